Source: an optimization exercise on an open RTL-to-GDS flow (aim: small area). Production flows keep margins and buffers that such runs may drop.
RTL that was checked went through simulation tests only; none was proved equivalent to the original.
Order is by start time. A run may have started before the one above it ended, and the first run may already hold edits.
Some runs may be left out. An edit can pass the tests and still lose a function that they never use.
For runs 3 to 6, only the layout was checked, not whether the RTL still works.
Power is estimated from default activity; no workload was simulated. No driver is modelled on the clock port, so clocking that relies on it looks cheaper here than on a real chip.

==> flow/design.v <==
`timescale 1ns / 1ps
`default_nettype none
module cic_filter# (
parameter INPUT_DATA_WIDTH = 16,
parameter DECIMATION_RATIO_R = 2048,
parameter NUMBER_OF_STAGES_N = 5,
parameter OUTPUT_DATA_WIDTH = 32
)(
    input wire i_clk,
    input wire i_resetn,
    input wire signed [INPUT_DATA_WIDTH - 1 : 0] i_data,
    output wire o_clk,
    output reg signed [OUTPUT_DATA_WIDTH - 1 : 0] o_data
);
localparam DATA_WIDTH = INPUT_DATA_WIDTH + NUMBER_OF_STAGES_N * $clog2(DECIMATION_RATIO_R);
localparam COUNTER_WIDTH = $clog2(DECIMATION_RATIO_R);
reg signed [DATA_WIDTH - 1 : 0] r_integratorData [NUMBER_OF_STAGES_N : 0];
reg signed [DATA_WIDTH - 1: 0] r_combData [NUMBER_OF_STAGES_N : 0];
reg signed [DATA_WIDTH - 1: 0] r_oldCombData [NUMBER_OF_STAGES_N - 1 : 0];
always @(posedge i_clk or negedge i_resetn) begin
    if(~i_resetn) begin
        r_integratorData[0] <= 0;
    end else begin
        r_integratorData[0] <= i_data;
    end
end
genvar i;
generate
    for(i = 0; i < NUMBER_OF_STAGES_N; i = i + 1) begin
        always @(posedge i_clk or negedge i_resetn) begin
            if(~i_resetn) begin
                r_integratorData[i+1] <= 0;
            end else begin
                r_integratorData[i+1] <= r_integratorData[i+1] + r_integratorData[i];
            end
        end
    end
endgenerate
reg [COUNTER_WIDTH - 1 : 0] r_clockCounter;
wire w_slowClock;
assign w_slowClock = r_clockCounter[COUNTER_WIDTH - 1];
always @(posedge i_clk or negedge i_resetn) begin
    if(~i_resetn) begin
        r_clockCounter <= 0;
    end else begin
        r_clockCounter <= r_clockCounter + 1;
    end
end
wire w_slowRise = (r_clockCounter == {1'b0, {(COUNTER_WIDTH - 1){1'b1}}});
wire w_slowFall = (r_clockCounter == {COUNTER_WIDTH{1'b1}});
always @(posedge i_clk or negedge i_resetn) begin
    if(~i_resetn) begin 
        r_combData[0] <= 0;
    end else if (w_slowRise) begin
        r_combData[0] <= r_integratorData[NUMBER_OF_STAGES_N];
    end
end
genvar j;
generate
    for(j = 0; j < NUMBER_OF_STAGES_N; j = j + 1) begin
        always @(posedge i_clk or negedge i_resetn) begin
            if (~i_resetn) begin
                r_combData[j+1] <= 0;
                r_oldCombData[j] <= 0;
            end else if (w_slowRise) begin
                r_combData[j+1] <= r_combData[j] - r_oldCombData[j];
                r_oldCombData[j] <= r_combData[j];
            end
        end
    end
endgenerate
always @(posedge i_clk or negedge i_resetn) begin
    if(~i_resetn) begin
        o_data <= 0;
    end else if (w_slowFall) begin
        o_data <= r_combData[NUMBER_OF_STAGES_N][(DATA_WIDTH - 1) -: OUTPUT_DATA_WIDTH];
    end
end
assign o_clk = w_slowClock;
endmodule
==> flow/run.sh <==
#!/bin/bash
# synth_recipe.tcl (not shown) runs the flow's synth.tcl, then flattens the netlist and writes it again
# the make line also repeats each setting of config.mk as NAME=value (left out here)
make -C /OpenROAD-flow-scripts/flow DESIGN_CONFIG=/design/flow/config.mk WORK_HOME=/design/flow/orfs CLKGATE_MAP_FILE= SYNTH_SCRIPT=/design/flow/synth_recipe.tcl finish
==> flow/config.mk <==
export PLATFORM = sky130hd
export DESIGN_NAME = cic_filter
export DESIGN_NICKNAME = cic_filter
export VERILOG_FILES = /design/flow/design.v
export SDC_FILE = /design/flow/constraint.sdc
export NUM_CORES = 4
export LEC_CHECK = 0
export CAP_MARGIN = 20
export CORE_MARGIN = 2
export CORE_UTILIZATION = 40
export SLEW_MARGIN = 20
==> flow/constraint.sdc <==
create_clock -name core_clock -period 6.0 [get_ports {i_clk}]
set_input_delay 1.2000 -clock core_clock [delete_from_list [all_inputs] [get_ports {i_clk}]]
set_output_delay 1.2000 -clock core_clock [all_outputs]
set_load 0.01 [all_outputs]
==> impl_metrics.sql, run 1 <==
INSERT INTO impl_metrics (metric_group, metric, value, unit) VALUES
('place', 'placement.io_buffers', '50', ''),
('worst_hold_path', 'worstHoldPathType', 'reg2reg', ''),
('clock_tree', 'clock_tree.root_cell', 'sky130_fd_sc_hd__clkbuf_16', ''),
('timing', 'min_period', '4309', 'ps'),
('global_routing', 'grt.total_usage', '18.31', '%'),
('synth', 'synth_top_cells_by_area', 'sky130_fd_sc_hd__dfrtp_1 37%, sky130_fd_sc_hd__ha_1 11%, sky130_fd_sc_hd__nand2_1 6.8%, sky130_fd_sc_hd__o21ai_0 6.5%, sky130_fd_sc_hd__a21oi_1 5.2%', ''),
('layout', 'post_route_cells_drive_above_1_share', '4.134', '%'),
('clock_tree', 'tritoncts', 'done', ''),
('pwr', 'power.leakage', '40.82', 'nW'),
('timing', 'fin_worst_skew', '24.88', 'ps'),
('clock_tree', 'cts.hold.buffers_added', '0', ''),
('clock_tree', 'max-clock-path-buffers', '3', ''),
('timing', 'worstMarginPinSlew', '1053', 'ps'),
('outcome', 'outcome', 'finished clean', ''),
('clock_tree', 'cts.repair.resized', '0', ''),
('route', 'finalWirelength', '182100', 'microns'),
('synth', 'netlist-cell-type-count', '97', ''),
('critical_path', 'regToRegStartpoint', 'r_integratorData[0][15]', ''),
('global_routing', 'grt_residual_overflow', '0', ''),
('pwr', 'peakVddDrop', '0.0002748', 'V'),
('synth', 'async_flop_share', '100.0', '%'),
('worst_hold_path', 'hp-start', 'r_clockCounter[9]', ''),
('die', 'std_cell_rows', '161', ''),
('critical_path', 'worst-path-max-fanout', '24', ''),
('layout', 'fin_area', '0.08492', 'sq mm'),
('layout', 'commonest_non_fill_non_tap_cell_in_the_layout', 'sky130_fd_sc_hd__nand2_1', ''),
('critical_path', 'crit_slowest_cell', 'sky130_fd_sc_hd__dfrtp_2', ''),
('pwr', 'powerDensity', '476.0', 'mW/mm^2'),
('route', 'avgViaCountPerCell', '5.359', ''),
('die', 'core', '0.1930', 'sq mm'),
('place', 'placer_congestion', '0.9132', ''),
('die', 'die_y', '445.0', 'microns'),
('critical_path', 'critical_path.endpoint', 'r_integratorData[1][64]', ''),
('route', 'dr.first_iter.drc_count', '3146', ''),
('synth', 'synth.cell_area', '0.07780', 'sq mm'),
('synth', 'synth_enable_flop_cells', '0', ''),
('timing', 'timing_max_transition_violations_final', '0', ''),
('synth', 'synth-warning-count', '4', ''),
('die', 'chipWidth', '445.0', 'microns'),
('clock_tree', 'cts-buffers-inserted', '136', ''),
('place', 'dpl-instance-area', '0.08034', 'sq mm'),
('critical_path', 'reg2reg_depth', '12', ''),
('clock_tree', 'cts.reportedPaths.clkPinSlew', '60', 'ps'),
('timing', 'grt_setup_unrepaired', 'false', ''),
('timing', 'finalHoldViolations', '0', ''),
('critical_path', 'worst_path_most_repeated_cell', 'sky130_fd_sc_hd__a21oi_1', ''),
('route', 'first_pass_iteration_count_of_the_detailed_router', '5', ''),
('place', 'dp.final_hpwl', '137600', 'microns'),
('layout', 'insertedDiodeCount', '0', ''),
('critical_path', 'critPathLaunch', 'r_integratorData[0][15]', ''),
('critical_path', 'critical_path.max_stage_delay', '670', 'ps'),
('route', 'ant_nets', '0', ''),
('route', 'dr_total_vias', '62140', ''),
('synth', 'synthFlopType', 'sky130_fd_sc_hd__dfrtp_1', ''),
('critical_path', 'reg2reg_end', 'r_integratorData[1][64]', ''),
('timing', 'maxClockFrequency', '232.1', 'MHz'),
('timing', 'final.period_utilization', '71.82', '%'),
('timing', 'setup_viol', '0', ''),
('synth', 'postSynthRegisterBits', '1156', ''),
('die', 'top_level_ports', '51', ''),
('timing', 'relSlewSlack', '28.91', '%'),
('synth', 'synth_area_leader_cell', 'sky130_fd_sc_hd__dfrtp_1', ''),
('layout', 'area.growth.synth_to_final', '9.157', '%'),
('die', 'initial_core_utilization', '40.31', '%'),
('global_routing', 'antenna_violations_before_repair', '0', ''),
('clock_tree', 'cts_num_sinks', '1156', ''),
('critical_path', 'crit_path_start_kind', 'flop', ''),
('flow_run', 'drv_cap', '0', ''),
('timing', 'final.setup.tns', '0', 'ps'),
('global_routing', 'wire_length_of_the_first_global_routing_pass', '307300', 'microns'),
('critical_path', 'cp_data_required_time', '6680', 'ps');
==> cell usage after synthesis (14+ instances only) <==
cell type / count
sky130_fd_sc_hd__xnor2_1: 384
sky130_fd_sc_hd__a31o_2: 15
sky130_fd_sc_hd__a211oi_1: 59
sky130_fd_sc_hd__a2111oi_0: 16
sky130_fd_sc_hd__o31ai_1: 53
sky130_fd_sc_hd__a221oi_1: 24
sky130_fd_sc_hd__or2_2: 15
sky130_fd_sc_hd__and2_1: 44
sky130_fd_sc_hd__nor2_1: 398
sky130_fd_sc_hd__a21o_1: 431
sky130_fd_sc_hd__o2111ai_1: 15
sky130_fd_sc_hd__and4_1: 16
sky130_fd_sc_hd__a21boi_0: 26
sky130_fd_sc_hd__o21a_1: 63
sky130_fd_sc_hd__inv_1: 529
sky130_fd_sc_hd__ha_1: 700
sky130_fd_sc_hd__nand2_1: 1401
sky130_fd_sc_hd__xor2_1: 244
sky130_fd_sc_hd__nor3_1: 102
sky130_fd_sc_hd__dfrtp_1: 1156
sky130_fd_sc_hd__mux2_2: 40
sky130_fd_sc_hd__a21oi_1: 816
sky130_fd_sc_hd__clkbuf_1: 397
sky130_fd_sc_hd__nor4_1: 23
sky130_fd_sc_hd__nand2b_1: 87
sky130_fd_sc_hd__nor2b_1: 63
sky130_fd_sc_hd__a221o_1: 19
sky130_fd_sc_hd__o21bai_1: 129
sky130_fd_sc_hd__o221ai_1: 14
sky130_fd_sc_hd__o211ai_1: 50
sky130_fd_sc_hd__o31a_1: 17
sky130_fd_sc_hd__o21ai_0: 1006
sky130_fd_sc_hd__o41ai_1: 14
sky130_fd_sc_hd__nand4_1: 208
sky130_fd_sc_hd__a31oi_1: 70
sky130_fd_sc_hd__nand3_1: 149
sky130_fd_sc_hd__and3_1: 60
sky130_fd_sc_hd__o21ai_1: 46
sky130_fd_sc_hd__or3_1: 29
sky130_fd_sc_hd__a211o_1: 16
==> per-stage QoR <==
step / hold WS, ps / std cells / total power [mW] / setup slack (ps) / utilization [%]
after floorplan: 433.1 / 9161 / 27.08 / 1922 / -
after global placement: 451.6 / 11350 / 31.69 / 1688 / 41.63
after detailed placement: 459.0 / 11350 / 31.90 / 1721 / 41.63
after CTS: 472.5 / 11600 / 40.62 / 1701 / 44.01
after global routing: 494.4 / 11600 / 43.74 / 1386 / 44.01
final: 467.5 / 11600 / 40.43 / 1691 / 44.01
==> worst max-delay path, delay by kind of cell, from the launching register on <==
| family | cells | cell delay, ps |
|---|---|---|
| fa+ha+maj | 1 | 410 |
| simple gates | 2 | 350 |
| xor+xnor | 1 | 140 |
| flops | 1 | 670 |
| compound gates | 8 | 2660 |
==> worst min-delay path by stage <==
| stage | endpoint | slack, ps | depth (start not counted) |
|---|---|---|---|
| floorplan | r_combData[5][39] | 430 | 2 |
| global placement | r_clockCounter[9] | 450 | 1 |
| detailed placement | r_clockCounter[9] | 460 | 1 |
| CTS | r_clockCounter[9] | 470 | 1 |
| global route | r_combData[5][69] | 490 | 2 |
| finish | r_clockCounter[9] | 470 | 1 |
==> registers in the layout, indices dropped and copies added (netlist names) <==
| register | cells |
|---|---|
| r_combData | 387 |
| r_integratorData | 371 |
| r_oldCombData | 355 |
| o_data | 32 |
| r_clockCounter | 11 |
==> cell type report <==
| cell class | instances | area [sq um] |
|---|---|---|
| inverter | 529 | 1986 |
| multi-input combinational | 7050 | 45270 |
| timing repair buffer | 91 | 988.4 |
| sequential | 1156 | 28930 |
| fill | 18920 | 108100 |
| clock buffer | 192 | 3945 |
| tap | 2526 | 3161 |
| clock inverter | 53 | 641.9 |
==> layer usage <==
metal	GRT usage, %	wire length (microns)
met1	24.24	87090
met4	7.436	7461
met2	30.30	82570
met3	2.247	4954
met5	0	0
==> power by group <==
part           total [mW]  internal, mW  switching (mW)
sequential           10.6          9.47            1.16
combinational        21.4          8.82            12.6
clock                8.42          5.00            3.42
==> cells by family after synthesis <==
group / Yosys count / synth area share (%)
DFF: 1156 / 37.18
buffers and inverters: 955 / 4.645
adders and majority gates: 709 / 11.49
muxes: 44 / 0.6304
and+or+nand+nor: 2640 / 15.18
xor gates and xnor gates: 628 / 7.070
AOI/OAI and AO/OA: 3029 / 23.80
==> run 2: changes to the inputs <==
==> flow/design.v (replaced) <==
`timescale 1ns / 1ps
`default_nettype none
module cic_filter# (
parameter INPUT_DATA_WIDTH = 16,
parameter DECIMATION_RATIO_R = 2048,
parameter NUMBER_OF_STAGES_N = 5,
parameter OUTPUT_DATA_WIDTH = 32
)(
    input wire i_clk,
    input wire i_resetn,
    input wire signed [INPUT_DATA_WIDTH - 1 : 0] i_data,
    output wire o_clk,
    output reg signed [OUTPUT_DATA_WIDTH - 1 : 0] o_data
);
localparam W  = 71;      
localparam SW = 12;      
localparam NS = 6;       
localparam QL = 208;     
reg [10:0] r_cnt;
always @(posedge i_clk or negedge i_resetn) begin
    if (~i_resetn) r_cnt <= 11'd0;
    else           r_cnt <= r_cnt + 11'd1;
end
assign o_clk = r_cnt[10];
reg r_ready;
always @(posedge i_clk or negedge i_resetn) begin
    if (~i_resetn) r_ready <= 1'b0;
    else           r_ready <= r_ready | r_cnt[9];
end
wire [NS-1:0] w_dump;
genvar gs;
generate
    for (gs = 0; gs < NS; gs = gs + 1) begin : DUMP
        assign w_dump[gs] = (r_cnt == 11'd1022 + gs);
    end
endgenerate
reg [3:0]    r_xd1;           
reg [NS-1:2] r_sgn;           
always @(posedge i_clk or negedge i_resetn) begin
    if (~i_resetn) begin
        r_xd1 <= 4'd0;
        r_sgn <= 0;
    end else begin
        r_xd1 <= i_data[15:12];
        r_sgn <= {r_sgn[NS-2:2], r_xd1[3]};
    end
end
reg  [5*W-1:0] r_int;
reg  [5*NS-1:0] r_cy;         
wire [5*W-1:0] w_sum;
wire [5*W-1:0] w_co;
genvar gi, gb;
generate
    for (gi = 0; gi < 5; gi = gi + 1) begin : INT
        for (gb = 0; gb < W; gb = gb + 1) begin : BIT
            wire a, b, ci;
            if (gi == 4)
                assign a = r_int[W*gi + gb] & ~w_dump[gb / SW];
            else
                assign a = r_int[W*gi + gb];
            if (gi == 0) begin
                if (gb < SW)        assign b = i_data[gb];
                else if (gb < 16)   assign b = r_xd1[gb - 12];
                else if (gb < 2*SW) assign b = r_xd1[3];
                else                assign b = r_sgn[gb / SW];
            end else begin
                assign b = r_int[W*(gi-1) + gb];
            end
            if (gb == 0)
                assign ci = 1'b0;
            else if (gb % SW == 0)
                assign ci = r_cy[NS*gi + gb / SW];
            else
                assign ci = w_co[W*gi + gb - 1];
            assign w_sum[W*gi + gb] = a ^ b ^ ci;
            assign w_co[W*gi + gb]  = (a & b) | (a & ci) | (b & ci);
        end
    end
endgenerate
integer ii, ss;
always @(posedge i_clk or negedge i_resetn) begin
    if (~i_resetn) begin
        r_int <= 0;
        r_cy  <= 0;
    end else begin
        r_int <= w_sum;
        for (ii = 0; ii < 5; ii = ii + 1)
            for (ss = 1; ss < NS; ss = ss + 1)
                r_cy[NS*ii + ss] <= w_co[W*ii + SW*ss - 1];
    end
end
localparam CL = W - NS + 1;   
reg  [CL-1:0] r_cap;
reg  [CL-1:0] w_cap_nxt;
integer pp, s2;
always @* begin
    for (pp = 0; pp < CL; pp = pp + 1) begin
        w_cap_nxt[pp] = (pp < CL-1) ? r_cap[(pp < CL-1) ? pp+1 : pp] : 1'b0;
        for (s2 = 0; s2 < NS; s2 = s2 + 1)
            if (((pp + s2) / SW == s2) && (pp + s2 < W) && w_dump[s2])
                w_cap_nxt[pp] = r_int[W*4 + pp + s2];
    end
end
always @(posedge i_clk) r_cap <= w_cap_nxt;
wire w_first = (r_cnt == 11'd1023);
wire w_lo    = (r_cnt >= 11'd1023) && (r_cnt <= 11'd1086);
wire w_hi    = (r_cnt >= 11'd1087) && (r_cnt <= 11'd1093);
wire w_qwr   = (r_cnt >= 11'd1062) && (r_cnt <= 11'd1093);
reg [63:0] r_la [0:3];
reg [7:0]  r_lb [0:3];
reg [3:0]  r_br;              
wire [4:0] w_n;               
wire [3:0] w_s;
wire [3:0] w_bo;
assign w_n[0] = r_cap[0];
genvar gj;
generate
    for (gj = 0; gj < 4; gj = gj + 1) begin : COMB
        assign w_s[gj] = w_hi ? r_lb[gj][0] : r_la[gj][0];
        wire nb = ~w_s[gj];
        wire ci = w_first | r_br[gj];
        assign w_n[gj+1] = w_n[gj] ^ nb ^ ci;
        assign w_bo[gj]  = (w_n[gj] & nb) | (w_n[gj] & ci) | (nb & ci);
        always @(posedge i_clk) begin
            r_br[gj]  <= w_bo[gj];
            r_la[gj]  <= {w_lo ? w_n[gj] : (r_ready & r_la[gj][0]), r_la[gj][63:1]};
            r_lb[gj]  <= {w_hi ? w_n[gj] : (r_ready & r_lb[gj][0]), r_lb[gj][7:1]};
        end
    end
endgenerate
reg [QL-1:0] r_q;
always @(posedge i_clk)
    r_q <= {w_qwr ? w_n[4] : (r_ready & r_q[0]), r_q[QL-1:1]};
always @(posedge i_clk or negedge i_resetn) begin
    if (~i_resetn)
        o_data <= 0;
    else if (r_cnt == 11'd2047)
        o_data <= r_q[38:7];
end
endmodule
==> run 2 against run 1 <==
  * Still clean
  * Clock power decreased by 27%
  * Non-clock buffer count decreased by 5
  * Critical path depth increased by 7
  * Synthesized cell count decreased by 80%
  * Sequential share of layout area increased by 24 points
  * Maximum frequency decreased by 27%
  * Register-to-register slack got worse by 1600 ps
  * First-iteration DRC count decreased by 84%
  * Count of clock-buffer cells in the layout decreased by 53
  * Sequential power decreased by 9.5%
==> impl_metrics.sql, run 2 <==
INSERT INTO impl_metrics (metric_group, metric, value, unit) VALUES
('route', 'avgViaCountPerCell', '4.121', ''),
('route', 'ant_nets', '0', ''),
('global_routing', 'vias_in_the_first_global_route', '15120', ''),
('timing', 'fin_worst_skew', '39.39', 'ps'),
('worst_hold_path', 'worstHoldPathType', 'reg2reg', ''),
('layout', 'post_route_cells_drive_above_1_share', '16.86', '%'),
('timing', 'final.setup.tns', '0', 'ps'),
('layout', 'insertedDiodeCount', '0', ''),
('synth', 'netlist-cell-type-count', '40', ''),
('route', 'dr.first_iter.drc_count', '509', ''),
('layout', 'largest_reg_by_ff_count', 'r_int', ''),
('synth', 'syn-mean-instance-area', '17.55', 'sq um'),
('synth', 'async_flop_share', '43.29', '%'),
('timing', 'setup_viol', '0', ''),
('die', 'std_cell_rows', '104', ''),
('clock_tree', 'cts.hold.buffers_added', '0', ''),
('critical_path', 'cp_data_required_time', '6590', 'ps'),
('pwr', 'peakVddDrop', '0.0002227', 'V'),
('critical_path', 'worst_path_most_repeated_cell', 'sky130_fd_sc_hd__fa_2', ''),
('synth', 'synth_commonest_cells', '566 x sky130_fd_sc_hd__dfxtp_1, 432 x sky130_fd_sc_hd__dfrtp_1, 349 x sky130_fd_sc_hd__fa_1', ''),
('clock_tree', 'htree_levels', '3', ''),
('die', 'initial_core_utilization', '40.22', '%'),
('synth', 'synthFlopType', 'sky130_fd_sc_hd__dfxtp_1', ''),
('route', 'drc', '0', ''),
('critical_path', 'worstPathArrival', '6460', 'ps'),
('clock_tree', 'cts-buffers-inserted', '95', ''),
('layout', 'finalCoreUtilization', '47.15', '%'),
('critical_path', 'critical_path.max_stage_delay', '430', 'ps'),
('die', 'die_area', '0.08302', 'sq mm'),
('layout', 'layout.nets', '2379', ''),
('clock_tree', 'cts.reportedPaths.clkPinSlew', '60', 'ps'),
('timing', 'worstMarginPinSlew', '772.2', 'ps'),
('timing', 'relSlewSlack', '48.52', '%'),
('clock_tree', 'tritoncts', 'done', ''),
('global_routing', 'wire_length_of_the_first_global_routing_pass', '74890', 'microns'),
('synth', 'postSynthRegisterBits', '998', ''),
('die', 'die_y', '288.1', 'microns'),
('timing', 'timing_max_transition_violations_final', '0', ''),
('place', 'placer_congestion', '0.7474', ''),
('synth', 'synth_area_leader_cell', 'sky130_fd_sc_hd__dfxtp_1', ''),
('timing', 'final.period_utilization', '97.76', '%'),
('synth', 'synth.cell_area', '0.03229', 'sq mm'),
('route', 'detail_route.wl_per_cell', '12.97', 'microns'),
('die', 'core', '0.08029', 'sq mm'),
('layout', 'top_regs', 'r_int (355), r_la (256), r_q (208)', ''),
('critical_path', 'crit_family', 'adder cells', ''),
('layout', 'mostFrequentLayoutCells', '566 x sky130_fd_sc_hd__dfxtp_1, 425 x sky130_fd_sc_hd__dfrtp_1, 311 x sky130_fd_sc_hd__fa_1', ''),
('critical_path', 'timing_worst_setup_path_type', 'reg2reg', ''),
('synth', 'synth_seq_area_share', '68.57', '%'),
('clock_tree', 'max-clock-path-buffers', '3', ''),
('critical_path', 'worstPathCellList', 'buf_12 > nor4_4 > and3_4 > nand2_2 > and2_1 > fa_2 > fa_2 > fa_2 > fa_2 > fa_2 > fa_2 > fa_2 > fa_2 > fa_2 > fa_2 > fa_2 > inv_2 > fa_1 > inv_1', ''),
('synth', 'synth_top_cells_by_area', 'sky130_fd_sc_hd__dfxtp_1 35%, sky130_fd_sc_hd__dfrtp_1 33%, sky130_fd_sc_hd__fa_1 22%, sky130_fd_sc_hd__mux2_2 3.3%, sky130_fd_sc_hd__inv_1 2.3%', ''),
('global_routing', 'largest_net_degree_at_the_start_of_global_routing', '135', ''),
('global_routing', 'grt.total_usage', '10.96', '%'),
('route', 'finalWirelength', '40750', 'microns'),
('synth', 'top_count_cell_post_synth', 'sky130_fd_sc_hd__dfxtp_1', ''),
('synth', 'synth-warning-count', '3', ''),
('timing', 'min_period', '5866', 'ps'),
('route', 'first_pass_iteration_count_of_the_detailed_router', '4', ''),
('critical_path', 'worst-path-max-fanout', '7', ''),
('timing', 'maxClockFrequency', '170.5', 'MHz'),
('outcome', 'outcome', 'finished clean', ''),
('timing', 'finalHoldViolations', '0', ''),
('layout', 'area.growth.synth_to_final', '17.23', '%'),
('place', 'dp.final_hpwl', '26300', 'microns'),
('synth', 'synthesis.nets', '2216', ''),
('critical_path', 'worst_setup_path_end_kind', 'flop', ''),
('critical_path', 'combined_buffer_and_inverter_count_along_the_critical_path', '3', ''),
('global_routing', 'antenna_violations_before_repair', '0', ''),
('global_routing', 'grt_residual_overflow', '0', ''),
('clock_tree', 'cts_num_sinks', '998', ''),
('layout', 'largest_reg_flops', '355', ''),
('die', 'top_level_ports', '51', ''),
('die', 'chipWidth', '288.1', 'microns'),
('clock_tree', 'worstSkewPairLatency', '650', 'ps'),
('pwr', 'powerDensity', '551.0', 'mW/mm^2'),
('synth', 'synth_top_area_share', '35.09', '%'),
('critical_path', 'crit_path_start_kind', 'flop', ''),
('layout', 'commonest_non_fill_non_tap_cell_in_the_layout', 'sky130_fd_sc_hd__dfxtp_1', ''),
('synth', 'mapped_cells', '1840', ''),
('clock_tree', 'clock_tree.root_cell', 'sky130_fd_sc_hd__clkbuf_16', ''),
('place', 'placement.io_buffers', '50', ''),
('flow_run', 'drv_cap', '0', ''),
('pwr', 'power.leakage', '16.30', 'nW'),
('critical_path', 'crit_slowest_cell', 'sky130_fd_sc_hd__dfrtp_2', ''),
('synth', 'synth_enable_flop_cells', '0', ''),
('route', 'dr_total_vias', '12950', '');
==> run 2: cell types whose count changed after synthesis, moves of 566 or more <==
cell,before,now
sky130_fd_sc_hd__o21ai_0,1006,5
sky130_fd_sc_hd__dfxtp_1,0,566
sky130_fd_sc_hd__a21oi_1,816,3
sky130_fd_sc_hd__ha_1,700,9
sky130_fd_sc_hd__dfrtp_1,1156,432
sky130_fd_sc_hd__nand2_1,1401,25
==> run 2: area by class of cell <==
| class | instances | area [sq um] |
|---|---|---|
| clock buffer | 139 | 2819 |
| multi-input combinational | 626 | 9467 |
| timing repair buffer | 86 | 813.3 |
| sequential | 998 | 22150 |
| fill | 6698 | 42430 |
| clock inverter | 37 | 544.3 |
| tap | 1060 | 1326 |
| inverter | 196 | 735.7 |
==> run 2: report_power, final <==
| group | switching (mW) | internal [mW] | leakage (nW) |
|---|---|---|---|
| Clock | 2.53 | 3.62 | 1.64 |
| Combinational | 2.58 | 2.54 | 4.99 |
| Sequential | 1.24 | 8.36 | 9.67 |
==> run 2: cell families (layout without fill, tap and decap cells) <==
group | after synthesis | after routing | share of synthesized area (%)
flip-flops | 998 | 998 | 68.57
adder cells (fa/ha/maj) | 358 | 358 | 21.99
buffers and inverters | 216 | 458 | 2.550
AND/OR/NAND/NOR | 126 | 126 | 2.275
multiplexers | 105 | 105 | 3.627
XOR/XNOR | 19 | 19 | 0.5153
AO/OA/AOI/OAI | 18 | 18 | 0.4805
==> run 2: metal layers <==
layer  up-vias  part of all wire (%)  global-route usage, %
li1       5964                     -                      -
met1      6739                    46                  15.16
met3        78                   4.3                  2.496
met2       167                    47                  17.06
met5         -                     0                      0
met4         0                   2.3                  4.016
==> run 2: through the flow <==
step           power, mW  setup WS (ps)  instance area [sq um]  std cells  hold slack, ps
3_3_place_gp       14.50         -327.9                  34340       2954           311.6
5_1_grt            23.04         -50.73                  37860       3142           307.3
6_report           20.86          134.2                  37860       3142           302.8
3_5_place_dp       15.06         -363.4                  34340       2954           312.1
2_1_floorplan      13.39         -30.53                  32420       1840           309.6
4_1_cts            21.37         0.5347                  37710       3131           299.2
==> run 2: path summary, 6_finish.rpt <==
kind,start,endpoint,slack (ps),cells after the start
hold / removal,r_la[2][33],r_la[2][32],300,0
setup reg to reg,r_cnt[6],r_int[343],130,19
min in group asynchronous,i_resetn,r_int[1],580,1
hold reg to reg,r_la[2][33],r_la[2][32],300,0
setup / recovery,r_cnt[6],r_int[343],130,19
max in group asynchronous,i_resetn,r_int[184],4180,2
==> run 2: repair_timing <==
item	in CTS	in global routing
buffers inserted	1	11
pin swaps	2	8
gates cloned	0	0
endpoints found under the setup margin	4	6
gates resized for setup	2	25
==> run 3: changes to the inputs <==
--- a/flow/design.v
+++ b/flow/design.v
@@ -69,7 +69,7 @@
             if (gb == 0)
                 assign ci = 1'b0;
             else if (gb % SW == 0)
-                assign ci = r_cy[NS*gi + gb / SW];
+                assign ci = ~r_cy[NS*gi + gb / SW];
             else
                 assign ci = w_co[W*gi + gb - 1];
             assign w_sum[W*gi + gb] = a ^ b ^ ci;
@@ -81,12 +81,12 @@
 always @(posedge i_clk or negedge i_resetn) begin
     if (~i_resetn) begin
         r_int <= 0;
-        r_cy  <= 0;
+        r_cy  <= {5*NS{1'b1}};
     end else begin
         r_int <= w_sum;
         for (ii = 0; ii < 5; ii = ii + 1)
             for (ss = 1; ss < NS; ss = ss + 1)
-                r_cy[NS*ii + ss] <= w_co[W*ii + SW*ss - 1];
+                r_cy[NS*ii + ss] <= ~w_co[W*ii + SW*ss - 1];
     end
 end
 localparam CL = W - NS + 1;   
--- a/flow/config.mk
+++ b/flow/config.mk
@@ -8,4 +8,7 @@
 export CAP_MARGIN = 20
 export CORE_MARGIN = 2
 export CORE_UTILIZATION = 40
+export CTS_BUF_LIST = sky130_fd_sc_hd__clkbuf_16
+export CTS_CLUSTER_DIAMETER = 60
+export CTS_CLUSTER_SIZE = 25
 export SLEW_MARGIN = 20
==> run 3 against run 2 <==
  * Die area is 0.97% lower
  * Via count is 5.5% lower
  * Critical endpoint is now r_int[331]
  * Still clean
  * Sequential power is 2% higher
  * Worst setup slack better by 75 ps
  * Sequential share of layout area is 2.3 points higher
  * Critical path depth is 1 lower
  * Global-route usage is 0.25 points lower
  * Cell count is 6.0% lower
  * Worst hold slack better by 10 ps
  * First-iteration DRC count is 9.0% lower
  * Highest routed layer unchanged
==> impl_metrics.sql, run 3 <==
INSERT INTO impl_metrics (metric_group, metric, value, unit) VALUES
('global_routing', 'grt.total_usage', '10.71', '%'),
('route', 'dr_total_vias', '12240', ''),
('route', 'drc', '0', ''),
('synth', 'postSynthRegisterBits', '998', ''),
('layout', 'mostFrequentLayoutCells', '566 x sky130_fd_sc_hd__dfxtp_1, 407 x sky130_fd_sc_hd__dfrtp_1, 329 x sky130_fd_sc_hd__fa_1', ''),
('place', 'post-place-cells', '2826', ''),
('synth', 'syn-mean-instance-area', '18.65', 'sq um'),
('global_routing', 'grt_residual_overflow', '0', ''),
('critical_path', 'crit_slowest_cell', 'sky130_fd_sc_hd__fa_1', ''),
('global_routing', 'vias_in_the_first_global_route', '14140', ''),
('synth', 'synth_top_area_share', '35.44', '%'),
('place', 'dp.final_hpwl', '26000', 'microns'),
('layout', 'top_regs', 'r_int (355), r_la (256), r_q (208)', ''),
('layout', 'finalNonFillerCells', '2953', ''),
('die', 'top_level_ports', '51', ''),
('timing', 'maxClockFrequency', '172.7', 'MHz'),
('worst_hold_path', 'worstHoldPathType', 'reg2reg', ''),
('synth', 'synth_top_cells_by_area', 'sky130_fd_sc_hd__dfxtp_1 35%, sky130_fd_sc_hd__dfrtp_1 32%, sky130_fd_sc_hd__fa_1 22%, sky130_fd_sc_hd__mux2_2 2.8%, sky130_fd_sc_hd__dfstp_2 2.1%', ''),
('timing', 'min_period', '5791', 'ps'),
('pwr', 'p_int', '13.21', 'mW'),
('flow_run', 'drv_cap', '0', ''),
('synth', 'synth_area_leader_cell', 'sky130_fd_sc_hd__dfxtp_1', ''),
('layout', 'largest_reg_flops', '355', ''),
('synth', 'async_flop_share', '43.29', '%'),
('critical_path', 'worst_setup_path_end_kind', 'flop', ''),
('timing', 'setup_viol', '0', ''),
('layout', 'commonest_non_fill_non_tap_cell_in_the_layout', 'sky130_fd_sc_hd__dfxtp_1', ''),
('critical_path', 'critical_path.max_stage_delay', '430', 'ps'),
('layout', 'area.growth.synth_to_final', '14.02', '%'),
('pwr', 'clockPowerShare', '25.2', '%'),
('clock_tree', 'cts-buffers-inserted', '68', ''),
('timing', 'worstMarginPinSlew', '894.3', 'ps'),
('clock_tree', 'htree_levels', '3', ''),
('pwr', 'combinationalPowerShare', '24.2', '%'),
('clock_tree', 'cts_num_sinks', '998', ''),
('route', 'detail_route.wl_per_cell', '13.40', 'microns'),
('timing', 'finalHoldViolations', '0', ''),
('timing', 'relSlewSlack', '40.17', '%'),
('pwr', 'power.leakage', '15.27', 'nW'),
('clock_tree', 'tritoncts', 'done', ''),
('timing', 'grt_setup_unrepaired', 'false', ''),
('place', 'placer_congestion', '0.7022', ''),
('pwr', 'share_seq_of_total_power', '50.6', '%'),
('clock_tree', 'clock_tree.root_cell', 'sky130_fd_sc_hd__clkbuf_16', ''),
('pwr', 'fin_total_pwr', '19.27', 'mW'),
('critical_path', 'worst_path_most_repeated_cell', 'sky130_fd_sc_hd__fa_1', ''),
('synth', 'top_count_cell_post_synth', 'sky130_fd_sc_hd__dfxtp_1', ''),
('critical_path', 'worstPathCellList', 'nor4b_4 > and3_1 > buf_4 > nand2_4 > nand2_1 > fa_1 > inv_1 > fa_1 > fa_1 > fa_1 > fa_1 > fa_1 > fa_1 > fa_1 > fa_2 > fa_2 > fa_1 > fa_1', ''),
('layout', 'post_route_cells_drive_above_1_share', '16.14', '%'),
('timing', 'final.period_utilization', '96.51', '%'),
('die', 'std_cell_rows', '103', ''),
('pwr', 'power_switching_share', '31.47', '%'),
('synth', 'netlist-cell-type-count', '41', ''),
('critical_path', 'crit_path_start_kind', 'flop', ''),
('layout', 'largest_reg_by_ff_count', 'r_int', ''),
('place', 'dpl-instance-area', '0.03398', 'sq mm'),
('global_routing', 'largest_net_degree_at_the_start_of_global_routing', '129', ''),
('critical_path', 'worstPathArrival', '6300', 'ps'),
('die', 'die_area', '0.08221', 'sq mm'),
('clock_tree', 'worstSkewPairLatency', '630', 'ps'),
('pwr', 'powerDensity', '528.7', 'mW/mm^2'),
('layout', 'layout.nets', '2228', ''),
('critical_path', 'worst-path-max-fanout', '5', ''),
('route', 'dr.first_iter.drc_count', '463', ''),
('route', 'ant_nets', '0', ''),
('synth', 'synthesis.nets', '2090', ''),
('critical_path', 'timing_worst_setup_path_type', 'reg2reg', ''),
('pwr', 'net-switching-power', '6.065', 'mW'),
('global_routing', 'antenna_violations_before_repair', '0', ''),
('pwr', 'peakVddDrop', '0.0002500', 'V'),
('layout', 'fin_area', '0.03646', 'sq mm'),
('route', 'avgViaCountPerCell', '4.145', ''),
('global_routing', 'wire_length_of_the_first_global_routing_pass', '72060', 'microns'),
('route', 'first_pass_iteration_count_of_the_detailed_router', '4', ''),
('outcome', 'outcome', 'finished clean', ''),
('synth', 'synth_seq_area_share', '69.34', '%'),
('route', 'finalWirelength', '39570', 'microns'),
('synth', 'synthFlopType', 'sky130_fd_sc_hd__dfxtp_1', ''),
('synth', 'synth_enable_flop_cells', '0', ''),
('die', 'core', '0.07900', 'sq mm'),
('synth', 'synth_commonest_cells', '566 x sky130_fd_sc_hd__dfxtp_1, 407 x sky130_fd_sc_hd__dfrtp_1, 349 x sky130_fd_sc_hd__fa_1', ''),
('synth', 'synth.cell_area', '0.03197', 'sq mm'),
('clock_tree', 'cts.reportedPaths.clkPinSlew', '90', 'ps'),
('die', 'die_y', '286.7', 'microns'),
('clock_tree', 'max-clock-path-buffers', '3', ''),
('die', 'initial_core_utilization', '40.47', '%'),
('die', 'chipWidth', '286.7', 'microns'),
('critical_path', 'cp_data_required_time', '6500', 'ps'),
('synth', 'synth-warning-count', '3', ''),
('synth', 'mapped_cells', '1714', ''),
('timing', 'fin_worst_skew', '39.93', 'ps'),
('place', 'placement.io_buffers', '50', ''),
('timing', 'timing_max_transition_violations_final', '0', '');
==> run 3: path summary, 6_finish.rpt <==
path,startpoint,end,slack [ps],cells past startpoint
setup / recovery,r_cnt[9],r_int[331],210,18
hold / removal,r_lb[2][6],r_lb[2][5],310,0
setup reg to reg,r_cnt[9],r_int[331],210,18
hold reg to reg,r_lb[2][6],r_lb[2][5],310,0
max in group asynchronous,i_resetn,r_int[106],4060,2
min in group asynchronous,i_resetn,r_int[72],560,1
==> run 3: per-layer routing <==
layer | up-vias | routed length, microns | GRT usage, %
li1 | 5639 | - | -
met2 | 128 | 18480 | 16.38
met3 | 75 | 1494 | 2.568
met5 | - | 0 | 0
met4 | 0 | 1075 | 3.594
met1 | 6399 | 18520 | 15.12
==> run 3: logic make-up after synthesis <==
kind of cell | after synthesis | synth area share [%]
buffers and inverters | 91 | 1.217
multiplexers | 107 | 3.921
AND/OR/NAND/NOR | 126 | 2.477
XOR/XNOR | 19 | 0.5204
AO/OA/AOI/OAI | 15 | 0.3170
adder cells (fa/ha/maj) | 358 | 22.20
flip-flops | 998 | 69.34
==> run 3: power groups by stage <==
stage          Sequential, mW  Combinational [mW]  Clock [mW]
2_1_floorplan            9.64                3.54           0
3_3_place_gp             9.95                4.32           0
3_5_place_dp             9.98                4.83           0
4_1_cts                  9.85                4.89        5.04
5_1_grt                  10.1                5.86        5.29
6_report                 9.76                4.66        4.86
==> run 3: through the flow <==
step | util, % | setup TNS (ps) | worst slack (ps) | hold slack (ps)
after CTS | 46.05 | 0 | 17.19 | 317.0
after floorplan | - | -2.669 | -2.669 | 309.6
after detailed placement | 43.02 | -521.6 | -292.6 | 312.1
after global routing | 46.15 | 0 | 4.476 | 320.8
after global placement | 43.02 | -378.5 | -215.2 | 310.1
final | 46.15 | 0 | 209.4 | 313.2
==> run 3: critical path, delay by kind of cell (launching register included) <==
| kind | cells | cell delay, ps |
|---|---|---|
| flip-flops | 1 | 420 |
| AND/OR/NAND/NOR | 4 | 670 |
| adder cells (fa/ha/maj) | 12 | 4380 |
| buffers and inverters | 2 | 210 |
==> run 3: layout make-up <==
class,count,area (sq um)
diodes,1,2.502
clock buffers,71,1777
clock inverters,49,604.3
fillers,6609,42540
inverters,69,259.0
multi-input cells,625,9498
flip-flops and latches,998,22170
well taps,1050,1314
repair buffers,90,830.8
==> run 3: timing repair <==
action / CTS / global route
hold endpoints to repair: 0 / 0
cloned: 0 / 0
pin swaps: 1 / 7
hold buffers: 0 / 0
endpoints found under the setup margin: 2 / 9
buffers inserted: 1 / 5
resized for setup: 1 / 15
==> run 4: changes to the inputs <==
--- a/flow/config.mk
+++ b/flow/config.mk
@@ -8,7 +8,7 @@
 export CAP_MARGIN = 20
 export CORE_MARGIN = 2
 export CORE_UTILIZATION = 40
-export CTS_BUF_LIST = sky130_fd_sc_hd__clkbuf_16
-export CTS_CLUSTER_DIAMETER = 60
-export CTS_CLUSTER_SIZE = 25
+export CTS_BUF_LIST = sky130_fd_sc_hd__clkbuf_8
+export CTS_CLUSTER_DIAMETER = 40
+export CTS_CLUSTER_SIZE = 12
 export SLEW_MARGIN = 20
==> run 4 against run 3 <==
  * Area after synthesis did not move
  * Die area did not move
  * Wire length rose by 2.1%
  * Clock power rose by 7.8%
  * Design area rose by 0.84%
  * Register-to-register slack barely moved
  * Utilization rose by 0.39 points
  * Count of clock-buffer cells in the layout rose by 63
  * Critical path type unchanged
==> impl_metrics.sql, run 4 <==
INSERT INTO impl_metrics (metric_group, metric, value, unit) VALUES
('timing', 'min_period', '5799', 'ps'),
('timing', 'worst_slack', '201.1', 'ps'),
('die', 'core', '0.07900', 'sq mm'),
('place', 'post-place-cells', '2826', ''),
('synth', 'synth_top_cells_by_area', 'sky130_fd_sc_hd__dfxtp_1 35%, sky130_fd_sc_hd__dfrtp_1 32%, sky130_fd_sc_hd__fa_1 22%, sky130_fd_sc_hd__mux2_2 2.8%, sky130_fd_sc_hd__dfstp_2 2.1%', ''),
('route', 'finalWirelength', '40400', 'microns'),
('route', 'avgViaCountPerCell', '4.132', ''),
('layout', 'largest_reg_by_ff_count', 'r_int', ''),
('global_routing', 'grt.total_usage', '10.91', '%'),
('place', 'placer_congestion', '0.7022', ''),
('global_routing', 'vias_in_the_first_global_route', '14630', ''),
('pwr', 'peakVddDrop', '0.0002681', 'V'),
('route', 'dr.first_iter.drc_count', '464', ''),
('worst_hold_path', 'worstHoldEndpoint', 'r_q[78]', ''),
('critical_path', 'reg2reg_slack', '200', 'ps'),
('die', 'die_y', '286.7', 'microns'),
('critical_path', 'worst_path_most_repeated_cell', 'sky130_fd_sc_hd__fa_1', ''),
('global_routing', 'groute.layer.met1.usage', '15.21', '%'),
('pwr', 'power.leakage', '15.53', 'nW'),
('critical_path', 'combined_buffer_and_inverter_count_along_the_critical_path', '2', ''),
('timing', 'setup_viol', '0', ''),
('synth', 'synth_seq_area_share', '69.34', '%'),
('die', 'top_level_ports', '51', ''),
('clock_tree', 'clock_tree.root_cell', 'sky130_fd_sc_hd__clkbuf_8', ''),
('pwr', 'powerDensity', '533.8', 'mW/mm^2'),
('critical_path', 'worst-path-max-fanout', '5', ''),
('timing', 'final.setup.tns', '0', 'ps'),
('route', 'first_pass_iteration_count_of_the_detailed_router', '4', ''),
('critical_path', 'reg2reg_depth', '18', ''),
('global_routing', 'grt_busiest_layer', 'met2', ''),
('place', 'placement.io_buffers', '50', ''),
('global_routing', 'antenna_violations_before_repair', '1', ''),
('outcome', 'outcome', 'finished clean', ''),
('synth', 'synthFlopType', 'sky130_fd_sc_hd__dfxtp_1', ''),
('critical_path', 'crit_path_start_kind', 'flop', ''),
('timing', 'worstMarginPinSlew', '897.2', 'ps'),
('layout', 'top_regs', 'r_int (355), r_la (256), r_q (208)', ''),
('global_routing', 'wire_length_of_the_first_global_routing_pass', '73560', 'microns'),
('layout', 'finalCoreUtilization', '46.54', '%'),
('clock_tree', 'htree_levels', '3', ''),
('synth', 'synthesis.nets', '2090', ''),
('layout', 'finalNonFillerCells', '3039', ''),
('route', 'detail_route.wl_per_cell', '13.29', 'microns'),
('global_routing', 'grt_use_met2', '16.38', '%'),
('place', 'dpl-instance-area', '0.03398', 'sq mm'),
('synth', 'syn-mean-instance-area', '18.65', 'sq um'),
('layout', 'fin_area', '0.03676', 'sq mm'),
('flow_run', 'drv_cap', '0', ''),
('timing', 'hold_ws', '301.3', 'ps'),
('global_routing', 'grt_residual_overflow', '0', ''),
('timing', 'relSlewSlack', '39.97', '%'),
('synth', 'mapped_cells', '1714', ''),
('critical_path', 'reg2reg_end', 'r_int[331]', ''),
('global_routing', 'groute.layer.met3.usage', '3.251', '%'),
('synth', 'netlist-cell-type-count', '41', ''),
('critical_path', 'worstPathArrival', '6380', 'ps'),
('synth', 'synth-warning-count', '3', ''),
('clock_tree', 'worstSkewPairLatency', '750', 'ps'),
('layout', 'post_route_cells_drive_above_1_share', '19.37', '%'),
('timing', 'grt_setup_unrepaired', 'false', ''),
('timing', 'timing_max_transition_violations_final', '0', ''),
('synth', 'synth_top_area_share', '35.44', '%'),
('critical_path', 'cp_data_required_time', '6580', 'ps'),
('clock_tree', 'max-clock-path-buffers', '3', ''),
('timing', 'fin_worst_skew', '59.99', 'ps'),
('synth', 'postSynthRegisterBits', '998', ''),
('clock_tree', 'cts.hold.buffers_added', '0', ''),
('synth', 'async_flop_share', '43.29', '%'),
('critical_path', 'crit_family', 'adder cells', ''),
('synth', 'top_count_cell_post_synth', 'sky130_fd_sc_hd__dfxtp_1', ''),
('synth', 'synth.cell_area', '0.03197', 'sq mm'),
('critical_path', 'timing_worst_setup_path_type', 'reg2reg', ''),
('layout', 'area.growth.synth_to_final', '14.98', '%'),
('worst_hold_path', 'min_path_cells', '0', ''),
('die', 'die_area', '0.08221', 'sq mm'),
('route', 'ant_nets', '0', ''),
('clock_tree', 'cts.reportedPaths.clkPinSlew', '80', 'ps'),
('critical_path', 'crit_slowest_cell', 'sky130_fd_sc_hd__fa_1', ''),
('place', 'dp.final_hpwl', '26000', 'microns'),
('clock_tree', 'tritoncts', 'done', ''),
('layout', 'commonest_non_fill_non_tap_cell_in_the_layout', 'sky130_fd_sc_hd__dfxtp_1', ''),
('pwr', 'fin_total_pwr', '19.62', 'mW'),
('critical_path', 'critical_path.max_stage_delay', '430', 'ps'),
('timing', 'final.period_utilization', '96.65', '%'),
('synth', 'synth_commonest_cells', '566 x sky130_fd_sc_hd__dfxtp_1, 407 x sky130_fd_sc_hd__dfrtp_1, 349 x sky130_fd_sc_hd__fa_1', ''),
('die', 'std_cell_rows', '103', ''),
('critical_path', 'worstPathCellList', 'nor4b_4 > and3_1 > buf_4 > nand2_4 > nand2_1 > fa_1 > inv_1 > fa_1 > fa_1 > fa_1 > fa_1 > fa_1 > fa_1 > fa_2 > fa_2 > fa_2 > fa_1 > fa_1', ''),
('critical_path', 'regToRegStartpoint', 'r_cnt[7]', ''),
('timing', 'finalHoldViolations', '0', ''),
('place', 'preCtsSetupSlack', '-292.6', 'ps'),
('worst_hold_path', 'worstHoldPathType', 'reg2reg', ''),
('synth', 'synth_enable_flop_cells', '0', ''),
('die', 'initial_core_utilization', '40.47', '%'),
('layout', 'final.fill_count', '6592', ''),
('route', 'drc', '0', ''),
('layout', 'mostFrequentLayoutCells', '566 x sky130_fd_sc_hd__dfxtp_1, 407 x sky130_fd_sc_hd__dfrtp_1, 332 x sky130_fd_sc_hd__fa_1', ''),
('synth', 'synth_area_leader_cell', 'sky130_fd_sc_hd__dfxtp_1', ''),
('global_routing', 'largest_net_degree_at_the_start_of_global_routing', '129', ''),
('die', 'chipWidth', '286.7', 'microns'),
('route', 'dr_total_vias', '12560', ''),
('layout', 'largest_reg_flops', '355', ''),
('worst_hold_path', 'hp-start', 'r_q[79]', ''),
('timing', 'maxClockFrequency', '172.4', 'MHz'),
('critical_path', 'worst_setup_path_end_kind', 'flop', ''),
('clock_tree', 'cts-buffers-inserted', '119', ''),
('layout', 'layout.nets', '2276', ''),
('clock_tree', 'cts_num_sinks', '998', '');
[run 4: cell count changes in the layout (fill, tap and decap cells not counted), moves of 6 or more]
cell | before | now
sky130_fd_sc_hd__clkbuf_8 | 0 | 134
sky130_fd_sc_hd__clkbuf_16 | 71 | 0
sky130_fd_sc_hd__clkinv_8 | 14 | 0
sky130_fd_sc_hd__bufinv_16 | 2 | 14
sky130_fd_sc_hd__clkinv_2 | 1 | 10
sky130_fd_sc_hd__inv_4 | 0 | 9
sky130_fd_sc_hd__inv_1 | 76 | 84
sky130_fd_sc_hd__inv_6 | 4 | 10
[run 4: worst max-delay path by stage]
stage          slack (ps)  startpoint  cells after the start    endpoint
2_1_floorplan          -3    r_cnt[0]                     19  r_int[307]
3_3_place_gp         -220   i_data[0]                     13   r_int[11]
3_5_place_dp         -290   i_data[0]                     13   r_int[11]
4_1_cts                 5    r_cnt[9]                     17  r_int[319]
5_1_grt                 1    r_cnt[8]                     17  r_int[295]
6_report              200    r_cnt[7]                     18  r_int[331]
[run 4: power breakdown]
part | leakage (nW) | internal [mW] | switching [mW]
Sequential | 9.65 | 8.41 | 1.35
Clock | 1.46 | 2.74 | 2.50
Combinational | 4.42 | 2.40 | 2.23
[run 4: what timing repair did]
item | 4_1_cts | 5_1_grt
gates resized for setup | 0 | 12
setup buffers | 0 | 3
setup endpoints to repair | 0 | 7
[run 4: metal layers]
metal  wire (microns)  vias up
li1                 -     5761
met1            18750     6533
met2            18600      168
met3             1977       96
met4             1068        0
met5                0        -
[run 4: cells by family after synthesis]
kind of cell             count (synthesis)  share of synthesized area [%]
XOR/XNOR                                19                         0.5204
AND/OR/NAND/NOR                        126                          2.477
AO/OA/AOI/OAI                           15                         0.3170
flip-flops                             998                          69.34
buffers and inverters                   91                          1.217
adder cells (fa/ha/maj)                358                          22.20
multiplexers                           107                          3.921
[run 4: area by class of cell]
type	instances	area [sq um]	share of cell area, %
diodes	1	2.502	0.006807
clock buffers	134	1844	5.017
clock inverters	75	874.6	2.379
inverters	69	259.0	0.7045
multi-input cells	625	9488	25.81
flip-flops and latches	998	22170	60.31
well taps	1050	1314	3.574
repair buffers	87	808.3	2.199
[run 4: worst reg2reg max path, cell delays in order (launching register included)]
cell                      delay (ps)
sky130_fd_sc_hd__dfrtp_1         410
sky130_fd_sc_hd__nor4b_4         340
sky130_fd_sc_hd__and3_1          220
sky130_fd_sc_hd__buf_4           160
sky130_fd_sc_hd__nand2_4          60
sky130_fd_sc_hd__nand2_1          90
sky130_fd_sc_hd__fa_1            160
sky130_fd_sc_hd__inv_1            50
sky130_fd_sc_hd__fa_1            370
sky130_fd_sc_hd__fa_1            390
sky130_fd_sc_hd__fa_1            390
sky130_fd_sc_hd__fa_1            390
sky130_fd_sc_hd__fa_1            390
sky130_fd_sc_hd__fa_1            390
sky130_fd_sc_hd__fa_2            350
sky130_fd_sc_hd__fa_2            350
sky130_fd_sc_hd__fa_2            340
sky130_fd_sc_hd__fa_1            390
sky130_fd_sc_hd__fa_1            430
==> run 5: changes to the inputs <==
==> flow/flow/run.sh (new file) <==
#!/bin/bash
# Own layout flow: the standard ORFS flow (standard synthesis unchanged) with
#  - a clock tree of clkbuf_16 sink buffers on larger clusters and no dummy loads,
#  - the port buffers made with buf_1 instead of the default cell.
set -euo pipefail
cd "$(dirname "$0")/.."
CTS="-sink_clustering_enable -repair_clock_nets -buf_list sky130_fd_sc_hd__clkbuf_16"
CTS="$CTS -sink_clustering_size ${CTS_SIZE:-25} -sink_clustering_max_diameter ${CTS_DIAM:-60} -dont_use_dummy_load"
bash standard.sh "CTS_ARGS=$CTS" "BUFFER_PORTS_ARGS=-buffer_cell sky130_fd_sc_hd__buf_1" finish > standard_flow.log 2>&1
test -f out/final.def
==> flow/standard.sh (new file) <==
#!/bin/bash
# synth_recipe.tcl (not shown) runs the flow's synth.tcl, then flattens the netlist and writes it again
# the make line also repeats each setting of config.mk as NAME=value (left out here)
make -C /OpenROAD-flow-scripts/flow DESIGN_CONFIG=/design/flow/config.mk WORK_HOME=/design/flow/orfs CLKGATE_MAP_FILE= SYNTH_SCRIPT=/design/flow/synth_recipe.tcl "${@:-finish}"
--- a/flow/config.mk
+++ b/flow/config.mk
@@ -8,7 +8,4 @@
 export CAP_MARGIN = 20
 export CORE_MARGIN = 2
 export CORE_UTILIZATION = 40
-export CTS_BUF_LIST = sky130_fd_sc_hd__clkbuf_8
-export CTS_CLUSTER_DIAMETER = 40
-export CTS_CLUSTER_SIZE = 12
 export SLEW_MARGIN = 20
removed: flow/run.sh
==> run 5 against run 4 <==
  * Worst setup slack lost 12 ps
  * Sequential cell count is the same
  * Clock power shrank 23%
  * Synthesized cell count is the same
  * Sequential share of layout area grew 2.2 points
==> impl_metrics.sql, run 5 <==
INSERT INTO impl_metrics (metric_group, metric, value, unit) VALUES
('outcome', 'outcome', 'finished clean', ''),
('synth', 'synth.cell_area', '0.03197', 'sq mm'),
('global_routing', 'vias_in_the_first_global_route', '14230', ''),
('place', 'placer_congestion', '0.7316', ''),
('critical_path', 'worstPathArrival', '6240', 'ps'),
('layout', 'layout.nets', '2226', ''),
('die', 'initial_core_utilization', '40.47', '%'),
('critical_path', 'cp_data_required_time', '6430', 'ps'),
('die', 'std_cell_rows', '103', ''),
('route', 'dr_total_vias', '12210', ''),
('route', 'drc', '0', ''),
('timing', 'finalHoldViolations', '0', ''),
('timing', 'worstMarginPinSlew', '902.1', 'ps'),
('clock_tree', 'tritoncts', 'done', ''),
('critical_path', 'reg2reg_depth', '18', ''),
('synth', 'mapped_cells', '1714', ''),
('worst_hold_path', 'worstHoldPathType', 'reg2reg', ''),
('pwr', 'power.leakage', '14.81', 'nW'),
('synth', 'synthFlopType', 'sky130_fd_sc_hd__dfxtp_1', ''),
('route', 'dr.max_layer_used', 'met4', ''),
('synth', 'async_flop_share', '43.29', '%'),
('synth', 'synth_top_cells_by_area', 'sky130_fd_sc_hd__dfxtp_1 35%, sky130_fd_sc_hd__dfrtp_1 32%, sky130_fd_sc_hd__fa_1 22%, sky130_fd_sc_hd__mux2_2 2.8%, sky130_fd_sc_hd__dfstp_2 2.1%', ''),
('route', 'detail_route.wl_per_cell', '13.47', 'microns'),
('layout', 'mostFrequentLayoutCells', '566 x sky130_fd_sc_hd__dfxtp_1, 407 x sky130_fd_sc_hd__dfrtp_1, 328 x sky130_fd_sc_hd__fa_1', ''),
('critical_path', 'worst_setup_path_end_kind', 'flop', ''),
('place', 'placement.io_buffers', '50', ''),
('critical_path', 'reg2reg_end', 'r_int[343]', ''),
('route', 'dr.first_iter.drc_count', '525', ''),
('route', 'met3RoutedLength', '1527', 'microns'),
('critical_path', 'crit_path_start_kind', 'flop', ''),
('clock_tree', 'worstSkewPairLatency', '640', 'ps'),
('route', 'detail_route.wirelength.met1', '18170', 'microns'),
('layout', 'top_regs', 'r_int (355), r_la (256), r_q (208)', ''),
('worst_hold_path', 'hp-start', 'r_lb[2][5]', ''),
('timing', 'setup_viol', '0', ''),
('timing', 'maxClockFrequency', '172.1', 'MHz'),
('route', 'first_pass_iteration_count_of_the_detailed_router', '6', ''),
('global_routing', 'grt_residual_overflow', '0', ''),
('synth', 'synthesis.nets', '2090', ''),
('synth', 'syn-mean-instance-area', '18.65', 'sq um'),
('route', 'finalWirelength', '39030', 'microns'),
('layout', 'post_route_cells_drive_above_1_share', '14.45', '%'),
('synth', 'synth-warning-count', '3', ''),
('flow_run', 'drv_cap', '0', ''),
('timing', 'relSlewSlack', '39.65', '%'),
('critical_path', 'worst-path-max-fanout', '5', ''),
('layout', 'final.fill_count', '6766', ''),
('synth', 'synth_commonest_cells', '566 x sky130_fd_sc_hd__dfxtp_1, 407 x sky130_fd_sc_hd__dfrtp_1, 349 x sky130_fd_sc_hd__fa_1', ''),
('route', 'ant_nets', '0', ''),
('timing', 'final.period_utilization', '96.85', '%'),
('timing', 'min_period', '5811', 'ps'),
('die', 'die_y', '286.7', 'microns'),
('critical_path', 'timing_worst_setup_path_type', 'reg2reg', ''),
('synth', 'postSynthRegisterBits', '998', ''),
('timing', 'timing_max_transition_violations_final', '0', ''),
('clock_tree', 'max-clock-path-buffers', '3', ''),
('global_routing', 'largest_net_degree_at_the_start_of_global_routing', '171', ''),
('clock_tree', 'htree_levels', '3', ''),
('critical_path', 'reg2reg_slack', '190', 'ps'),
('layout', 'largest_reg_by_ff_count', 'r_int', ''),
('timing', 'fin_worst_skew', '85.61', 'ps'),
('global_routing', 'grt.total_usage', '10.63', '%'),
('clock_tree', 'cts_num_sinks', '998', ''),
('pwr', 'peakVddDrop', '0.0002205', 'V'),
('die', 'chipWidth', '286.7', 'microns'),
('critical_path', 'regToRegStartpoint', 'r_cnt[7]', ''),
('timing', 'final.setup.tns', '0', 'ps'),
('layout', 'area.growth.synth_to_final', '10.95', '%'),
('layout', 'finalCoreUtilization', '44.91', '%'),
('synth', 'synth_enable_flop_cells', '0', ''),
('synth', 'synth_top_area_share', '35.44', '%'),
('die', 'die_area', '0.08221', 'sq mm'),
('route', 'met2WireLength', '18220', 'microns'),
('worst_hold_path', 'min_path_cells', '0', ''),
('synth', 'netlist-cell-type-count', '41', ''),
('synth', 'synth_area_leader_cell', 'sky130_fd_sc_hd__dfxtp_1', ''),
('global_routing', 'antenna_violations_before_repair', '0', ''),
('global_routing', 'wire_length_of_the_first_global_routing_pass', '71790', 'microns'),
('synth', 'top_count_cell_post_synth', 'sky130_fd_sc_hd__dfxtp_1', ''),
('layout', 'largest_reg_flops', '355', ''),
('layout', 'commonest_non_fill_non_tap_cell_in_the_layout', 'sky130_fd_sc_hd__dfxtp_1', ''),
('worst_hold_path', 'worstHoldEndpoint', 'r_lb[2][4]', ''),
('pwr', 'powerDensity', '520.2', 'mW/mm^2'),
('die', 'top_level_ports', '51', ''),
('layout', 'insertedDiodeCount', '0', ''),
('clock_tree', 'cts-buffers-inserted', '68', ''),
('route', 'avgViaCountPerCell', '4.215', ''),
('clock_tree', 'cts.reportedPaths.clkPinSlew', '90', 'ps'),
('synth', 'synth_seq_area_share', '69.34', '%'),
('clock_tree', 'clock_tree.root_cell', 'sky130_fd_sc_hd__clkbuf_16', ''),
('die', 'core', '0.07900', 'sq mm'),
('place', 'dp.final_hpwl', '25670', 'microns');
[run 5: cell count changes in the layout (fill, tap and decap cells not counted), moves of 14 or more]
cell                              previous run  this run
sky130_fd_sc_hd__clkbuf_16                   0        68
sky130_fd_sc_hd__buf_1                       0        49
sky130_fd_sc_hd__bufinv_16                  14         0
sky130_fd_sc_hd__clkbuf_8                  134         0
sky130_fd_sc_hd__inv_1                      84        67
sky130_fd_sc_hd__clkdlybuf4s50_1            49         0
[run 5: repair_timing]
item,4_1_cts,5_1_grt
endpoints found under the setup margin,3,9
pin swaps,2,6
setup buffers,2,3
hold buffers,0,0
gates resized for setup,1,16
gates cloned,0,0
[run 5: through the flow]
stage	worst slack, ps	std cells	power [mW]	cell area, sq um	hold slack, ps
floorplan	-2.669	1714	13.18	32030	309.6
global placement	138.6	2824	14.27	33670	310.0
detailed placement	58.00	2824	14.80	33670	312.1
CTS	23.67	2894	18.96	35390	286.2
global route	-20.33	2898	20.43	35480	288.9
finish	189.1	2898	18.45	35480	282.5
[run 5: report_power, final]
part           internal [mW]  leakage, nW  total, mW  switching, mW
Clock                   2.01        0.838       4.01           2.01
Sequential              8.41         9.65       9.77           1.36
Combinational           2.42         4.32       4.67           2.25
[run 5: area by class of cell]
class                      count  area, sq um  area share (%)
tap                         1050         1314           3.703
clock buffer                  68         1702           4.796
sequential                   998        22170           62.50
inverter                      69        259.0          0.7301
timing repair buffer          88        538.0           1.517
multi-input combinational    625         9492           26.75
[run 5: layer usage]
metal,global-route usage [%],vias to the layer above
met2,16.26,124
met5,0,-
met4,3.620,0
li1,-,5573
met3,2.591,80
met1,14.96,6437
[run 5: worst max-delay path by stage]
stage | start | end | slack [ps] | depth (start not counted)
after floorplan | r_cnt[0] | r_int[307] | -3 | 19
after global placement | i_data[0] | r_int[11] | 140 | 13
after detailed placement | i_data[0] | r_int[11] | 60 | 13
after CTS | r_cnt[7] | r_int[295] | 20 | 17
after global routing | r_cnt[9] | r_int[331] | -20 | 18
final | r_cnt[7] | r_int[343] | 190 | 18
[run 5: logic make-up after synthesis]
| group | after synthesis | share of synthesized area, % |
|---|---|---|
| mux | 107 | 3.921 |
| fa+ha+maj | 358 | 22.20 |
| xor+xnor | 19 | 0.5204 |
| compound gates | 15 | 0.3170 |
| buf+inv | 91 | 1.217 |
| flops | 998 | 69.34 |
| simple gates | 126 | 2.477 |
[run 5: worst max-delay path, stage by stage, from the launching register on]
cell and delay, ps:
sky130_fd_sc_hd__dfrtp_1 410, sky130_fd_sc_hd__nor4b_4 350, sky130_fd_sc_hd__and3_1 240, sky130_fd_sc_hd__buf_6 140, sky130_fd_sc_hd__nand2_4 50, sky130_fd_sc_hd__nand2_1 80, sky130_fd_sc_hd__fa_1 160, sky130_fd_sc_hd__inv_1 50
sky130_fd_sc_hd__fa_2 340, sky130_fd_sc_hd__fa_2 350, sky130_fd_sc_hd__fa_2 350, sky130_fd_sc_hd__fa_1 390, sky130_fd_sc_hd__fa_2 350, sky130_fd_sc_hd__fa_1 390, sky130_fd_sc_hd__fa_2 350, sky130_fd_sc_hd__fa_1 380
sky130_fd_sc_hd__fa_1 390, sky130_fd_sc_hd__fa_1 390, sky130_fd_sc_hd__fa_1 430
==> run 6: changes to the inputs <==
--- a/flow/flow/run.sh
+++ b/flow/flow/run.sh
@@ -5,6 +5,6 @@
 set -euo pipefail
 cd "$(dirname "$0")/.."
 CTS="-sink_clustering_enable -repair_clock_nets -buf_list sky130_fd_sc_hd__clkbuf_16"
-CTS="$CTS -sink_clustering_size ${CTS_SIZE:-25} -sink_clustering_max_diameter ${CTS_DIAM:-60} -dont_use_dummy_load"
+CTS="$CTS -sink_clustering_size ${CTS_SIZE:-32} -sink_clustering_max_diameter ${CTS_DIAM:-120} -dont_use_dummy_load"
 bash standard.sh "CTS_ARGS=$CTS" "BUFFER_PORTS_ARGS=-buffer_cell sky130_fd_sc_hd__buf_1" finish > standard_flow.log 2>&1
 test -f out/final.def
==> run 6 against run 5 <==
  * Still clean
  * Design area shrank 2.3%
  * Via count shrank 1.9%
  * Worst setup slack worse by 21 ps
  * Total power shrank 6.0%
  * Utilization decreased by 1.0 points
  * Clock skew down 3.9 ps
  * Sequential power about the same
  * Register-to-register slack worse by 20 ps
  * Critical path depth down 1
  * Global-route usage shrank 0.32 points
  * Sequential cell count is the same
  * Non-clock buffer count is 3 lower
  * Critical endpoint is now r_int[354]
==> impl_metrics.sql, run 6 <==
INSERT INTO impl_metrics (metric_group, metric, value, unit) VALUES
('outcome', 'outcome', 'finished clean', ''),
('synth', 'synth_commonest_cells', '566 x sky130_fd_sc_hd__dfxtp_1, 407 x sky130_fd_sc_hd__dfrtp_1, 349 x sky130_fd_sc_hd__fa_1', ''),
('synth', 'synth.cell_area', '0.03197', 'sq mm'),
('clock_tree', 'cts.reportedPaths.clkPinSlew', '110', 'ps'),
('timing', 'fin_worst_skew', '81.74', 'ps'),
('critical_path', 'cp_data_required_time', '6480', 'ps'),
('die', 'core', '0.07900', 'sq mm'),
('synth', 'synth_seq_area_share', '69.34', '%'),
('clock_tree', 'cts.hold.buffers_added', '0', ''),
('critical_path', 'timing_worst_setup_path_type', 'reg2reg', ''),
('route', 'ant_nets', '0', ''),
('timing', 'min_period', '5832', 'ps'),
('layout', 'layout.nets', '2192', ''),
('clock_tree', 'cts-buffers-inserted', '37', ''),
('die', 'chipWidth', '286.7', 'microns'),
('synth', 'synthFlopType', 'sky130_fd_sc_hd__dfxtp_1', ''),
('critical_path', 'worst-path-max-fanout', '4', ''),
('clock_tree', 'worstSkewPairLatency', '580', 'ps'),
('route', 'dr_total_vias', '11980', ''),
('critical_path', 'crit_path_start_kind', 'flop', ''),
('route', 'first_pass_iteration_count_of_the_detailed_router', '4', ''),
('layout', 'top_regs', 'r_int (355), r_la (256), r_q (208)', ''),
('die', 'die_y', '286.7', 'microns'),
('global_routing', 'grt.total_usage', '10.31', '%'),
('synth', 'synth_top_area_share', '35.44', '%'),
('timing', 'final.setup.tns', '0', 'ps'),
('layout', 'largest_reg_flops', '355', ''),
('place', 'preCtsSetupSlack', '58.00', 'ps'),
('timing', 'maxClockFrequency', '171.5', 'MHz'),
('layout', 'multi_input_comb_area', '0.009487', 'sq mm'),
('synth', 'top_count_cell_post_synth', 'sky130_fd_sc_hd__dfxtp_1', ''),
('global_routing', 'wire_length_of_the_first_global_routing_pass', '70410', 'microns'),
('layout', 'fin_area', '0.03467', 'sq mm'),
('synth', 'synth-warning-count', '3', ''),
('place', 'dpl-instance-area', '0.03367', 'sq mm'),
('worst_hold_path', 'worstHoldPathType', 'reg2reg', ''),
('die', 'initial_core_utilization', '40.47', '%'),
('place', 'placement.io_buffers', '50', ''),
('clock_tree', 'max-clock-path-buffers', '3', ''),
('flow_run', 'drv_cap', '0', ''),
('global_routing', 'antenna_violations_before_repair', '1', ''),
('layout', 'post_route_cells_drive_above_1_share', '12.73', '%'),
('layout', 'mostFrequentLayoutCells', '566 x sky130_fd_sc_hd__dfxtp_1, 407 x sky130_fd_sc_hd__dfrtp_1, 329 x sky130_fd_sc_hd__fa_1', ''),
('layout', 'sequential_standard_cell_area', '0.02217', 'sq mm'),
('critical_path', 'worst_setup_path_end_kind', 'flop', ''),
('timing', 'timing_max_transition_violations_final', '0', ''),
('place', 'dp.final_hpwl', '25670', 'microns'),
('synth', 'synth_top_cells_by_area', 'sky130_fd_sc_hd__dfxtp_1 35%, sky130_fd_sc_hd__dfrtp_1 32%, sky130_fd_sc_hd__fa_1 22%, sky130_fd_sc_hd__mux2_2 2.8%, sky130_fd_sc_hd__dfstp_2 2.1%', ''),
('synth', 'synth_enable_flop_cells', '0', ''),
('place', 'placer_congestion', '0.7316', ''),
('layout', 'largest_reg_by_ff_count', 'r_int', ''),
('die', 'std_cell_rows', '103', ''),
('route', 'avgViaCountPerCell', '4.183', ''),
('synth', 'postSynthRegisterBits', '998', ''),
('pwr', 'powerDensity', '500.5', 'mW/mm^2'),
('layout', 'commonest_non_fill_non_tap_cell_in_the_layout', 'sky130_fd_sc_hd__dfxtp_1', ''),
('clock_tree', 'cts_num_sinks', '998', ''),
('synth', 'synthesis.nets', '2090', ''),
('global_routing', 'largest_net_degree_at_the_start_of_global_routing', '171', ''),
('route', 'detail_route.wl_per_cell', '13.34', 'microns'),
('critical_path', 'worstPathArrival', '6310', 'ps'),
('die', 'top_level_ports', '51', ''),
('route', 'finalWirelength', '38190', 'microns'),
('timing', 'worst_slack', '168.4', 'ps'),
('die', 'die_area', '0.08221', 'sq mm'),
('synth', 'mapped_cells', '1714', ''),
('route', 'dr.first_iter.drc_count', '540', ''),
('synth', 'netlist-cell-type-count', '41', ''),
('clock_tree', 'tritoncts', 'done', ''),
('timing', 'finalHoldViolations', '0', ''),
('clock_tree', 'clock_tree.root_cell', 'sky130_fd_sc_hd__clkbuf_16', ''),
('pwr', 'power.leakage', '14.41', 'nW'),
('global_routing', 'grt_residual_overflow', '0', ''),
('layout', 'area.growth.synth_to_final', '8.441', '%'),
('synth', 'synth_area_leader_cell', 'sky130_fd_sc_hd__dfxtp_1', ''),
('synth', 'syn-mean-instance-area', '18.65', 'sq um'),
('route', 'drc', '0', ''),
('global_routing', 'vias_in_the_first_global_route', '13890', ''),
('clock_tree', 'htree_levels', '2', ''),
('layout', 'insertedDiodeCount', '0', ''),
('timing', 'worstMarginPinSlew', '900.8', 'ps'),
('layout', 'final.fill_count', '6828', ''),
('pwr', 'peakVddDrop', '0.0002936', 'V'),
('timing', 'final.period_utilization', '97.19', '%'),
('timing', 'relSlewSlack', '39.73', '%'),
('pwr', 'fin_total_pwr', '17.35', 'mW'),
('timing', 'setup_viol', '0', ''),
('synth', 'async_flop_share', '43.29', '%');
## run 6: changes by cell type in the layout (fill, tap and decap cells not counted)
cell / previous run / this run
sky130_fd_sc_hd__fa_2: 21 / 20
sky130_fd_sc_hd__clkbuf_16: 68 / 37
sky130_fd_sc_hd__buf_4: 33 / 30
sky130_fd_sc_hd__fa_1: 328 / 329
sky130_fd_sc_hd__and2_1: 42 / 43
sky130_fd_sc_hd__and2_4: 1 / 0
## run 6: logic make-up after synthesis
family	count (synthesis)	synth area share (%)
flops	998	69.34
fa+ha+maj	358	22.20
simple gates	126	2.477
mux	107	3.921
buf+inv	91	1.217
xor+xnor	19	0.5204
compound gates	15	0.3170
## run 6: cell type report
type	instances	area share (%)
Sequential cell	998	63.95
Tap cell	1050	3.789
Multi-Input combinational cell	625	27.36
Timing Repair Buffer	85	1.487
Clock buffer	37	2.670
Inverter	69	0.7470
## run 6: timing repair
action | in CTS | in global routing
buffers inserted | 0 | 2
resized for setup | 0 | 15
setup endpoints to repair | 0 | 8
## run 6: per-layer routing
metal	global-route usage (%)	vias up	wire length, microns
li1	-	5495	-
met3	2.099	57	1404
met5	0	-	0
met2	16.03	90	17810
met1	14.94	6338	18160
met4	2.604	0	818
## run 6: final timing paths
kind / endpoint / slack [ps] / start / depth (start not counted)
setup / recovery: r_int[354] / 170 / r_cnt[7] / 17
hold / removal: r_la[3][1] / 300 / r_la[3][2] / 0
setup reg to reg: r_int[354] / 170 / r_cnt[7] / 17
hold reg to reg: r_la[3][1] / 300 / r_la[3][2] / 0
max in group asynchronous: r_int[352] / 4380 / i_resetn / 3
min in group asynchronous: o_data[3] / 650 / i_resetn / 2
## run 6: where the power goes
part           total [mW]  internal, mW  switching [mW]
logic                4.64          2.40            2.24
registers            9.75          8.40            1.35
clock network        2.96          1.12            1.84
## run 6: worst max-delay path, stage by stage, from the launching register on
cell                      delay (ps)
sky130_fd_sc_hd__dfrtp_1         430
sky130_fd_sc_hd__nor4b_4         360
sky130_fd_sc_hd__buf_4           190
sky130_fd_sc_hd__buf_4           110
sky130_fd_sc_hd__nand4_1         170
sky130_fd_sc_hd__and2_1          230
sky130_fd_sc_hd__fa_1            400
sky130_fd_sc_hd__fa_1            400
sky130_fd_sc_hd__fa_1            400
sky130_fd_sc_hd__fa_1            400
sky130_fd_sc_hd__fa_1            400
sky130_fd_sc_hd__fa_1            390
sky130_fd_sc_hd__fa_1            400
sky130_fd_sc_hd__fa_1            390
sky130_fd_sc_hd__fa_1            390
sky130_fd_sc_hd__fa_1            380
sky130_fd_sc_hd__xor2_1          160
sky130_fd_sc_hd__xnor2_1         120
## run 6: per-stage QoR
| stage | std cells | hold WS [ps] | util, % |
|---|---|---|---|
| detailed placement | 2824 | 312.1 | 42.62 |
| CTS | 2861 | 316.0 | 43.79 |
| finish | 2864 | 301.6 | 43.89 |
| global route | 2864 | 315.6 | 43.89 |
| floorplan | 1714 | 309.6 | - |
| global placement | 2824 | 310.0 | 42.62 |
==> run 7: changes to the inputs <==
--- a/flow/design.v
+++ b/flow/design.v
@@ -15,7 +15,7 @@
 localparam W  = 71;      
 localparam SW = 12;      
 localparam NS = 6;       
-localparam QL = 208;     
+localparam QL = 260;     
 reg [10:0] r_cnt;
 always @(posedge i_clk or negedge i_resetn) begin
     if (~i_resetn) r_cnt <= 11'd0;
@@ -90,18 +90,20 @@
     end
 end
 localparam CL = W - NS + 1;   
-reg  [CL-1:0] r_cap;
+reg  [QL-1:0] r_q;
 reg  [CL-1:0] w_cap_nxt;
+wire w_qin;
 integer pp, s2;
 always @* begin
     for (pp = 0; pp < CL; pp = pp + 1) begin
-        w_cap_nxt[pp] = (pp < CL-1) ? r_cap[(pp < CL-1) ? pp+1 : pp] : 1'b0;
+        w_cap_nxt[pp] = r_q[pp+1];
         for (s2 = 0; s2 < NS; s2 = s2 + 1)
-            if (((pp + s2) / SW == s2) && (pp + s2 < W) && w_dump[s2])
-                w_cap_nxt[pp] = r_int[W*4 + pp + s2];
+            if (((pp + s2) / SW == s2) && (pp + s2 < W))
+                w_cap_nxt[pp] = w_cap_nxt[pp] | (w_dump[s2] & r_int[W*4 + pp + s2]);
     end
 end
-always @(posedge i_clk) r_cap <= w_cap_nxt;
+always @(posedge i_clk)
+    r_q <= {w_qin, r_q[QL-1:CL+1], w_cap_nxt};
 wire w_first = (r_cnt == 11'd1023);
 wire w_lo    = (r_cnt >= 11'd1023) && (r_cnt <= 11'd1086);
 wire w_hi    = (r_cnt >= 11'd1087) && (r_cnt <= 11'd1093);
@@ -112,7 +114,7 @@
 wire [4:0] w_n;               
 wire [3:0] w_s;
 wire [3:0] w_bo;
-assign w_n[0] = r_cap[0];
+assign w_n[0] = r_q[0];
 genvar gj;
 generate
     for (gj = 0; gj < 4; gj = gj + 1) begin : COMB
@@ -128,13 +130,14 @@
         end
     end
 endgenerate
-reg [QL-1:0] r_q;
-always @(posedge i_clk)
-    r_q <= {w_qwr ? w_n[4] : (r_ready & r_q[0]), r_q[QL-1:1]};
+wire w_qclr = ~r_ready
+            | ((r_cnt >= 11'd1023) && (r_cnt <= 11'd1061))    
+            | ((r_cnt >= 11'd215)  && (r_cnt <= 11'd246));    
+assign w_qin = w_qwr ? w_n[4] : (~w_qclr & r_q[0]);
 always @(posedge i_clk or negedge i_resetn) begin
     if (~i_resetn)
         o_data <= 0;
     else if (r_cnt == 11'd2047)
-        o_data <= r_q[38:7];
+        o_data <= r_q[246:215];
 end
 endmodule
==> run 7 against run 6 <==
  * Still clean
  * Largest power group unchanged
  * Clock power is essentially flat
  * Via count shrank 0.18%
  * Utilization is essentially flat
  * Total power shrank 0.94%
  * Design area shrank 1.7%
==> impl_metrics.sql, run 7 <==
INSERT INTO impl_metrics (metric_group, metric, value, unit) VALUES
('timing', 'final.period_utilization', '97.18', '%'),
('critical_path', 'regToRegStartpoint', 'r_cnt[9]', ''),
('critical_path', 'crit_family', 'adder cells', ''),
('layout', 'area.growth.synth_to_final', '8.553', '%'),
('clock_tree', 'htree_levels', '2', ''),
('critical_path', 'crit_slowest_cell', 'sky130_fd_sc_hd__or4b_4', ''),
('synth', 'postSynthRegisterBits', '984', ''),
('die', 'std_cell_rows', '102', ''),
('synth', 'synth_seq_area_share', '69.70', '%'),
('critical_path', 'worst-path-max-fanout', '7', ''),
('pwr', 'powerDensity', '504.2', 'mW/mm^2'),
('die', 'chipWidth', '284.2', 'microns'),
('critical_path', 'worstPathArrival', '6290', 'ps'),
('clock_tree', 'clock_tree.root_cell', 'sky130_fd_sc_hd__clkbuf_16', ''),
('clock_tree', 'tritoncts', 'done', ''),
('route', 'finalWirelength', '38070', 'microns'),
('timing', 'final.setup.tns', '0', 'ps'),
('global_routing', 'grt.total_usage', '10.38', '%'),
('route', 'first_pass_iteration_count_of_the_detailed_router', '5', ''),
('layout', 'largest_reg_flops', '355', ''),
('layout', 'mostFrequentLayoutCells', '552 x sky130_fd_sc_hd__dfxtp_1, 405 x sky130_fd_sc_hd__dfrtp_1, 325 x sky130_fd_sc_hd__fa_1', ''),
('flow_run', 'drv_cap', '0', ''),
('route', 'avgViaCountPerCell', '4.217', ''),
('route', 'dr.first_iter.drc_count', '722', ''),
('place', 'dp.final_hpwl', '25600', 'microns'),
('synth', 'netlist-cell-type-count', '47', ''),
('worst_hold_path', 'worstHoldPathType', 'reg2reg', ''),
('place', 'placer_congestion', '0.7693', ''),
('synth', 'synthesis.nets', '2080', ''),
('die', 'top_level_ports', '51', ''),
('global_routing', 'largest_net_degree_at_the_start_of_global_routing', '165', ''),
('critical_path', 'critPathLaunch', 'r_cnt[9]', ''),
('synth', 'async_flop_share', '43.90', '%'),
('layout', 'final.fill_count', '6825', ''),
('layout', 'top_regs', 'r_int (355), r_q (260), r_la (256)', ''),
('pwr', 'peakVddDrop', '0.0001988', 'V'),
('synth', 'synth-warning-count', '3', ''),
('synth', 'mapped_cells', '1704', ''),
('critical_path', 'worst_path_most_repeated_cell', 'sky130_fd_sc_hd__fa_2', ''),
('layout', 'post_route_cells_drive_above_1_share', '9.354', '%'),
('synth', 'synth_commonest_cells', '552 x sky130_fd_sc_hd__dfxtp_1, 407 x sky130_fd_sc_hd__dfrtp_1, 349 x sky130_fd_sc_hd__fa_1', ''),
('layout', 'largest_reg_by_ff_count', 'r_int', ''),
('die', 'initial_core_utilization', '40.48', '%'),
('timing', 'relSlewSlack', '34.59', '%'),
('place', 'placement.io_buffers', '50', ''),
('die', 'core', '0.07759', 'sq mm'),
('global_routing', 'grt_residual_overflow', '0', ''),
('synth', 'synth_top_cells_by_area', 'sky130_fd_sc_hd__dfxtp_1 35%, sky130_fd_sc_hd__dfrtp_1 32%, sky130_fd_sc_hd__fa_1 22%, sky130_fd_sc_hd__dfstp_2 2.1%, sky130_fd_sc_hd__a21o_1 1.5%', ''),
('worst_hold_path', 'hp-start', 'r_la[1][63]', ''),
('critical_path', 'worstPathCellList', 'or4b_4 > nor3b_4 > buf_6 > nand2_1 > nand2_1 > fa_1 > inv_1 > fa_1 > fa_2 > fa_1 > fa_1 > fa_2 > fa_2 > fa_2 > fa_2 > fa_2 > fa_2 > fa_1', ''),
('layout', 'commonest_non_fill_non_tap_cell_in_the_layout', 'sky130_fd_sc_hd__dfxtp_1', ''),
('clock_tree', 'worstSkewPairLatency', '610', 'ps'),
('die', 'die_area', '0.08078', 'sq mm'),
('timing', 'finalHoldViolations', '0', ''),
('route', 'dr_total_vias', '11960', ''),
('global_routing', 'wire_length_of_the_first_global_routing_pass', '69990', 'microns'),
('timing', 'min_period', '5831', 'ps'),
('critical_path', 'cp_data_required_time', '6460', 'ps'),
('layout', 'finalCoreUtilization', '43.94', '%'),
('synth', 'synth.cell_area', '0.03141', 'sq mm'),
('synth', 'synth_enable_flop_cells', '0', ''),
('synth', 'synth_area_leader_cell', 'sky130_fd_sc_hd__dfxtp_1', ''),
('synth', 'synth_top_area_share', '35.18', '%'),
('timing', 'maxClockFrequency', '171.5', 'MHz'),
('timing', 'grt_setup_unrepaired', 'true', ''),
('outcome', 'outcome', 'finished clean', ''),
('critical_path', 'critical_path.max_stage_delay', '560', 'ps'),
('synth', 'synthFlopType', 'sky130_fd_sc_hd__dfxtp_1', ''),
('timing', 'worstMarginPinSlew', '981.1', 'ps'),
('route', 'drc', '0', ''),
('clock_tree', 'cts_num_sinks', '984', ''),
('pwr', 'fin_total_pwr', '17.19', 'mW'),
('clock_tree', 'cts-buffers-inserted', '37', ''),
('critical_path', 'timing_worst_setup_path_type', 'reg2reg', ''),
('layout', 'layout.nets', '2174', ''),
('synth', 'syn-mean-instance-area', '18.43', 'sq um'),
('timing', 'setup_viol', '0', ''),
('clock_tree', 'max-clock-path-buffers', '3', ''),
('timing', 'fin_worst_skew', '81.94', 'ps'),
('critical_path', 'combined_buffer_and_inverter_count_along_the_critical_path', '2', ''),
('clock_tree', 'cts.hold.buffers_added', '0', ''),
('die', 'die_y', '284.2', 'microns'),
('global_routing', 'vias_in_the_first_global_route', '13620', ''),
('layout', 'insertedDiodeCount', '0', ''),
('critical_path', 'crit_path_start_kind', 'flop', ''),
('route', 'ant_nets', '0', ''),
('timing', 'timing_max_transition_violations_final', '0', ''),
('route', 'detail_route.wl_per_cell', '13.42', 'microns'),
('pwr', 'power.leakage', '14.49', 'nW'),
('global_routing', 'antenna_violations_before_repair', '0', ''),
('synth', 'top_count_cell_post_synth', 'sky130_fd_sc_hd__dfxtp_1', ''),
('clock_tree', 'cts.reportedPaths.clkPinSlew', '120', 'ps'),
('critical_path', 'worst_setup_path_end_kind', 'flop', '');
[run 7: cell count changes after synthesis, moves of 3 or more]
cell,before,now
sky130_fd_sc_hd__a22o_1,3,0
sky130_fd_sc_hd__nor2b_1,23,11
sky130_fd_sc_hd__mux2_4,16,0
sky130_fd_sc_hd__dfxtp_1,566,552
sky130_fd_sc_hd__mux2_2,80,36
sky130_fd_sc_hd__a221o_1,0,5
sky130_fd_sc_hd__a21o_1,0,62
sky130_fd_sc_hd__nand2_1,21,18
sky130_fd_sc_hd__buf_1,0,3
sky130_fd_sc_hd__o21ai_0,6,1
sky130_fd_sc_hd__and2_1,43,59
[run 7: power breakdown]
group          leakage (nW)  internal (mW)  switching [mW]
logic                  4.50           2.38            2.20
clock network         0.456           1.12            1.82
registers              9.53           8.31            1.36
[run 7: what timing repair did]
item	CTS	global route
setup buffers	0	2
gates cloned	1	0
resized for setup	3	15
setup endpoints to repair	2	11
pin swaps	1	3
[run 7: final timing paths]
check / to / slack, ps / cells after the start
worst max-delay path: r_int[331] / 170 / 18
worst min-delay path: r_la[1][62] / 280 / 0
worst max register to register: r_int[331] / 170 / 18
worst min register to register: r_la[1][62] / 280 / 0
max in group asynchronous: r_int[269] / 4060 / 2
min in group asynchronous: r_int[5] / 630 / 1
[run 7: cell families (layout without fill, tap and decap cells)]
family | after synthesis | count (layout) | share of synthesized area [%]
flip-flops | 984 | 984 | 69.70
XOR/XNOR | 19 | 19 | 0.5298
AO/OA/AOI/OAI | 82 | 82 | 2.020
AND/OR/NAND/NOR | 126 | 127 | 2.378
adder cells (fa/ha/maj) | 358 | 358 | 22.60
buffers and inverters | 91 | 182 | 1.223
multiplexers | 44 | 44 | 1.546
[run 7: routing by layer]
metal	routed length, microns	vias up	track usage (%)
li1	-	5480	-
met1	18700	6314	15.54
met2	17370	109	15.76
met3	1197	56	1.870
met4	801	0	2.605
met5	0	-	0
[run 7: cell type report]
cell class	count	area, sq um	share of cell area, %
clock buffer	37	925.9	2.716
inverter	67	251.5	0.7376
multi-input combinational	630	9279	27.21
sequential	984	21890	64.22
tap	1040	1301	3.817
timing repair buffer	78	442.9	1.299
[run 7: worst reg2reg max path, cell delays in order (launching register included)]
cell and delay, ps:
sky130_fd_sc_hd__dfrtp_1 400, sky130_fd_sc_hd__or4b_4 560, sky130_fd_sc_hd__nor3b_4 210, sky130_fd_sc_hd__buf_6 140
sky130_fd_sc_hd__nand2_1 90, sky130_fd_sc_hd__nand2_1 100, sky130_fd_sc_hd__fa_1 170, sky130_fd_sc_hd__inv_1 50
sky130_fd_sc_hd__fa_1 370, sky130_fd_sc_hd__fa_2 340, sky130_fd_sc_hd__fa_1 380, sky130_fd_sc_hd__fa_1 390
sky130_fd_sc_hd__fa_2 350, sky130_fd_sc_hd__fa_2 340, sky130_fd_sc_hd__fa_2 350, sky130_fd_sc_hd__fa_2 340
sky130_fd_sc_hd__fa_2 340, sky130_fd_sc_hd__fa_2 340, sky130_fd_sc_hd__fa_1 440
[run 7: through the flow]
step	cell area, sq um	hold slack [ps]	setup slack, ps	std cells
after floorplan	31500	309.6	5.506	1704
after global placement	33080	310.9	75.48	2796
after detailed placement	33080	312.1	-133.0	2796
after CTS	34030	289.3	13.09	2834
after global routing	34100	291.1	-37.48	2836
final	34100	283.7	169.1	2836
==> run 8: changes to the inputs <==
--- a/flow/flow/run.sh
+++ b/flow/flow/run.sh
@@ -5,6 +5,6 @@
 set -euo pipefail
 cd "$(dirname "$0")/.."
 CTS="-sink_clustering_enable -repair_clock_nets -buf_list sky130_fd_sc_hd__clkbuf_16"
-CTS="$CTS -sink_clustering_size ${CTS_SIZE:-32} -sink_clustering_max_diameter ${CTS_DIAM:-120} -dont_use_dummy_load"
+CTS="$CTS -sink_clustering_size ${CTS_SIZE:-28} -sink_clustering_max_diameter ${CTS_DIAM:-120} -dont_use_dummy_load"
 bash standard.sh "CTS_ARGS=$CTS" "BUFFER_PORTS_ARGS=-buffer_cell sky130_fd_sc_hd__buf_1" finish > standard_flow.log 2>&1
 test -f out/final.def
==> run 8 against run 7 <==
  * Worst setup slack lost 0.70 ps
  * Utilization rose by 0.13 points
  * Synthesized cell count is the same
  * Sequential share of layout area down 0.19 points
  * Maximum frequency about the same
  * Clock skew is 7.0 ps lower
  * Global-route usage about the same
  * Via count shrank 0.14%
==> impl_metrics.sql, run 8 <==
INSERT INTO impl_metrics (metric_group, metric, value, unit) VALUES
('outcome', 'outcome', 'finished clean', ''),
('timing', 'hold_ws', '303.9', 'ps'),
('flow_run', 'drv_cap', '0', ''),
('route', 'dr.max_layer_used', 'met4', ''),
('route', 'met3RoutedLength', '1130', 'microns'),
('clock_tree', 'cts.hold.buffers_added', '0', ''),
('pwr', 'share_seq_of_total_power', '55.9', '%'),
('synth', 'synth.cell_area', '0.03141', 'sq mm'),
('critical_path', 'worst_setup_path_end_kind', 'flop', ''),
('die', 'initial_core_utilization', '40.48', '%'),
('timing', 'setup_viol', '0', ''),
('layout', 'finalCoreUtilization', '44.07', '%'),
('worst_hold_path', 'hp-start', 'r_lb[3][7]', ''),
('route', 'avgViaCountPerCell', '4.205', ''),
('timing', 'fin_worst_skew', '74.99', 'ps'),
('critical_path', 'regToRegStartpoint', 'r_cnt[9]', ''),
('layout', 'largest_reg_by_ff_count', 'r_int', ''),
('pwr', 'fin_total_pwr', '17.31', 'mW'),
('global_routing', 'antenna_violations_before_repair', '0', ''),
('route', 'met2WireLength', '17250', 'microns'),
('timing', 'relSlewSlack', '31.25', '%'),
('timing', 'worstMarginPinSlew', '1031', 'ps'),
('global_routing', 'wire_length_of_the_first_global_routing_pass', '70000', 'microns'),
('route', 'first_pass_iteration_count_of_the_detailed_router', '5', ''),
('synth', 'synth-warning-count', '3', ''),
('synth', 'syn-mean-instance-area', '18.43', 'sq um'),
('timing', 'final.period_utilization', '97.19', '%'),
('pwr', 'power_switching_share', '31.16', '%'),
('pwr', 'power.leakage', '14.54', 'nW'),
('pwr', 'combinationalPowerShare', '26.4', '%'),
('route', 'drc', '0', ''),
('critical_path', 'worstPathArrival', '6290', 'ps'),
('layout', 'largest_reg_flops', '355', ''),
('synth', 'postSynthRegisterBits', '984', ''),
('synth', 'synth_commonest_cells', '552 x sky130_fd_sc_hd__dfxtp_1, 407 x sky130_fd_sc_hd__dfrtp_1, 349 x sky130_fd_sc_hd__fa_1', ''),
('global_routing', 'grt_residual_overflow', '0', ''),
('route', 'detail_route.wirelength.met1', '18660', 'microns'),
('timing', 'grt_setup_unrepaired', 'true', ''),
('timing', 'worst_slack', '168.4', 'ps'),
('global_routing', 'vias_in_the_first_global_route', '13650', ''),
('layout', 'top_regs', 'r_int (355), r_q (260), r_la (256)', ''),
('global_routing', 'grt.total_usage', '10.39', '%'),
('pwr', 'clockPowerShare', '17.7', '%'),
('clock_tree', 'htree_levels', '2', ''),
('layout', 'final.fill_count', '6806', ''),
('route', 'dr.first_iter.drc_count', '662', ''),
('pwr', 'peakVddDrop', '0.0002000', 'V'),
('route', 'finalWirelength', '37910', 'microns'),
('critical_path', 'cp_data_required_time', '6460', 'ps'),
('critical_path', 'critPathLaunch', 'r_cnt[9]', ''),
('clock_tree', 'worstSkewPairLatency', '590', 'ps'),
('place', 'preCtsSetupSlack', '-133.0', 'ps'),
('die', 'die_area', '0.08078', 'sq mm'),
('synth', 'async_flop_share', '43.90', '%'),
('layout', 'multi_input_comb_area', '0.009281', 'sq mm'),
('place', 'placer_congestion', '0.7693', ''),
('die', 'top_level_ports', '51', ''),
('die', 'std_cell_rows', '102', ''),
('pwr', 'net-switching-power', '5.392', 'mW'),
('synth', 'synth_top_area_share', '35.18', '%'),
('place', 'placement.io_buffers', '50', ''),
('synth', 'mapped_cells', '1704', ''),
('layout', 'sequential_standard_cell_area', '0.02189', 'sq mm'),
('critical_path', 'crit_path_start_kind', 'flop', ''),
('timing', 'maxClockFrequency', '171.5', 'MHz'),
('timing', 'min_period', '5832', 'ps'),
('place', 'dpl-instance-area', '0.03308', 'sq mm'),
('place', 'dp.final_hpwl', '25600', 'microns'),
('timing', 'timing_max_transition_violations_final', '0', ''),
('die', 'chipWidth', '284.2', 'microns'),
('synth', 'top_count_cell_post_synth', 'sky130_fd_sc_hd__dfxtp_1', ''),
('critical_path', 'timing_worst_setup_path_type', 'reg2reg', ''),
('worst_hold_path', 'worstHoldPathType', 'reg2reg', ''),
('synth', 'synth_top_cells_by_area', 'sky130_fd_sc_hd__dfxtp_1 35%, sky130_fd_sc_hd__dfrtp_1 32%, sky130_fd_sc_hd__fa_1 22%, sky130_fd_sc_hd__dfstp_2 2.1%, sky130_fd_sc_hd__a21o_1 1.5%', ''),
('clock_tree', 'cts_num_sinks', '984', ''),
('timing', 'finalHoldViolations', '0', ''),
('layout', 'layout.nets', '2178', ''),
('synth', 'synth_area_leader_cell', 'sky130_fd_sc_hd__dfxtp_1', ''),
('layout', 'area.growth.synth_to_final', '8.879', '%'),
('layout', 'insertedDiodeCount', '0', ''),
('die', 'core', '0.07759', 'sq mm'),
('global_routing', 'largest_net_degree_at_the_start_of_global_routing', '165', ''),
('pwr', 'p_int', '11.91', 'mW'),
('clock_tree', 'cts.reportedPaths.clkPinSlew', '100', 'ps'),
('route', 'detail_route.wl_per_cell', '13.35', 'microns'),
('layout', 'post_route_cells_drive_above_1_share', '9.611', '%'),
('layout', 'commonest_non_fill_non_tap_cell_in_the_layout', 'sky130_fd_sc_hd__dfxtp_1', ''),
('synth', 'synthFlopType', 'sky130_fd_sc_hd__dfxtp_1', ''),
('layout', 'mostFrequentLayoutCells', '552 x sky130_fd_sc_hd__dfxtp_1, 405 x sky130_fd_sc_hd__dfrtp_1, 324 x sky130_fd_sc_hd__fa_1', ''),
('clock_tree', 'cts-buffers-inserted', '41', ''),
('pwr', 'powerDensity', '506.1', 'mW/mm^2'),
('synth', 'synthesis.nets', '2080', ''),
('route', 'dr_total_vias', '11940', ''),
('critical_path', 'worst-path-max-fanout', '7', ''),
('clock_tree', 'max-clock-path-buffers', '3', ''),
('clock_tree', 'tritoncts', 'done', ''),
('layout', 'fin_area', '0.03420', 'sq mm'),
('die', 'die_y', '284.2', 'microns'),
('synth', 'netlist-cell-type-count', '47', ''),
('synth', 'synth_seq_area_share', '69.70', '%'),
('clock_tree', 'clock_tree.root_cell', 'sky130_fd_sc_hd__clkbuf_16', ''),
('synth', 'synth_enable_flop_cells', '0', ''),
('route', 'ant_nets', '0', '');
-- run 8: cell counts after synthesis --
No cell type changed its count.
-- run 8: area by class of cell --
class / instances / share of cell area, %
multi-input cells: 630 / 27.14
inverters: 67 / 0.7354
well taps: 1040 / 3.805
flip-flops and latches: 984 / 64.02
clock buffers: 41 / 3.000
repair buffers: 78 / 1.295
-- run 8: kinds of logic (layout without fill, tap and decap cells) --
logic type                 count (synthesis)  after routing  share of synthesized area, %
AOI/OAI and AO/OA                         82             82                         2.020
xor gates and xnor gates                  19             19                        0.5298
adders and majority gates                358            358                         22.60
buffers and inverters                     91            186                         1.223
DFF                                      984            984                         69.70
muxes                                     44             44                         1.546
and+or+nand+nor                          126            127                         2.378
-- run 8: per-stage QoR --
step | std cells | setup TNS, ps
detailed placement | 2796 | -233.5
global placement | 2796 | 0
finish | 2840 | 0
global route | 2840 | -63.74
CTS | 2838 | 0
floorplan | 1704 | 0
-- run 8: worst max-delay path: stages (launching register included) --
cell and delay [ps]:
sky130_fd_sc_hd__dfrtp_1 400, sky130_fd_sc_hd__or4b_4 560, sky130_fd_sc_hd__nor3b_4 210, sky130_fd_sc_hd__buf_6 140
sky130_fd_sc_hd__nand2_1 80, sky130_fd_sc_hd__nand2_1 100, sky130_fd_sc_hd__fa_1 170, sky130_fd_sc_hd__inv_1 50
sky130_fd_sc_hd__fa_1 370, sky130_fd_sc_hd__fa_2 340, sky130_fd_sc_hd__fa_1 380, sky130_fd_sc_hd__fa_1 390
sky130_fd_sc_hd__fa_2 350, sky130_fd_sc_hd__fa_2 340, sky130_fd_sc_hd__fa_2 350, sky130_fd_sc_hd__fa_2 340
sky130_fd_sc_hd__fa_2 340, sky130_fd_sc_hd__fa_2 340, sky130_fd_sc_hd__fa_1 440
-- run 8: repair_timing --
| action | in CTS | in global routing |
|---|---|---|
| endpoints found under the setup margin | 2 | 11 |
| pin swaps | 1 | 3 |
| gates resized for setup | 3 | 16 |
| gates cloned | 1 | 0 |
| buffers inserted | 0 | 2 |
-- run 8: power groups by stage --
stage,registers [mW],clock network (mW),logic (mW)
final,9.67,3.07,4.57
after global routing,10.0,3.46,5.85
after CTS,9.77,3.23,4.79
after detailed placement,9.90,0,4.76
after global placement,9.88,0,4.31
after floorplan,9.56,0,3.55
-- run 8: layer usage --
metal,track usage (%),vias up
met4,2.763,0
met3,1.950,66
met1,15.49,6292
met5,0,-
met2,15.70,93
li1,-,5491
-- run 8: path summary, 6_finish.rpt --
check	to	slack, ps	cells after the start
max in group asynchronous	o_data[5]	4010	2
setup reg to reg	r_int[331]	170	18
min in group asynchronous	r_int[20]	630	1
setup / recovery	r_int[331]	170	18
hold / removal	r_lb[3][6]	300	0
hold reg to reg	r_lb[3][6]	300	0
==> run 9: changes to the inputs <==
--- a/flow/design.v
+++ b/flow/design.v
@@ -13,63 +13,77 @@
     output reg signed [OUTPUT_DATA_WIDTH - 1 : 0] o_data
 );
 localparam W  = 71;      
-localparam SW = 12;      
+localparam S0 = 11;      
+localparam SW = 12;
 localparam NS = 6;       
 localparam QL = 260;     
+function integer slc;
+    input integer b;
+    slc = (b < S0) ? 0 : 1 + (b - S0) / SW;
+endfunction
+function integer slo;
+    input integer s;
+    slo = (s == 0) ? 0 : S0 + (s - 1) * SW;
+endfunction
 reg [10:0] r_cnt;
 always @(posedge i_clk or negedge i_resetn) begin
     if (~i_resetn) r_cnt <= 11'd0;
     else           r_cnt <= r_cnt + 11'd1;
 end
 assign o_clk = r_cnt[10];
-reg r_ready;
+reg r_ready, r_run;
 always @(posedge i_clk or negedge i_resetn) begin
-    if (~i_resetn) r_ready <= 1'b0;
-    else           r_ready <= r_ready | r_cnt[9];
+    if (~i_resetn) begin
+        r_ready <= 1'b0;
+        r_run   <= 1'b0;
+    end else begin
+        r_ready <= r_ready | r_cnt[9];
+        r_run   <= 1'b1;
+    end
 end
-wire [NS-1:0] w_dump;
-genvar gs;
-generate
-    for (gs = 0; gs < NS; gs = gs + 1) begin : DUMP
-        assign w_dump[gs] = (r_cnt == 11'd1022 + gs);
-    end
-endgenerate
-reg [3:0]    r_xd1;           
+reg [NS-1:0] r_dump;
+always @(posedge i_clk)
+    r_dump <= {r_dump[NS-2:0], r_cnt == 11'd1021};
+localparam XH = 16 - S0;      
+reg [XH-1:0] r_xd1;           
 reg [NS-1:2] r_sgn;           
 always @(posedge i_clk or negedge i_resetn) begin
     if (~i_resetn) begin
-        r_xd1 <= 4'd0;
+        r_xd1 <= 0;
         r_sgn <= 0;
     end else begin
-        r_xd1 <= i_data[15:12];
-        r_sgn <= {r_sgn[NS-2:2], r_xd1[3]};
+        r_xd1 <= i_data[15:S0];
+        r_sgn <= {r_sgn[NS-2:2], r_xd1[XH-1]};
     end
 end
-reg  [5*W-1:0] r_int;
-reg  [5*NS-1:0] r_cy;         
+reg  [4*W-1:0] r_int;
+reg  [W-1:0]   r_b5;
+reg  [5*NS-1:0] r_cyn;        
+wire [5*W-1:0] w_acc = {r_b5, r_int};
 wire [5*W-1:0] w_sum;
 wire [5*W-1:0] w_co;
+wire [NS-1:0]  w_keep = ~r_dump & {NS{r_run}};
 genvar gi, gb;
 generate
     for (gi = 0; gi < 5; gi = gi + 1) begin : INT
         for (gb = 0; gb < W; gb = gb + 1) begin : BIT
             wire a, b, ci;
             if (gi == 4)
-                assign a = r_int[W*gi + gb] & ~w_dump[gb / SW];
+                assign a = w_acc[W*gi + gb] & w_keep[slc(gb)];
             else
-                assign a = r_int[W*gi + gb];
+                assign a = w_acc[W*gi + gb];
             if (gi == 0) begin
-                if (gb < SW)        assign b = i_data[gb];
-                else if (gb < 16)   assign b = r_xd1[gb - 12];
-                else if (gb < 2*SW) assign b = r_xd1[3];
-                else                assign b = r_sgn[gb / SW];
+                if (gb < S0)        assign b = i_data[gb];
+                else if (gb < 16)   assign b = r_xd1[gb - S0];
+                else if (slc(gb) == 1) assign b = r_xd1[XH-1];
+                else                assign b = r_sgn[slc(gb)];
             end else begin
-                assign b = r_int[W*(gi-1) + gb];
+                assign b = w_acc[W*(gi-1) + gb];
             end
             if (gb == 0)
                 assign ci = 1'b0;
-            else if (gb % SW == 0)
-                assign ci = ~r_cy[NS*gi + gb / SW];
+            else if (gb == slo(slc(gb)))
+                assign ci = ~r_cyn[NS*gi + slc(gb)];
             else
                 assign ci = w_co[W*gi + gb - 1];
             assign w_sum[W*gi + gb] = a ^ b ^ ci;
@@ -81,14 +95,16 @@
 always @(posedge i_clk or negedge i_resetn) begin
     if (~i_resetn) begin
         r_int <= 0;
-        r_cy  <= {5*NS{1'b1}};
+        r_cyn <= {5*NS{1'b1}};
     end else begin
-        r_int <= w_sum;
+        r_int <= w_sum[4*W-1:0];
         for (ii = 0; ii < 5; ii = ii + 1)
             for (ss = 1; ss < NS; ss = ss + 1)
-                r_cy[NS*ii + ss] <= ~w_co[W*ii + SW*ss - 1];
+                r_cyn[NS*ii + ss] <= ~w_co[W*ii + slo(ss) - 1];
     end
 end
+always @(posedge i_clk)
+    r_b5 <= w_sum[5*W-1:4*W];
 localparam CL = W - NS + 1;   
 reg  [QL-1:0] r_q;
 reg  [CL-1:0] w_cap_nxt;
@@ -98,8 +114,8 @@
     for (pp = 0; pp < CL; pp = pp + 1) begin
         w_cap_nxt[pp] = r_q[pp+1];
         for (s2 = 0; s2 < NS; s2 = s2 + 1)
-            if (((pp + s2) / SW == s2) && (pp + s2 < W))
-                w_cap_nxt[pp] = w_cap_nxt[pp] | (w_dump[s2] & r_int[W*4 + pp + s2]);
+            if ((slc(pp + s2) == s2) && (pp + s2 < W))
+                w_cap_nxt[pp] = w_cap_nxt[pp] | (r_dump[s2] & r_b5[pp + s2]);
     end
 end
 always @(posedge i_clk)
==> run 9 against run 8 <==
  * Still clean on timing, DRC and antenna
  * Combinational power is 8.8% lower
  * Total power is 2.6% lower
  * Register-to-register slack improved by 220 ps
  * Sequential power decreased by 0.5%
  * Critical path depth shrank 3
  * Wire length fell by 2.0%
  * Critical path type unchanged
  * Critical endpoint is now r_b5[46]
==> impl_metrics.sql, run 9 <==
INSERT INTO impl_metrics (metric_group, metric, value, unit) VALUES
('route', 'detail_route.wirelength.met1', '18520', 'microns'),
('pwr', 'peakVddDrop', '0.0002461', 'V'),
('route', 'finalWirelength', '37150', 'microns'),
('timing', 'maxClockFrequency', '178.3', 'MHz'),
('die', 'die_area', '0.08021', 'sq mm'),
('clock_tree', 'cts.hold.buffers_added', '0', ''),
('critical_path', 'worst-path-max-fanout', '12', ''),
('clock_tree', 'cts_num_sinks', '992', ''),
('synth', 'synth_area_leader_cell', 'sky130_fd_sc_hd__dfxtp_1', ''),
('clock_tree', 'cts.reportedPaths.clkPinSlew', '90', 'ps'),
('critical_path', 'crit_slowest_cell', 'sky130_fd_sc_hd__dfrtp_1', ''),
('route', 'met3RoutedLength', '1457', 'microns'),
('timing', 'relSlewSlack', '44.83', '%'),
('layout', 'finalNonFillerCells', '2832', ''),
('clock_tree', 'tritoncts', 'done', ''),
('outcome', 'outcome', 'finished clean', ''),
('layout', 'commonest_non_fill_non_tap_cell_in_the_layout', 'sky130_fd_sc_hd__dfxtp_1', ''),
('synth', 'synthesis.nets', '2082', ''),
('pwr', 'net-switching-power', '5.150', 'mW'),
('layout', 'layout.nets', '2169', ''),
('route', 'first_pass_iteration_count_of_the_detailed_router', '4', ''),
('route', 'dr_total_vias', '11730', ''),
('route', 'ant_nets', '0', ''),
('timing', 'worstMarginPinSlew', '827.6', 'ps'),
('synth', 'syn-mean-instance-area', '18.27', 'sq um'),
('critical_path', 'worst_path_most_repeated_cell', 'sky130_fd_sc_hd__fa_1', ''),
('pwr', 'share_seq_of_total_power', '57.1', '%'),
('route', 'dr.max_layer_used', 'met4', ''),
('die', 'initial_core_utilization', '40.32', '%'),
('synth', 'synth_commonest_cells', '629 x sky130_fd_sc_hd__dfxtp_1, 349 x sky130_fd_sc_hd__fa_1, 338 x sky130_fd_sc_hd__dfrtp_1', ''),
('layout', 'post_route_cells_drive_above_1_share', '6.027', '%'),
('clock_tree', 'cts-buffers-inserted', '41', ''),
('pwr', 'p_int', '11.71', 'mW'),
('global_routing', 'vias_in_the_first_global_route', '13520', ''),
('pwr', 'powerDensity', '499.5', 'mW/mm^2'),
('layout', 'largest_reg_flops', '284', ''),
('flow_run', 'drv_cap', '0', ''),
('route', 'avgViaCountPerCell', '4.141', ''),
('route', 'drc', '0', ''),
('critical_path', 'worst_setup_path_end_kind', 'flop', ''),
('synth', 'synth_top_area_share', '40.38', '%'),
('timing', 'finalHoldViolations', '0', ''),
('layout', 'insertedDiodeCount', '0', ''),
('global_routing', 'largest_net_degree_at_the_start_of_global_routing', '160', ''),
('die', 'std_cell_rows', '102', ''),
('clock_tree', 'clock_tree.root_cell', 'sky130_fd_sc_hd__clkbuf_16', ''),
('critical_path', 'crit_family', 'adder cells', ''),
('layout', 'area.growth.synth_to_final', '8.214', '%'),
('die', 'chipWidth', '283.2', 'microns'),
('synth', 'top_count_cell_post_synth', 'sky130_fd_sc_hd__dfxtp_1', ''),
('clock_tree', 'cts.repair.resized', '0', ''),
('die', 'core', '0.07734', 'sq mm'),
('critical_path', 'critical_path.max_stage_delay', '490', 'ps'),
('synth', 'mapped_cells', '1707', ''),
('place', 'placement.io_buffers', '50', ''),
('clock_tree', 'htree_levels', '2', ''),
('global_routing', 'grt.total_usage', '10.31', '%'),
('pwr', 'clockPowerShare', '18.2', '%'),
('clock_tree', 'cts_setup_buffers', '0', ''),
('timing', 'hold_ws', '282.3', 'ps'),
('route', 'detail_route.wl_per_cell', '13.12', 'microns'),
('timing', 'final.setup.tns', '0', 'ps'),
('synth', 'synth_seq_area_share', '69.61', '%'),
('global_routing', 'antenna_violations_before_repair', '1', ''),
('place', 'placer_congestion', '0.7261', ''),
('place', 'dp.final_hpwl', '24850', 'microns'),
('synth', 'synth.cell_area', '0.03118', 'sq mm'),
('timing', 'grt_setup_unrepaired', 'false', ''),
('timing', 'setup_viol', '0', ''),
('timing', 'fin_worst_skew', '61.76', 'ps'),
('place', 'post-place-cells', '2790', ''),
('critical_path', 'combined_buffer_and_inverter_count_along_the_critical_path', '1', ''),
('global_routing', 'grt_residual_overflow', '0', ''),
('timing', 'timing_max_transition_violations_final', '0', ''),
('global_routing', 'wire_length_of_the_first_global_routing_pass', '69420', 'microns'),
('pwr', 'combinationalPowerShare', '24.7', '%'),
('layout', 'mostFrequentLayoutCells', '629 x sky130_fd_sc_hd__dfxtp_1, 349 x sky130_fd_sc_hd__fa_1, 338 x sky130_fd_sc_hd__dfrtp_1', ''),
('critical_path', 'cp_data_required_time', '6470', 'ps'),
('synth', 'synthFlopType', 'sky130_fd_sc_hd__dfxtp_1', ''),
('route', 'dr.first_iter.drc_count', '518', ''),
('synth', 'synth_enable_flop_cells', '0', ''),
('clock_tree', 'max-clock-path-buffers', '3', ''),
('layout', 'largest_reg_by_ff_count', 'r_int', ''),
('route', 'met2WireLength', '16370', 'microns'),
('pwr', 'power.leakage', '14.48', 'nW'),
('pwr', 'power_switching_share', '30.55', '%'),
('synth', 'netlist-cell-type-count', '45', ''),
('critical_path', 'worstPathCellList', 'nor2b_1 > nand2_1 > fa_1 > inv_1 > fa_1 > fa_1 > fa_1 > fa_1 > fa_1 > fa_1 > fa_1 > fa_1 > fa_1 > fa_1 > fa_1', ''),
('die', 'die_y', '283.2', 'microns'),
('layout', 'final.fill_count', '6811', ''),
('critical_path', 'crit_path_start_kind', 'flop', ''),
('layout', 'multi_input_comb_area', '0.009106', 'sq mm'),
('critical_path', 'worstPathArrival', '6080', 'ps'),
('layout', 'sequential_standard_cell_area', '0.02171', 'sq mm'),
('synth', 'synth-warning-count', '3', ''),
('pwr', 'fin_total_pwr', '16.86', 'mW'),
('timing', 'min_period', '5609', 'ps'),
('synth', 'synth_top_cells_by_area', 'sky130_fd_sc_hd__dfxtp_1 40%, sky130_fd_sc_hd__dfrtp_1 27%, sky130_fd_sc_hd__fa_1 22%, sky130_fd_sc_hd__dfstp_2 2.1%, sky130_fd_sc_hd__a21o_1 1.5%', ''),
('clock_tree', 'worstSkewPairLatency', '610', 'ps'),
('synth', 'postSynthRegisterBits', '992', ''),
('layout', 'top_regs', 'r_int (284), r_q (260), r_la (256)', ''),
('worst_hold_path', 'worstHoldPathType', 'reg2reg', ''),
('synth', 'async_flop_share', '36.59', '%'),
('critical_path', 'timing_worst_setup_path_type', 'reg2reg', ''),
('timing', 'final.period_utilization', '93.48', '%'),
('die', 'top_level_ports', '51', '');
run 9: changes by cell type after synthesis, sizes merged, moves of 3 or more:
cell / before / now
buf: 16 / 8
clkbuf: 8 / 13
nor2b: 11 / 6
inv: 67 / 73
dfxtp: 552 / 629
and3: 3 / 0
and2: 59 / 65
dfrtp: 407 / 338
run 9: path summary, 6_finish.rpt:
kind | cells after the start | to | start | slack, ps
worst min-delay path | 0 | r_la[2][14] | r_la[2][15] | 280
worst min register to register | 0 | r_la[2][14] | r_la[2][15] | 280
max in group asynchronous | 3 | o_data[22] | i_resetn | 4220
min in group asynchronous | 1 | r_int[42] | i_resetn | 560
worst max-delay path | 15 | r_b5[46] | r_run | 390
worst max register to register | 15 | r_b5[46] | r_run | 390
run 9: layer usage:
metal / track usage [%] / up-vias
li1: - / 5445
met1: 15.68 / 6094
met2: 15.12 / 127
met3: 1.884 / 62
met4: 3.016 / 0
met5: 0 / -
run 9: through the flow:
stage | utilization, % | setup slack, ps | area (sq um)
floorplan | - | 520.8 | 31180
global placement | 42.28 | 273.0 | 32700
detailed placement | 42.28 | 243.9 | 32700
CTS | 43.60 | 310.9 | 33720
global route | 43.63 | 124.9 | 33740
finish | 43.63 | 391.0 | 33740
run 9: final cells by class:
class                   count  share of cell area, %
clock buffers              41                  3.041
inverters                  73                 0.8120
multi-input cells         621                  26.99
flip-flops and latches    992                  64.33
well taps                1040                  3.856
repair buffers             65                 0.9752
run 9: power groups by stage:
stage / sequential [mW] / combinational [mW] / clock, mW
CTS: 9.72 / 4.38 / 3.22
global route: 9.96 / 5.32 / 3.47
detailed placement: 9.84 / 4.30 / 0
floorplan: 9.57 / 3.16 / 0
global placement: 9.82 / 3.97 / 0
finish: 9.62 / 4.17 / 3.06
run 9: cell families after synthesis:
group | after synthesis | share of synthesized area [%]
flops | 992 | 69.61
fa+ha+maj | 357 | 22.73
simple gates | 117 | 2.219
buf+inv | 94 | 1.184
compound gates | 83 | 2.107
mux | 44 | 1.605
xor+xnor | 19 | 0.5337
other cells | 1 | 0.01203
run 9: worst register-to-register path, cell delays in order, from the launching register on:
cell	delay [ps]
sky130_fd_sc_hd__dfrtp_1	490
sky130_fd_sc_hd__nor2b_1	300
sky130_fd_sc_hd__nand2_1	130
sky130_fd_sc_hd__fa_1	170
sky130_fd_sc_hd__inv_1	50
sky130_fd_sc_hd__fa_1	370
sky130_fd_sc_hd__fa_1	410
sky130_fd_sc_hd__fa_1	400
sky130_fd_sc_hd__fa_1	400
sky130_fd_sc_hd__fa_1	390
sky130_fd_sc_hd__fa_1	400
sky130_fd_sc_hd__fa_1	390
sky130_fd_sc_hd__fa_1	390
sky130_fd_sc_hd__fa_1	400
sky130_fd_sc_hd__fa_1	390
sky130_fd_sc_hd__fa_1	430
==> run 10: changes to the inputs <==
--- a/flow/design.v
+++ b/flow/design.v
@@ -17,6 +17,12 @@
 localparam SW = 12;
 localparam NS = 6;       
 localparam QL = 260;     
+localparam [W-1:0] K_B5 = 71'h0459c315ab030000;
+localparam [W-1:0] P_S1 = 71'h040f37671356000000;
+localparam [W-1:0] P_S2 = 71'h53d949b42000000000;
+localparam [W-1:0] P_S3 = 71'h084007c00000000000;
+localparam [W-1:0] P_S4 = 71'h5fe000000000000000;
+localparam [4*W-1:0] P_S = {P_S4, P_S3, P_S2, P_S1};
 function integer slc;
     input integer b;
     slc = (b < S0) ? 0 : 1 + (b - S0) / SW;
@@ -45,45 +51,39 @@
 always @(posedge i_clk)
     r_dump <= {r_dump[NS-2:0], r_cnt == 11'd1021};
 localparam XH = 16 - S0;      
+wire [15:0]  w_xu = {~i_data[15], i_data[14:0]};
 reg [XH-1:0] r_xd1;           
-reg [NS-1:2] r_sgn;           
 always @(posedge i_clk or negedge i_resetn) begin
-    if (~i_resetn) begin
-        r_xd1 <= 0;
-        r_sgn <= 0;
-    end else begin
-        r_xd1 <= i_data[15:S0];
-        r_sgn <= {r_sgn[NS-2:2], r_xd1[XH-1]};
-    end
+    if (~i_resetn) r_xd1 <= 0;
+    else           r_xd1 <= w_xu[15:S0];
 end
 reg  [4*W-1:0] r_int;
 reg  [W-1:0]   r_b5;
-reg  [5*NS-1:0] r_cyn;        
+reg  [5*NS-1:0] r_cy;        
 wire [5*W-1:0] w_acc = {r_b5, r_int};
 wire [5*W-1:0] w_sum;
 wire [5*W-1:0] w_co;
-wire [NS-1:0]  w_keep = ~r_dump & {NS{r_run}};
+wire [NS-1:0]  w_keep = ~r_dump;
 genvar gi, gb;
 generate
     for (gi = 0; gi < 5; gi = gi + 1) begin : INT
         for (gb = 0; gb < W; gb = gb + 1) begin : BIT
             wire a, b, ci;
             if (gi == 4)
-                assign a = w_acc[W*gi + gb] & w_keep[slc(gb)];
+                assign a = r_run ? (w_acc[W*gi + gb] & w_keep[slc(gb)]) : K_B5[gb];
             else
                 assign a = w_acc[W*gi + gb];
             if (gi == 0) begin
-                if (gb < S0)        assign b = i_data[gb];
+                if (gb < S0)        assign b = w_xu[gb];
                 else if (gb < 16)   assign b = r_xd1[gb - S0];
-                else if (slc(gb) == 1) assign b = r_xd1[XH-1];
-                else                assign b = r_sgn[slc(gb)];
+                else                assign b = 1'b0;
             end else begin
                 assign b = w_acc[W*(gi-1) + gb];
             end
             if (gb == 0)
                 assign ci = 1'b0;
             else if (gb == slo(slc(gb)))
-                assign ci = ~r_cyn[NS*gi + slc(gb)];
+                assign ci = r_cy[NS*gi + slc(gb)];
             else
                 assign ci = w_co[W*gi + gb - 1];
             assign w_sum[W*gi + gb] = a ^ b ^ ci;
@@ -95,12 +95,12 @@
 always @(posedge i_clk or negedge i_resetn) begin
     if (~i_resetn) begin
         r_int <= 0;
-        r_cyn <= {5*NS{1'b1}};
+        r_cy <= 0;
     end else begin
         r_int <= w_sum[4*W-1:0];
         for (ii = 0; ii < 5; ii = ii + 1)
             for (ss = 1; ss < NS; ss = ss + 1)
-                r_cyn[NS*ii + ss] <= ~w_co[W*ii + slo(ss) - 1];
+                r_cy[NS*ii + ss] <= w_co[W*ii + slo(ss) - 1];
     end
 end
 always @(posedge i_clk)
@@ -127,6 +127,8 @@
 reg [63:0] r_la [0:3];
 reg [7:0]  r_lb [0:3];
 reg [3:0]  r_br;              
+wire [5:0] w_ix  = r_cnt[5:0] + 6'd1;
+wire [2:0] w_ixb = r_cnt[2:0] + 3'd1;
 wire [4:0] w_n;               
 wire [3:0] w_s;
 wire [3:0] w_bo;
@@ -136,20 +138,22 @@
     for (gj = 0; gj < 4; gj = gj + 1) begin : COMB
         assign w_s[gj] = w_hi ? r_lb[gj][0] : r_la[gj][0];
         wire nb = ~w_s[gj];
+        wire [7:0] w_pbw = {1'b0, P_S[W*gj + 64 +: 7]};
+        wire w_pb = w_pbw[w_ixb];
         wire ci = w_first | r_br[gj];
         assign w_n[gj+1] = w_n[gj] ^ nb ^ ci;
         assign w_bo[gj]  = (w_n[gj] & nb) | (w_n[gj] & ci) | (nb & ci);
         always @(posedge i_clk) begin
             r_br[gj]  <= w_bo[gj];
-            r_la[gj]  <= {w_lo ? w_n[gj] : (r_ready & r_la[gj][0]), r_la[gj][63:1]};
-            r_lb[gj]  <= {w_hi ? w_n[gj] : (r_ready & r_lb[gj][0]), r_lb[gj][7:1]};
+            r_la[gj]  <= {w_lo ? w_n[gj] : (r_ready ? r_la[gj][0] : P_S[W*gj + w_ix]), r_la[gj][63:1]};
+            r_lb[gj]  <= {w_hi ? w_n[gj] : (r_ready ? r_lb[gj][0] : w_pb), r_lb[gj][7:1]};
         end
     end
 endgenerate
 wire w_qclr = ~r_ready
             | ((r_cnt >= 11'd1023) && (r_cnt <= 11'd1061))    
             | ((r_cnt >= 11'd215)  && (r_cnt <= 11'd246));    
-assign w_qin = w_qwr ? w_n[4] : (~w_qclr & r_q[0]);
+assign w_qin = w_qwr ? (w_n[4] ^ (r_cnt == 11'd1093)) : (~w_qclr & r_q[0]);
 always @(posedge i_clk or negedge i_resetn) begin
     if (~i_resetn)
         o_data <= 0;
==> flow/flow/run.sh (replaced) <==
#!/bin/bash
# Own layout flow: the standard ORFS flow, with
#  - the standard synthesis unchanged (bash standard.sh synth), followed by
#    fa_polarity.py, which only moves inverters around full-adder cells
#    (flip-flops untouched), and the netlist is read into the flow again;
#  - a clock tree of clkbuf_16 sink buffers on larger clusters, no dummy loads;
#  - the port buffers made with buf_1.
# Each tool's output goes to a log file in this folder.
set -euo pipefail
cd "$(dirname "$0")/.."
R="$PWD/orfs/results/$FLOW_PLATFORM/cic_filter/base"
CTS="-sink_clustering_enable -repair_clock_nets -buf_list sky130_fd_sc_hd__clkbuf_16"
CTS="$CTS -sink_clustering_size 28 -sink_clustering_max_diameter 120 -dont_use_dummy_load"
ARGS=("CTS_ARGS=$CTS" "BUFFER_PORTS_ARGS=-buffer_cell sky130_fd_sc_hd__buf_1")

bash standard.sh "${ARGS[@]}" synth > flow_synth.log 2>&1
cp "$R/1_2_yosys.v" "$R/1_2_yosys_standard.v"
python3 flow/fa_polarity.py "$R/1_2_yosys_standard.v" "$R/1_2_yosys.v" > flow_fa_polarity.log 2>&1
touch "$R/1_2_yosys.v"
bash standard.sh "${ARGS[@]}" finish > flow_layout.log 2>&1
test -f out/final.def
==> flow/flow/fa_polarity.py (new file) <==
#!/usr/bin/env python3
"""Remove inverters around full adders in a flat Yosys netlist.

A full adder is self-dual: FA(~a, ~b, ~c) = (~cout, ~sum). Yosys's adder
extraction often leaves a full adder with inverters on its inputs or outputs.
This script chooses, for every sky130 fa cell, whether to implement it on the
complemented signals, so that as few inverters as possible are needed, and
rewrites the netlist. Only combinational cells change: every flip-flop keeps
its name, type and connections (its D pin still sees the same logic value).

usage: fa_polarity.py IN.v OUT.v
"""
import re
import sys
from collections import defaultdict

INV = {"sky130_fd_sc_hd__inv_1", "sky130_fd_sc_hd__inv_2", "sky130_fd_sc_hd__clkinv_1"}
FA = re.compile(r"sky130_fd_sc_hd__fa_\d+$")
OUT_PINS = {"X", "Y", "Q", "Q_N", "COUT", "SUM", "HI", "LO"}
CONST = {"1'h0": "1'h1", "1'h1": "1'h0", "1'b0": "1'b1", "1'b1": "1'b0"}

src = open(sys.argv[1]).read()
m_body = re.search(r"(module\s+\w+\s*\(.*?\);)(.*)(endmodule)", src, re.S)
head, body = m_body.group(1), m_body.group(2)

decl_lines = []
cells = []  # [type, name, [(pin, net)]]
for stmt in re.split(r";\s*\n", body):
    s = stmt.strip()
    if not s:
        continue
    m = re.match(r"(\S+)\s+(\\\S+\s|\S+)\s*\((.*)\)\s*$", s, re.S)
    if m and m.group(1).startswith("sky130_"):
        pins = re.findall(r"\.(\w+)\(([^()]*)\)", m.group(3))
        cells.append([m.group(1), m.group(2).strip(), [(p, n.strip()) for p, n in pins]])
    else:
        assert s.split()[0] in ("wire", "input", "output", "reg"), s[:80]
        decl_lines.append(s)

ports = set()
for d in decl_lines:
    if d.startswith(("input", "output")):
        for nm in re.findall(r"(\\\S+|\w+)\s*$", d):
            ports.add(nm)

allnets = set()
for t, n, pins in cells:
    for p, net in pins:
        allnets.add(net)
ports = {net for net in allnets if re.sub(r"\[\d+\]$", "", net) in ports}

# drivers and loads
drv = {}
loads = defaultdict(list)
for ci, (t, n, pins) in enumerate(cells):
    for k, (p, net) in enumerate(pins):
        if p in OUT_PINS:
            drv[net] = (ci, k)
        else:
            loads[net].append((ci, k))

# base signal of each net: (root net, inverted?) following inverter chains
def base(net):
    inv = False
    while net in drv and cells[drv[net][0]][0] in INV:
        ci = drv[net][0]
        net = dict(cells[ci][2])["A"]
        inv = not inv
    return net, inv

fas = [ci for ci, c in enumerate(cells) if FA.match(c[0])]
flip = {ci: False for ci in fas}

# every non-inverter load pin: which base signal and polarity it wants
# want[root] = list of (ci, k, pol) where pol = pin wants ~root (in logic terms)
want = defaultdict(list)
for ci, (t, n, pins) in enumerate(cells):
    if t in INV:
        continue
    for k, (p, net) in enumerate(pins):
        if p in OUT_PINS or net in CONST or net == "":
            continue
        r, pol = base(net)
        want[r].append((ci, k, pol))
# ports that are outputs want true polarity of their net
port_roots = defaultdict(int)
for net in ports:
    if net in drv:
        r, pol = base(net)
        port_roots[r] += 1

def root_cost(r):
    """inverters needed for root signal r under the current flips"""
    phys = False  # polarity carried by the root net itself (relative to its logic value)
    if r in drv and drv[r][0] in flip and flip[drv[r][0]]:
        phys = True
    need = set()
    for ci, k, pol in want[r]:
        p = pol ^ (flip.get(ci, False))
        need.add(p != phys)
    if r in port_roots:
        need.add(phys)  # port wants the logic value (False); it gets phys
    return 1 if True in need else 0

def fa_roots(ci):
    rs = set()
    for p, net in cells[ci][2]:
        if net in CONST or net == "":
            continue
        rs.add(base(net)[0])
    return rs

def fixed_root(r):
    # a port output root or a root whose loads include non-movable polarity is still fine;
    # roots that are themselves ports (inputs) are fine too.
    return False

total = sum(root_cost(r) for r in set(want) | set(port_roots))
before_inv = sum(1 for c in cells if c[0] in INV)
improved = True
while improved:
    improved = False
    for ci in fas:
        rs = fa_roots(ci)
        old = sum(root_cost(r) for r in rs)
        flip[ci] = not flip[ci]
        new = sum(root_cost(r) for r in rs)
        if new < old:
            total += new - old
            improved = True
        else:
            flip[ci] = not flip[ci]

# rebuild: for each root, the physical net carries root ^ phys; make one inverted net if needed
inv_net = {}
new_cells = []
new_wires = []
counter = [0]

def inverted(r, phys_is_inverted):
    """net carrying ~logic(r) given r physically carries logic ^ phys"""
    if not phys_is_inverted:
        if r not in inv_net:
            counter[0] += 1
            nn = "_fapol_%d_" % counter[0]
            inv_net[r] = nn
            new_wires.append(nn)
            new_cells.append(["sky130_fd_sc_hd__inv_1", "_fapol_inv_%d_" % counter[0], [("A", r), ("Y", nn)]])
        return inv_net[r]
    return r

def logic_net(r, want_inverted):
    """net carrying logic(r) ^ want_inverted"""
    if r in CONST:
        return CONST[r] if want_inverted else r
    phys = bool(r in drv and drv[r][0] in flip and flip[drv[r][0]])
    if want_inverted == phys:
        return r
    # need the other polarity
    if r not in inv_net:
        counter[0] += 1
        nn = "_fapol_%d_" % counter[0]
        inv_net[r] = nn
        new_wires.append(nn)
        new_cells.append(["sky130_fd_sc_hd__inv_1", "_fapol_inv_%d_" % counter[0], [("A", r), ("Y", nn)]])
    return inv_net[r]

out_cells = []
for ci, (t, n, pins) in enumerate(cells):
    if t in INV:
        continue
    npins = []
    for k, (p, net) in enumerate(pins):
        if p in OUT_PINS or net == "":
            npins.append((p, net))
            continue
        f = flip.get(ci, False)
        if net in CONST:
            npins.append((p, CONST[net] if f else net))
            continue
        r, pol = base(net)
        npins.append((p, logic_net(r, pol ^ f)))
    out_cells.append([t, n, npins])

# port nets: must carry their logic value. If a port net is now inverted
# physically (driven by a flipped FA) or was driven through an inverter, fix it.
extra_assign = []
for net in ports:
    if net not in drv:
        continue
    r, pol = base(net)
    if r == net and not (r in drv and drv[r][0] in flip and flip[drv[r][0]]):
        continue
    raise SystemExit("port %s is driven through an inverter or a flipped adder; not handled" % net)

out_cells += new_cells
after_inv = sum(1 for c in out_cells if c[0] in INV)

lines = [head]
for d in decl_lines:
    lines.append("  " + d + " ;")
for w in new_wires:
    lines.append("  wire %s;" % w)
for t, n, pins in out_cells:
    lines.append("  %s %s (" % (t, n if not n.startswith("\\") else n + " "))
    lines.append(",\n".join("    .%s(%s)" % (p, net if not net.startswith("\\") else net + " ") for p, net in pins))
    lines.append("  );")
lines.append("endmodule")
open(sys.argv[2], "w").write("\n".join(lines) + "\n")
print("fa_polarity: %d full adders, %d flipped; inverters %d -> %d"
      % (len(fas), sum(flip.values()), before_inv, after_inv))
==> run 10 against run 9 <==
  * Utilization rose by 0.19 points
  * Cell count barely moved
  * Sequential power fell by 19%
  * Highest routed layer unchanged
  * Critical path depth fell by 1
  * Via count rose by 2.2%
  * Non-clock buffer count rose by 1
  * Register-to-register slack got worse by 160 ps
  * First-iteration DRC count fell by 7.3%
  * Sequential cell count fell by 4
  * Critical endpoint unchanged
  * Global-route usage barely moved
  * Synthesized cell count rose by 0.76%
  * Worst setup slack got worse by 160 ps
==> impl_metrics.sql, run 10 <==
INSERT INTO impl_metrics (metric_group, metric, value, unit) VALUES
('timing', 'grt_setup_unrepaired', 'false', ''),
('die', 'std_cell_rows', '101', ''),
('clock_tree', 'cts.repair.resized', '0', ''),
('place', 'preCtsSetupSlack', '223.0', 'ps'),
('timing', 'worstMarginPinSlew', '984.0', 'ps'),
('clock_tree', 'tritoncts', 'done', ''),
('global_routing', 'grt.total_usage', '10.27', '%'),
('die', 'top_level_ports', '51', ''),
('place', 'dpl-instance-area', '0.03236', 'sq mm'),
('clock_tree', 'cts_setup_buffers', '0', ''),
('timing', 'min_period', '5767', 'ps'),
('route', 'avgViaCountPerCell', '4.228', ''),
('die', 'chipWidth', '281.8', 'microns'),
('pwr', 'clockPowerShare', '24.4', '%'),
('global_routing', 'wire_length_of_the_first_global_routing_pass', '67030', 'microns'),
('layout', 'area.growth.synth_to_final', '8.176', '%'),
('layout', 'sequential_standard_cell_area', '0.02158', 'sq mm'),
('worst_hold_path', 'hp-start', 'r_la[1][29]', ''),
('pwr', 'peakVddDrop', '0.0002085', 'V'),
('layout', 'final.fill_count', '6569', ''),
('synth', 'synthesis.nets', '2099', ''),
('layout', 'fin_area', '0.03339', 'sq mm'),
('critical_path', 'worst_path_most_repeated_cell', 'sky130_fd_sc_hd__fa_1', ''),
('timing', 'fin_worst_skew', '79.20', 'ps'),
('die', 'initial_core_utilization', '40.51', '%'),
('timing', 'worst_slack', '232.8', 'ps'),
('synth', 'mapped_cells', '1720', ''),
('layout', 'mostFrequentLayoutCells', '629 x sky130_fd_sc_hd__dfxtp_1, 358 x sky130_fd_sc_hd__dfrtp_1, 295 x sky130_fd_sc_hd__fa_1', ''),
('place', 'dp.final_hpwl', '25420', 'microns'),
('place', 'post-place-cells', '2793', ''),
('clock_tree', 'max-clock-path-buffers', '3', ''),
('synth', 'synth-warning-count', '3', ''),
('layout', 'largest_reg_by_ff_count', 'r_int', ''),
('critical_path', 'reg2reg_depth', '14', ''),
('pwr', 'combinationalPowerShare', '13.3', '%'),
('layout', 'commonest_non_fill_non_tap_cell_in_the_layout', 'sky130_fd_sc_hd__dfxtp_1', ''),
('timing', 'final.setup.tns', '0', 'ps'),
('worst_hold_path', 'worstHoldPathType', 'reg2reg', ''),
('clock_tree', 'cts.reportedPaths.clkPinSlew', '100', 'ps'),
('place', 'placer_congestion', '0.7320', ''),
('worst_hold_path', 'min_path_cells', '0', ''),
('route', 'finalWirelength', '37340', 'microns'),
('pwr', 'power_switching_share', '25.43', '%'),
('timing', 'setup_viol', '0', ''),
('worst_hold_path', 'worstHoldEndpoint', 'r_la[1][28]', ''),
('critical_path', 'cp_data_required_time', '6440', 'ps'),
('critical_path', 'crit_slowest_cell', 'sky130_fd_sc_hd__dfrtp_2', ''),
('pwr', 'net-switching-power', '3.190', 'mW'),
('clock_tree', 'cts-buffers-inserted', '41', ''),
('layout', 'layout.nets', '2185', ''),
('pwr', 'fin_total_pwr', '12.54', 'mW'),
('critical_path', 'crit_path_start_kind', 'flop', ''),
('outcome', 'outcome', 'finished clean', ''),
('synth', 'syn-mean-instance-area', '17.95', 'sq um'),
('critical_path', 'reg2reg_slack', '230', 'ps'),
('critical_path', 'worst-path-max-fanout', '8', ''),
('route', 'first_pass_iteration_count_of_the_detailed_router', '4', ''),
('pwr', 'share_seq_of_total_power', '62.4', '%'),
('timing', 'final.period_utilization', '96.12', '%'),
('layout', 'post_route_cells_drive_above_1_share', '5.820', '%'),
('global_routing', 'antenna_violations_before_repair', '0', ''),
('route', 'ant_nets', '0', ''),
('global_routing', 'vias_in_the_first_global_route', '13210', ''),
('layout', 'finalCoreUtilization', '43.82', '%'),
('pwr', 'p_int', '9.352', 'mW'),
('timing', 'maxClockFrequency', '173.4', 'MHz'),
('place', 'placement.io_buffers', '50', ''),
('synth', 'synth.cell_area', '0.03087', 'sq mm'),
('critical_path', 'critical_path.max_stage_delay', '490', 'ps'),
('critical_path', 'worst_setup_path_end_kind', 'flop', ''),
('layout', 'finalNonFillerCells', '2834', ''),
('layout', 'insertedDiodeCount', '0', ''),
('route', 'drc', '0', ''),
('critical_path', 'worstPathArrival', '6210', 'ps'),
('global_routing', 'grt_residual_overflow', '0', ''),
('die', 'core', '0.07620', 'sq mm'),
('global_routing', 'largest_net_degree_at_the_start_of_global_routing', '120', ''),
('clock_tree', 'worstSkewPairLatency', '610', 'ps'),
('critical_path', 'reg2reg_end', 'r_b5[46]', ''),
('layout', 'top_regs', 'r_int (284), r_q (260), r_la (256)', ''),
('flow_run', 'drv_cap', '0', ''),
('clock_tree', 'cts.hold.buffers_added', '0', ''),
('layout', 'multi_input_comb_area', '0.009000', 'sq mm'),
('timing', 'relSlewSlack', '34.24', '%'),
('layout', 'largest_reg_flops', '284', ''),
('critical_path', 'timing_worst_setup_path_type', 'reg2reg', ''),
('die', 'die_y', '281.8', 'microns'),
('timing', 'timing_max_transition_violations_final', '0', ''),
('critical_path', 'regToRegStartpoint', 'r_run', ''),
('timing', 'hold_ws', '324.3', 'ps'),
('clock_tree', 'clock_tree.root_cell', 'sky130_fd_sc_hd__clkbuf_16', ''),
('critical_path', 'worstPathCellList', 'nor2b_1 > and2_1 > fa_1 > fa_1 > fa_1 > fa_1 > fa_1 > fa_1 > fa_1 > fa_1 > fa_1 > fa_1 > fa_1 > fa_1', ''),
('timing', 'finalHoldViolations', '0', ''),
('die', 'die_area', '0.07940', 'sq mm'),
('clock_tree', 'cts_num_sinks', '988', ''),
('pwr', 'powerDensity', '375.6', 'mW/mm^2'),
('route', 'dr_total_vias', '11980', ''),
('route', 'dr.first_iter.drc_count', '480', ''),
('pwr', 'power.leakage', '15.66', 'nW'),
('route', 'detail_route.wl_per_cell', '13.18', 'microns'),
('clock_tree', 'htree_levels', '2', '');
==> run 10: layout make-up <==
| cell class | count | area share (%) |
|---|---|---|
| flip-flops and latches | 988 | 64.62 |
| clock buffers | 41 | 3.073 |
| repair buffers | 66 | 1.008 |
| multi-input cells | 666 | 26.95 |
| well taps | 1030 | 3.860 |
| inverters | 43 | 0.4834 |
==> run 10: per-layer routing <==
| layer | wire length (microns) | up-vias | GRT usage [%] |
|---|---|---|---|
| met5 | 0 | - | 0 |
| met4 | 905 | 0 | 3.014 |
| met3 | 1216 | 53 | 1.881 |
| met2 | 16210 | 86 | 15.14 |
| met1 | 19000 | 6196 | 15.52 |
| li1 | - | 5647 | - |
==> run 10: power by group through the flow <==
| stage | Combinational, mW | Sequential, mW | Clock (mW) |
|---|---|---|---|
| 4_1_cts | 1.78 | 7.86 | 3.23 |
| 5_1_grt | 2.10 | 7.96 | 3.44 |
| 2_1_floorplan | 1.18 | 7.86 | 0 |
| 3_5_place_dp | 1.71 | 7.99 | 0 |
| 3_3_place_gp | 1.58 | 7.99 | 0 |
| 6_report | 1.67 | 7.82 | 3.06 |
==> run 10: critical path: cells and delay by family, from the launching register on <==
kind	cells	cell delay (ps)
adders and majority gates	12	4730
DFF	1	490
and+or+nand+nor	2	410
==> run 10: worst max path at each step <==
stage	slack (ps)	to	from	cells after the start
global route	50	r_b5[46]	r_run	14
global placement	260	r_b5[70]	r_run	16
CTS	170	r_b5[46]	r_run	14
finish	230	r_b5[46]	r_run	14
detailed placement	220	r_b5[46]	r_run	14
floorplan	410	r_b5[34]	r_run	15
==> run 11: changes to the inputs <==
--- a/flow/config.mk
+++ b/flow/config.mk
@@ -5,7 +5,7 @@
 export SDC_FILE = /design/flow/constraint.sdc
 export NUM_CORES = 4
 export LEC_CHECK = 0
-export CAP_MARGIN = 20
+export CAP_MARGIN = 0
 export CORE_MARGIN = 2
 export CORE_UTILIZATION = 40
-export SLEW_MARGIN = 20
+export SLEW_MARGIN = 0
==> run 11 against run 10 <==
  * Largest cell class unchanged
  * Cell count stayed put
  * Worst hold slack unchanged
  * Clock power barely moved
  * Combinational power about the same
  * Maximum frequency stayed put
  * Total power did not move
  * Sequential cell count stayed put
  * Sequential share of layout area is the same
==> impl_metrics.sql, run 11 <==
INSERT INTO impl_metrics (metric_group, metric, value, unit) VALUES
('route', 'first_pass_iteration_count_of_the_detailed_router', '4', ''),
('route', 'ant_nets', '0', ''),
('critical_path', 'reg2reg_slack', '230', 'ps'),
('pwr', 'power.leakage', '15.66', 'nW'),
('timing', 'final.setup.tns', '0', 'ps'),
('layout', 'layout.nets', '2185', ''),
('die', 'core', '0.07620', 'sq mm'),
('outcome', 'outcome', 'finished clean', ''),
('critical_path', 'cp_data_required_time', '6440', 'ps'),
('synth', 'synthesis.nets', '2099', ''),
('clock_tree', 'worstSkewPairLatency', '610', 'ps'),
('die', 'die_area', '0.07940', 'sq mm'),
('layout', 'multi_input_comb_area', '0.009000', 'sq mm'),
('route', 'detail_route.wl_per_cell', '13.18', 'microns'),
('die', 'die_y', '281.8', 'microns'),
('clock_tree', 'max-clock-path-buffers', '3', ''),
('pwr', 'share_seq_of_total_power', '62.4', '%'),
('pwr', 'peakVddDrop', '0.0002085', 'V'),
('clock_tree', 'htree_levels', '2', ''),
('pwr', 'net-switching-power', '3.190', 'mW'),
('clock_tree', 'cts_num_sinks', '988', ''),
('clock_tree', 'cts.repair.resized', '0', ''),
('clock_tree', 'cts.reportedPaths.clkPinSlew', '100', 'ps'),
('synth', 'syn-mean-instance-area', '17.95', 'sq um'),
('timing', 'min_period', '5767', 'ps'),
('clock_tree', 'clock_tree.root_cell', 'sky130_fd_sc_hd__clkbuf_16', ''),
('layout', 'post_route_cells_drive_above_1_share', '5.820', '%'),
('critical_path', 'crit_family', 'adder cells', ''),
('route', 'dr_total_vias', '11980', ''),
('layout', 'sequential_standard_cell_area', '0.02158', 'sq mm'),
('route', 'avgViaCountPerCell', '4.228', ''),
('pwr', 'p_int', '9.352', 'mW'),
('layout', 'top_regs', 'r_int (284), r_q (260), r_la (256)', ''),
('layout', 'final.fill_count', '6569', ''),
('global_routing', 'wire_length_of_the_first_global_routing_pass', '67030', 'microns'),
('timing', 'relSlewSlack', '34.24', '%'),
('global_routing', 'largest_net_degree_at_the_start_of_global_routing', '120', ''),
('pwr', 'clockPowerShare', '24.4', '%'),
('die', 'top_level_ports', '51', ''),
('pwr', 'power_switching_share', '25.43', '%'),
('route', 'drc', '0', ''),
('route', 'dr.first_iter.drc_count', '480', ''),
('worst_hold_path', 'worstHoldPathType', 'reg2reg', ''),
('timing', 'final.period_utilization', '96.12', '%'),
('layout', 'largest_reg_by_ff_count', 'r_int', ''),
('timing', 'finalHoldViolations', '0', ''),
('critical_path', 'crit_slowest_cell', 'sky130_fd_sc_hd__dfrtp_2', ''),
('flow_run', 'drv_cap', '0', ''),
('clock_tree', 'tritoncts', 'done', ''),
('synth', 'mapped_cells', '1720', ''),
('critical_path', 'worst_setup_path_end_kind', 'flop', ''),
('die', 'chipWidth', '281.8', 'microns'),
('die', 'std_cell_rows', '101', ''),
('critical_path', 'critical_path.max_stage_delay', '490', 'ps'),
('global_routing', 'antenna_violations_before_repair', '0', ''),
('global_routing', 'grt.total_usage', '10.27', '%'),
('worst_hold_path', 'hp-start', 'r_la[1][29]', ''),
('worst_hold_path', 'worstHoldEndpoint', 'r_la[1][28]', ''),
('place', 'dp.final_hpwl', '25420', 'microns'),
('critical_path', 'worst_path_most_repeated_cell', 'sky130_fd_sc_hd__fa_1', ''),
('layout', 'mostFrequentLayoutCells', '629 x sky130_fd_sc_hd__dfxtp_1, 358 x sky130_fd_sc_hd__dfrtp_1, 295 x sky130_fd_sc_hd__fa_1', ''),
('timing', 'fin_worst_skew', '79.20', 'ps'),
('route', 'finalWirelength', '37340', 'microns'),
('layout', 'area.growth.synth_to_final', '8.176', '%'),
('global_routing', 'grt_residual_overflow', '0', ''),
('layout', 'largest_reg_flops', '284', ''),
('pwr', 'combinationalPowerShare', '13.3', '%'),
('pwr', 'powerDensity', '375.6', 'mW/mm^2'),
('clock_tree', 'cts-buffers-inserted', '41', ''),
('critical_path', 'worst-path-max-fanout', '8', ''),
('clock_tree', 'cts_setup_buffers', '0', ''),
('timing', 'worstMarginPinSlew', '984.0', 'ps'),
('critical_path', 'reg2reg_end', 'r_b5[46]', ''),
('critical_path', 'combined_buffer_and_inverter_count_along_the_critical_path', '0', ''),
('timing', 'grt_setup_unrepaired', 'false', ''),
('synth', 'synth-warning-count', '3', ''),
('timing', 'maxClockFrequency', '173.4', 'MHz'),
('die', 'initial_core_utilization', '40.51', '%'),
('critical_path', 'crit_path_start_kind', 'flop', ''),
('critical_path', 'timing_worst_setup_path_type', 'reg2reg', ''),
('critical_path', 'worstPathArrival', '6210', 'ps'),
('place', 'preCtsSetupSlack', '223.0', 'ps'),
('critical_path', 'reg2reg_depth', '14', ''),
('worst_hold_path', 'min_path_cells', '0', ''),
('timing', 'timing_max_transition_violations_final', '0', ''),
('timing', 'setup_viol', '0', ''),
('critical_path', 'worstPathCellList', 'nor2b_1 > and2_1 > fa_1 > fa_1 > fa_1 > fa_1 > fa_1 > fa_1 > fa_1 > fa_1 > fa_1 > fa_1 > fa_1 > fa_1', ''),
('clock_tree', 'cts.hold.buffers_added', '0', ''),
('critical_path', 'regToRegStartpoint', 'r_run', ''),
('global_routing', 'vias_in_the_first_global_route', '13210', ''),
('timing', 'worst_slack', '232.8', 'ps'),
('layout', 'finalCoreUtilization', '43.82', '%'),
('place', 'placer_congestion', '0.7320', ''),
('synth', 'synth.cell_area', '0.03087', 'sq mm'),
('place', 'placement.io_buffers', '50', ''),
('layout', 'commonest_non_fill_non_tap_cell_in_the_layout', 'sky130_fd_sc_hd__dfxtp_1', ''),
('layout', 'insertedDiodeCount', '0', '');
[run 11: cell counts in the layout (fill, tap and decap cells not counted)]
Identical to the previous run, type by type.
[run 11: worst register-to-register path: cells and delay by family (launching register included)]
kind                       cells  cell delay [ps]
DFF                            1              490
and+or+nand+nor                2              410
adders and majority gates     12             4740
[run 11: how the worst max path moves through the flow]
stage                     start  endpoint  slack, ps  cells after the start
final                     r_run  r_b5[46]        230                     14
after detailed placement  r_run  r_b5[46]        220                     14
after global placement    r_run  r_b5[70]        260                     16
after global routing      r_run  r_b5[46]         50                     14
after floorplan           r_run  r_b5[34]        410                     15
after CTS                 r_run  r_b5[46]        170                     14
[run 11: cell type report]
class	count	area share (%)
clock buffer	41	3.073
tap	1030	3.860
timing repair buffer	66	1.008
sequential	988	64.62
inverter	43	0.4834
multi-input combinational	666	26.95
[run 11: routing by layer]
layer	track usage, %	part of all wire (%)	vias up
met5	0	0	-
met1	15.52	51	6196
li1	-	-	5647
met4	3.014	2.4	0
met3	1.881	3.3	53
met2	15.14	43	86
[run 11: metrics by stage]
stage               total power [mW]  instances  instance area, sq um  hold WS [ps]
floorplan                      9.037       1720                 30870         309.6
CTS                            12.87       2834                 33390         317.2
global route                   13.51       2834                 33390         328.9
finish                         12.54       2834                 33390         324.3
global placement               9.571       2793                 32360         309.9
detailed placement             9.702       2793                 32360         312.1
[run 11: power groups by stage]
| stage | logic (mW) | clock network (mW) | registers [mW] |
|---|---|---|---|
| 2_1_floorplan | 1.18 | 0 | 7.86 |
| 3_3_place_gp | 1.58 | 0 | 7.99 |
| 3_5_place_dp | 1.71 | 0 | 7.99 |
| 4_1_cts | 1.78 | 3.23 | 7.86 |
| 5_1_grt | 2.10 | 3.44 | 7.96 |
| 6_report | 1.67 | 3.06 | 7.82 |
==> run 12: changes to the inputs <==
--- a/flow/design.v
+++ b/flow/design.v
@@ -16,7 +16,8 @@
 localparam S0 = 11;      
 localparam SW = 12;
 localparam NS = 6;       
-localparam QL = 260;     
+localparam QL = 252;     
+localparam QW = QL - 40;  
 localparam [W-1:0] K_B5 = 71'h0459c315ab030000;
 localparam [W-1:0] P_S1 = 71'h040f37671356000000;
 localparam [W-1:0] P_S2 = 71'h53d949b42000000000;
@@ -48,8 +49,10 @@
     end
 end
 reg [NS-1:0] r_dump;
-always @(posedge i_clk)
-    r_dump <= {r_dump[NS-2:0], r_cnt == 11'd1021};
+always @(posedge i_clk or negedge i_resetn) begin
+    if (~i_resetn) r_dump <= 0;
+    else           r_dump <= {r_dump[NS-2:0], r_cnt == 11'd1021};
+end
 localparam XH = 16 - S0;      
 wire [15:0]  w_xu = {~i_data[15], i_data[14:0]};
 reg [XH-1:0] r_xd1;           
@@ -108,7 +111,7 @@
 localparam CL = W - NS + 1;   
 reg  [QL-1:0] r_q;
 reg  [CL-1:0] w_cap_nxt;
-wire w_qin;
+wire w_qin, w_res;
 integer pp, s2;
 always @* begin
     for (pp = 0; pp < CL; pp = pp + 1) begin
@@ -119,7 +122,7 @@
     end
 end
 always @(posedge i_clk)
-    r_q <= {w_qin, r_q[QL-1:CL+1], w_cap_nxt};
+    r_q <= {w_qin, r_q[QL-1:QW+2], w_qwr ? w_res : r_q[QW+1], r_q[QW:CL+1], w_cap_nxt};
 wire w_first = (r_cnt == 11'd1023);
 wire w_lo    = (r_cnt >= 11'd1023) && (r_cnt <= 11'd1086);
 wire w_hi    = (r_cnt >= 11'd1087) && (r_cnt <= 11'd1093);
@@ -127,8 +130,6 @@
 reg [63:0] r_la [0:3];
 reg [7:0]  r_lb [0:3];
 reg [3:0]  r_br;              
-wire [5:0] w_ix  = r_cnt[5:0] + 6'd1;
-wire [2:0] w_ixb = r_cnt[2:0] + 3'd1;
 wire [4:0] w_n;               
 wire [3:0] w_s;
 wire [3:0] w_bo;
@@ -138,26 +139,29 @@
     for (gj = 0; gj < 4; gj = gj + 1) begin : COMB
         assign w_s[gj] = w_hi ? r_lb[gj][0] : r_la[gj][0];
         wire nb = ~w_s[gj];
-        wire [7:0] w_pbw = {1'b0, P_S[W*gj + 64 +: 7]};
-        wire w_pb = w_pbw[w_ixb];
+        wire [63:0] w_paw = {P_S[W*gj], P_S[W*gj + 1 +: 63]};
+        wire [7:0]  w_pbw = {P_S[W*gj + 64], 1'b0, P_S[W*gj + 65 +: 6]};
+        wire w_pa = w_paw[r_cnt[5:0]];
+        wire w_pb = w_pbw[r_cnt[2:0]];
         wire ci = w_first | r_br[gj];
         assign w_n[gj+1] = w_n[gj] ^ nb ^ ci;
         assign w_bo[gj]  = (w_n[gj] & nb) | (w_n[gj] & ci) | (nb & ci);
         always @(posedge i_clk) begin
             r_br[gj]  <= w_bo[gj];
-            r_la[gj]  <= {w_lo ? w_n[gj] : (r_ready ? r_la[gj][0] : P_S[W*gj + w_ix]), r_la[gj][63:1]};
+            r_la[gj]  <= {w_lo ? w_n[gj] : (r_ready ? r_la[gj][0] : w_pa), r_la[gj][63:1]};
             r_lb[gj]  <= {w_hi ? w_n[gj] : (r_ready ? r_lb[gj][0] : w_pb), r_lb[gj][7:1]};
         end
     end
 endgenerate
 wire w_qclr = ~r_ready
-            | ((r_cnt >= 11'd1023) && (r_cnt <= 11'd1061))    
-            | ((r_cnt >= 11'd215)  && (r_cnt <= 11'd246));    
-assign w_qin = w_qwr ? (w_n[4] ^ (r_cnt == 11'd1093)) : (~w_qclr & r_q[0]);
+            | ((r_cnt >= 11'd1023) && (r_cnt <= 11'd1093))    
+            | ((r_cnt >= 11'd75)   && (r_cnt <= 11'd106));    
+assign w_qin = ~w_qclr & r_q[0];
+assign w_res = w_n[4] ^ (r_cnt == 11'd1093);
 always @(posedge i_clk or negedge i_resetn) begin
     if (~i_resetn)
         o_data <= 0;
     else if (r_cnt == 11'd2047)
-        o_data <= r_q[246:215];
+        o_data <= r_q[107:76];
 end
 endmodule
==> flow/flow/run.sh (replaced) <==
#!/bin/bash
# Own layout flow: the standard ORFS flow, with
#  - the standard synthesis unchanged (bash standard.sh synth), followed by
#    fa_polarity.py, which only moves inverters around full-adder cells
#    (flip-flops untouched), and the netlist is read into the flow again;
#  - a clock tree of clkbuf_16 sink buffers on larger clusters (clkbuf_8 above
#    them), no dummy loads;
#  - the port buffers made with buf_1.
# Each tool's output goes to a log file in this folder.
set -euo pipefail
cd "$(dirname "$0")/.."
R="$PWD/orfs/results/$FLOW_PLATFORM/cic_filter/base"
CTS="-sink_clustering_enable -repair_clock_nets -buf_list sky130_fd_sc_hd__clkbuf_8 -root_buf sky130_fd_sc_hd__clkbuf_8 -sink_clustering_buffer sky130_fd_sc_hd__clkbuf_16"
CTS="$CTS -sink_clustering_size 30 -sink_clustering_max_diameter 150 -dont_use_dummy_load"
ARGS=("CTS_ARGS=$CTS" "BUFFER_PORTS_ARGS=-buffer_cell sky130_fd_sc_hd__buf_1")

bash standard.sh "${ARGS[@]}" synth > flow_synth.log 2>&1
cp "$R/1_2_yosys.v" "$R/1_2_yosys_standard.v"
python3 flow/fa_polarity.py "$R/1_2_yosys_standard.v" "$R/1_2_yosys.v" > flow_fa_polarity.log 2>&1
touch "$R/1_2_yosys.v"
bash standard.sh "${ARGS[@]}" finish > flow_layout.log 2>&1
test -f out/final.def
--- a/flow/config.mk
+++ b/flow/config.mk
@@ -5,7 +5,7 @@
 export SDC_FILE = /design/flow/constraint.sdc
 export NUM_CORES = 4
 export LEC_CHECK = 0
-export CAP_MARGIN = 0
+export CAP_MARGIN = 20
 export CORE_MARGIN = 2
 export CORE_UTILIZATION = 40
-export SLEW_MARGIN = 0
+export SLEW_MARGIN = 20
==> run 12 against run 11 <==
  * Register-to-register slack worse by 40 ps
  * Largest power group unchanged
  * Worst setup slack got worse by 35 ps
  * Still clean on timing, DRC and antenna
  * Critical endpoint unchanged
  * Total power down 2.6%
  * Count of clock-buffer cells in the layout is 3 lower
  * Utilization is 0.24 points lower
==> impl_metrics.sql, run 12 <==
INSERT INTO impl_metrics (metric_group, metric, value, unit) VALUES
('route', 'finalWirelength', '36960', 'microns'),
('layout', 'largest_reg_flops', '284', ''),
('die', 'die_y', '281.7', 'microns'),
('outcome', 'outcome', 'finished clean', ''),
('layout', 'commonest_non_fill_non_tap_cell_in_the_layout', 'sky130_fd_sc_hd__dfxtp_1', ''),
('synth', 'synthesis.nets', '2090', ''),
('layout', 'fin_area', '0.03321', 'sq mm'),
('layout', 'post_route_cells_drive_above_1_share', '5.546', '%'),
('critical_path', 'worstPathArrival', '6360', 'ps'),
('layout', 'layout.nets', '2168', ''),
('pwr', 'peakVddDrop', '0.0001799', 'V'),
('layout', 'finalCoreUtilization', '43.58', '%'),
('synth', 'synth.cell_area', '0.03085', 'sq mm'),
('global_routing', 'grt_residual_overflow', '0', ''),
('critical_path', 'critPathLaunch', 'r_run', ''),
('die', 'chipWidth', '281.7', 'microns'),
('pwr', 'power.leakage', '15.63', 'nW'),
('place', 'placement.io_buffers', '50', ''),
('timing', 'relSlewSlack', '29.11', '%'),
('layout', 'final.fill_count', '6656', ''),
('critical_path', 'crit_family', 'adder cells', ''),
('critical_path', 'worst-path-max-fanout', '13', ''),
('global_routing', 'vias_in_the_first_global_route', '13190', ''),
('place', 'dp.final_hpwl', '25350', 'microns'),
('die', 'initial_core_utilization', '40.48', '%'),
('place', 'placer_congestion', '0.7540', ''),
('clock_tree', 'cts_num_sinks', '980', ''),
('layout', 'largest_reg_by_ff_count', 'r_int', ''),
('flow_run', 'drv_cap', '0', ''),
('die', 'core', '0.07620', 'sq mm'),
('worst_hold_path', 'hp-start', 'r_q[238]', ''),
('timing', 'maxClockFrequency', '172.3', 'MHz'),
('timing', 'min_period', '5803', 'ps'),
('die', 'die_area', '0.07936', 'sq mm'),
('pwr', 'combinationalPowerShare', '12.9', '%'),
('pwr', 'power_switching_share', '25.55', '%'),
('route', 'drc', '0', ''),
('worst_hold_path', 'worstHoldPathType', 'reg2reg', ''),
('timing', 'finalHoldViolations', '0', ''),
('critical_path', 'regToRegStartpoint', 'r_run', ''),
('critical_path', 'worstPathCellList', 'nor2b_1 > and2_1 > fa_1 > fa_1 > fa_1 > fa_1 > fa_1 > fa_1 > fa_1 > fa_1 > fa_1 > fa_1 > fa_1 > fa_1', ''),
('layout', 'mostFrequentLayoutCells', '615 x sky130_fd_sc_hd__dfxtp_1, 364 x sky130_fd_sc_hd__dfrtp_1, 295 x sky130_fd_sc_hd__fa_1', ''),
('synth', 'synth-warning-count', '3', ''),
('route', 'dr.first_iter.drc_count', '489', ''),
('critical_path', 'cp_data_required_time', '6550', 'ps'),
('pwr', 'clockPowerShare', '23.4', '%'),
('pwr', 'powerDensity', '367.7', 'mW/mm^2'),
('clock_tree', 'clock_tree.root_cell', 'sky130_fd_sc_hd__clkbuf_8', ''),
('timing', 'hold_ws', '266.3', 'ps'),
('pwr', 'fin_total_pwr', '12.21', 'mW'),
('pwr', 'share_seq_of_total_power', '63.7', '%'),
('synth', 'mapped_cells', '1709', ''),
('timing', 'timing_max_transition_violations_final', '0', ''),
('timing', 'final.setup.tns', '0', 'ps'),
('timing', 'worstMarginPinSlew', '1063', 'ps'),
('die', 'top_level_ports', '51', ''),
('critical_path', 'worst_path_most_repeated_cell', 'sky130_fd_sc_hd__fa_1', ''),
('layout', 'area.growth.synth_to_final', '7.637', '%'),
('route', 'avgViaCountPerCell', '4.220', ''),
('die', 'std_cell_rows', '101', ''),
('timing', 'final.period_utilization', '96.71', '%'),
('clock_tree', 'cts.hold.buffers_added', '0', ''),
('critical_path', 'crit_path_start_kind', 'flop', ''),
('clock_tree', 'cts-buffers-inserted', '38', ''),
('timing', 'grt_setup_unrepaired', 'false', ''),
('critical_path', 'crit_slowest_cell', 'sky130_fd_sc_hd__dfrtp_2', ''),
('clock_tree', 'max-clock-path-buffers', '3', ''),
('route', 'dr_total_vias', '11880', ''),
('clock_tree', 'tritoncts', 'done', ''),
('clock_tree', 'cts_setup_buffers', '0', ''),
('clock_tree', 'htree_levels', '2', ''),
('place', 'dpl-instance-area', '0.03231', 'sq mm'),
('route', 'ant_nets', '0', ''),
('critical_path', 'worst_setup_path_end_kind', 'flop', ''),
('clock_tree', 'worstSkewPairLatency', '710', 'ps'),
('timing', 'fin_worst_skew', '71.05', 'ps'),
('critical_path', 'combined_buffer_and_inverter_count_along_the_critical_path', '0', ''),
('timing', 'setup_viol', '0', ''),
('critical_path', 'timing_worst_setup_path_type', 'reg2reg', ''),
('layout', 'top_regs', 'r_int (284), r_la (256), r_q (252)', ''),
('clock_tree', 'cts.reportedPaths.clkPinSlew', '110', 'ps'),
('global_routing', 'grt.total_usage', '10.35', '%'),
('pwr', 'net-switching-power', '3.119', 'mW'),
('global_routing', 'antenna_violations_before_repair', '1', ''),
('synth', 'syn-mean-instance-area', '18.05', 'sq um'),
('clock_tree', 'cts.repair.resized', '0', ''),
('global_routing', 'wire_length_of_the_first_global_routing_pass', '67610', 'microns'),
('critical_path', 'critical_path.max_stage_delay', '520', 'ps'),
('pwr', 'p_int', '9.091', 'mW'),
('route', 'detail_route.wl_per_cell', '13.12', 'microns'),
('route', 'first_pass_iteration_count_of_the_detailed_router', '4', ''),
('global_routing', 'largest_net_degree_at_the_start_of_global_routing', '156', '');
## run 12: cell type report
cell class	count	area, sq um	area share [%]
antenna	1	2.502	0.007536
clock buffer	38	894.6	2.694
inverter	39	146.4	0.4409
multi-input combinational	664	9117	27.46
sequential	980	21450	64.59
tap	1030	1289	3.881
timing repair buffer	64	309.0	0.9307
## run 12: metrics by stage
stage,setup slack [ps],cells
finish,197.4,2816
floorplan,415.1,1709
detailed placement,120.5,2777
global placement,192.3,2777
global route,5.386,2816
CTS,110.3,2815
## run 12: final timing paths
check | endpoint | slack (ps) | depth (start not counted)
setup / recovery | r_b5[46] | 200 | 14
hold / removal | r_q[237] | 270 | 0
setup reg to reg | r_b5[46] | 200 | 14
hold reg to reg | r_q[237] | 270 | 0
max in group asynchronous | r_run | 4100 | 2
min in group asynchronous | r_int[32] | 610 | 1
## run 12: power groups by stage
stage / Clock (mW) / Combinational [mW] / Sequential (mW)
2_1_floorplan: 0 / 1.18 / 7.80
3_3_place_gp: 0 / 1.50 / 7.95
3_5_place_dp: 0 / 1.69 / 7.96
4_1_cts: 3.01 / 1.69 / 7.82
5_1_grt: 3.24 / 2.03 / 7.92
6_report: 2.85 / 1.58 / 7.78
## run 12: per-layer routing
| metal | wire, microns | GRT usage (%) |
|---|---|---|
| met4 | 817 | 2.741 |
| met3 | 1262 | 1.898 |
| met5 | 0 | 0 |
| met2 | 16280 | 15.64 |
| met1 | 18600 | 15.44 |
==> run 13: changes to the inputs <==
--- a/flow/config.mk
+++ b/flow/config.mk
@@ -5,6 +5,7 @@
 export SDC_FILE = /design/flow/constraint.sdc
 export NUM_CORES = 4
 export LEC_CHECK = 0
+export ABC_AREA = 1
 export CAP_MARGIN = 20
 export CORE_MARGIN = 2
 export CORE_UTILIZATION = 40
==> run 13 against run 12 <==
  * Utilization is 0.14 points higher
  * Wire length is 0.70% higher
  * Clock skew is 33 ps lower
  * Worst hold slack better by 46 ps
  * Clock power hardly changed
  * First-iteration DRC count is 2.2% higher
  * Sequential cell count stayed put
  * Total power hardly changed
  * Global-route usage hardly changed
  * Critical path type unchanged
  * Largest cell class unchanged
==> impl_metrics.sql, run 13 <==
INSERT INTO impl_metrics (metric_group, metric, value, unit) VALUES
('synth', 'syn-mean-instance-area', '16.25', 'sq um'),
('pwr', 'peakVddDrop', '0.0002191', 'V'),
('layout', 'mostFrequentLayoutCells', '615 x sky130_fd_sc_hd__dfxtp_1, 365 x sky130_fd_sc_hd__dfrtp_1, 295 x sky130_fd_sc_hd__fa_1', ''),
('route', 'dr_total_vias', '12500', ''),
('layout', 'top_regs', 'r_int (284), r_la (256), r_q (252)', ''),
('clock_tree', 'cts.repair.resized', '0', ''),
('pwr', 'combinationalPowerShare', '13.3', '%'),
('clock_tree', 'worstSkewPairLatency', '680', 'ps'),
('synth', 'synth-warning-count', '3', ''),
('die', 'die_area', '0.07960', 'sq mm'),
('route', 'ant_nets', '0', ''),
('timing', 'maxClockFrequency', '177.6', 'MHz'),
('critical_path', 'worst-path-max-fanout', '8', ''),
('synth', 'mapped_cells', '1904', ''),
('clock_tree', 'cts.reportedPaths.clkPinSlew', '110', 'ps'),
('die', 'chipWidth', '282.1', 'microns'),
('layout', 'post_route_cells_drive_above_1_share', '3.333', '%'),
('timing', 'setup_viol', '0', ''),
('route', 'dr.first_iter.drc_count', '500', ''),
('timing', 'fin_worst_skew', '37.56', 'ps'),
('global_routing', 'grt.total_usage', '10.31', '%'),
('layout', 'commonest_non_fill_non_tap_cell_in_the_layout', 'sky130_fd_sc_hd__dfxtp_1', ''),
('layout', 'area.growth.synth_to_final', '7.655', '%'),
('pwr', 'net-switching-power', '3.121', 'mW'),
('critical_path', 'worstPathArrival', '6180', 'ps'),
('pwr', 'powerDensity', '366.6', 'mW/mm^2'),
('layout', 'layout.nets', '2363', ''),
('route', 'avgViaCountPerCell', '4.153', ''),
('global_routing', 'antenna_violations_before_repair', '1', ''),
('die', 'die_y', '282.1', 'microns'),
('critical_path', 'timing_worst_setup_path_type', 'reg2reg', ''),
('route', 'first_pass_iteration_count_of_the_detailed_router', '4', ''),
('die', 'top_level_ports', '51', ''),
('layout', 'final.fill_count', '6745', ''),
('clock_tree', 'max-clock-path-buffers', '3', ''),
('die', 'initial_core_utilization', '40.61', '%'),
('worst_hold_path', 'worstHoldPathType', 'reg2reg', ''),
('timing', 'final.setup.tns', '0', 'ps'),
('place', 'dp.final_hpwl', '25280', 'microns'),
('route', 'drc', '0', ''),
('place', 'placement.io_buffers', '50', ''),
('global_routing', 'largest_net_degree_at_the_start_of_global_routing', '181', ''),
('global_routing', 'wire_length_of_the_first_global_routing_pass', '67860', 'microns'),
('critical_path', 'cp_data_required_time', '6550', 'ps'),
('die', 'std_cell_rows', '101', ''),
('clock_tree', 'htree_levels', '2', ''),
('clock_tree', 'cts-buffers-inserted', '38', ''),
('pwr', 'share_seq_of_total_power', '63.3', '%'),
('pwr', 'power.leakage', '15.54', 'nW'),
('outcome', 'outcome', 'finished clean', ''),
('timing', 'relSlewSlack', '45.28', '%'),
('timing', 'grt_setup_unrepaired', 'false', ''),
('timing', 'worstMarginPinSlew', '820.8', 'ps'),
('clock_tree', 'tritoncts', 'done', ''),
('pwr', 'p_int', '9.090', 'mW'),
('pwr', 'power_switching_share', '25.56', '%'),
('critical_path', 'worst_setup_path_end_kind', 'flop', ''),
('critical_path', 'crit_path_start_kind', 'flop', ''),
('timing', 'finalHoldViolations', '0', ''),
('clock_tree', 'cts_num_sinks', '980', ''),
('clock_tree', 'cts.hold.buffers_added', '0', ''),
('clock_tree', 'cts_setup_buffers', '0', ''),
('global_routing', 'grt_residual_overflow', '0', ''),
('layout', 'largest_reg_flops', '284', ''),
('timing', 'min_period', '5631', 'ps'),
('timing', 'final.period_utilization', '93.85', '%'),
('clock_tree', 'clock_tree.root_cell', 'sky130_fd_sc_hd__clkbuf_8', ''),
('flow_run', 'drv_cap', '0', ''),
('route', 'detail_route.wl_per_cell', '12.36', 'microns'),
('timing', 'timing_max_transition_violations_final', '0', ''),
('synth', 'synthesis.nets', '2285', ''),
('layout', 'largest_reg_by_ff_count', 'r_int', ''),
('timing', 'hold_ws', '312.6', 'ps'),
('place', 'placer_congestion', '0.7421', ''),
('layout', 'finalCoreUtilization', '43.71', '%'),
('synth', 'synth.cell_area', '0.03094', 'sq mm'),
('global_routing', 'vias_in_the_first_global_route', '13700', ''),
('pwr', 'clockPowerShare', '23.4', '%'),
('die', 'core', '0.07620', 'sq mm'),
('route', 'finalWirelength', '37220', 'microns');
## run 13: layout make-up
cell class,count,area [sq um],share of cell area (%)
sequential,980,21450,64.38
multi-input combinational,788,8929,26.80
tap,1030,1289,3.869
clock buffer,38,894.6,2.686
inverter,111,416.7,1.251
timing repair buffer,63,334.1,1.003
antenna,1,2.502,0.007512
## run 13: worst paths after layout
| kind | cells after the start | from | end | slack, ps |
|---|---|---|---|---|
| setup / recovery | 14 | r_run | r_b5[46] | 370 |
| hold reg to reg | 0 | r_lb[0][1] | r_lb[0][0] | 310 |
| min in group asynchronous | 1 | i_resetn | r_int[168] | 620 |
| max in group asynchronous | 3 | i_resetn | r_int[67] | 3970 |
| hold / removal | 0 | r_lb[0][1] | r_lb[0][0] | 310 |
| setup reg to reg | 14 | r_run | r_b5[46] | 370 |
## run 13: routing by layer
layer	up-vias	track usage [%]	part of all wire, %
li1	6079	-	-
met1	6285	15.75	52
met2	94	15.16	42
met3	46	1.685	3.0
met4	0	2.971	2.2
met5	-	0	0
## run 13: worst max-delay path, cell delays in order (launching register included)
cell	delay, ps
sky130_fd_sc_hd__dfrtp_1	440
sky130_fd_sc_hd__nand2_1	240
sky130_fd_sc_hd__nor2_1	90
sky130_fd_sc_hd__fa_1	380
sky130_fd_sc_hd__fa_1	400
sky130_fd_sc_hd__fa_1	390
sky130_fd_sc_hd__fa_1	390
sky130_fd_sc_hd__fa_1	390
sky130_fd_sc_hd__fa_1	390
sky130_fd_sc_hd__fa_1	390
sky130_fd_sc_hd__fa_1	390
sky130_fd_sc_hd__fa_1	390
sky130_fd_sc_hd__fa_1	390
sky130_fd_sc_hd__fa_1	400
sky130_fd_sc_hd__fa_1	430
## run 13: metrics by stage
stage / setup slack, ps / cell area (sq um) / instances / power (mW)
global placement: 468.3 / 32390 / 2971 / 9.455
CTS: 352.4 / 33280 / 3009 / 12.50
floorplan: 351.1 / 30940 / 1904 / 9.010
detailed placement: 406.9 / 32390 / 2971 / 9.600
global route: 134.6 / 33310 / 3011 / 13.18
finish: 369.0 / 33310 / 3011 / 12.21
## run 13: power by group through the flow
stage | Combinational [mW] | Sequential (mW) | Clock, mW
after floorplan | 1.22 | 7.79 | 0
after detailed placement | 1.69 | 7.91 | 0
after global routing | 2.08 | 7.86 | 3.24
final | 1.62 | 7.73 | 2.86
after CTS | 1.72 | 7.77 | 3.01
after global placement | 1.55 | 7.91 | 0
==> run 14: changes to the inputs <==
--- a/flow/design.v
+++ b/flow/design.v
@@ -158,10 +158,15 @@
             | ((r_cnt >= 11'd75)   && (r_cnt <= 11'd106));    
 assign w_qin = ~w_qclr & r_q[0];
 assign w_res = w_n[4] ^ (r_cnt == 11'd1093);
+reg r_ld;
 always @(posedge i_clk or negedge i_resetn) begin
-    if (~i_resetn)
+    if (~i_resetn) begin
+        r_ld   <= 1'b0;
         o_data <= 0;
-    else if (r_cnt == 11'd2047)
-        o_data <= r_q[107:76];
+    end else begin
+        r_ld   <= (r_cnt == 11'd2046);
+        if (r_ld)
+            o_data <= r_q[107:76];
+    end
 end
 endmodule
--- a/flow/config.mk
+++ b/flow/config.mk
@@ -5,7 +5,7 @@
 export SDC_FILE = /design/flow/constraint.sdc
 export NUM_CORES = 4
 export LEC_CHECK = 0
-export ABC_AREA = 1
+export ABC_CLOCK_PERIOD_IN_PS = 6000
 export CAP_MARGIN = 20
 export CORE_MARGIN = 2
 export CORE_UTILIZATION = 40
==> run 14 against run 13 <==
  * Sequential power is 0.5% higher
  * Via count fell by 6.6%
  * Worst setup slack got worse by 150 ps
  * Worst hold slack got worse by 63 ps
  * Non-clock buffer count is 1 lower
  * Wire length fell by 2.6%
  * First-iteration DRC count up 13%
  * Still clean on timing, DRC and antenna
==> impl_metrics.sql, run 14 <==
INSERT INTO impl_metrics (metric_group, metric, value, unit) VALUES
('clock_tree', 'htree_levels', '2', ''),
('synth', 'synth-warning-count', '3', ''),
('critical_path', 'reg2reg_end', 'r_b5[70]', ''),
('global_routing', 'grt_residual_overflow', '0', ''),
('route', 'dr.first_iter.drc_count', '565', ''),
('worst_hold_path', 'min_path_cells', '0', ''),
('clock_tree', 'max-clock-path-buffers', '3', ''),
('place', 'dp.final_hpwl', '24510', 'microns'),
('layout', 'final.fill_count', '6598', ''),
('worst_hold_path', 'worstHoldPathType', 'reg2reg', ''),
('layout', 'post_route_cells_drive_above_1_share', '5.509', '%'),
('timing', 'min_period', '5780', 'ps'),
('die', 'initial_core_utilization', '40.39', '%'),
('critical_path', 'worstPathArrival', '6330', 'ps'),
('route', 'avgViaCountPerCell', '4.156', ''),
('synth', 'syn-mean-instance-area', '18.00', 'sq um'),
('global_routing', 'largest_net_degree_at_the_start_of_global_routing', '152', ''),
('outcome', 'outcome', 'finished clean', ''),
('route', 'finalWirelength', '36240', 'microns'),
('pwr', 'powerDensity', '368.5', 'mW/mm^2'),
('critical_path', 'reg2reg_depth', '16', ''),
('layout', 'top_regs', 'r_int (284), r_la (256), r_q (252)', ''),
('critical_path', 'reg2reg_slack', '220', 'ps'),
('global_routing', 'vias_in_the_first_global_route', '12930', ''),
('route', 'first_pass_iteration_count_of_the_detailed_router', '4', ''),
('route', 'ant_nets', '0', ''),
('layout', 'commonest_non_fill_non_tap_cell_in_the_layout', 'sky130_fd_sc_hd__dfxtp_1', ''),
('clock_tree', 'cts_setup_buffers', '0', ''),
('layout', 'largest_reg_flops', '284', ''),
('clock_tree', 'cts_num_sinks', '981', ''),
('global_routing', 'grt.total_usage', '10.07', '%'),
('clock_tree', 'clock_tree.root_cell', 'sky130_fd_sc_hd__clkbuf_8', ''),
('timing', 'maxClockFrequency', '173.0', 'MHz'),
('critical_path', 'worst-path-max-fanout', '12', ''),
('timing', 'relSlewSlack', '41.61', '%'),
('timing', 'final.period_utilization', '96.34', '%'),
('critical_path', 'regToRegStartpoint', 'r_run', ''),
('route', 'dr_total_vias', '11680', ''),
('layout', 'multi_input_comb_area', '0.008961', 'sq mm'),
('critical_path', 'timing_worst_setup_path_type', 'reg2reg', ''),
('layout', 'layout.nets', '2162', ''),
('critical_path', 'critical_path.max_stage_delay', '470', 'ps'),
('timing', 'worstMarginPinSlew', '875.8', 'ps'),
('critical_path', 'worstPathCellList', 'buf_4 > nor2b_1 > and2_1 > fa_1 > fa_1 > fa_1 > fa_1 > fa_1 > fa_1 > fa_1 > fa_1 > fa_1 > fa_1 > fa_1 > xor2_1 > xnor2_1', ''),
('pwr', 'power.leakage', '15.55', 'nW'),
('timing', 'fin_worst_skew', '87.83', 'ps'),
('critical_path', 'crit_slowest_cell', 'sky130_fd_sc_hd__dfrtp_2', ''),
('timing', 'setup_viol', '0', ''),
('timing', 'timing_max_transition_violations_final', '0', ''),
('layout', 'fin_area', '0.03306', 'sq mm'),
('clock_tree', 'cts.reportedPaths.clkPinSlew', '110', 'ps'),
('critical_path', 'worst_setup_path_end_kind', 'flop', ''),
('global_routing', 'wire_length_of_the_first_global_routing_pass', '65490', 'microns'),
('critical_path', 'worst_path_most_repeated_cell', 'sky130_fd_sc_hd__fa_1', ''),
('global_routing', 'antenna_violations_before_repair', '1', ''),
('layout', 'area.growth.synth_to_final', '7.775', '%'),
('layout', 'mostFrequentLayoutCells', '615 x sky130_fd_sc_hd__dfxtp_1, 364 x sky130_fd_sc_hd__dfrtp_1, 295 x sky130_fd_sc_hd__fa_1', ''),
('clock_tree', 'cts.repair.resized', '0', ''),
('place', 'dpl-instance-area', '0.03216', 'sq mm'),
('synth', 'synthesis.nets', '2085', ''),
('synth', 'synth.cell_area', '0.03067', 'sq mm'),
('place', 'placer_congestion', '0.7322', ''),
('clock_tree', 'tritoncts', 'done', ''),
('worst_hold_path', 'worstHoldEndpoint', 'r_la[3][54]', ''),
('layout', 'largest_reg_by_ff_count', 'r_int', ''),
('place', 'placement.io_buffers', '50', ''),
('timing', 'final.setup.tns', '0', 'ps'),
('critical_path', 'crit_path_start_kind', 'flop', ''),
('synth', 'mapped_cells', '1704', ''),
('die', 'top_level_ports', '51', ''),
('clock_tree', 'cts-buffers-inserted', '38', ''),
('pwr', 'peakVddDrop', '0.0001690', 'V'),
('die', 'std_cell_rows', '101', ''),
('flow_run', 'drv_cap', '0', ''),
('die', 'die_area', '0.07891', 'sq mm'),
('route', 'drc', '0', ''),
('timing', 'grt_setup_unrepaired', 'false', ''),
('worst_hold_path', 'hp-start', 'r_la[3][55]', ''),
('die', 'chipWidth', '280.9', 'microns'),
('die', 'core', '0.07595', 'sq mm'),
('clock_tree', 'worstSkewPairLatency', '720', 'ps'),
('layout', 'sequential_standard_cell_area', '0.02147', 'sq mm'),
('critical_path', 'cp_data_required_time', '6550', 'ps'),
('die', 'die_y', '280.9', 'microns'),
('route', 'detail_route.wl_per_cell', '12.90', 'microns'),
('clock_tree', 'cts.hold.buffers_added', '0', ''),
('timing', 'finalHoldViolations', '0', '');
run 14: routing by layer:
| layer | track usage [%] | vias to the layer above | part of all wire (%) |
|---|---|---|---|
| met4 | 3.017 | 0 | 2.1 |
| met2 | 14.51 | 119 | 43 |
| met1 | 15.47 | 5927 | 51 |
| li1 | - | 5583 | - |
| met3 | 1.829 | 49 | 3.7 |
| met5 | 0 | - | 0 |
run 14: cell type report:
type                       instances  share of cell area (%)
antenna                            1                0.007570
timing repair buffer              62                  0.9273
clock buffer                      38                   2.706
multi-input combinational        663                   27.11
tap                             1030                   3.898
sequential                       981                   64.96
inverter                          35                  0.3974
run 14: worst max path at each step:
stage	start	endpoint	slack, ps	cells after the start
finish	r_run	r_b5[70]	220	16
global route	r_run	r_b5[70]	5	16
CTS	r_run	r_b5[70]	170	16
detailed placement	r_run	r_b5[46]	240	14
global placement	r_run	r_b5[70]	230	16
floorplan	r_run	r_b5[34]	420	15
run 14: metrics by stage:
| step | power (mW) | util (%) | std cells | setup slack, ps | hold WS [ps] |
|---|---|---|---|---|---|
| after floorplan | 8.990 | - | 1704 | 415.1 | 309.6 |
| after global placement | 9.400 | 42.34 | 2771 | 226.1 | 311.0 |
| after detailed placement | 9.602 | 42.34 | 2771 | 236.1 | 312.1 |
| after CTS | 12.47 | 43.52 | 2809 | 173.2 | 239.3 |
| after global routing | 13.12 | 43.53 | 2810 | 5.374 | 254.6 |
| final | 12.18 | 43.53 | 2810 | 219.9 | 250.0 |
run 14: power breakdown:
group	leakage [nW]	internal (mW)	switching, mW
Combinational	5.29	0.804	0.763
Clock	0.443	1.06	1.78
Sequential	9.81	7.22	0.543
run 14: worst max-delay path, delay by kind of cell, from the launching register on:
kind	cells	cell delay (ps)
flops	1	470
buf+inv	1	190
xor+xnor	2	310
fa+ha+maj	11	4380
simple gates	2	320
==> run 15: changes to the inputs <==
--- a/flow/config.mk
+++ b/flow/config.mk
@@ -5,7 +5,6 @@
 export SDC_FILE = /design/flow/constraint.sdc
 export NUM_CORES = 4
 export LEC_CHECK = 0
-export ABC_CLOCK_PERIOD_IN_PS = 6000
 export CAP_MARGIN = 20
 export CORE_MARGIN = 2
 export CORE_UTILIZATION = 40
==> run 15 against run 14 <==
  * Clock power barely moved
  * Combinational power hardly changed
  * Global-route usage is the same
  * First-iteration DRC count unchanged
  * Largest power group unchanged
  * Synthesized cell count unchanged
  * Critical endpoint unchanged
  * Maximum frequency unchanged
  * Count of clock-buffer cells in the layout unchanged
  * Area after synthesis unchanged
  * Register-to-register slack hardly changed
  * Largest cell class unchanged
  * Critical path type unchanged
  * Utilization unchanged
  * Highest routed layer unchanged
  * Sequential share of layout area is the same
  * Via count stayed put
  * Still clean
==> impl_metrics.sql, run 15 <==
INSERT INTO impl_metrics (metric_group, metric, value, unit) VALUES
('synth', 'synthesis.nets', '2085', ''),
('route', 'first_pass_iteration_count_of_the_detailed_router', '4', ''),
('synth', 'mapped_cells', '1704', ''),
('clock_tree', 'worstSkewPairLatency', '720', 'ps'),
('clock_tree', 'cts.reportedPaths.clkPinSlew', '110', 'ps'),
('synth', 'synth-warning-count', '3', ''),
('timing', 'timing_max_transition_violations_final', '0', ''),
('worst_hold_path', 'hp-start', 'r_la[3][55]', ''),
('critical_path', 'crit_path_start_kind', 'flop', ''),
('pwr', 'share_seq_of_total_power', '63.7', '%'),
('critical_path', 'reg2reg_depth', '16', ''),
('clock_tree', 'cts.repair.resized', '0', ''),
('pwr', 'peakVddDrop', '0.0001690', 'V'),
('global_routing', 'vias_in_the_first_global_route', '12930', ''),
('route', 'avgViaCountPerCell', '4.156', ''),
('global_routing', 'grt_residual_overflow', '0', ''),
('critical_path', 'worstPathCellList', 'buf_4 > nor2b_1 > and2_1 > fa_1 > fa_1 > fa_1 > fa_1 > fa_1 > fa_1 > fa_1 > fa_1 > fa_1 > fa_1 > fa_1 > xor2_1 > xnor2_1', ''),
('die', 'chipWidth', '280.9', 'microns'),
('die', 'die_y', '280.9', 'microns'),
('global_routing', 'wire_length_of_the_first_global_routing_pass', '65490', 'microns'),
('flow_run', 'drv_cap', '0', ''),
('layout', 'final.fill_count', '6598', ''),
('critical_path', 'worst-path-max-fanout', '12', ''),
('critical_path', 'reg2reg_end', 'r_b5[70]', ''),
('layout', 'layout.nets', '2162', ''),
('clock_tree', 'clock_tree.root_cell', 'sky130_fd_sc_hd__clkbuf_8', ''),
('critical_path', 'regToRegStartpoint', 'r_run', ''),
('clock_tree', 'cts-buffers-inserted', '38', ''),
('pwr', 'powerDensity', '368.5', 'mW/mm^2'),
('critical_path', 'worst_setup_path_end_kind', 'flop', ''),
('place', 'dp.final_hpwl', '24510', 'microns'),
('layout', 'largest_reg_flops', '284', ''),
('timing', 'final.setup.tns', '0', 'ps'),
('critical_path', 'critical_path.max_stage_delay', '470', 'ps'),
('critical_path', 'worstPathArrival', '6330', 'ps'),
('route', 'ant_nets', '0', ''),
('layout', 'top_regs', 'r_int (284), r_la (256), r_q (252)', ''),
('clock_tree', 'cts_num_sinks', '981', ''),
('route', 'dr_total_vias', '11680', ''),
('layout', 'post_route_cells_drive_above_1_share', '5.509', '%'),
('layout', 'mostFrequentLayoutCells', '615 x sky130_fd_sc_hd__dfxtp_1, 364 x sky130_fd_sc_hd__dfrtp_1, 295 x sky130_fd_sc_hd__fa_1', ''),
('clock_tree', 'cts.hold.buffers_added', '0', ''),
('pwr', 'net-switching-power', '3.091', 'mW'),
('timing', 'grt_setup_unrepaired', 'false', ''),
('critical_path', 'crit_family', 'adder cells', ''),
('timing', 'fin_worst_skew', '87.83', 'ps'),
('die', 'core', '0.07595', 'sq mm'),
('die', 'std_cell_rows', '101', ''),
('pwr', 'power.leakage', '15.55', 'nW'),
('route', 'drc', '0', ''),
('worst_hold_path', 'worstHoldEndpoint', 'r_la[3][54]', ''),
('critical_path', 'timing_worst_setup_path_type', 'reg2reg', ''),
('worst_hold_path', 'min_path_cells', '0', ''),
('pwr', 'combinationalPowerShare', '12.9', '%'),
('layout', 'area.growth.synth_to_final', '7.775', '%'),
('critical_path', 'crit_slowest_cell', 'sky130_fd_sc_hd__dfrtp_2', ''),
('route', 'dr.first_iter.drc_count', '565', ''),
('synth', 'synth.cell_area', '0.03067', 'sq mm'),
('timing', 'final.period_utilization', '96.34', '%'),
('die', 'top_level_ports', '51', ''),
('route', 'detail_route.wl_per_cell', '12.90', 'microns'),
('layout', 'fin_area', '0.03306', 'sq mm'),
('clock_tree', 'tritoncts', 'done', ''),
('timing', 'finalHoldViolations', '0', ''),
('critical_path', 'cp_data_required_time', '6550', 'ps'),
('worst_hold_path', 'worstHoldPathType', 'reg2reg', ''),
('die', 'initial_core_utilization', '40.39', '%'),
('critical_path', 'worst_path_most_repeated_cell', 'sky130_fd_sc_hd__fa_1', ''),
('clock_tree', 'max-clock-path-buffers', '3', ''),
('timing', 'setup_viol', '0', ''),
('die', 'die_area', '0.07891', 'sq mm'),
('outcome', 'outcome', 'finished clean', ''),
('global_routing', 'antenna_violations_before_repair', '1', ''),
('global_routing', 'grt.total_usage', '10.07', '%'),
('timing', 'maxClockFrequency', '173.0', 'MHz'),
('layout', 'finalCoreUtilization', '43.53', '%'),
('pwr', 'p_int', '9.091', 'mW'),
('layout', 'largest_reg_by_ff_count', 'r_int', ''),
('place', 'placement.io_buffers', '50', ''),
('route', 'finalWirelength', '36240', 'microns'),
('place', 'dpl-instance-area', '0.03216', 'sq mm'),
('layout', 'commonest_non_fill_non_tap_cell_in_the_layout', 'sky130_fd_sc_hd__dfxtp_1', ''),
('critical_path', 'combined_buffer_and_inverter_count_along_the_critical_path', '1', ''),
('timing', 'worstMarginPinSlew', '875.8', 'ps'),
('critical_path', 'reg2reg_slack', '220', 'ps'),
('clock_tree', 'cts_setup_buffers', '0', ''),
('timing', 'min_period', '5780', 'ps'),
('place', 'placer_congestion', '0.7322', ''),
('pwr', 'power_switching_share', '25.37', '%'),
('timing', 'relSlewSlack', '41.61', '%'),
('synth', 'syn-mean-instance-area', '18.00', 'sq um'),
('global_routing', 'largest_net_degree_at_the_start_of_global_routing', '152', ''),
('pwr', 'clockPowerShare', '23.4', '%'),
('clock_tree', 'htree_levels', '2', '');
[run 15: how the worst max path moves through the flow]
stage	start	cells after the start	slack, ps	endpoint
floorplan	r_run	15	420	r_b5[34]
global placement	r_run	16	230	r_b5[70]
detailed placement	r_run	14	240	r_b5[46]
CTS	r_run	16	170	r_b5[70]
global route	r_run	16	5	r_b5[70]
finish	r_run	16	220	r_b5[70]
[run 15: power by group through the flow]
stage | clock [mW] | combinational (mW) | sequential (mW)
4_1_cts | 3.01 | 1.66 | 7.81
3_3_place_gp | 0 | 1.47 | 7.93
6_report | 2.85 | 1.57 | 7.77
2_1_floorplan | 0 | 1.18 | 7.81
5_1_grt | 3.23 | 1.99 | 7.90
3_5_place_dp | 0 | 1.66 | 7.94
[run 15: through the flow]
stage	hold WS, ps	total power [mW]	cells	worst slack (ps)
6_report	250.0	12.18	2810	219.9
3_5_place_dp	312.1	9.602	2771	236.1
3_3_place_gp	311.0	9.400	2771	226.1
4_1_cts	239.3	12.47	2809	173.2
2_1_floorplan	309.6	8.990	1704	415.1
5_1_grt	254.6	13.12	2810	5.374
[run 15: area by class of cell]
class / instances / area, sq um / share of cell area, %
diodes: 1 / 2.502 / 0.007570
clock buffers: 38 / 894.6 / 2.706
inverters: 35 / 131.4 / 0.3974
multi-input cells: 663 / 8961 / 27.11
flip-flops and latches: 981 / 21470 / 64.96
well taps: 1030 / 1289 / 3.898
repair buffers: 62 / 306.5 / 0.9273
[run 15: worst reg2reg max path, cell delays in order, from the launching register on]
cell,delay [ps]
sky130_fd_sc_hd__dfrtp_2,470
sky130_fd_sc_hd__buf_4,190
sky130_fd_sc_hd__nor2b_1,150
sky130_fd_sc_hd__and2_1,180
sky130_fd_sc_hd__fa_1,390
sky130_fd_sc_hd__fa_1,390
sky130_fd_sc_hd__fa_1,390
sky130_fd_sc_hd__fa_1,410
sky130_fd_sc_hd__fa_1,400
sky130_fd_sc_hd__fa_1,410
sky130_fd_sc_hd__fa_1,410
sky130_fd_sc_hd__fa_1,390
sky130_fd_sc_hd__fa_1,410
sky130_fd_sc_hd__fa_1,390
sky130_fd_sc_hd__fa_1,390
sky130_fd_sc_hd__xor2_1,180
sky130_fd_sc_hd__xnor2_1,130
[run 15: routing by layer]
metal  GRT usage, %  vias up  share of wire, %
li1               -     5583                 -
met1          15.47     5927                51
met2          14.51      119                43
met3          1.829       49               3.7
met4          3.017        0               2.1
met5              0        -                 0
==> run 16: changes to the inputs <==
--- a/flow/flow/fa_polarity.py
+++ b/flow/flow/fa_polarity.py
@@ -194,6 +194,62 @@
     raise SystemExit("port %s is driven through an inverter or a flipped adder; not handled" % net)
 
 out_cells += new_cells
+
+# Peephole: an inverting gate whose output only feeds one inverter becomes the
+# non-inverting gate of the same function (a21boi + inv becomes a21o with the
+# B1_N input inverted, sharing that inverter).
+TWIN = {"nand2": "and2", "nor2": "or2", "a21oi": "a21o", "o21ai": "o21a",
+        "nand3": "and3", "nor3": "or3", "a22oi": "a22o", "o22ai": "o22a",
+        "xnor2": "xor2", "xor2": "xnor2", "mux2i": "mux2"}
+def kind(t):
+    m = re.match(r"sky130_fd_sc_hd__(\w+?)_\d+$", t)
+    return m.group(1) if m else None
+def outpin(pins):
+    return next((k, net) for k, (p, net) in enumerate(pins) if p in OUT_PINS)
+ld = defaultdict(list)
+dr = {}
+for ci, (t, n, pins) in enumerate(out_cells):
+    for k, (p, net) in enumerate(pins):
+        if p in OUT_PINS:
+            dr[net] = ci
+        else:
+            ld[net].append(ci)
+inv_of = {}
+for ci, (t, n, pins) in enumerate(out_cells):
+    if t in INV:
+        inv_of.setdefault(dict(pins)["A"], dict(pins)["Y"])
+dead = set()
+extra = []
+peep = 0
+for ci, (t, n, pins) in enumerate(out_cells):
+    k = kind(t)
+    if k not in TWIN and k != "a21boi":
+        continue
+    ko, y = outpin(pins)
+    if y in ports or len(ld[y]) != 1:
+        continue
+    ii = ld[y][0]
+    if out_cells[ii][0] not in INV or ii in dead:
+        continue
+    z = dict(out_cells[ii][2])["Y"]
+    if k == "a21boi":
+        d = dict(pins)
+        b = d["B1_N"]
+        if b not in inv_of:
+            counter[0] += 1
+            nn = "_fapol_%d_" % counter[0]
+            new_wires.append(nn)
+            extra.append(["sky130_fd_sc_hd__inv_1", "_fapol_inv_%d_" % counter[0], [("A", b), ("Y", nn)]])
+            inv_of[b] = nn
+        out_cells[ci] = ["sky130_fd_sc_hd__a21o_1", n, [("A1", d["A1"]), ("A2", d["A2"]), ("B1", inv_of[b]), ("X", z)]]
+    else:
+        tw = TWIN[k]
+        op = "X" if tw not in ("xnor2",) else "Y"
+        out_cells[ci] = ["sky130_fd_sc_hd__%s_1" % tw, n,
+                         [(p, net) if p not in OUT_PINS else (op, z) for p, net in pins]]
+    dead.add(ii)
+    peep += 1
+out_cells = [c for i, c in enumerate(out_cells) if i not in dead] + extra
 after_inv = sum(1 for c in out_cells if c[0] in INV)
 
 lines = [head]
@@ -207,5 +263,5 @@
     lines.append("  );")
 lines.append("endmodule")
 open(sys.argv[2], "w").write("\n".join(lines) + "\n")
-print("fa_polarity: %d full adders, %d flipped; inverters %d -> %d"
-      % (len(fas), sum(flip.values()), before_inv, after_inv))
+print("fa_polarity: %d full adders, %d flipped; inverters %d -> %d; %d gates made non-inverting"
+      % (len(fas), sum(flip.values()), before_inv, after_inv, peep))
==> run 16 against run 15 <==
  * Cell count shrank 2.3%
  * Largest cell class unchanged
  * Worst setup slack gained 14 ps
  * Critical endpoint is now r_b5[46]
  * Combinational power is essentially flat
  * Register-to-register slack is essentially flat
  * Largest power group unchanged
  * Still clean on timing, DRC and antenna
  * Design area shrank 0.31%
  * Worst hold slack gained 32 ps
  * Die area shrank 0.16%
  * Highest routed layer unchanged
==> impl_metrics.sql, run 16 <==
INSERT INTO impl_metrics (metric_group, metric, value, unit) VALUES
('layout', 'fin_area', '0.03296', 'sq mm'),
('die', 'top_level_ports', '51', ''),
('synth', 'synth.cell_area', '0.03062', 'sq mm'),
('synth', 'mapped_cells', '1689', ''),
('critical_path', 'crit_family', 'adder cells', ''),
('place', 'placement.io_buffers', '50', ''),
('critical_path', 'worst_path_most_repeated_cell', 'sky130_fd_sc_hd__fa_1', ''),
('pwr', 'powerDensity', '369.3', 'mW/mm^2'),
('timing', 'relSlewSlack', '45.21', '%'),
('flow_run', 'drv_cap', '0', ''),
('global_routing', 'antenna_violations_before_repair', '1', ''),
('clock_tree', 'worstSkewPairLatency', '690', 'ps'),
('global_routing', 'vias_in_the_first_global_route', '13230', ''),
('timing', 'timing_max_transition_violations_final', '0', ''),
('layout', 'largest_reg_flops', '284', ''),
('critical_path', 'worstPathCellList', 'buf_4 > nor2b_1 > and2_1 > fa_1 > fa_1 > fa_1 > fa_1 > fa_1 > fa_1 > fa_1 > fa_1 > fa_1 > fa_1 > fa_1 > fa_1', ''),
('pwr', 'power.leakage', '15.55', 'nW'),
('critical_path', 'worst-path-max-fanout', '8', ''),
('timing', 'worstMarginPinSlew', '821.8', 'ps'),
('die', 'core', '0.07582', 'sq mm'),
('route', 'ant_nets', '0', ''),
('die', 'die_area', '0.07878', 'sq mm'),
('critical_path', 'critical_path.max_stage_delay', '430', 'ps'),
('worst_hold_path', 'worstHoldPathType', 'reg2reg', ''),
('layout', 'top_regs', 'r_int (284), r_la (256), r_q (252)', ''),
('route', 'dr_total_vias', '11870', ''),
('clock_tree', 'cts_num_sinks', '981', ''),
('critical_path', 'crit_path_start_kind', 'flop', ''),
('timing', 'min_period', '5766', 'ps'),
('route', 'finalWirelength', '37190', 'microns'),
('place', 'dp.final_hpwl', '25160', 'microns'),
('die', 'chipWidth', '280.7', 'microns'),
('global_routing', 'wire_length_of_the_first_global_routing_pass', '67400', 'microns'),
('timing', 'final.period_utilization', '96.10', '%'),
('place', 'preCtsSetupSlack', '206.8', 'ps'),
('clock_tree', 'clock_tree.root_cell', 'sky130_fd_sc_hd__clkbuf_8', ''),
('clock_tree', 'cts_setup_buffers', '0', ''),
('clock_tree', 'tritoncts', 'done', ''),
('timing', 'worst_slack', '234.3', 'ps'),
('die', 'initial_core_utilization', '40.39', '%'),
('timing', 'grt_setup_unrepaired', 'false', ''),
('pwr', 'clockPowerShare', '23.5', '%'),
('layout', 'largest_reg_by_ff_count', 'r_int', ''),
('clock_tree', 'cts.hold.buffers_added', '0', ''),
('clock_tree', 'cts.repair.resized', '0', ''),
('clock_tree', 'cts-buffers-inserted', '38', ''),
('layout', 'commonest_non_fill_non_tap_cell_in_the_layout', 'sky130_fd_sc_hd__dfxtp_1', ''),
('critical_path', 'combined_buffer_and_inverter_count_along_the_critical_path', '1', ''),
('clock_tree', 'cts.reportedPaths.clkPinSlew', '110', 'ps'),
('pwr', 'peakVddDrop', '0.0002364', 'V'),
('layout', 'finalCoreUtilization', '43.47', '%'),
('critical_path', 'crit_slowest_cell', 'sky130_fd_sc_hd__fa_1', ''),
('timing', 'maxClockFrequency', '173.4', 'MHz'),
('global_routing', 'largest_net_degree_at_the_start_of_global_routing', '142', ''),
('die', 'std_cell_rows', '101', ''),
('timing', 'final.setup.tns', '0', 'ps'),
('route', 'avgViaCountPerCell', '4.323', ''),
('critical_path', 'worst_setup_path_end_kind', 'flop', ''),
('timing', 'setup_viol', '0', ''),
('synth', 'synth-warning-count', '3', ''),
('route', 'detail_route.wl_per_cell', '13.54', 'microns'),
('outcome', 'outcome', 'finished clean', ''),
('synth', 'synthesis.nets', '2070', ''),
('pwr', 'share_seq_of_total_power', '63.8', '%'),
('layout', 'mostFrequentLayoutCells', '615 x sky130_fd_sc_hd__dfxtp_1, 366 x sky130_fd_sc_hd__dfrtp_1, 295 x sky130_fd_sc_hd__fa_1', ''),
('timing', 'finalHoldViolations', '0', ''),
('pwr', 'power_switching_share', '25.37', '%'),
('timing', 'fin_worst_skew', '57.78', 'ps'),
('route', 'first_pass_iteration_count_of_the_detailed_router', '4', ''),
('pwr', 'fin_total_pwr', '12.17', 'mW'),
('layout', 'area.growth.synth_to_final', '7.624', '%'),
('die', 'die_y', '280.7', 'microns'),
('pwr', 'combinationalPowerShare', '12.7', '%'),
('critical_path', 'timing_worst_setup_path_type', 'reg2reg', ''),
('clock_tree', 'htree_levels', '2', ''),
('critical_path', 'worstPathArrival', '6290', 'ps'),
('synth', 'syn-mean-instance-area', '18.13', 'sq um'),
('layout', 'post_route_cells_drive_above_1_share', '5.549', '%'),
('global_routing', 'grt.total_usage', '10.37', '%'),
('global_routing', 'grt_residual_overflow', '0', ''),
('route', 'drc', '0', ''),
('clock_tree', 'max-clock-path-buffers', '3', ''),
('place', 'placer_congestion', '0.7634', ''),
('place', 'dpl-instance-area', '0.03206', 'sq mm'),
('critical_path', 'cp_data_required_time', '6530', 'ps'),
('layout', 'layout.nets', '2149', ''),
('pwr', 'net-switching-power', '3.087', 'mW'),
('route', 'dr.first_iter.drc_count', '482', ''),
('pwr', 'p_int', '9.083', 'mW');
-- run 16: power groups by stage --
| stage | Combinational, mW | Clock (mW) | Sequential [mW] |
|---|---|---|---|
| 3_3_place_gp | 1.46 | 0 | 7.94 |
| 6_report | 1.54 | 2.86 | 7.77 |
| 2_1_floorplan | 1.18 | 0 | 7.81 |
| 5_1_grt | 1.97 | 3.24 | 7.90 |
| 4_1_cts | 1.65 | 3.02 | 7.80 |
| 3_5_place_dp | 1.64 | 0 | 7.94 |
-- run 16: final cells by class --
cell class | instances | area [sq um]
Fill cell | 6624 | 42870
Sequential cell | 981 | 21470
Multi-Input combinational cell | 663 | 8966
Tap cell | 978 | 1224
Clock buffer | 38 | 894.6
Timing Repair Buffer | 64 | 321.6
Inverter | 20 | 75.07
Antenna cell | 2 | 5.005
-- run 16: stage by stage --
step,hold slack (ps),instances
global placement,310.6,2706
floorplan,309.6,1689
detailed placement,312.1,2706
finish,282.3,2746
global route,283.1,2746
CTS,281.3,2744
-- run 16: per-layer routing --
| layer | GRT usage, % | wire, microns | vias to the layer above |
|---|---|---|---|
| met5 | 0 | 0 | - |
| met4 | 3.071 | 858 | 0 |
| met3 | 1.771 | 1165 | 59 |
| met2 | 15.21 | 16330 | 115 |
| met1 | 15.80 | 18840 | 6155 |
| li1 | - | - | 5543 |
-- run 16: final timing paths --
check | start | endpoint | slack (ps) | cells after the start
worst max-delay path | r_run | r_b5[46] | 230 | 15
worst min-delay path | r_la[3][34] | r_la[3][33] | 280 | 0
worst max register to register | r_run | r_b5[46] | 230 | 15
worst min register to register | r_la[3][34] | r_la[3][33] | 280 | 0
max in group asynchronous | i_resetn | r_int[82] | 4110 | 2
min in group asynchronous | i_resetn | r_int[27] | 610 | 1
==> run 17: changes to the inputs <==
--- a/flow/flow/run.sh
+++ b/flow/flow/run.sh
@@ -11,7 +11,7 @@
 cd "$(dirname "$0")/.."
 R="$PWD/orfs/results/$FLOW_PLATFORM/cic_filter/base"
 CTS="-sink_clustering_enable -repair_clock_nets -buf_list sky130_fd_sc_hd__clkbuf_8 -root_buf sky130_fd_sc_hd__clkbuf_8 -sink_clustering_buffer sky130_fd_sc_hd__clkbuf_16"
-CTS="$CTS -sink_clustering_size 30 -sink_clustering_max_diameter 150 -dont_use_dummy_load"
+CTS="$CTS -sink_clustering_size 34 -sink_clustering_max_diameter 100 -dont_use_dummy_load"
 ARGS=("CTS_ARGS=$CTS" "BUFFER_PORTS_ARGS=-buffer_cell sky130_fd_sc_hd__buf_1")
 
 bash standard.sh "${ARGS[@]}" synth > flow_synth.log 2>&1
--- a/flow/config.mk
+++ b/flow/config.mk
@@ -7,5 +7,6 @@
 export LEC_CHECK = 0
 export CAP_MARGIN = 20
 export CORE_MARGIN = 2
-export CORE_UTILIZATION = 40
+export CORE_UTILIZATION = 60
+export PLACE_DENSITY = 0.75
 export SLEW_MARGIN = 20
==> run 17 against run 16 <==
  * Critical path depth is 1 lower
  * Via count hardly changed
  * Worst setup slack worse by 51 ps
  * Maximum frequency is 0.88% lower
  * Sequential share of layout area is 1.0 points higher
  * Still clean
==> impl_metrics.sql, run 17 <==
INSERT INTO impl_metrics (metric_group, metric, value, unit) VALUES
('outcome', 'outcome', 'finished clean', ''),
('route', 'dr_total_vias', '11880', ''),
('critical_path', 'worstPathArrival', '6360', 'ps'),
('synth', 'syn-mean-instance-area', '18.13', 'sq um'),
('critical_path', 'cp_data_required_time', '6550', 'ps'),
('clock_tree', 'worstSkewPairLatency', '710', 'ps'),
('synth', 'synth-warning-count', '3', ''),
('layout', 'area.growth.synth_to_final', '6.019', '%'),
('timing', 'final.period_utilization', '96.95', '%'),
('synth', 'mapped_cells', '1689', ''),
('clock_tree', 'cts.reportedPaths.clkPinSlew', '110', 'ps'),
('global_routing', 'largest_net_degree_at_the_start_of_global_routing', '148', ''),
('worst_hold_path', 'min_path_cells', '0', ''),
('timing', 'min_period', '5817', 'ps'),
('flow_run', 'drv_cap', '0', ''),
('layout', 'largest_reg_flops', '284', ''),
('timing', 'final.setup.tns', '0', 'ps'),
('clock_tree', 'cts.hold.buffers_added', '0', ''),
('die', 'top_level_ports', '51', ''),
('timing', 'grt_setup_unrepaired', 'false', ''),
('place', 'dpl-instance-area', '0.03164', 'sq mm'),
('critical_path', 'crit_family', 'adder cells', ''),
('critical_path', 'crit_path_start_kind', 'flop', ''),
('global_routing', 'grt.total_usage', '15.29', '%'),
('critical_path', 'combined_buffer_and_inverter_count_along_the_critical_path', '0', ''),
('pwr', 'power.leakage', '15.49', 'nW'),
('critical_path', 'worst_setup_path_end_kind', 'flop', ''),
('timing', 'fin_worst_skew', '104.0', 'ps'),
('clock_tree', 'cts-buffers-inserted', '35', ''),
('die', 'chipWidth', '229.9', 'microns'),
('layout', 'commonest_non_fill_non_tap_cell_in_the_layout', 'sky130_fd_sc_hd__dfxtp_1', ''),
('route', 'first_pass_iteration_count_of_the_detailed_router', '4', ''),
('critical_path', 'reg2reg_depth', '14', ''),
('global_routing', 'vias_in_the_first_global_route', '13170', ''),
('timing', 'setup_viol', '0', ''),
('clock_tree', 'clock_tree.root_cell', 'sky130_fd_sc_hd__clkbuf_8', ''),
('clock_tree', 'cts_num_sinks', '981', ''),
('place', 'dp.final_hpwl', '25350', 'microns'),
('layout', 'fin_area', '0.03246', 'sq mm'),
('layout', 'mostFrequentLayoutCells', '615 x sky130_fd_sc_hd__dfxtp_1, 363 x sky130_fd_sc_hd__dfrtp_1, 295 x sky130_fd_sc_hd__fa_1', ''),
('critical_path', 'worst-path-max-fanout', '12', ''),
('global_routing', 'grt_residual_overflow', '0', ''),
('clock_tree', 'htree_levels', '2', ''),
('layout', 'top_regs', 'r_int (284), r_la (256), r_q (252)', ''),
('die', 'initial_core_utilization', '60.91', '%'),
('timing', 'finalHoldViolations', '0', ''),
('route', 'ant_nets', '0', ''),
('timing', 'hold_ws', '248.2', 'ps'),
('pwr', 'fin_total_pwr', '12.20', 'mW'),
('die', 'die_y', '229.9', 'microns'),
('critical_path', 'critical_path_depth', '14', ''),
('route', 'drc', '0', ''),
('timing', 'maxClockFrequency', '171.9', 'MHz'),
('critical_path', 'worst_path_most_repeated_cell', 'sky130_fd_sc_hd__fa_1', ''),
('layout', 'layout.nets', '2143', ''),
('route', 'dr.first_iter.drc_count', '558', ''),
('synth', 'synthesis.nets', '2070', ''),
('critical_path', 'worstPathCellList', 'nor2b_1 > and2_1 > fa_1 > fa_1 > fa_1 > fa_1 > fa_1 > fa_1 > fa_1 > fa_1 > fa_1 > fa_1 > fa_1 > fa_1', ''),
('place', 'placer_congestion', '0.7704', ''),
('timing', 'worstMarginPinSlew', '881.9', 'ps'),
('synth', 'synth.cell_area', '0.03062', 'sq mm'),
('layout', 'largest_reg_by_ff_count', 'r_int', ''),
('layout', 'finalCoreUtilization', '64.58', '%'),
('critical_path', 'critical_path.max_stage_delay', '540', 'ps'),
('worst_hold_path', 'worstHoldPathType', 'reg2reg', ''),
('die', 'core', '0.05027', 'sq mm'),
('pwr', 'powerDensity', '375.7', 'mW/mm^2'),
('die', 'die_area', '0.05286', 'sq mm'),
('route', 'finalWirelength', '36720', 'microns'),
('layout', 'insertedDiodeCount', '0', ''),
('critical_path', 'timing_worst_setup_path_type', 'reg2reg', ''),
('critical_path', 'crit_slowest_cell', 'sky130_fd_sc_hd__dfrtp_2', ''),
('global_routing', 'antenna_violations_before_repair', '0', ''),
('die', 'std_cell_rows', '82', ''),
('pwr', 'peakVddDrop', '0.0002334', 'V'),
('global_routing', 'wire_length_of_the_first_global_routing_pass', '66000', 'microns'),
('place', 'placement.io_buffers', '50', ''),
('timing', 'timing_max_transition_violations_final', '0', ''),
('layout', 'post_route_cells_drive_above_1_share', '5.455', '%'),
('route', 'avgViaCountPerCell', '4.883', ''),
('timing', 'relSlewSlack', '41.21', '%'),
('route', 'detail_route.wl_per_cell', '15.10', 'microns'),
('clock_tree', 'max-clock-path-buffers', '3', ''),
('clock_tree', 'tritoncts', 'done', '');
run 17: layout make-up:
class	instances	area, sq um
fill	3459	17810
inverter	20	75.07
tap	672	840.8
sequential	981	21470
timing repair buffer	61	286.5
clock buffer	35	819.5
multi-input combinational	663	8969
run 17: worst paths after layout:
check / from / to / slack, ps
max reg2reg: r_run / r_b5[46] / 180
min reg2reg: r_la[3][52] / r_la[3][51] / 250
min in group asynchronous: i_resetn / r_cy[3] / 660
min: r_la[3][52] / r_la[3][51] / 250
max: r_run / r_b5[46] / 180
max in group asynchronous: i_resetn / r_int[136] / 3980
run 17: per-layer routing:
metal | up-vias | wire length [microns] | track usage (%)
met1 | 6177 | 18060 | 23.40
met2 | 113 | 16890 | 23.45
met5 | - | 0 | 0
li1 | 5534 | - | -
met3 | 52 | 940 | 2.009
met4 | 0 | 833 | 4.375
run 17: what timing repair did:
action	in CTS	in global routing
setup endpoints to repair	0	7
gates resized for setup	0	3
setup buffers	0	0
run 17: stage by stage:
stage	instances	worst slack, ps
3_5_place_dp	2397	62.11
3_3_place_gp	2397	209.3
5_1_grt	2432	1.322
6_report	2432	183.1
2_1_floorplan	1689	495.0
4_1_cts	2432	41.07
run 17: worst reg2reg max path: cells and delay by family, from the launching register on:
kind / cells / cell delay (ps)
AND/OR/NAND/NOR: 2 / 440
adder cells (fa/ha/maj): 12 / 4740
flip-flops: 1 / 540
run 17: power by group:
group / switching (mW) / internal (mW)
Combinational: 0.823 / 0.861
Clock: 1.75 / 0.981
Sequential: 0.558 / 7.22
Total: 3.13 / 9.07
==> run 18: changes to the inputs <==
--- a/flow/flow/run.sh
+++ b/flow/flow/run.sh
@@ -11,7 +11,7 @@
 cd "$(dirname "$0")/.."
 R="$PWD/orfs/results/$FLOW_PLATFORM/cic_filter/base"
 CTS="-sink_clustering_enable -repair_clock_nets -buf_list sky130_fd_sc_hd__clkbuf_8 -root_buf sky130_fd_sc_hd__clkbuf_8 -sink_clustering_buffer sky130_fd_sc_hd__clkbuf_16"
-CTS="$CTS -sink_clustering_size 34 -sink_clustering_max_diameter 100 -dont_use_dummy_load"
+CTS="$CTS -sink_clustering_size 32 -sink_clustering_max_diameter 100 -dont_use_dummy_load"
 ARGS=("CTS_ARGS=$CTS" "BUFFER_PORTS_ARGS=-buffer_cell sky130_fd_sc_hd__buf_1")
 
 bash standard.sh "${ARGS[@]}" synth > flow_synth.log 2>&1
==> run 18 against run 17 <==
  * Sequential share of layout area down 0.056 points
  * Count of clock-buffer cells in the layout up 1
  * Still clean
  * First-iteration DRC count up 2.2%
  * Largest power group unchanged
  * Critical path type unchanged
==> impl_metrics.sql, run 18 <==
INSERT INTO impl_metrics (metric_group, metric, value, unit) VALUES
('outcome', 'outcome', 'finished clean', ''),
('worst_hold_path', 'min_path_cells', '0', ''),
('route', 'avgViaCountPerCell', '4.856', ''),
('global_routing', 'largest_net_degree_at_the_start_of_global_routing', '148', ''),
('global_routing', 'vias_in_the_first_global_route', '13200', ''),
('critical_path', 'reg2reg_slack', '170', 'ps'),
('flow_run', 'drv_cap', '0', ''),
('layout', 'finalCoreUtilization', '64.63', '%'),
('synth', 'syn-mean-instance-area', '18.13', 'sq um'),
('route', 'dr_total_vias', '11820', ''),
('place', 'dp.final_hpwl', '25350', 'microns'),
('clock_tree', 'cts_setup_buffers', '0', ''),
('die', 'top_level_ports', '51', ''),
('layout', 'largest_reg_by_ff_count', 'r_int', ''),
('global_routing', 'wire_length_of_the_first_global_routing_pass', '66530', 'microns'),
('die', 'std_cell_rows', '82', ''),
('synth', 'synth.cell_area', '0.03062', 'sq mm'),
('pwr', 'p_int', '9.092', 'mW'),
('clock_tree', 'worstSkewPairLatency', '690', 'ps'),
('die', 'chipWidth', '229.9', 'microns'),
('route', 'detail_route.wl_per_cell', '15.15', 'microns'),
('layout', 'layout.nets', '2144', ''),
('critical_path', 'crit_path_start_kind', 'flop', ''),
('place', 'placer_congestion', '0.7704', ''),
('timing', 'min_period', '5830', 'ps'),
('clock_tree', 'cts.hold.buffers_added', '0', ''),
('layout', 'commonest_non_fill_non_tap_cell_in_the_layout', 'sky130_fd_sc_hd__dfxtp_1', ''),
('pwr', 'net-switching-power', '3.129', 'mW'),
('route', 'drc', '0', ''),
('clock_tree', 'max-clock-path-buffers', '3', ''),
('die', 'initial_core_utilization', '60.91', '%'),
('global_routing', 'groute.layer.met3.usage', '2.232', '%'),
('timing', 'timing_max_transition_violations_final', '0', ''),
('timing', 'finalHoldViolations', '0', ''),
('clock_tree', 'clock_tree.root_cell', 'sky130_fd_sc_hd__clkbuf_8', ''),
('critical_path', 'cp_data_required_time', '6530', 'ps'),
('global_routing', 'grt_busiest_layer', 'met2', ''),
('place', 'placement.io_buffers', '50', ''),
('pwr', 'power_switching_share', '25.60', '%'),
('layout', 'area.growth.synth_to_final', '6.108', '%'),
('clock_tree', 'cts.reportedPaths.clkPinSlew', '110', 'ps'),
('pwr', 'combinationalPowerShare', '13.8', '%'),
('layout', 'final.fill_count', '3428', ''),
('critical_path', 'timing_worst_setup_path_type', 'reg2reg', ''),
('critical_path', 'worst-path-max-fanout', '12', ''),
('global_routing', 'grt.total_usage', '15.42', '%'),
('synth', 'synth-warning-count', '3', ''),
('synth', 'synthesis.nets', '2070', ''),
('critical_path', 'worst_setup_path_end_kind', 'flop', ''),
('global_routing', 'antenna_violations_before_repair', '1', ''),
('timing', 'setup_viol', '0', ''),
('route', 'dr.first_iter.drc_count', '570', ''),
('critical_path', 'reg2reg_depth', '14', ''),
('timing', 'maxClockFrequency', '171.5', 'MHz'),
('pwr', 'clockPowerShare', '22.6', '%'),
('clock_tree', 'htree_levels', '2', ''),
('timing', 'worstMarginPinSlew', '881.5', 'ps'),
('synth', 'mapped_cells', '1689', ''),
('timing', 'relSlewSlack', '41.24', '%'),
('global_routing', 'grt_use_met2', '23.88', '%'),
('critical_path', 'worstPathArrival', '6360', 'ps'),
('layout', 'top_regs', 'r_int (284), r_la (256), r_q (252)', ''),
('die', 'die_area', '0.05286', 'sq mm'),
('layout', 'post_route_cells_drive_above_1_share', '5.508', '%'),
('timing', 'grt_setup_unrepaired', 'false', ''),
('pwr', 'share_seq_of_total_power', '63.7', '%'),
('global_routing', 'groute.layer.met1.usage', '23.38', '%'),
('clock_tree', 'cts_num_sinks', '981', ''),
('clock_tree', 'tritoncts', 'done', ''),
('place', 'preCtsSetupSlack', '62.11', 'ps'),
('route', 'first_pass_iteration_count_of_the_detailed_router', '4', ''),
('route', 'finalWirelength', '36880', 'microns'),
('clock_tree', 'cts-buffers-inserted', '36', ''),
('pwr', 'powerDensity', '376.1', 'mW/mm^2'),
('timing', 'worst_slack', '170.0', 'ps'),
('pwr', 'power.leakage', '15.50', 'nW'),
('layout', 'largest_reg_flops', '284', ''),
('layout', 'mostFrequentLayoutCells', '615 x sky130_fd_sc_hd__dfxtp_1, 363 x sky130_fd_sc_hd__dfrtp_1, 295 x sky130_fd_sc_hd__fa_1', ''),
('route', 'ant_nets', '0', ''),
('pwr', 'peakVddDrop', '0.0002182', 'V'),
('clock_tree', 'cts.repair.resized', '0', ''),
('timing', 'final.period_utilization', '97.17', '%'),
('timing', 'final.setup.tns', '0', 'ps'),
('timing', 'fin_worst_skew', '77.17', 'ps'),
('worst_hold_path', 'worstHoldPathType', 'reg2reg', ''),
('die', 'die_y', '229.9', 'microns'),
('global_routing', 'grt_residual_overflow', '0', ''),
('die', 'core', '0.05027', 'sq mm');
## run 18: path summary, 6_finish.rpt
kind	from	to
max in group asynchronous	i_resetn	r_ld
worst max-delay path	r_run	r_b5[46]
worst min-delay path	r_la[2][61]	r_la[2][60]
worst max register to register	r_run	r_b5[46]
min in group asynchronous	i_resetn	r_int[35]
worst min register to register	r_la[2][61]	r_la[2][60]
## run 18: critical path, stage by stage (launching register included)
cell and delay [ps]:
sky130_fd_sc_hd__dfrtp_2 540, sky130_fd_sc_hd__nor2b_1 240, sky130_fd_sc_hd__and2_1 190, sky130_fd_sc_hd__fa_1 390, sky130_fd_sc_hd__fa_1 390, sky130_fd_sc_hd__fa_1 390
sky130_fd_sc_hd__fa_1 380, sky130_fd_sc_hd__fa_1 390, sky130_fd_sc_hd__fa_1 390, sky130_fd_sc_hd__fa_1 390, sky130_fd_sc_hd__fa_1 390, sky130_fd_sc_hd__fa_1 390
sky130_fd_sc_hd__fa_1 390, sky130_fd_sc_hd__fa_1 390, sky130_fd_sc_hd__fa_1 440
## run 18: power groups by stage
stage	sequential, mW	combinational [mW]	clock (mW)
global placement	7.93	1.48	0
global route	7.91	2.05	3.10
finish	7.78	1.68	2.76
CTS	7.81	1.79	2.88
detailed placement	7.95	1.75	0
floorplan	7.81	1.18	0
## run 18: layout make-up
class | count | area [sq um] | area share [%]
multi-input combinational | 663 | 8969 | 27.60
tap | 672 | 840.8 | 2.588
timing repair buffer | 61 | 286.5 | 0.8818
antenna | 1 | 2.502 | 0.007701
inverter | 20 | 75.07 | 0.2310
clock buffer | 36 | 844.6 | 2.599
sequential | 981 | 21470 | 66.09
## run 18: through the flow
stage	cell area [sq um]	instances	total power [mW]	hold slack [ps]
detailed placement	31640	2397	9.701	312.1
global route	32490	2434	13.05	265.5
global placement	31640	2397	9.415	310.2
CTS	32480	2433	12.48	255.1
floorplan	30620	1689	8.992	309.6
finish	32490	2434	12.22	265.9
## run 18: per-layer routing
layer  part of all wire (%)  up-vias  wire (microns)
li1                       -     5536               -
met1                     49     6126           17950
met2                     46      117           17150
met3                    2.9       41            1077
met4                    1.9        0             703
met5                      0        -               0

## afterwards: timing with drivers on the ports
The flow's constraints put no driver on any port. The routed layouts listed below were extracted and timed again, unchanged, in two steps.
Step 1: set_driving_cell puts a clkbuf_16 on i_clk and a buf_2 on each other input, an assumption about the parent block.
Step 2 moves the port delays by t, midway between the first and last clock arrival at a register: inputs arrive t later, outputs are due t later. That takes back most of the time a late clock gives input paths.
Slacks: no drivers / after step 1 / after step 2; pairs: no drivers / after step 1.
run	t, ns	slack for setup (ns)	hold slack, ns	worst register clock-pin slew, ns	cell pins on the clock port's net
run 1	0.843	1.691 / 1.691 / 1.691	0.467 / 0.467 / 0.467	0.06 / 0.06	1
run 2	0.703	0.134 / 0.134 / -0.307	0.303 / 0.303 / 0.303	0.07 / 0.07	1
run 3	0.667	0.209 / 0.209 / -0.263	0.313 / 0.313 / 0.313	0.09 / 0.09	1
run 4	0.780	0.201 / 0.201 / -0.246	0.301 / 0.301 / 0.301	0.08 / 0.08	1
run 5	0.644	0.189 / 0.189 / 0.071	0.283 / 0.283 / 0.283	0.09 / 0.09	1
run 6	0.614	0.168 / 0.168 / 0.104	0.302 / 0.302 / 0.302	0.12 / 0.12	1
run 7	0.625	0.169 / 0.169 / 0.040	0.284 / 0.284 / 0.284	0.12 / 0.12	1
run 8	0.618	0.168 / 0.168 / 0.048	0.304 / 0.304 / 0.304	0.11 / 0.11	1
run 9	0.619	0.391 / 0.391 / 0.296	0.282 / 0.282 / 0.282	0.11 / 0.11	1
run 10	0.630	0.233 / 0.233 / 0.233	0.324 / 0.324 / 0.324	0.11 / 0.11	1
run 11	0.630	0.233 / 0.233 / 0.233	0.324 / 0.324 / 0.324	0.11 / 0.11	1
run 12	0.725	0.197 / 0.197 / 0.197	0.266 / 0.266 / 0.266	0.11 / 0.11	1
run 13	0.718	0.369 / 0.369 / 0.369	0.313 / 0.313 / 0.313	0.12 / 0.12	1
run 14	0.734	0.220 / 0.220 / 0.220	0.250 / 0.250 / 0.250	0.12 / 0.12	1
run 15	0.734	0.220 / 0.220 / 0.220	0.250 / 0.250 / 0.250	0.12 / 0.12	1
run 16	0.715	0.234 / 0.234 / 0.234	0.282 / 0.282 / 0.282	0.11 / 0.11	1
run 17	0.692	0.183 / 0.183 / 0.183	0.248 / 0.248 / 0.248	0.12 / 0.12	1
run 18	0.698	0.170 / 0.170 / 0.170	0.266 / 0.266 / 0.266	0.12 / 0.12	1
Met with ideal ports but missed after step 2: setup timing in run 2, run 3 and run 4. The setup slack of run 3, which loses most, moves by 0.000 ns with the drivers and by -0.472 ns with both steps.
